What follows belongs to an exercise in optimizing a design on an open flow for small area and a short achievable clock period; a production flow would make more cautious choices. Only simulation tests tie the RTL to the original design; equivalence was not proved. Runs are listed by start time; runs that overlapped did not see each other's results, and the first one shown may already differ from the original design. Not every run is shown, and edits may drop behaviour that the tests do not exercise.

**design/flow/config.mk**
```make
export PLATFORM = sky130hd
export DESIGN_NAME = datapath
export DESIGN_NICKNAME = datapath
export VERILOG_FILES = /design/flow/design.v
export SDC_FILE = /design/flow/constraint.sdc
export NUM_CORES = 4
export LEC_CHECK = 0
export CAP_MARGIN = 20
export CORE_MARGIN = 2
export CORE_UTILIZATION = 40
export SLEW_MARGIN = 20
```
**design/flow/constraint.sdc**
```tcl
create_clock -name core_clock -period 22.0 [get_ports {clk}]
set_input_delay 4.4000 -clock core_clock [delete_from_list [all_inputs] [get_ports {clk}]]
set_output_delay 4.4000 -clock core_clock [all_outputs]
set_load 0.01 [all_outputs]
```
**design/flow/design.v**
```verilog
module flipper (input logic a,
            output logic notA);
    assign notA = ~a;
endmodule  
module and3 (input logic a, b, c,
                output logic out);
        assign out = a & b & c;
endmodule  
module or4(input logic a, b, c, d,
            output logic out);
    assign out = a | b | c | d;
endmodule  
module mux2 #(parameter WIDTH = 8)
   (input  logic [WIDTH-1:0] d0, d1,
    input  logic             s,
    output logic [WIDTH-1:0] y);
   assign y = s ? d1 : d0;
endmodule
module mux4 (   input  logic        d0, d1, d2, d3,
                input  logic [1:0]  S,
                output logic        Y);
    flipper i1 (S[0], Sbar0);
    flipper i2 (S[1], Sbar1);
    and3 a1 (d0, Sbar0, Sbar1, w1);
    and3 a2 (d1, S[0], Sbar1, w2);
    and3 a3 (d2, Sbar0, S[1], w3);
    and3 a4 (d3, S[0], S[1], w4);
    or4 o1 (w1, w2, w3, w4, Y);
endmodule  
module mux4by19(input  logic [18:0]     d0, d1, d2, d3,
                input  logic [1:0]      S,
                output logic [18:0]     Y);
    mux4 m0 (d0[0], d1[0], d2[0], d3[0], S, Y[0]);
    mux4 m1 (d0[1], d1[1], d2[1], d3[1], S, Y[1]);
    mux4 m2 (d0[2], d1[2], d2[2], d3[2], S, Y[2]);
    mux4 m3 (d0[3], d1[3], d2[3], d3[3], S, Y[3]);
    mux4 m4 (d0[4], d1[4], d2[4], d3[4], S, Y[4]);
    mux4 m5 (d0[5], d1[5], d2[5], d3[5], S, Y[5]);
    mux4 m6 (d0[6], d1[6], d2[6], d3[6], S, Y[6]);
    mux4 m7 (d0[7], d1[7], d2[7], d3[7], S, Y[7]);
    mux4 m8 (d0[8], d1[8], d2[8], d3[8], S, Y[8]);
    mux4 m9 (d0[9], d1[9], d2[9], d3[9], S, Y[9]);
    mux4 m10 (d0[10], d1[10], d2[10], d3[10], S, Y[10]);
    mux4 m11 (d0[11], d1[11], d2[11], d3[11], S, Y[11]);
    mux4 m12 (d0[12], d1[12], d2[12], d3[12], S, Y[12]);
    mux4 m13 (d0[13], d1[13], d2[13], d3[13], S, Y[13]);
    mux4 m14 (d0[14], d1[14], d2[14], d3[14], S, Y[14]);
    mux4 m15 (d0[15], d1[15], d2[15], d3[15], S, Y[15]);
    mux4 m16 (d0[16], d1[16], d2[16], d3[16], S, Y[16]);
    mux4 m17 (d0[17], d1[17], d2[17], d3[17], S, Y[17]);
    mux4 m18 (d0[18], d1[18], d2[18], d3[18], S, Y[18]);
endmodule  
module oneC #(parameter WIDTH = 8)
    (   input [WIDTH-1:0] num,
        output [WIDTH-1:0] answer);
    assign answer = ~num;
endmodule
module half_adder(output logic Cout, S, input logic A, B);
  wire n;
  assign Cout = A & B;
  assign n = A & B;
  assign S = (A | B) & ~n;
endmodule
module full_adder(output logic Cout, S, input logic A, B , Cin);
  wire toOr1, toOr2, aNext;
  half_adder first(toOr1, aNext, A, B);
  half_adder second(toOr2, S, aNext, Cin);
  assign Cout = toOr1 | toOr2;
endmodule
module halfAdderChain(  input logic [18:0] oneC,
                        output logic [18:0] toMux);
    logic carry[18:0];
    half_adder CPA0(carry[0], toMux[0], oneC[0], 1'b0);
    half_adder CPA1(carry[1], toMux[1], oneC[1], 1'b1);
    half_adder CPA2(carry[2], toMux[2], oneC[2], carry[1]);
    half_adder CPA3(carry[3], toMux[3], oneC[3], carry[2]);
    half_adder CPA4(carry[4], toMux[4], oneC[4], carry[3]);
    half_adder CPA5(carry[5], toMux[5], oneC[5], carry[4]);
    half_adder CPA6(carry[6], toMux[6], oneC[6], carry[5]);
    half_adder CPA7(carry[7], toMux[7], oneC[7], carry[6]);
    half_adder CPA8(carry[8], toMux[8], oneC[8], carry[7]);
    half_adder CPA9(carry[9], toMux[9], oneC[9], carry[8]);
    half_adder CPA10(carry[10], toMux[10], oneC[10], carry[9]);
    half_adder CPA11(carry[11], toMux[11], oneC[11], carry[10]);
    half_adder CPA12(carry[12], toMux[12], oneC[12], carry[11]);
    half_adder CPA13(carry[13], toMux[13], oneC[13], carry[12]);
    half_adder CPA14(carry[14], toMux[14], oneC[14], carry[13]);
    half_adder CPA15(carry[15], toMux[15], oneC[15], carry[14]);
    half_adder CPA16(carry[16], toMux[16], oneC[16], carry[15]);
    half_adder CPA17(carry[17], toMux[17], oneC[17], carry[16]);
    half_adder CPA18(carry[18], toMux[18], oneC[18], carry[17]);
endmodule
module kGenerator(  input logic[18:0] previousK,
                    input logic[18:0] IA,
                    input logic kSelect,
                    output logic[18:0] k);
    logic [18:0] sum;
    logic [18:0] between;
    oneC #(19) negate(previousK, between);
    halfAdderChain adder(between, sum);
    mux2 #(19) selecter(sum, IA, kSelect, k);
endmodule
module partialProduct(output logic P, input logic A, B);
  assign P = A & B;
endmodule
module CSAM(Z, X, Y);
        input logic [18:0] Y;
        input logic [18:0] X;
        output logic [37:0] Z;
        logic [18:0] P0;
        logic [18:0] carry1;
        logic [18:0] sum1;
        logic [18:0] P1;
        logic [18:0] carry2;
        logic [18:0] sum2;
        logic [18:0] P2;
        logic [18:0] carry3;
        logic [18:0] sum3;
        logic [18:0] P3;
        logic [18:0] carry4;
        logic [18:0] sum4;
        logic [18:0] P4;
        logic [18:0] carry5;
        logic [18:0] sum5;
        logic [18:0] P5;
        logic [18:0] carry6;
        logic [18:0] sum6;
        logic [18:0] P6;
        logic [18:0] carry7;
        logic [18:0] sum7;
        logic [18:0] P7;
        logic [18:0] carry8;
        logic [18:0] sum8;
        logic [18:0] P8;
        logic [18:0] carry9;
        logic [18:0] sum9;
        logic [18:0] P9;
        logic [18:0] carry10;
        logic [18:0] sum10;
        logic [18:0] P10;
        logic [18:0] carry11;
        logic [18:0] sum11;
        logic [18:0] P11;
        logic [18:0] carry12;
        logic [18:0] sum12;
        logic [18:0] P12;
        logic [18:0] carry13;
        logic [18:0] sum13;
        logic [18:0] P13;
        logic [18:0] carry14;
        logic [18:0] sum14;
        logic [18:0] P14;
        logic [18:0] carry15;
        logic [18:0] sum15;
        logic [18:0] P15;
        logic [18:0] carry16;
        logic [18:0] sum16;
        logic [18:0] P16;
        logic [18:0] carry17;
        logic [18:0] sum17;
        logic [18:0] P17;
        logic [18:0] carry18;
        logic [18:0] sum18;
        logic [18:0] P18;
        logic [18:0] carry19;
        logic [18:0] sum19;
        logic [36:0] carry20;
        partialProduct pp1(P0[18], X[18], Y[0]);
        partialProduct pp2(P0[17], X[17], Y[0]);
        partialProduct pp3(P0[16], X[16], Y[0]);
        partialProduct pp4(P0[15], X[15], Y[0]);
        partialProduct pp5(P0[14], X[14], Y[0]);
        partialProduct pp6(P0[13], X[13], Y[0]);
        partialProduct pp7(P0[12], X[12], Y[0]);
        partialProduct pp8(P0[11], X[11], Y[0]);
        partialProduct pp9(P0[10], X[10], Y[0]);
        partialProduct pp10(P0[9], X[9], Y[0]);
        partialProduct pp11(P0[8], X[8], Y[0]);
        partialProduct pp12(P0[7], X[7], Y[0]);
        partialProduct pp13(P0[6], X[6], Y[0]);
        partialProduct pp14(P0[5], X[5], Y[0]);
        partialProduct pp15(P0[4], X[4], Y[0]);
        partialProduct pp16(P0[3], X[3], Y[0]);
        partialProduct pp17(P0[2], X[2], Y[0]);
        partialProduct pp18(P0[1], X[1], Y[0]);
        partialProduct pp19(P0[0], X[0], Y[0]);
        partialProduct pp20(sum1[18], X[18], Y[1]);
        partialProduct pp21(P1[17], X[17], Y[1]);
        partialProduct pp22(P1[16], X[16], Y[1]);
        partialProduct pp23(P1[15], X[15], Y[1]);
        partialProduct pp24(P1[14], X[14], Y[1]);
        partialProduct pp25(P1[13], X[13], Y[1]);
        partialProduct pp26(P1[12], X[12], Y[1]);
        partialProduct pp27(P1[11], X[11], Y[1]);
        partialProduct pp28(P1[10], X[10], Y[1]);
        partialProduct pp29(P1[9], X[9], Y[1]);
        partialProduct pp30(P1[8], X[8], Y[1]);
        partialProduct pp31(P1[7], X[7], Y[1]);
        partialProduct pp32(P1[6], X[6], Y[1]);
        partialProduct pp33(P1[5], X[5], Y[1]);
        partialProduct pp34(P1[4], X[4], Y[1]);
        partialProduct pp35(P1[3], X[3], Y[1]);
        partialProduct pp36(P1[2], X[2], Y[1]);
        partialProduct pp37(P1[1], X[1], Y[1]);
        partialProduct pp38(P1[0], X[0], Y[1]);
        partialProduct pp39(sum2[18], X[18], Y[2]);
        partialProduct pp40(P2[17], X[17], Y[2]);
        partialProduct pp41(P2[16], X[16], Y[2]);
        partialProduct pp42(P2[15], X[15], Y[2]);
        partialProduct pp43(P2[14], X[14], Y[2]);
        partialProduct pp44(P2[13], X[13], Y[2]);
        partialProduct pp45(P2[12], X[12], Y[2]);
        partialProduct pp46(P2[11], X[11], Y[2]);
        partialProduct pp47(P2[10], X[10], Y[2]);
        partialProduct pp48(P2[9], X[9], Y[2]);
        partialProduct pp49(P2[8], X[8], Y[2]);
        partialProduct pp50(P2[7], X[7], Y[2]);
        partialProduct pp51(P2[6], X[6], Y[2]);
        partialProduct pp52(P2[5], X[5], Y[2]);
        partialProduct pp53(P2[4], X[4], Y[2]);
        partialProduct pp54(P2[3], X[3], Y[2]);
        partialProduct pp55(P2[2], X[2], Y[2]);
        partialProduct pp56(P2[1], X[1], Y[2]);
        partialProduct pp57(P2[0], X[0], Y[2]);
        partialProduct pp58(sum3[18], X[18], Y[3]);
        partialProduct pp59(P3[17], X[17], Y[3]);
        partialProduct pp60(P3[16], X[16], Y[3]);
        partialProduct pp61(P3[15], X[15], Y[3]);
        partialProduct pp62(P3[14], X[14], Y[3]);
        partialProduct pp63(P3[13], X[13], Y[3]);
        partialProduct pp64(P3[12], X[12], Y[3]);
        partialProduct pp65(P3[11], X[11], Y[3]);
        partialProduct pp66(P3[10], X[10], Y[3]);
        partialProduct pp67(P3[9], X[9], Y[3]);
        partialProduct pp68(P3[8], X[8], Y[3]);
        partialProduct pp69(P3[7], X[7], Y[3]);
        partialProduct pp70(P3[6], X[6], Y[3]);
        partialProduct pp71(P3[5], X[5], Y[3]);
        partialProduct pp72(P3[4], X[4], Y[3]);
        partialProduct pp73(P3[3], X[3], Y[3]);
        partialProduct pp74(P3[2], X[2], Y[3]);
        partialProduct pp75(P3[1], X[1], Y[3]);
        partialProduct pp76(P3[0], X[0], Y[3]);
        partialProduct pp77(sum4[18], X[18], Y[4]);
        partialProduct pp78(P4[17], X[17], Y[4]);
        partialProduct pp79(P4[16], X[16], Y[4]);
        partialProduct pp80(P4[15], X[15], Y[4]);
        partialProduct pp81(P4[14], X[14], Y[4]);
        partialProduct pp82(P4[13], X[13], Y[4]);
        partialProduct pp83(P4[12], X[12], Y[4]);
        partialProduct pp84(P4[11], X[11], Y[4]);
        partialProduct pp85(P4[10], X[10], Y[4]);
        partialProduct pp86(P4[9], X[9], Y[4]);
        partialProduct pp87(P4[8], X[8], Y[4]);
        partialProduct pp88(P4[7], X[7], Y[4]);
        partialProduct pp89(P4[6], X[6], Y[4]);
        partialProduct pp90(P4[5], X[5], Y[4]);
        partialProduct pp91(P4[4], X[4], Y[4]);
        partialProduct pp92(P4[3], X[3], Y[4]);
        partialProduct pp93(P4[2], X[2], Y[4]);
        partialProduct pp94(P4[1], X[1], Y[4]);
        partialProduct pp95(P4[0], X[0], Y[4]);
        partialProduct pp96(sum5[18], X[18], Y[5]);
        partialProduct pp97(P5[17], X[17], Y[5]);
        partialProduct pp98(P5[16], X[16], Y[5]);
        partialProduct pp99(P5[15], X[15], Y[5]);
        partialProduct pp100(P5[14], X[14], Y[5]);
        partialProduct pp101(P5[13], X[13], Y[5]);
        partialProduct pp102(P5[12], X[12], Y[5]);
        partialProduct pp103(P5[11], X[11], Y[5]);
        partialProduct pp104(P5[10], X[10], Y[5]);
        partialProduct pp105(P5[9], X[9], Y[5]);
        partialProduct pp106(P5[8], X[8], Y[5]);
        partialProduct pp107(P5[7], X[7], Y[5]);
        partialProduct pp108(P5[6], X[6], Y[5]);
        partialProduct pp109(P5[5], X[5], Y[5]);
        partialProduct pp110(P5[4], X[4], Y[5]);
        partialProduct pp111(P5[3], X[3], Y[5]);
        partialProduct pp112(P5[2], X[2], Y[5]);
        partialProduct pp113(P5[1], X[1], Y[5]);
        partialProduct pp114(P5[0], X[0], Y[5]);
        partialProduct pp115(sum6[18], X[18], Y[6]);
        partialProduct pp116(P6[17], X[17], Y[6]);
        partialProduct pp117(P6[16], X[16], Y[6]);
        partialProduct pp118(P6[15], X[15], Y[6]);
        partialProduct pp119(P6[14], X[14], Y[6]);
        partialProduct pp120(P6[13], X[13], Y[6]);
        partialProduct pp121(P6[12], X[12], Y[6]);
        partialProduct pp122(P6[11], X[11], Y[6]);
        partialProduct pp123(P6[10], X[10], Y[6]);
        partialProduct pp124(P6[9], X[9], Y[6]);
        partialProduct pp125(P6[8], X[8], Y[6]);
        partialProduct pp126(P6[7], X[7], Y[6]);
        partialProduct pp127(P6[6], X[6], Y[6]);
        partialProduct pp128(P6[5], X[5], Y[6]);
        partialProduct pp129(P6[4], X[4], Y[6]);
        partialProduct pp130(P6[3], X[3], Y[6]);
        partialProduct pp131(P6[2], X[2], Y[6]);
        partialProduct pp132(P6[1], X[1], Y[6]);
        partialProduct pp133(P6[0], X[0], Y[6]);
        partialProduct pp134(sum7[18], X[18], Y[7]);
        partialProduct pp135(P7[17], X[17], Y[7]);
        partialProduct pp136(P7[16], X[16], Y[7]);
        partialProduct pp137(P7[15], X[15], Y[7]);
        partialProduct pp138(P7[14], X[14], Y[7]);
        partialProduct pp139(P7[13], X[13], Y[7]);
        partialProduct pp140(P7[12], X[12], Y[7]);
        partialProduct pp141(P7[11], X[11], Y[7]);
        partialProduct pp142(P7[10], X[10], Y[7]);
        partialProduct pp143(P7[9], X[9], Y[7]);
        partialProduct pp144(P7[8], X[8], Y[7]);
        partialProduct pp145(P7[7], X[7], Y[7]);
        partialProduct pp146(P7[6], X[6], Y[7]);
        partialProduct pp147(P7[5], X[5], Y[7]);
        partialProduct pp148(P7[4], X[4], Y[7]);
        partialProduct pp149(P7[3], X[3], Y[7]);
        partialProduct pp150(P7[2], X[2], Y[7]);
        partialProduct pp151(P7[1], X[1], Y[7]);
        partialProduct pp152(P7[0], X[0], Y[7]);
        partialProduct pp153(sum8[18], X[18], Y[8]);
        partialProduct pp154(P8[17], X[17], Y[8]);
        partialProduct pp155(P8[16], X[16], Y[8]);
        partialProduct pp156(P8[15], X[15], Y[8]);
        partialProduct pp157(P8[14], X[14], Y[8]);
        partialProduct pp158(P8[13], X[13], Y[8]);
        partialProduct pp159(P8[12], X[12], Y[8]);
        partialProduct pp160(P8[11], X[11], Y[8]);
        partialProduct pp161(P8[10], X[10], Y[8]);
        partialProduct pp162(P8[9], X[9], Y[8]);
        partialProduct pp163(P8[8], X[8], Y[8]);
        partialProduct pp164(P8[7], X[7], Y[8]);
        partialProduct pp165(P8[6], X[6], Y[8]);
        partialProduct pp166(P8[5], X[5], Y[8]);
        partialProduct pp167(P8[4], X[4], Y[8]);
        partialProduct pp168(P8[3], X[3], Y[8]);
        partialProduct pp169(P8[2], X[2], Y[8]);
        partialProduct pp170(P8[1], X[1], Y[8]);
        partialProduct pp171(P8[0], X[0], Y[8]);
        partialProduct pp172(sum9[18], X[18], Y[9]);
        partialProduct pp173(P9[17], X[17], Y[9]);
        partialProduct pp174(P9[16], X[16], Y[9]);
        partialProduct pp175(P9[15], X[15], Y[9]);
        partialProduct pp176(P9[14], X[14], Y[9]);
        partialProduct pp177(P9[13], X[13], Y[9]);
        partialProduct pp178(P9[12], X[12], Y[9]);
        partialProduct pp179(P9[11], X[11], Y[9]);
        partialProduct pp180(P9[10], X[10], Y[9]);
        partialProduct pp181(P9[9], X[9], Y[9]);
        partialProduct pp182(P9[8], X[8], Y[9]);
        partialProduct pp183(P9[7], X[7], Y[9]);
        partialProduct pp184(P9[6], X[6], Y[9]);
        partialProduct pp185(P9[5], X[5], Y[9]);
        partialProduct pp186(P9[4], X[4], Y[9]);
        partialProduct pp187(P9[3], X[3], Y[9]);
        partialProduct pp188(P9[2], X[2], Y[9]);
        partialProduct pp189(P9[1], X[1], Y[9]);
        partialProduct pp190(P9[0], X[0], Y[9]);
        partialProduct pp191(sum10[18], X[18], Y[10]);
        partialProduct pp192(P10[17], X[17], Y[10]);
        partialProduct pp193(P10[16], X[16], Y[10]);
        partialProduct pp194(P10[15], X[15], Y[10]);
        partialProduct pp195(P10[14], X[14], Y[10]);
        partialProduct pp196(P10[13], X[13], Y[10]);
        partialProduct pp197(P10[12], X[12], Y[10]);
        partialProduct pp198(P10[11], X[11], Y[10]);
        partialProduct pp199(P10[10], X[10], Y[10]);
        partialProduct pp200(P10[9], X[9], Y[10]);
        partialProduct pp201(P10[8], X[8], Y[10]);
        partialProduct pp202(P10[7], X[7], Y[10]);
        partialProduct pp203(P10[6], X[6], Y[10]);
        partialProduct pp204(P10[5], X[5], Y[10]);
        partialProduct pp205(P10[4], X[4], Y[10]);
        partialProduct pp206(P10[3], X[3], Y[10]);
        partialProduct pp207(P10[2], X[2], Y[10]);
        partialProduct pp208(P10[1], X[1], Y[10]);
        partialProduct pp209(P10[0], X[0], Y[10]);
        partialProduct pp210(sum11[18], X[18], Y[11]);
        partialProduct pp211(P11[17], X[17], Y[11]);
        partialProduct pp212(P11[16], X[16], Y[11]);
        partialProduct pp213(P11[15], X[15], Y[11]);
        partialProduct pp214(P11[14], X[14], Y[11]);
        partialProduct pp215(P11[13], X[13], Y[11]);
        partialProduct pp216(P11[12], X[12], Y[11]);
        partialProduct pp217(P11[11], X[11], Y[11]);
        partialProduct pp218(P11[10], X[10], Y[11]);
        partialProduct pp219(P11[9], X[9], Y[11]);
        partialProduct pp220(P11[8], X[8], Y[11]);
        partialProduct pp221(P11[7], X[7], Y[11]);
        partialProduct pp222(P11[6], X[6], Y[11]);
        partialProduct pp223(P11[5], X[5], Y[11]);
        partialProduct pp224(P11[4], X[4], Y[11]);
        partialProduct pp225(P11[3], X[3], Y[11]);
        partialProduct pp226(P11[2], X[2], Y[11]);
        partialProduct pp227(P11[1], X[1], Y[11]);
        partialProduct pp228(P11[0], X[0], Y[11]);
        partialProduct pp229(sum12[18], X[18], Y[12]);
        partialProduct pp230(P12[17], X[17], Y[12]);
        partialProduct pp231(P12[16], X[16], Y[12]);
        partialProduct pp232(P12[15], X[15], Y[12]);
        partialProduct pp233(P12[14], X[14], Y[12]);
        partialProduct pp234(P12[13], X[13], Y[12]);
        partialProduct pp235(P12[12], X[12], Y[12]);
        partialProduct pp236(P12[11], X[11], Y[12]);
        partialProduct pp237(P12[10], X[10], Y[12]);
        partialProduct pp238(P12[9], X[9], Y[12]);
        partialProduct pp239(P12[8], X[8], Y[12]);
        partialProduct pp240(P12[7], X[7], Y[12]);
        partialProduct pp241(P12[6], X[6], Y[12]);
        partialProduct pp242(P12[5], X[5], Y[12]);
        partialProduct pp243(P12[4], X[4], Y[12]);
        partialProduct pp244(P12[3], X[3], Y[12]);
        partialProduct pp245(P12[2], X[2], Y[12]);
        partialProduct pp246(P12[1], X[1], Y[12]);
        partialProduct pp247(P12[0], X[0], Y[12]);
        partialProduct pp248(sum13[18], X[18], Y[13]);
        partialProduct pp249(P13[17], X[17], Y[13]);
        partialProduct pp250(P13[16], X[16], Y[13]);
        partialProduct pp251(P13[15], X[15], Y[13]);
        partialProduct pp252(P13[14], X[14], Y[13]);
        partialProduct pp253(P13[13], X[13], Y[13]);
        partialProduct pp254(P13[12], X[12], Y[13]);
        partialProduct pp255(P13[11], X[11], Y[13]);
        partialProduct pp256(P13[10], X[10], Y[13]);
        partialProduct pp257(P13[9], X[9], Y[13]);
        partialProduct pp258(P13[8], X[8], Y[13]);
        partialProduct pp259(P13[7], X[7], Y[13]);
        partialProduct pp260(P13[6], X[6], Y[13]);
        partialProduct pp261(P13[5], X[5], Y[13]);
        partialProduct pp262(P13[4], X[4], Y[13]);
        partialProduct pp263(P13[3], X[3], Y[13]);
        partialProduct pp264(P13[2], X[2], Y[13]);
        partialProduct pp265(P13[1], X[1], Y[13]);
        partialProduct pp266(P13[0], X[0], Y[13]);
        partialProduct pp267(sum14[18], X[18], Y[14]);
        partialProduct pp268(P14[17], X[17], Y[14]);
        partialProduct pp269(P14[16], X[16], Y[14]);
        partialProduct pp270(P14[15], X[15], Y[14]);
        partialProduct pp271(P14[14], X[14], Y[14]);
        partialProduct pp272(P14[13], X[13], Y[14]);
        partialProduct pp273(P14[12], X[12], Y[14]);
        partialProduct pp274(P14[11], X[11], Y[14]);
        partialProduct pp275(P14[10], X[10], Y[14]);
        partialProduct pp276(P14[9], X[9], Y[14]);
        partialProduct pp277(P14[8], X[8], Y[14]);
        partialProduct pp278(P14[7], X[7], Y[14]);
        partialProduct pp279(P14[6], X[6], Y[14]);
        partialProduct pp280(P14[5], X[5], Y[14]);
        partialProduct pp281(P14[4], X[4], Y[14]);
        partialProduct pp282(P14[3], X[3], Y[14]);
        partialProduct pp283(P14[2], X[2], Y[14]);
        partialProduct pp284(P14[1], X[1], Y[14]);
        partialProduct pp285(P14[0], X[0], Y[14]);
        partialProduct pp286(sum15[18], X[18], Y[15]);
        partialProduct pp287(P15[17], X[17], Y[15]);
        partialProduct pp288(P15[16], X[16], Y[15]);
        partialProduct pp289(P15[15], X[15], Y[15]);
        partialProduct pp290(P15[14], X[14], Y[15]);
        partialProduct pp291(P15[13], X[13], Y[15]);
        partialProduct pp292(P15[12], X[12], Y[15]);
        partialProduct pp293(P15[11], X[11], Y[15]);
        partialProduct pp294(P15[10], X[10], Y[15]);
        partialProduct pp295(P15[9], X[9], Y[15]);
        partialProduct pp296(P15[8], X[8], Y[15]);
        partialProduct pp297(P15[7], X[7], Y[15]);
        partialProduct pp298(P15[6], X[6], Y[15]);
        partialProduct pp299(P15[5], X[5], Y[15]);
        partialProduct pp300(P15[4], X[4], Y[15]);
        partialProduct pp301(P15[3], X[3], Y[15]);
        partialProduct pp302(P15[2], X[2], Y[15]);
        partialProduct pp303(P15[1], X[1], Y[15]);
        partialProduct pp304(P15[0], X[0], Y[15]);
        partialProduct pp305(sum16[18], X[18], Y[16]);
        partialProduct pp306(P16[17], X[17], Y[16]);
        partialProduct pp307(P16[16], X[16], Y[16]);
        partialProduct pp308(P16[15], X[15], Y[16]);
        partialProduct pp309(P16[14], X[14], Y[16]);
        partialProduct pp310(P16[13], X[13], Y[16]);
        partialProduct pp311(P16[12], X[12], Y[16]);
        partialProduct pp312(P16[11], X[11], Y[16]);
        partialProduct pp313(P16[10], X[10], Y[16]);
        partialProduct pp314(P16[9], X[9], Y[16]);
        partialProduct pp315(P16[8], X[8], Y[16]);
        partialProduct pp316(P16[7], X[7], Y[16]);
        partialProduct pp317(P16[6], X[6], Y[16]);
        partialProduct pp318(P16[5], X[5], Y[16]);
        partialProduct pp319(P16[4], X[4], Y[16]);
        partialProduct pp320(P16[3], X[3], Y[16]);
        partialProduct pp321(P16[2], X[2], Y[16]);
        partialProduct pp322(P16[1], X[1], Y[16]);
        partialProduct pp323(P16[0], X[0], Y[16]);
        partialProduct pp324(sum17[18], X[18], Y[17]);
        partialProduct pp325(P17[17], X[17], Y[17]);
        partialProduct pp326(P17[16], X[16], Y[17]);
        partialProduct pp327(P17[15], X[15], Y[17]);
        partialProduct pp328(P17[14], X[14], Y[17]);
        partialProduct pp329(P17[13], X[13], Y[17]);
        partialProduct pp330(P17[12], X[12], Y[17]);
        partialProduct pp331(P17[11], X[11], Y[17]);
        partialProduct pp332(P17[10], X[10], Y[17]);
        partialProduct pp333(P17[9], X[9], Y[17]);
        partialProduct pp334(P17[8], X[8], Y[17]);
        partialProduct pp335(P17[7], X[7], Y[17]);
        partialProduct pp336(P17[6], X[6], Y[17]);
        partialProduct pp337(P17[5], X[5], Y[17]);
        partialProduct pp338(P17[4], X[4], Y[17]);
        partialProduct pp339(P17[3], X[3], Y[17]);
        partialProduct pp340(P17[2], X[2], Y[17]);
        partialProduct pp341(P17[1], X[1], Y[17]);
        partialProduct pp342(P17[0], X[0], Y[17]);
        partialProduct pp343(sum18[18], X[18], Y[18]);
        partialProduct pp344(P18[17], X[17], Y[18]);
        partialProduct pp345(P18[16], X[16], Y[18]);
        partialProduct pp346(P18[15], X[15], Y[18]);
        partialProduct pp347(P18[14], X[14], Y[18]);
        partialProduct pp348(P18[13], X[13], Y[18]);
        partialProduct pp349(P18[12], X[12], Y[18]);
        partialProduct pp350(P18[11], X[11], Y[18]);
        partialProduct pp351(P18[10], X[10], Y[18]);
        partialProduct pp352(P18[9], X[9], Y[18]);
        partialProduct pp353(P18[8], X[8], Y[18]);
        partialProduct pp354(P18[7], X[7], Y[18]);
        partialProduct pp355(P18[6], X[6], Y[18]);
        partialProduct pp356(P18[5], X[5], Y[18]);
        partialProduct pp357(P18[4], X[4], Y[18]);
        partialProduct pp358(P18[3], X[3], Y[18]);
        partialProduct pp359(P18[2], X[2], Y[18]);
        partialProduct pp360(P18[1], X[1], Y[18]);
        partialProduct pp361(P18[0], X[0], Y[18]);
        half_adder  HA1(carry1[17],sum1[17],P1[17],P0[18]);
        half_adder  HA2(carry1[16],sum1[16],P1[16],P0[17]);
        half_adder  HA3(carry1[15],sum1[15],P1[15],P0[16]);
        half_adder  HA4(carry1[14],sum1[14],P1[14],P0[15]);
        half_adder  HA5(carry1[13],sum1[13],P1[13],P0[14]);
        half_adder  HA6(carry1[12],sum1[12],P1[12],P0[13]);
        half_adder  HA7(carry1[11],sum1[11],P1[11],P0[12]);
        half_adder  HA8(carry1[10],sum1[10],P1[10],P0[11]);
        half_adder  HA9(carry1[9],sum1[9],P1[9],P0[10]);
        half_adder  HA10(carry1[8],sum1[8],P1[8],P0[9]);
        half_adder  HA11(carry1[7],sum1[7],P1[7],P0[8]);
        half_adder  HA12(carry1[6],sum1[6],P1[6],P0[7]);
        half_adder  HA13(carry1[5],sum1[5],P1[5],P0[6]);
        half_adder  HA14(carry1[4],sum1[4],P1[4],P0[5]);
        half_adder  HA15(carry1[3],sum1[3],P1[3],P0[4]);
        half_adder  HA16(carry1[2],sum1[2],P1[2],P0[3]);
        half_adder  HA17(carry1[1],sum1[1],P1[1],P0[2]);
        half_adder  HA18(carry1[0],sum1[0],P1[0],P0[1]);
        full_adder  FA1(carry2[17],sum2[17],P2[17],sum1[18],carry1[17]);
        full_adder  FA2(carry2[16],sum2[16],P2[16],sum1[17],carry1[16]);
        full_adder  FA3(carry2[15],sum2[15],P2[15],sum1[16],carry1[15]);
        full_adder  FA4(carry2[14],sum2[14],P2[14],sum1[15],carry1[14]);
        full_adder  FA5(carry2[13],sum2[13],P2[13],sum1[14],carry1[13]);
        full_adder  FA6(carry2[12],sum2[12],P2[12],sum1[13],carry1[12]);
        full_adder  FA7(carry2[11],sum2[11],P2[11],sum1[12],carry1[11]);
        full_adder  FA8(carry2[10],sum2[10],P2[10],sum1[11],carry1[10]);
        full_adder  FA9(carry2[9],sum2[9],P2[9],sum1[10],carry1[9]);
        full_adder  FA10(carry2[8],sum2[8],P2[8],sum1[9],carry1[8]);
        full_adder  FA11(carry2[7],sum2[7],P2[7],sum1[8],carry1[7]);
        full_adder  FA12(carry2[6],sum2[6],P2[6],sum1[7],carry1[6]);
        full_adder  FA13(carry2[5],sum2[5],P2[5],sum1[6],carry1[5]);
        full_adder  FA14(carry2[4],sum2[4],P2[4],sum1[5],carry1[4]);
        full_adder  FA15(carry2[3],sum2[3],P2[3],sum1[4],carry1[3]);
        full_adder  FA16(carry2[2],sum2[2],P2[2],sum1[3],carry1[2]);
        full_adder  FA17(carry2[1],sum2[1],P2[1],sum1[2],carry1[1]);
        full_adder  FA18(carry2[0],sum2[0],P2[0],sum1[1],carry1[0]);
        full_adder  FA19(carry3[17],sum3[17],P3[17],sum2[18],carry2[17]);
        full_adder  FA20(carry3[16],sum3[16],P3[16],sum2[17],carry2[16]);
        full_adder  FA21(carry3[15],sum3[15],P3[15],sum2[16],carry2[15]);
        full_adder  FA22(carry3[14],sum3[14],P3[14],sum2[15],carry2[14]);
        full_adder  FA23(carry3[13],sum3[13],P3[13],sum2[14],carry2[13]);
        full_adder  FA24(carry3[12],sum3[12],P3[12],sum2[13],carry2[12]);
        full_adder  FA25(carry3[11],sum3[11],P3[11],sum2[12],carry2[11]);
        full_adder  FA26(carry3[10],sum3[10],P3[10],sum2[11],carry2[10]);
        full_adder  FA27(carry3[9],sum3[9],P3[9],sum2[10],carry2[9]);
        full_adder  FA28(carry3[8],sum3[8],P3[8],sum2[9],carry2[8]);
        full_adder  FA29(carry3[7],sum3[7],P3[7],sum2[8],carry2[7]);
        full_adder  FA30(carry3[6],sum3[6],P3[6],sum2[7],carry2[6]);
        full_adder  FA31(carry3[5],sum3[5],P3[5],sum2[6],carry2[5]);
        full_adder  FA32(carry3[4],sum3[4],P3[4],sum2[5],carry2[4]);
        full_adder  FA33(carry3[3],sum3[3],P3[3],sum2[4],carry2[3]);
        full_adder  FA34(carry3[2],sum3[2],P3[2],sum2[3],carry2[2]);
        full_adder  FA35(carry3[1],sum3[1],P3[1],sum2[2],carry2[1]);
        full_adder  FA36(carry3[0],sum3[0],P3[0],sum2[1],carry2[0]);
        full_adder  FA37(carry4[17],sum4[17],P4[17],sum3[18],carry3[17]);
        full_adder  FA38(carry4[16],sum4[16],P4[16],sum3[17],carry3[16]);
        full_adder  FA39(carry4[15],sum4[15],P4[15],sum3[16],carry3[15]);
        full_adder  FA40(carry4[14],sum4[14],P4[14],sum3[15],carry3[14]);
        full_adder  FA41(carry4[13],sum4[13],P4[13],sum3[14],carry3[13]);
        full_adder  FA42(carry4[12],sum4[12],P4[12],sum3[13],carry3[12]);
        full_adder  FA43(carry4[11],sum4[11],P4[11],sum3[12],carry3[11]);
        full_adder  FA44(carry4[10],sum4[10],P4[10],sum3[11],carry3[10]);
        full_adder  FA45(carry4[9],sum4[9],P4[9],sum3[10],carry3[9]);
        full_adder  FA46(carry4[8],sum4[8],P4[8],sum3[9],carry3[8]);
        full_adder  FA47(carry4[7],sum4[7],P4[7],sum3[8],carry3[7]);
        full_adder  FA48(carry4[6],sum4[6],P4[6],sum3[7],carry3[6]);
        full_adder  FA49(carry4[5],sum4[5],P4[5],sum3[6],carry3[5]);
        full_adder  FA50(carry4[4],sum4[4],P4[4],sum3[5],carry3[4]);
        full_adder  FA51(carry4[3],sum4[3],P4[3],sum3[4],carry3[3]);
        full_adder  FA52(carry4[2],sum4[2],P4[2],sum3[3],carry3[2]);
        full_adder  FA53(carry4[1],sum4[1],P4[1],sum3[2],carry3[1]);
        full_adder  FA54(carry4[0],sum4[0],P4[0],sum3[1],carry3[0]);
        full_adder  FA55(carry5[17],sum5[17],P5[17],sum4[18],carry4[17]);
        full_adder  FA56(carry5[16],sum5[16],P5[16],sum4[17],carry4[16]);
        full_adder  FA57(carry5[15],sum5[15],P5[15],sum4[16],carry4[15]);
        full_adder  FA58(carry5[14],sum5[14],P5[14],sum4[15],carry4[14]);
        full_adder  FA59(carry5[13],sum5[13],P5[13],sum4[14],carry4[13]);
        full_adder  FA60(carry5[12],sum5[12],P5[12],sum4[13],carry4[12]);
        full_adder  FA61(carry5[11],sum5[11],P5[11],sum4[12],carry4[11]);
        full_adder  FA62(carry5[10],sum5[10],P5[10],sum4[11],carry4[10]);
        full_adder  FA63(carry5[9],sum5[9],P5[9],sum4[10],carry4[9]);
        full_adder  FA64(carry5[8],sum5[8],P5[8],sum4[9],carry4[8]);
        full_adder  FA65(carry5[7],sum5[7],P5[7],sum4[8],carry4[7]);
        full_adder  FA66(carry5[6],sum5[6],P5[6],sum4[7],carry4[6]);
        full_adder  FA67(carry5[5],sum5[5],P5[5],sum4[6],carry4[5]);
        full_adder  FA68(carry5[4],sum5[4],P5[4],sum4[5],carry4[4]);
        full_adder  FA69(carry5[3],sum5[3],P5[3],sum4[4],carry4[3]);
        full_adder  FA70(carry5[2],sum5[2],P5[2],sum4[3],carry4[2]);
        full_adder  FA71(carry5[1],sum5[1],P5[1],sum4[2],carry4[1]);
        full_adder  FA72(carry5[0],sum5[0],P5[0],sum4[1],carry4[0]);
        full_adder  FA73(carry6[17],sum6[17],P6[17],sum5[18],carry5[17]);
        full_adder  FA74(carry6[16],sum6[16],P6[16],sum5[17],carry5[16]);
        full_adder  FA75(carry6[15],sum6[15],P6[15],sum5[16],carry5[15]);
        full_adder  FA76(carry6[14],sum6[14],P6[14],sum5[15],carry5[14]);
        full_adder  FA77(carry6[13],sum6[13],P6[13],sum5[14],carry5[13]);
        full_adder  FA78(carry6[12],sum6[12],P6[12],sum5[13],carry5[12]);
        full_adder  FA79(carry6[11],sum6[11],P6[11],sum5[12],carry5[11]);
        full_adder  FA80(carry6[10],sum6[10],P6[10],sum5[11],carry5[10]);
        full_adder  FA81(carry6[9],sum6[9],P6[9],sum5[10],carry5[9]);
        full_adder  FA82(carry6[8],sum6[8],P6[8],sum5[9],carry5[8]);
        full_adder  FA83(carry6[7],sum6[7],P6[7],sum5[8],carry5[7]);
        full_adder  FA84(carry6[6],sum6[6],P6[6],sum5[7],carry5[6]);
        full_adder  FA85(carry6[5],sum6[5],P6[5],sum5[6],carry5[5]);
        full_adder  FA86(carry6[4],sum6[4],P6[4],sum5[5],carry5[4]);
        full_adder  FA87(carry6[3],sum6[3],P6[3],sum5[4],carry5[3]);
        full_adder  FA88(carry6[2],sum6[2],P6[2],sum5[3],carry5[2]);
        full_adder  FA89(carry6[1],sum6[1],P6[1],sum5[2],carry5[1]);
        full_adder  FA90(carry6[0],sum6[0],P6[0],sum5[1],carry5[0]);
        full_adder  FA91(carry7[17],sum7[17],P7[17],sum6[18],carry6[17]);
        full_adder  FA92(carry7[16],sum7[16],P7[16],sum6[17],carry6[16]);
        full_adder  FA93(carry7[15],sum7[15],P7[15],sum6[16],carry6[15]);
        full_adder  FA94(carry7[14],sum7[14],P7[14],sum6[15],carry6[14]);
        full_adder  FA95(carry7[13],sum7[13],P7[13],sum6[14],carry6[13]);
        full_adder  FA96(carry7[12],sum7[12],P7[12],sum6[13],carry6[12]);
        full_adder  FA97(carry7[11],sum7[11],P7[11],sum6[12],carry6[11]);
        full_adder  FA98(carry7[10],sum7[10],P7[10],sum6[11],carry6[10]);
        full_adder  FA99(carry7[9],sum7[9],P7[9],sum6[10],carry6[9]);
        full_adder  FA100(carry7[8],sum7[8],P7[8],sum6[9],carry6[8]);
        full_adder  FA101(carry7[7],sum7[7],P7[7],sum6[8],carry6[7]);
        full_adder  FA102(carry7[6],sum7[6],P7[6],sum6[7],carry6[6]);
        full_adder  FA103(carry7[5],sum7[5],P7[5],sum6[6],carry6[5]);
        full_adder  FA104(carry7[4],sum7[4],P7[4],sum6[5],carry6[4]);
        full_adder  FA105(carry7[3],sum7[3],P7[3],sum6[4],carry6[3]);
        full_adder  FA106(carry7[2],sum7[2],P7[2],sum6[3],carry6[2]);
        full_adder  FA107(carry7[1],sum7[1],P7[1],sum6[2],carry6[1]);
        full_adder  FA108(carry7[0],sum7[0],P7[0],sum6[1],carry6[0]);
        full_adder  FA109(carry8[17],sum8[17],P8[17],sum7[18],carry7[17]);
        full_adder  FA110(carry8[16],sum8[16],P8[16],sum7[17],carry7[16]);
        full_adder  FA111(carry8[15],sum8[15],P8[15],sum7[16],carry7[15]);
        full_adder  FA112(carry8[14],sum8[14],P8[14],sum7[15],carry7[14]);
        full_adder  FA113(carry8[13],sum8[13],P8[13],sum7[14],carry7[13]);
        full_adder  FA114(carry8[12],sum8[12],P8[12],sum7[13],carry7[12]);
        full_adder  FA115(carry8[11],sum8[11],P8[11],sum7[12],carry7[11]);
        full_adder  FA116(carry8[10],sum8[10],P8[10],sum7[11],carry7[10]);
        full_adder  FA117(carry8[9],sum8[9],P8[9],sum7[10],carry7[9]);
        full_adder  FA118(carry8[8],sum8[8],P8[8],sum7[9],carry7[8]);
        full_adder  FA119(carry8[7],sum8[7],P8[7],sum7[8],carry7[7]);
        full_adder  FA120(carry8[6],sum8[6],P8[6],sum7[7],carry7[6]);
        full_adder  FA121(carry8[5],sum8[5],P8[5],sum7[6],carry7[5]);
        full_adder  FA122(carry8[4],sum8[4],P8[4],sum7[5],carry7[4]);
        full_adder  FA123(carry8[3],sum8[3],P8[3],sum7[4],carry7[3]);
        full_adder  FA124(carry8[2],sum8[2],P8[2],sum7[3],carry7[2]);
        full_adder  FA125(carry8[1],sum8[1],P8[1],sum7[2],carry7[1]);
        full_adder  FA126(carry8[0],sum8[0],P8[0],sum7[1],carry7[0]);
        full_adder  FA127(carry9[17],sum9[17],P9[17],sum8[18],carry8[17]);
        full_adder  FA128(carry9[16],sum9[16],P9[16],sum8[17],carry8[16]);
        full_adder  FA129(carry9[15],sum9[15],P9[15],sum8[16],carry8[15]);
        full_adder  FA130(carry9[14],sum9[14],P9[14],sum8[15],carry8[14]);
        full_adder  FA131(carry9[13],sum9[13],P9[13],sum8[14],carry8[13]);
        full_adder  FA132(carry9[12],sum9[12],P9[12],sum8[13],carry8[12]);
        full_adder  FA133(carry9[11],sum9[11],P9[11],sum8[12],carry8[11]);
        full_adder  FA134(carry9[10],sum9[10],P9[10],sum8[11],carry8[10]);
        full_adder  FA135(carry9[9],sum9[9],P9[9],sum8[10],carry8[9]);
        full_adder  FA136(carry9[8],sum9[8],P9[8],sum8[9],carry8[8]);
        full_adder  FA137(carry9[7],sum9[7],P9[7],sum8[8],carry8[7]);
        full_adder  FA138(carry9[6],sum9[6],P9[6],sum8[7],carry8[6]);
        full_adder  FA139(carry9[5],sum9[5],P9[5],sum8[6],carry8[5]);
        full_adder  FA140(carry9[4],sum9[4],P9[4],sum8[5],carry8[4]);
        full_adder  FA141(carry9[3],sum9[3],P9[3],sum8[4],carry8[3]);
        full_adder  FA142(carry9[2],sum9[2],P9[2],sum8[3],carry8[2]);
        full_adder  FA143(carry9[1],sum9[1],P9[1],sum8[2],carry8[1]);
        full_adder  FA144(carry9[0],sum9[0],P9[0],sum8[1],carry8[0]);
        full_adder  FA145(carry10[17],sum10[17],P10[17],sum9[18],carry9[17]);
        full_adder  FA146(carry10[16],sum10[16],P10[16],sum9[17],carry9[16]);
        full_adder  FA147(carry10[15],sum10[15],P10[15],sum9[16],carry9[15]);
        full_adder  FA148(carry10[14],sum10[14],P10[14],sum9[15],carry9[14]);
        full_adder  FA149(carry10[13],sum10[13],P10[13],sum9[14],carry9[13]);
        full_adder  FA150(carry10[12],sum10[12],P10[12],sum9[13],carry9[12]);
        full_adder  FA151(carry10[11],sum10[11],P10[11],sum9[12],carry9[11]);
        full_adder  FA152(carry10[10],sum10[10],P10[10],sum9[11],carry9[10]);
        full_adder  FA153(carry10[9],sum10[9],P10[9],sum9[10],carry9[9]);
        full_adder  FA154(carry10[8],sum10[8],P10[8],sum9[9],carry9[8]);
        full_adder  FA155(carry10[7],sum10[7],P10[7],sum9[8],carry9[7]);
        full_adder  FA156(carry10[6],sum10[6],P10[6],sum9[7],carry9[6]);
        full_adder  FA157(carry10[5],sum10[5],P10[5],sum9[6],carry9[5]);
        full_adder  FA158(carry10[4],sum10[4],P10[4],sum9[5],carry9[4]);
        full_adder  FA159(carry10[3],sum10[3],P10[3],sum9[4],carry9[3]);
        full_adder  FA160(carry10[2],sum10[2],P10[2],sum9[3],carry9[2]);
        full_adder  FA161(carry10[1],sum10[1],P10[1],sum9[2],carry9[1]);
        full_adder  FA162(carry10[0],sum10[0],P10[0],sum9[1],carry9[0]);
        full_adder  FA163(carry11[17],sum11[17],P11[17],sum10[18],carry10[17]);
        full_adder  FA164(carry11[16],sum11[16],P11[16],sum10[17],carry10[16]);
        full_adder  FA165(carry11[15],sum11[15],P11[15],sum10[16],carry10[15]);
        full_adder  FA166(carry11[14],sum11[14],P11[14],sum10[15],carry10[14]);
        full_adder  FA167(carry11[13],sum11[13],P11[13],sum10[14],carry10[13]);
        full_adder  FA168(carry11[12],sum11[12],P11[12],sum10[13],carry10[12]);
        full_adder  FA169(carry11[11],sum11[11],P11[11],sum10[12],carry10[11]);
        full_adder  FA170(carry11[10],sum11[10],P11[10],sum10[11],carry10[10]);
        full_adder  FA171(carry11[9],sum11[9],P11[9],sum10[10],carry10[9]);
        full_adder  FA172(carry11[8],sum11[8],P11[8],sum10[9],carry10[8]);
        full_adder  FA173(carry11[7],sum11[7],P11[7],sum10[8],carry10[7]);
        full_adder  FA174(carry11[6],sum11[6],P11[6],sum10[7],carry10[6]);
        full_adder  FA175(carry11[5],sum11[5],P11[5],sum10[6],carry10[5]);
        full_adder  FA176(carry11[4],sum11[4],P11[4],sum10[5],carry10[4]);
        full_adder  FA177(carry11[3],sum11[3],P11[3],sum10[4],carry10[3]);
        full_adder  FA178(carry11[2],sum11[2],P11[2],sum10[3],carry10[2]);
        full_adder  FA179(carry11[1],sum11[1],P11[1],sum10[2],carry10[1]);
        full_adder  FA180(carry11[0],sum11[0],P11[0],sum10[1],carry10[0]);
        full_adder  FA181(carry12[17],sum12[17],P12[17],sum11[18],carry11[17]);
        full_adder  FA182(carry12[16],sum12[16],P12[16],sum11[17],carry11[16]);
        full_adder  FA183(carry12[15],sum12[15],P12[15],sum11[16],carry11[15]);
        full_adder  FA184(carry12[14],sum12[14],P12[14],sum11[15],carry11[14]);
        full_adder  FA185(carry12[13],sum12[13],P12[13],sum11[14],carry11[13]);
        full_adder  FA186(carry12[12],sum12[12],P12[12],sum11[13],carry11[12]);
        full_adder  FA187(carry12[11],sum12[11],P12[11],sum11[12],carry11[11]);
        full_adder  FA188(carry12[10],sum12[10],P12[10],sum11[11],carry11[10]);
        full_adder  FA189(carry12[9],sum12[9],P12[9],sum11[10],carry11[9]);
        full_adder  FA190(carry12[8],sum12[8],P12[8],sum11[9],carry11[8]);
        full_adder  FA191(carry12[7],sum12[7],P12[7],sum11[8],carry11[7]);
        full_adder  FA192(carry12[6],sum12[6],P12[6],sum11[7],carry11[6]);
        full_adder  FA193(carry12[5],sum12[5],P12[5],sum11[6],carry11[5]);
        full_adder  FA194(carry12[4],sum12[4],P12[4],sum11[5],carry11[4]);
        full_adder  FA195(carry12[3],sum12[3],P12[3],sum11[4],carry11[3]);
        full_adder  FA196(carry12[2],sum12[2],P12[2],sum11[3],carry11[2]);
        full_adder  FA197(carry12[1],sum12[1],P12[1],sum11[2],carry11[1]);
        full_adder  FA198(carry12[0],sum12[0],P12[0],sum11[1],carry11[0]);
        full_adder  FA199(carry13[17],sum13[17],P13[17],sum12[18],carry12[17]);
        full_adder  FA200(carry13[16],sum13[16],P13[16],sum12[17],carry12[16]);
        full_adder  FA201(carry13[15],sum13[15],P13[15],sum12[16],carry12[15]);
        full_adder  FA202(carry13[14],sum13[14],P13[14],sum12[15],carry12[14]);
        full_adder  FA203(carry13[13],sum13[13],P13[13],sum12[14],carry12[13]);
        full_adder  FA204(carry13[12],sum13[12],P13[12],sum12[13],carry12[12]);
        full_adder  FA205(carry13[11],sum13[11],P13[11],sum12[12],carry12[11]);
        full_adder  FA206(carry13[10],sum13[10],P13[10],sum12[11],carry12[10]);
        full_adder  FA207(carry13[9],sum13[9],P13[9],sum12[10],carry12[9]);
        full_adder  FA208(carry13[8],sum13[8],P13[8],sum12[9],carry12[8]);
        full_adder  FA209(carry13[7],sum13[7],P13[7],sum12[8],carry12[7]);
        full_adder  FA210(carry13[6],sum13[6],P13[6],sum12[7],carry12[6]);
        full_adder  FA211(carry13[5],sum13[5],P13[5],sum12[6],carry12[5]);
        full_adder  FA212(carry13[4],sum13[4],P13[4],sum12[5],carry12[4]);
        full_adder  FA213(carry13[3],sum13[3],P13[3],sum12[4],carry12[3]);
        full_adder  FA214(carry13[2],sum13[2],P13[2],sum12[3],carry12[2]);
        full_adder  FA215(carry13[1],sum13[1],P13[1],sum12[2],carry12[1]);
        full_adder  FA216(carry13[0],sum13[0],P13[0],sum12[1],carry12[0]);
        full_adder  FA217(carry14[17],sum14[17],P14[17],sum13[18],carry13[17]);
        full_adder  FA218(carry14[16],sum14[16],P14[16],sum13[17],carry13[16]);
        full_adder  FA219(carry14[15],sum14[15],P14[15],sum13[16],carry13[15]);
        full_adder  FA220(carry14[14],sum14[14],P14[14],sum13[15],carry13[14]);
        full_adder  FA221(carry14[13],sum14[13],P14[13],sum13[14],carry13[13]);
        full_adder  FA222(carry14[12],sum14[12],P14[12],sum13[13],carry13[12]);
        full_adder  FA223(carry14[11],sum14[11],P14[11],sum13[12],carry13[11]);
        full_adder  FA224(carry14[10],sum14[10],P14[10],sum13[11],carry13[10]);
        full_adder  FA225(carry14[9],sum14[9],P14[9],sum13[10],carry13[9]);
        full_adder  FA226(carry14[8],sum14[8],P14[8],sum13[9],carry13[8]);
        full_adder  FA227(carry14[7],sum14[7],P14[7],sum13[8],carry13[7]);
        full_adder  FA228(carry14[6],sum14[6],P14[6],sum13[7],carry13[6]);
        full_adder  FA229(carry14[5],sum14[5],P14[5],sum13[6],carry13[5]);
        full_adder  FA230(carry14[4],sum14[4],P14[4],sum13[5],carry13[4]);
        full_adder  FA231(carry14[3],sum14[3],P14[3],sum13[4],carry13[3]);
        full_adder  FA232(carry14[2],sum14[2],P14[2],sum13[3],carry13[2]);
        full_adder  FA233(carry14[1],sum14[1],P14[1],sum13[2],carry13[1]);
        full_adder  FA234(carry14[0],sum14[0],P14[0],sum13[1],carry13[0]);
        full_adder  FA235(carry15[17],sum15[17],P15[17],sum14[18],carry14[17]);
        full_adder  FA236(carry15[16],sum15[16],P15[16],sum14[17],carry14[16]);
        full_adder  FA237(carry15[15],sum15[15],P15[15],sum14[16],carry14[15]);
        full_adder  FA238(carry15[14],sum15[14],P15[14],sum14[15],carry14[14]);
        full_adder  FA239(carry15[13],sum15[13],P15[13],sum14[14],carry14[13]);
        full_adder  FA240(carry15[12],sum15[12],P15[12],sum14[13],carry14[12]);
        full_adder  FA241(carry15[11],sum15[11],P15[11],sum14[12],carry14[11]);
        full_adder  FA242(carry15[10],sum15[10],P15[10],sum14[11],carry14[10]);
        full_adder  FA243(carry15[9],sum15[9],P15[9],sum14[10],carry14[9]);
        full_adder  FA244(carry15[8],sum15[8],P15[8],sum14[9],carry14[8]);
        full_adder  FA245(carry15[7],sum15[7],P15[7],sum14[8],carry14[7]);
        full_adder  FA246(carry15[6],sum15[6],P15[6],sum14[7],carry14[6]);
        full_adder  FA247(carry15[5],sum15[5],P15[5],sum14[6],carry14[5]);
        full_adder  FA248(carry15[4],sum15[4],P15[4],sum14[5],carry14[4]);
        full_adder  FA249(carry15[3],sum15[3],P15[3],sum14[4],carry14[3]);
        full_adder  FA250(carry15[2],sum15[2],P15[2],sum14[3],carry14[2]);
        full_adder  FA251(carry15[1],sum15[1],P15[1],sum14[2],carry14[1]);
        full_adder  FA252(carry15[0],sum15[0],P15[0],sum14[1],carry14[0]);
        full_adder  FA253(carry16[17],sum16[17],P16[17],sum15[18],carry15[17]);
        full_adder  FA254(carry16[16],sum16[16],P16[16],sum15[17],carry15[16]);
        full_adder  FA255(carry16[15],sum16[15],P16[15],sum15[16],carry15[15]);
        full_adder  FA256(carry16[14],sum16[14],P16[14],sum15[15],carry15[14]);
        full_adder  FA257(carry16[13],sum16[13],P16[13],sum15[14],carry15[13]);
        full_adder  FA258(carry16[12],sum16[12],P16[12],sum15[13],carry15[12]);
        full_adder  FA259(carry16[11],sum16[11],P16[11],sum15[12],carry15[11]);
        full_adder  FA260(carry16[10],sum16[10],P16[10],sum15[11],carry15[10]);
        full_adder  FA261(carry16[9],sum16[9],P16[9],sum15[10],carry15[9]);
        full_adder  FA262(carry16[8],sum16[8],P16[8],sum15[9],carry15[8]);
        full_adder  FA263(carry16[7],sum16[7],P16[7],sum15[8],carry15[7]);
        full_adder  FA264(carry16[6],sum16[6],P16[6],sum15[7],carry15[6]);
        full_adder  FA265(carry16[5],sum16[5],P16[5],sum15[6],carry15[5]);
        full_adder  FA266(carry16[4],sum16[4],P16[4],sum15[5],carry15[4]);
        full_adder  FA267(carry16[3],sum16[3],P16[3],sum15[4],carry15[3]);
        full_adder  FA268(carry16[2],sum16[2],P16[2],sum15[3],carry15[2]);
        full_adder  FA269(carry16[1],sum16[1],P16[1],sum15[2],carry15[1]);
        full_adder  FA270(carry16[0],sum16[0],P16[0],sum15[1],carry15[0]);
        full_adder  FA271(carry17[17],sum17[17],P17[17],sum16[18],carry16[17]);
        full_adder  FA272(carry17[16],sum17[16],P17[16],sum16[17],carry16[16]);
        full_adder  FA273(carry17[15],sum17[15],P17[15],sum16[16],carry16[15]);
        full_adder  FA274(carry17[14],sum17[14],P17[14],sum16[15],carry16[14]);
        full_adder  FA275(carry17[13],sum17[13],P17[13],sum16[14],carry16[13]);
        full_adder  FA276(carry17[12],sum17[12],P17[12],sum16[13],carry16[12]);
        full_adder  FA277(carry17[11],sum17[11],P17[11],sum16[12],carry16[11]);
        full_adder  FA278(carry17[10],sum17[10],P17[10],sum16[11],carry16[10]);
        full_adder  FA279(carry17[9],sum17[9],P17[9],sum16[10],carry16[9]);
        full_adder  FA280(carry17[8],sum17[8],P17[8],sum16[9],carry16[8]);
        full_adder  FA281(carry17[7],sum17[7],P17[7],sum16[8],carry16[7]);
        full_adder  FA282(carry17[6],sum17[6],P17[6],sum16[7],carry16[6]);
        full_adder  FA283(carry17[5],sum17[5],P17[5],sum16[6],carry16[5]);
        full_adder  FA284(carry17[4],sum17[4],P17[4],sum16[5],carry16[4]);
        full_adder  FA285(carry17[3],sum17[3],P17[3],sum16[4],carry16[3]);
        full_adder  FA286(carry17[2],sum17[2],P17[2],sum16[3],carry16[2]);
        full_adder  FA287(carry17[1],sum17[1],P17[1],sum16[2],carry16[1]);
        full_adder  FA288(carry17[0],sum17[0],P17[0],sum16[1],carry16[0]);
        full_adder  FA289(carry18[17],sum18[17],P18[17],sum17[18],carry17[17]);
        full_adder  FA290(carry18[16],sum18[16],P18[16],sum17[17],carry17[16]);
        full_adder  FA291(carry18[15],sum18[15],P18[15],sum17[16],carry17[15]);
        full_adder  FA292(carry18[14],sum18[14],P18[14],sum17[15],carry17[14]);
        full_adder  FA293(carry18[13],sum18[13],P18[13],sum17[14],carry17[13]);
        full_adder  FA294(carry18[12],sum18[12],P18[12],sum17[13],carry17[12]);
        full_adder  FA295(carry18[11],sum18[11],P18[11],sum17[12],carry17[11]);
        full_adder  FA296(carry18[10],sum18[10],P18[10],sum17[11],carry17[10]);
        full_adder  FA297(carry18[9],sum18[9],P18[9],sum17[10],carry17[9]);
        full_adder  FA298(carry18[8],sum18[8],P18[8],sum17[9],carry17[8]);
        full_adder  FA299(carry18[7],sum18[7],P18[7],sum17[8],carry17[7]);
        full_adder  FA300(carry18[6],sum18[6],P18[6],sum17[7],carry17[6]);
        full_adder  FA301(carry18[5],sum18[5],P18[5],sum17[6],carry17[5]);
        full_adder  FA302(carry18[4],sum18[4],P18[4],sum17[5],carry17[4]);
        full_adder  FA303(carry18[3],sum18[3],P18[3],sum17[4],carry17[3]);
        full_adder  FA304(carry18[2],sum18[2],P18[2],sum17[3],carry17[2]);
        full_adder  FA305(carry18[1],sum18[1],P18[1],sum17[2],carry17[1]);
        full_adder  FA306(carry18[0],sum18[0],P18[0],sum17[1],carry17[0]);
        buf b1(Z[0], P0[0]);
        assign Z[1] = sum1[0];
        assign Z[2] = sum2[0];
        assign Z[3] = sum3[0];
        assign Z[4] = sum4[0];
        assign Z[5] = sum5[0];
        assign Z[6] = sum6[0];
        assign Z[7] = sum7[0];
        assign Z[8] = sum8[0];
        assign Z[9] = sum9[0];
        assign Z[10] = sum10[0];
        assign Z[11] = sum11[0];
        assign Z[12] = sum12[0];
        assign Z[13] = sum13[0];
        assign Z[14] = sum14[0];
        assign Z[15] = sum15[0];
        assign Z[16] = sum16[0];
        assign Z[17] = sum17[0];
        assign Z[18] = sum18[0];
        half_adder CPA1(carry19[0],Z[19],carry18[0],sum18[1]);
        full_adder CPA2(carry19[1],Z[20],carry18[1],carry19[0],sum18[2]);
        full_adder CPA3(carry19[2],Z[21],carry18[2],carry19[1],sum18[3]);
        full_adder CPA4(carry19[3],Z[22],carry18[3],carry19[2],sum18[4]);
        full_adder CPA5(carry19[4],Z[23],carry18[4],carry19[3],sum18[5]);
        full_adder CPA6(carry19[5],Z[24],carry18[5],carry19[4],sum18[6]);
        full_adder CPA7(carry19[6],Z[25],carry18[6],carry19[5],sum18[7]);
        full_adder CPA8(carry19[7],Z[26],carry18[7],carry19[6],sum18[8]);
        full_adder CPA9(carry19[8],Z[27],carry18[8],carry19[7],sum18[9]);
        full_adder CPA10(carry19[9],Z[28],carry18[9],carry19[8],sum18[10]);
        full_adder CPA11(carry19[10],Z[29],carry18[10],carry19[9],sum18[11]);
        full_adder CPA12(carry19[11],Z[30],carry18[11],carry19[10],sum18[12]);
        full_adder CPA13(carry19[12],Z[31],carry18[12],carry19[11],sum18[13]);
        full_adder CPA14(carry19[13],Z[32],carry18[13],carry19[12],sum18[14]);
        full_adder CPA15(carry19[14],Z[33],carry18[14],carry19[13],sum18[15]);
        full_adder CPA16(carry19[15],Z[34],carry18[15],carry19[14],sum18[16]);
        full_adder CPA17(carry19[16],Z[35],carry18[16],carry19[15],sum18[17]);
        full_adder CPA18(Z[37],Z[36],carry18[17],carry19[16],sum18[18]);
endmodule
module RNE19(input logic[37:0] big,
            output logic [18:0] rounded);
    assign rounded[18:1] = big[37:19];
    assign rounded[0] = (big[18] & big[17]) | (big[17]&big[16]);
endmodule
module RNE16(input logic[18:0] big,
            output logic [15:0] rounded);
    assign rounded[15:1] = big[18:3];
    assign rounded[0] = (big[2] & big[1]) | (big[1]&big[0]);
endmodule
module flopenr #(parameter WIDTH = 8)
   (input  logic             clk,
    input logic              reset,
    input logic              en,
    input logic [WIDTH-1:0]  d,
    output logic [WIDTH-1:0] q);
  always_ff @(posedge clk, posedge reset)
    if      (reset) q <= 0;
    else if (en)    q <= d;
endmodule  
module datapath(input   logic              clk, reset, kSelect, nEnable, dEnable,
                input   logic       [1:0]  ndSelect,
                input   logic       [15:0] N, D, IA,
                output  logic       [15:0] result);
    wire [37:0] CSAM_RNE;
    wire [18:0] RNE_reg, K_CSAM, newD, newN, num_CSAM;
    wire [15:0] final_16;
    wire [18:0] N19, D19, IA19;
    assign N19[18:3] = N;
    assign N19[2:0] = 3'b000;
    assign D19[18:3] = D;
    assign D19[2:0] = 3'b000;
    assign IA19[18:3] = IA;
    assign IA19[2:0] = 3'b000;
    kGenerator kStuff(.previousK(newD),
                      .IA(IA19),
                      .kSelect(kSelect),
                      .k(K_CSAM));
    mux4by19   selecter(.d0(D19),
                        .d1(N19),
                        .d2(newD),
                        .d3(newN),
                        .S(ndSelect),
                        .Y(num_CSAM));
    CSAM multiplier(.Z(CSAM_RNE),
                    .X(K_CSAM),
                    .Y(num_CSAM));
    RNE19 rounder19(.big(CSAM_RNE),
                .rounded(RNE_reg));
    flopenr  #(19) CSAM_Reg_N(.clk(clk),
                        .reset(reset),
                        .en(nEnable),
                        .d(RNE_reg),
                        .q(newN));
    flopenr  #(19) CSAM_Reg_D(.clk(clk),
                            .reset(reset),
                            .en(dEnable),
                            .d(RNE_reg),
                            .q(newD));
    RNE16 rounder16(.big(newD),
                    .rounded(final_16));
    assign result = final_16;
endmodule
```
**design/flow/run.sh**
```bash
#!/bin/bash
# synth_recipe.tcl (not shown) runs the flow's synth.tcl, then flattens the netlist and writes it again
# the make line also repeats each setting of config.mk as NAME=value (left out here)
make -C /OpenROAD-flow-scripts/flow DESIGN_CONFIG=/design/flow/config.mk WORK_HOME=/design/flow/orfs CLKGATE_MAP_FILE= SYNTH_SCRIPT=/design/flow/synth_recipe.tcl finish
```
==> results of run 1 <==
## metrics by stage
step | setup TNS [ns] | cells
global placement | 0 | 1441
detailed placement | -0.0717 | 1441
global route | 0 | 1450
CTS | 0 | 1449
finish | 0 | 1450
floorplan | 0 | 1063
## what timing repair did
action                     4_1_cts  5_1_grt
setup buffers                    0        1
resized for setup                0       11
setup endpoints to repair        0        4
## critical path: cells and delay by family
kind / cells / cell delay [ns]
AND/OR/NAND/NOR: 3 / 0.23
adder cells (fa/ha/maj): 35 / 15.10
AO/OA/AOI/OAI: 1 / 0.09
buffers and inverters: 6 / 0.97
multiplexers: 1 / 0.26
XOR/XNOR: 2 / 0.31
## cell type report
cell class                      count  area, µm²  share of cell area
Clock buffer                        6        139              0.0114
Tap cell                          378        473              0.0388
Inverter                           72        270              0.0222
Sequential cell                    38        951              0.0779
Clock inverter                      2       60.1             0.00492
Multi-Input combinational cell    865       9470               0.776
Timing Repair Buffer               89        838              0.0687
## logic make-up (layout without fill, tap and decap cells)
logic type / Yosys count / in the layout / share of synthesized area
multiplexers: 56 / 56 / 0.0708
XOR/XNOR: 3 / 3 / 0.00236
adder cells (fa/ha/maj): 357 / 357 / 0.609
flip-flops: 38 / 38 / 0.0855
AO/OA/AOI/OAI: 49 / 49 / 0.0257
AND/OR/NAND/NOR: 400 / 400 / 0.141
buffers and inverters: 160 / 169 / 0.0659
## flip-flops by register name, indices dropped and copies added (netlist names)
| signal | count |
|---|---|
| CSAM_Reg_D.q | 19 |
| CSAM_Reg_N.q | 19 |
## worst max path at each step
stage	start	to	slack, ns	cells past startpoint
2_1_floorplan	kSelect	CSAM_Reg_D.q[18]	0.60	46
3_3_place_gp	ndSelect[0]	CSAM_Reg_N.q[18]	0.15	45
3_5_place_dp	ndSelect[0]	CSAM_Reg_D.q[18]	-0.04	51
4_1_cts	ndSelect[0]	CSAM_Reg_D.q[18]	0.23	51
5_1_grt	ndSelect[0]	CSAM_Reg_D.q[18]	0.04	52
6_report	ndSelect[0]	CSAM_Reg_D.q[18]	0.79	48
## cell usage after synthesis, drive strengths merged, types with 2 or more instances
cell     number  share of area
and2         16         0.0090
ha           49          0.055
a21oi        31          0.014
fa          308           0.55
o21a          3         0.0020
dfrtp        38          0.085
buf          56          0.031
nor2         78          0.026
xnor2         2         0.0016
nor3          2        0.00090
inv          72          0.024
a2111oi       2         0.0016
nand2b        3         0.0017
mux4         16          0.032
nor2b         2         0.0011
mux2i        18          0.016
a21o          3         0.0020
clkbuf       32          0.011
mux2         22          0.022
o211ai        3         0.0025
nand3         2        0.00090
nand2       295           0.10
o21ai         5         0.0022
## routing by layer
| layer | global-route usage | vias to the layer above |
|---|---|---|
| met4 | 0.0357 | 0 |
| met3 | 0.0204 | 30 |
| li1 | - | 3262 |
| met2 | 0.343 | 84 |
| met1 | 0.227 | 3955 |
| met5 | 0 | - |
==> results.ini, run 1 <==
[cells_and_area]
final_util=0.443
area_delta_synth_final_pct=9.64
mostFrequentLayoutCells=fa_1 (303), nand2_1 (292), nor2_1 (78)
stdcell_area_um2=12200
n_antenna_cell=0
layout-drive-gt1-share=0.0700
final_common_cell=fa_1
fillers=2698
nNetsFinal=1483

[timing]
slew_violations=0
fin_crit_sh=0.964
finalHoldViolCount=0
setup_ws_ns=0.786
rsz0062_at_grt=no
fin_crit_ns=21.21
max_slew_margin=0.363
worstMarginPinSlew_ns=0.951
finClkSkew_ns=0.00601
setup_violations=0
holdWs_ns=0.515
fmax_mhz=47.1

[clock_tree]
cts_root_buf=clkbuf_16
clkTransAtPathRegs_ns=0.06
clock_latency_ns=0.28
clock_sinks=38
cts_buffers=5
hold_buffers=0
cts.htree.levels=2
cts.path.max_buffers=2
cts_tree=done

[worst_hold_path]
min_to=CSAM_Reg_N.q[2]
hp-class=register to register
hold_depth=1
worstHoldStart=CSAM_Reg_N.q[2]

[synthesis]
ys_warn_count=9
syn-num-nets=1475
syn_area_um2=11100
yosys_most_used_dff=dfrtp_1
post_synth.cell_area_avg_um2=10.5
synthCells=1063
ys_seq_area_frac=0.0855
synth_cell_type_count=32
synth_edf_count=0
async_reset_ff_frac=1.00
ys_ff_latch=38

[worst_setup_path]
r2r-end=CSAM_Reg_D.q[18]
slowest_stage=fa_1
crit_type=input port to register
required_ns=22.17
crit_path_frequent_cell=fa_1
rr_worst_depth=62
cp-start-kind=input port
cpPeakStageDelay_ns=0.57
cp_max_fo=7
reg2reg_slack_ns=1.73
worstReg2RegStart=CSAM_Reg_D.q[1]
cp.arrival_ns=21.39
cp-end-kind=register

[route]
firstDrtPassIters=5
met2WireLength_um=13100
wl_met1_um=10100
route.detailed.drc=0
route.met3.wl_um=551
wl_per_cell_um=16.7
drt-total-wl_um=24300
drt-initial-drc-count=309
highest-signal-layer=met4
vias=7331
drtAntennaViolNets=0
vias_per_cell=5.06

[grt]
grt_pass1_wl_um=41800
grt_pass1_vias=8209
globalRouteOverflowTotal=0
grt_max_degree=39
grt.total_usage=0.182
antenna_found_initial=0

[floorplan]
std_cell_rows=61
core_um2=27600
dieWidth_um=171
dieArea_um2=29200
dieHeight_um=171
ios=71
start_util=0.404

[status]
status=complete, no violations

[place]
post_dp_cell_area_um2=12000
dpl_worst_slack_ns=-0.0387
place.gp.congestion=0.829
hpwl_um=20800
port_buffers=70

[run]
drv_cap=0

Power of run 1 is not shown: default switching activity piles up to over one toggle a cycle in this logic, so the estimate is an artifact.
==> inputs of run 2 (changes only) <==
==> design/flow/design.v (replaced) <==
module fa(input logic a, b, ci, output logic s, co);
    assign s  = a ^ b ^ ci;
    assign co = (a & b) | (a & ci) | (b & ci);
endmodule
module ha(input logic a, b, output logic s, co);
    assign s  = a ^ b;
    assign co = a & b;
endmodule
module datapath(input   logic              clk, reset, kSelect, nEnable, dEnable,
                input   logic       [1:0]  ndSelect,
                input   logic       [15:0] N, D, IA,
                output  logic       [15:0] result);
    logic [18:0] regN, regD, K, M, R;
    assign K = kSelect ? {IA, 3'b000} : (~regD + 19'd2);
    always_comb
        case (ndSelect)
            2'd0: M = {D, 3'b000};
            2'd1: M = {N, 3'b000};
            2'd2: M = regD;
            default: M = regN;
        endcase
    wire s1;
    wire c2;
    ha u2 (.a((K[0] & M[13])), .b((K[1] & M[12])), .s(s1), .co(c2));
    wire s3;
    wire c4;
    fa u4 (.a((K[0] & M[14])), .b((K[1] & M[13])), .ci((K[2] & M[12])), .s(s3), .co(c4));
    wire s5;
    wire c6;
    ha u6 (.a((K[3] & M[11])), .b((K[4] & M[10])), .s(s5), .co(c6));
    wire s7;
    wire c8;
    fa u8 (.a((K[0] & M[15])), .b((K[1] & M[14])), .ci((K[2] & M[13])), .s(s7), .co(c8));
    wire s9;
    wire c10;
    fa u10 (.a((K[3] & M[12])), .b((K[4] & M[11])), .ci((K[5] & M[10])), .s(s9), .co(c10));
    wire s11;
    wire c12;
    ha u12 (.a((K[6] & M[9])), .b((K[7] & M[8])), .s(s11), .co(c12));
    wire s13;
    wire c14;
    fa u14 (.a((K[0] & M[16])), .b((K[1] & M[15])), .ci((K[2] & M[14])), .s(s13), .co(c14));
    wire s15;
    wire c16;
    fa u16 (.a((K[3] & M[13])), .b((K[4] & M[12])), .ci((K[5] & M[11])), .s(s15), .co(c16));
    wire s17;
    wire c18;
    fa u18 (.a((K[6] & M[10])), .b((K[7] & M[9])), .ci((K[8] & M[8])), .s(s17), .co(c18));
    wire s19;
    wire c20;
    ha u20 (.a((K[9] & M[7])), .b((K[10] & M[6])), .s(s19), .co(c20));
    wire s21;
    wire c22;
    fa u22 (.a((K[0] & M[17])), .b((K[1] & M[16])), .ci((K[2] & M[15])), .s(s21), .co(c22));
    wire s23;
    wire c24;
    fa u24 (.a((K[3] & M[14])), .b((K[4] & M[13])), .ci((K[5] & M[12])), .s(s23), .co(c24));
    wire s25;
    wire c26;
    fa u26 (.a((K[6] & M[11])), .b((K[7] & M[10])), .ci((K[8] & M[9])), .s(s25), .co(c26));
    wire s27;
    wire c28;
    fa u28 (.a((K[9] & M[8])), .b((K[10] & M[7])), .ci((K[11] & M[6])), .s(s27), .co(c28));
    wire s29;
    wire c30;
    ha u30 (.a((K[12] & M[5])), .b((K[13] & M[4])), .s(s29), .co(c30));
    wire s31;
    wire c32;
    fa u32 (.a((K[0] & M[18])), .b((K[1] & M[17])), .ci((K[2] & M[16])), .s(s31), .co(c32));
    wire s33;
    wire c34;
    fa u34 (.a((K[3] & M[15])), .b((K[4] & M[14])), .ci((K[5] & M[13])), .s(s33), .co(c34));
    wire s35;
    wire c36;
    fa u36 (.a((K[6] & M[12])), .b((K[7] & M[11])), .ci((K[8] & M[10])), .s(s35), .co(c36));
    wire s37;
    wire c38;
    fa u38 (.a((K[9] & M[9])), .b((K[10] & M[8])), .ci((K[11] & M[7])), .s(s37), .co(c38));
    wire s39;
    wire c40;
    fa u40 (.a((K[12] & M[6])), .b((K[13] & M[5])), .ci((K[14] & M[4])), .s(s39), .co(c40));
    wire s41;
    wire c42;
    ha u42 (.a((K[15] & M[3])), .b((K[16] & M[2])), .s(s41), .co(c42));
    wire s43;
    wire c44;
    fa u44 (.a((K[1] & M[18])), .b((K[2] & M[17])), .ci((K[3] & M[16])), .s(s43), .co(c44));
    wire s45;
    wire c46;
    fa u46 (.a((K[4] & M[15])), .b((K[5] & M[14])), .ci((K[6] & M[13])), .s(s45), .co(c46));
    wire s47;
    wire c48;
    fa u48 (.a((K[7] & M[12])), .b((K[8] & M[11])), .ci((K[9] & M[10])), .s(s47), .co(c48));
    wire s49;
    wire c50;
    fa u50 (.a((K[10] & M[9])), .b((K[11] & M[8])), .ci((K[12] & M[7])), .s(s49), .co(c50));
    wire s51;
    wire c52;
    fa u52 (.a((K[13] & M[6])), .b((K[14] & M[5])), .ci((K[15] & M[4])), .s(s51), .co(c52));
    wire s53;
    wire c54;
    ha u54 (.a((K[16] & M[3])), .b((K[17] & M[2])), .s(s53), .co(c54));
    wire s55;
    wire c56;
    fa u56 (.a((K[2] & M[18])), .b((K[3] & M[17])), .ci((K[4] & M[16])), .s(s55), .co(c56));
    wire s57;
    wire c58;
    fa u58 (.a((K[5] & M[15])), .b((K[6] & M[14])), .ci((K[7] & M[13])), .s(s57), .co(c58));
    wire s59;
    wire c60;
    fa u60 (.a((K[8] & M[12])), .b((K[9] & M[11])), .ci((K[10] & M[10])), .s(s59), .co(c60));
    wire s61;
    wire c62;
    fa u62 (.a((K[11] & M[9])), .b((K[12] & M[8])), .ci((K[13] & M[7])), .s(s61), .co(c62));
    wire s63;
    wire c64;
    fa u64 (.a((K[14] & M[6])), .b((K[15] & M[5])), .ci((K[16] & M[4])), .s(s63), .co(c64));
    wire s65;
    wire c66;
    fa u66 (.a((K[3] & M[18])), .b((K[4] & M[17])), .ci((K[5] & M[16])), .s(s65), .co(c66));
    wire s67;
    wire c68;
    fa u68 (.a((K[6] & M[15])), .b((K[7] & M[14])), .ci((K[8] & M[13])), .s(s67), .co(c68));
    wire s69;
    wire c70;
    fa u70 (.a((K[9] & M[12])), .b((K[10] & M[11])), .ci((K[11] & M[10])), .s(s69), .co(c70));
    wire s71;
    wire c72;
    fa u72 (.a((K[12] & M[9])), .b((K[13] & M[8])), .ci((K[14] & M[7])), .s(s71), .co(c72));
    wire s73;
    wire c74;
    fa u74 (.a((K[4] & M[18])), .b((K[5] & M[17])), .ci((K[6] & M[16])), .s(s73), .co(c74));
    wire s75;
    wire c76;
    fa u76 (.a((K[7] & M[15])), .b((K[8] & M[14])), .ci((K[9] & M[13])), .s(s75), .co(c76));
    wire s77;
    wire c78;
    fa u78 (.a((K[10] & M[12])), .b((K[11] & M[11])), .ci((K[12] & M[10])), .s(s77), .co(c78));
    wire s79;
    wire c80;
    fa u80 (.a((K[5] & M[18])), .b((K[6] & M[17])), .ci((K[7] & M[16])), .s(s79), .co(c80));
    wire s81;
    wire c82;
    fa u82 (.a((K[8] & M[15])), .b((K[9] & M[14])), .ci((K[10] & M[13])), .s(s81), .co(c82));
    wire s83;
    wire c84;
    fa u84 (.a((K[6] & M[18])), .b((K[7] & M[17])), .ci((K[8] & M[16])), .s(s83), .co(c84));
    wire s85;
    wire c86;
    ha u86 (.a((K[0] & M[9])), .b((K[1] & M[8])), .s(s85), .co(c86));
    wire s87;
    wire c88;
    fa u88 (.a((K[0] & M[10])), .b((K[1] & M[9])), .ci((K[2] & M[8])), .s(s87), .co(c88));
    wire s89;
    wire c90;
    ha u90 (.a((K[3] & M[7])), .b((K[4] & M[6])), .s(s89), .co(c90));
    wire s91;
    wire c92;
    fa u92 (.a((K[0] & M[11])), .b((K[1] & M[10])), .ci((K[2] & M[9])), .s(s91), .co(c92));
    wire s93;
    wire c94;
    fa u94 (.a((K[3] & M[8])), .b((K[4] & M[7])), .ci((K[5] & M[6])), .s(s93), .co(c94));
    wire s95;
    wire c96;
    ha u96 (.a((K[6] & M[5])), .b((K[7] & M[4])), .s(s95), .co(c96));
    wire s97;
    wire c98;
    fa u98 (.a((K[0] & M[12])), .b((K[1] & M[11])), .ci((K[2] & M[10])), .s(s97), .co(c98));
    wire s99;
    wire c100;
    fa u100 (.a((K[3] & M[9])), .b((K[4] & M[8])), .ci((K[5] & M[7])), .s(s99), .co(c100));
    wire s101;
    wire c102;
    fa u102 (.a((K[6] & M[6])), .b((K[7] & M[5])), .ci((K[8] & M[4])), .s(s101), .co(c102));
    wire s103;
    wire c104;
    ha u104 (.a((K[9] & M[3])), .b((K[10] & M[2])), .s(s103), .co(c104));
    wire s105;
    wire c106;
    fa u106 (.a(s1), .b((K[2] & M[11])), .ci((K[3] & M[10])), .s(s105), .co(c106));
    wire s107;
    wire c108;
    fa u108 (.a((K[4] & M[9])), .b((K[5] & M[8])), .ci((K[6] & M[7])), .s(s107), .co(c108));
    wire s109;
    wire c110;
    fa u110 (.a((K[7] & M[6])), .b((K[8] & M[5])), .ci((K[9] & M[4])), .s(s109), .co(c110));
    wire s111;
    wire c112;
    fa u112 (.a((K[10] & M[3])), .b((K[11] & M[2])), .ci((K[12] & M[1])), .s(s111), .co(c112));
    wire s113;
    wire c114;
    fa u114 (.a(c2), .b(s3), .ci(s5), .s(s113), .co(c114));
    wire s115;
    wire c116;
    fa u116 (.a((K[5] & M[9])), .b((K[6] & M[8])), .ci((K[7] & M[7])), .s(s115), .co(c116));
    wire s117;
    wire c118;
    fa u118 (.a((K[8] & M[6])), .b((K[9] & M[5])), .ci((K[10] & M[4])), .s(s117), .co(c118));
    wire s119;
    wire c120;
    fa u120 (.a((K[11] & M[3])), .b((K[12] & M[2])), .ci((K[13] & M[1])), .s(s119), .co(c120));
    wire s121;
    wire c122;
    fa u122 (.a(c4), .b(c6), .ci(s7), .s(s121), .co(c122));
    wire s123;
    wire c124;
    fa u124 (.a(s9), .b(s11), .ci((K[8] & M[7])), .s(s123), .co(c124));
    wire s125;
    wire c126;
    fa u126 (.a((K[9] & M[6])), .b((K[10] & M[5])), .ci((K[11] & M[4])), .s(s125), .co(c126));
    wire s127;
    wire c128;
    fa u128 (.a((K[12] & M[3])), .b((K[13] & M[2])), .ci((K[14] & M[1])), .s(s127), .co(c128));
    wire s129;
    wire c130;
    fa u130 (.a(c8), .b(c10), .ci(c12), .s(s129), .co(c130));
    wire s131;
    wire c132;
    fa u132 (.a(s13), .b(s15), .ci(s17), .s(s131), .co(c132));
    wire s133;
    wire c134;
    fa u134 (.a(s19), .b((K[11] & M[5])), .ci((K[12] & M[4])), .s(s133), .co(c134));
    wire s135;
    wire c136;
    fa u136 (.a((K[13] & M[3])), .b((K[14] & M[2])), .ci((K[15] & M[1])), .s(s135), .co(c136));
    wire s137;
    wire c138;
    fa u138 (.a(c14), .b(c16), .ci(c18), .s(s137), .co(c138));
    wire s139;
    wire c140;
    fa u140 (.a(c20), .b(s21), .ci(s23), .s(s139), .co(c140));
    wire s141;
    wire c142;
    fa u142 (.a(s25), .b(s27), .ci(s29), .s(s141), .co(c142));
    wire s143;
    wire c144;
    fa u144 (.a((K[14] & M[3])), .b((K[15] & M[2])), .ci((K[16] & M[1])), .s(s143), .co(c144));
    wire s145;
    wire c146;
    fa u146 (.a(c22), .b(c24), .ci(c26), .s(s145), .co(c146));
    wire s147;
    wire c148;
    fa u148 (.a(c28), .b(c30), .ci(s31), .s(s147), .co(c148));
    wire s149;
    wire c150;
    fa u150 (.a(s33), .b(s35), .ci(s37), .s(s149), .co(c150));
    wire s151;
    wire c152;
    fa u152 (.a(s39), .b(s41), .ci((K[17] & M[1])), .s(s151), .co(c152));
    wire s153;
    wire c154;
    fa u154 (.a(c32), .b(c34), .ci(c36), .s(s153), .co(c154));
    wire s155;
    wire c156;
    fa u156 (.a(c38), .b(c40), .ci(c42), .s(s155), .co(c156));
    wire s157;
    wire c158;
    fa u158 (.a(s43), .b(s45), .ci(s47), .s(s157), .co(c158));
    wire s159;
    wire c160;
    fa u160 (.a(s49), .b(s51), .ci(s53), .s(s159), .co(c160));
    wire s161;
    wire c162;
    fa u162 (.a(c44), .b(c46), .ci(c48), .s(s161), .co(c162));
    wire s163;
    wire c164;
    fa u164 (.a(c50), .b(c52), .ci(c54), .s(s163), .co(c164));
    wire s165;
    wire c166;
    fa u166 (.a(s55), .b(s57), .ci(s59), .s(s165), .co(c166));
    wire s167;
    wire c168;
    fa u168 (.a(s61), .b(s63), .ci((K[17] & M[3])), .s(s167), .co(c168));
    wire s169;
    wire c170;
    fa u170 (.a(c56), .b(c58), .ci(c60), .s(s169), .co(c170));
    wire s171;
    wire c172;
    fa u172 (.a(c62), .b(c64), .ci(s65), .s(s171), .co(c172));
    wire s173;
    wire c174;
    fa u174 (.a(s67), .b(s69), .ci(s71), .s(s173), .co(c174));
    wire s175;
    wire c176;
    fa u176 (.a((K[15] & M[6])), .b((K[16] & M[5])), .ci((K[17] & M[4])), .s(s175), .co(c176));
    wire s177;
    wire c178;
    fa u178 (.a(c66), .b(c68), .ci(c70), .s(s177), .co(c178));
    wire s179;
    wire c180;
    fa u180 (.a(c72), .b(s73), .ci(s75), .s(s179), .co(c180));
    wire s181;
    wire c182;
    fa u182 (.a(s77), .b((K[13] & M[9])), .ci((K[14] & M[8])), .s(s181), .co(c182));
    wire s183;
    wire c184;
    fa u184 (.a((K[15] & M[7])), .b((K[16] & M[6])), .ci((K[17] & M[5])), .s(s183), .co(c184));
    wire s185;
    wire c186;
    fa u186 (.a(c74), .b(c76), .ci(c78), .s(s185), .co(c186));
    wire s187;
    wire c188;
    fa u188 (.a(s79), .b(s81), .ci((K[11] & M[12])), .s(s187), .co(c188));
    wire s189;
    wire c190;
    fa u190 (.a((K[12] & M[11])), .b((K[13] & M[10])), .ci((K[14] & M[9])), .s(s189), .co(c190));
    wire s191;
    wire c192;
    fa u192 (.a((K[15] & M[8])), .b((K[16] & M[7])), .ci((K[17] & M[6])), .s(s191), .co(c192));
    wire s193;
    wire c194;
    fa u194 (.a(c80), .b(c82), .ci(s83), .s(s193), .co(c194));
    wire s195;
    wire c196;
    fa u196 (.a((K[9] & M[15])), .b((K[10] & M[14])), .ci((K[11] & M[13])), .s(s195), .co(c196));
    wire s197;
    wire c198;
    fa u198 (.a((K[12] & M[12])), .b((K[13] & M[11])), .ci((K[14] & M[10])), .s(s197), .co(c198));
    wire s199;
    wire c200;
    fa u200 (.a((K[15] & M[9])), .b((K[16] & M[8])), .ci((K[17] & M[7])), .s(s199), .co(c200));
    wire s201;
    wire c202;
    fa u202 (.a(c84), .b((K[7] & M[18])), .ci((K[8] & M[17])), .s(s201), .co(c202));
    wire s203;
    wire c204;
    fa u204 (.a((K[9] & M[16])), .b((K[10] & M[15])), .ci((K[11] & M[14])), .s(s203), .co(c204));
    wire s205;
    wire c206;
    fa u206 (.a((K[12] & M[13])), .b((K[13] & M[12])), .ci((K[14] & M[11])), .s(s205), .co(c206));
    wire s207;
    wire c208;
    fa u208 (.a((K[15] & M[10])), .b((K[16] & M[9])), .ci((K[17] & M[8])), .s(s207), .co(c208));
    wire s209;
    wire c210;
    fa u210 (.a((K[8] & M[18])), .b((K[9] & M[17])), .ci((K[10] & M[16])), .s(s209), .co(c210));
    wire s211;
    wire c212;
    fa u212 (.a((K[11] & M[15])), .b((K[12] & M[14])), .ci((K[13] & M[13])), .s(s211), .co(c212));
    wire s213;
    wire c214;
    fa u214 (.a((K[14] & M[12])), .b((K[15] & M[11])), .ci((K[16] & M[10])), .s(s213), .co(c214));
    wire s215;
    wire c216;
    fa u216 (.a((K[9] & M[18])), .b((K[10] & M[17])), .ci((K[11] & M[16])), .s(s215), .co(c216));
    wire s217;
    wire c218;
    fa u218 (.a((K[12] & M[15])), .b((K[13] & M[14])), .ci((K[14] & M[13])), .s(s217), .co(c218));
    wire s219;
    wire c220;
    fa u220 (.a((K[10] & M[18])), .b((K[11] & M[17])), .ci((K[12] & M[16])), .s(s219), .co(c220));
    wire s221;
    wire c222;
    ha u222 (.a((K[0] & M[6])), .b((K[1] & M[5])), .s(s221), .co(c222));
    wire s223;
    wire c224;
    fa u224 (.a((K[0] & M[7])), .b((K[1] & M[6])), .ci((K[2] & M[5])), .s(s223), .co(c224));
    wire s225;
    wire c226;
    ha u226 (.a((K[3] & M[4])), .b((K[4] & M[3])), .s(s225), .co(c226));
    wire s227;
    wire c228;
    fa u228 (.a((K[0] & M[8])), .b((K[1] & M[7])), .ci((K[2] & M[6])), .s(s227), .co(c228));
    wire s229;
    wire c230;
    fa u230 (.a((K[3] & M[5])), .b((K[4] & M[4])), .ci((K[5] & M[3])), .s(s229), .co(c230));
    wire s231;
    wire c232;
    ha u232 (.a((K[6] & M[2])), .b((K[7] & M[1])), .s(s231), .co(c232));
    wire s233;
    wire c234;
    fa u234 (.a(s85), .b((K[2] & M[7])), .ci((K[3] & M[6])), .s(s233), .co(c234));
    wire s235;
    wire c236;
    fa u236 (.a((K[4] & M[5])), .b((K[5] & M[4])), .ci((K[6] & M[3])), .s(s235), .co(c236));
    wire s237;
    wire c238;
    fa u238 (.a((K[7] & M[2])), .b((K[8] & M[1])), .ci((K[9] & M[0])), .s(s237), .co(c238));
    wire s239;
    wire c240;
    fa u240 (.a(c86), .b(s87), .ci(s89), .s(s239), .co(c240));
    wire s241;
    wire c242;
    fa u242 (.a((K[5] & M[5])), .b((K[6] & M[4])), .ci((K[7] & M[3])), .s(s241), .co(c242));
    wire s243;
    wire c244;
    fa u244 (.a((K[8] & M[2])), .b((K[9] & M[1])), .ci((K[10] & M[0])), .s(s243), .co(c244));
    wire s245;
    wire c246;
    fa u246 (.a(c88), .b(c90), .ci(s91), .s(s245), .co(c246));
    wire s247;
    wire c248;
    fa u248 (.a(s93), .b(s95), .ci((K[8] & M[3])), .s(s247), .co(c248));
    wire s249;
    wire c250;
    fa u250 (.a((K[9] & M[2])), .b((K[10] & M[1])), .ci((K[11] & M[0])), .s(s249), .co(c250));
    wire s251;
    wire c252;
    fa u252 (.a(c92), .b(c94), .ci(c96), .s(s251), .co(c252));
    wire s253;
    wire c254;
    fa u254 (.a(s97), .b(s99), .ci(s101), .s(s253), .co(c254));
    wire s255;
    wire c256;
    fa u256 (.a(s103), .b((K[11] & M[1])), .ci((K[12] & M[0])), .s(s255), .co(c256));
    wire s257;
    wire c258;
    fa u258 (.a(c98), .b(c100), .ci(c102), .s(s257), .co(c258));
    wire s259;
    wire c260;
    fa u260 (.a(c104), .b(s105), .ci(s107), .s(s259), .co(c260));
    wire s261;
    wire c262;
    fa u262 (.a(s109), .b(s111), .ci((K[13] & M[0])), .s(s261), .co(c262));
    wire s263;
    wire c264;
    fa u264 (.a(c106), .b(c108), .ci(c110), .s(s263), .co(c264));
    wire s265;
    wire c266;
    fa u266 (.a(c112), .b(s113), .ci(s115), .s(s265), .co(c266));
    wire s267;
    wire c268;
    fa u268 (.a(s117), .b(s119), .ci((K[14] & M[0])), .s(s267), .co(c268));
    wire s269;
    wire c270;
    fa u270 (.a(c114), .b(c116), .ci(c118), .s(s269), .co(c270));
    wire s271;
    wire c272;
    fa u272 (.a(c120), .b(s121), .ci(s123), .s(s271), .co(c272));
    wire s273;
    wire c274;
    fa u274 (.a(s125), .b(s127), .ci((K[15] & M[0])), .s(s273), .co(c274));
    wire s275;
    wire c276;
    fa u276 (.a(c122), .b(c124), .ci(c126), .s(s275), .co(c276));
    wire s277;
    wire c278;
    fa u278 (.a(c128), .b(s129), .ci(s131), .s(s277), .co(c278));
    wire s279;
    wire c280;
    fa u280 (.a(s133), .b(s135), .ci((K[16] & M[0])), .s(s279), .co(c280));
    wire s281;
    wire c282;
    fa u282 (.a(c130), .b(c132), .ci(c134), .s(s281), .co(c282));
    wire s283;
    wire c284;
    fa u284 (.a(c136), .b(s137), .ci(s139), .s(s283), .co(c284));
    wire s285;
    wire c286;
    fa u286 (.a(s141), .b(s143), .ci((K[17] & M[0])), .s(s285), .co(c286));
    wire s287;
    wire c288;
    fa u288 (.a(c138), .b(c140), .ci(c142), .s(s287), .co(c288));
    wire s289;
    wire c290;
    fa u290 (.a(c144), .b(s145), .ci(s147), .s(s289), .co(c290));
    wire s291;
    wire c292;
    fa u292 (.a(s149), .b(s151), .ci((K[18] & M[0])), .s(s291), .co(c292));
    wire s293;
    wire c294;
    fa u294 (.a(c146), .b(c148), .ci(c150), .s(s293), .co(c294));
    wire s295;
    wire c296;
    fa u296 (.a(c152), .b(s153), .ci(s155), .s(s295), .co(c296));
    wire s297;
    wire c298;
    fa u298 (.a(s157), .b(s159), .ci((K[18] & M[1])), .s(s297), .co(c298));
    wire s299;
    wire c300;
    fa u300 (.a(c154), .b(c156), .ci(c158), .s(s299), .co(c300));
    wire s301;
    wire c302;
    fa u302 (.a(c160), .b(s161), .ci(s163), .s(s301), .co(c302));
    wire s303;
    wire c304;
    fa u304 (.a(s165), .b(s167), .ci((K[18] & M[2])), .s(s303), .co(c304));
    wire s305;
    wire c306;
    fa u306 (.a(c162), .b(c164), .ci(c166), .s(s305), .co(c306));
    wire s307;
    wire c308;
    fa u308 (.a(c168), .b(s169), .ci(s171), .s(s307), .co(c308));
    wire s309;
    wire c310;
    fa u310 (.a(s173), .b(s175), .ci((K[18] & M[3])), .s(s309), .co(c310));
    wire s311;
    wire c312;
    fa u312 (.a(c170), .b(c172), .ci(c174), .s(s311), .co(c312));
    wire s313;
    wire c314;
    fa u314 (.a(c176), .b(s177), .ci(s179), .s(s313), .co(c314));
    wire s315;
    wire c316;
    fa u316 (.a(s181), .b(s183), .ci((K[18] & M[4])), .s(s315), .co(c316));
    wire s317;
    wire c318;
    fa u318 (.a(c178), .b(c180), .ci(c182), .s(s317), .co(c318));
    wire s319;
    wire c320;
    fa u320 (.a(c184), .b(s185), .ci(s187), .s(s319), .co(c320));
    wire s321;
    wire c322;
    fa u322 (.a(s189), .b(s191), .ci((K[18] & M[5])), .s(s321), .co(c322));
    wire s323;
    wire c324;
    fa u324 (.a(c186), .b(c188), .ci(c190), .s(s323), .co(c324));
    wire s325;
    wire c326;
    fa u326 (.a(c192), .b(s193), .ci(s195), .s(s325), .co(c326));
    wire s327;
    wire c328;
    fa u328 (.a(s197), .b(s199), .ci((K[18] & M[6])), .s(s327), .co(c328));
    wire s329;
    wire c330;
    fa u330 (.a(c194), .b(c196), .ci(c198), .s(s329), .co(c330));
    wire s331;
    wire c332;
    fa u332 (.a(c200), .b(s201), .ci(s203), .s(s331), .co(c332));
    wire s333;
    wire c334;
    fa u334 (.a(s205), .b(s207), .ci((K[18] & M[7])), .s(s333), .co(c334));
    wire s335;
    wire c336;
    fa u336 (.a(c202), .b(c204), .ci(c206), .s(s335), .co(c336));
    wire s337;
    wire c338;
    fa u338 (.a(c208), .b(s209), .ci(s211), .s(s337), .co(c338));
    wire s339;
    wire c340;
    fa u340 (.a(s213), .b((K[17] & M[9])), .ci((K[18] & M[8])), .s(s339), .co(c340));
    wire s341;
    wire c342;
    fa u342 (.a(c210), .b(c212), .ci(c214), .s(s341), .co(c342));
    wire s343;
    wire c344;
    fa u344 (.a(s215), .b(s217), .ci((K[15] & M[12])), .s(s343), .co(c344));
    wire s345;
    wire c346;
    fa u346 (.a((K[16] & M[11])), .b((K[17] & M[10])), .ci((K[18] & M[9])), .s(s345), .co(c346));
    wire s347;
    wire c348;
    fa u348 (.a(c216), .b(c218), .ci(s219), .s(s347), .co(c348));
    wire s349;
    wire c350;
    fa u350 (.a((K[13] & M[15])), .b((K[14] & M[14])), .ci((K[15] & M[13])), .s(s349), .co(c350));
    wire s351;
    wire c352;
    fa u352 (.a((K[16] & M[12])), .b((K[17] & M[11])), .ci((K[18] & M[10])), .s(s351), .co(c352));
    wire s353;
    wire c354;
    fa u354 (.a(c220), .b((K[11] & M[18])), .ci((K[12] & M[17])), .s(s353), .co(c354));
    wire s355;
    wire c356;
    fa u356 (.a((K[13] & M[16])), .b((K[14] & M[15])), .ci((K[15] & M[14])), .s(s355), .co(c356));
    wire s357;
    wire c358;
    fa u358 (.a((K[16] & M[13])), .b((K[17] & M[12])), .ci((K[18] & M[11])), .s(s357), .co(c358));
    wire s359;
    wire c360;
    fa u360 (.a((K[12] & M[18])), .b((K[13] & M[17])), .ci((K[14] & M[16])), .s(s359), .co(c360));
    wire s361;
    wire c362;
    fa u362 (.a((K[15] & M[15])), .b((K[16] & M[14])), .ci((K[17] & M[13])), .s(s361), .co(c362));
    wire s363;
    wire c364;
    fa u364 (.a((K[13] & M[18])), .b((K[14] & M[17])), .ci((K[15] & M[16])), .s(s363), .co(c364));
    wire s365;
    wire c366;
    ha u366 (.a((K[0] & M[4])), .b((K[1] & M[3])), .s(s365), .co(c366));
    wire s367;
    wire c368;
    fa u368 (.a((K[0] & M[5])), .b((K[1] & M[4])), .ci((K[2] & M[3])), .s(s367), .co(c368));
    wire s369;
    wire c370;
    ha u370 (.a((K[3] & M[2])), .b((K[4] & M[1])), .s(s369), .co(c370));
    wire s371;
    wire c372;
    fa u372 (.a(s221), .b((K[2] & M[4])), .ci((K[3] & M[3])), .s(s371), .co(c372));
    wire s373;
    wire c374;
    fa u374 (.a((K[4] & M[2])), .b((K[5] & M[1])), .ci((K[6] & M[0])), .s(s373), .co(c374));
    wire s375;
    wire c376;
    fa u376 (.a(c222), .b(s223), .ci(s225), .s(s375), .co(c376));
    wire s377;
    wire c378;
    fa u378 (.a((K[5] & M[2])), .b((K[6] & M[1])), .ci((K[7] & M[0])), .s(s377), .co(c378));
    wire s379;
    wire c380;
    fa u380 (.a(c224), .b(c226), .ci(s227), .s(s379), .co(c380));
    wire s381;
    wire c382;
    fa u382 (.a(s229), .b(s231), .ci((K[8] & M[0])), .s(s381), .co(c382));
    wire s383;
    wire c384;
    fa u384 (.a(c228), .b(c230), .ci(c232), .s(s383), .co(c384));
    wire s385;
    wire c386;
    fa u386 (.a(s233), .b(s235), .ci(s237), .s(s385), .co(c386));
    wire s387;
    wire c388;
    fa u388 (.a(c234), .b(c236), .ci(c238), .s(s387), .co(c388));
    wire s389;
    wire c390;
    fa u390 (.a(s239), .b(s241), .ci(s243), .s(s389), .co(c390));
    wire s391;
    wire c392;
    fa u392 (.a(c240), .b(c242), .ci(c244), .s(s391), .co(c392));
    wire s393;
    wire c394;
    fa u394 (.a(s245), .b(s247), .ci(s249), .s(s393), .co(c394));
    wire s395;
    wire c396;
    fa u396 (.a(c246), .b(c248), .ci(c250), .s(s395), .co(c396));
    wire s397;
    wire c398;
    fa u398 (.a(s251), .b(s253), .ci(s255), .s(s397), .co(c398));
    wire s399;
    wire c400;
    fa u400 (.a(c252), .b(c254), .ci(c256), .s(s399), .co(c400));
    wire s401;
    wire c402;
    fa u402 (.a(s257), .b(s259), .ci(s261), .s(s401), .co(c402));
    wire s403;
    wire c404;
    fa u404 (.a(c258), .b(c260), .ci(c262), .s(s403), .co(c404));
    wire s405;
    wire c406;
    fa u406 (.a(s263), .b(s265), .ci(s267), .s(s405), .co(c406));
    wire s407;
    wire c408;
    fa u408 (.a(c264), .b(c266), .ci(c268), .s(s407), .co(c408));
    wire s409;
    wire c410;
    fa u410 (.a(s269), .b(s271), .ci(s273), .s(s409), .co(c410));
    wire s411;
    wire c412;
    fa u412 (.a(c270), .b(c272), .ci(c274), .s(s411), .co(c412));
    wire s413;
    wire c414;
    fa u414 (.a(s275), .b(s277), .ci(s279), .s(s413), .co(c414));
    wire s415;
    wire c416;
    fa u416 (.a(c276), .b(c278), .ci(c280), .s(s415), .co(c416));
    wire s417;
    wire c418;
    fa u418 (.a(s281), .b(s283), .ci(s285), .s(s417), .co(c418));
    wire s419;
    wire c420;
    fa u420 (.a(c282), .b(c284), .ci(c286), .s(s419), .co(c420));
    wire s421;
    wire c422;
    fa u422 (.a(s287), .b(s289), .ci(s291), .s(s421), .co(c422));
    wire s423;
    wire c424;
    fa u424 (.a(c288), .b(c290), .ci(c292), .s(s423), .co(c424));
    wire s425;
    wire c426;
    fa u426 (.a(s293), .b(s295), .ci(s297), .s(s425), .co(c426));
    wire s427;
    wire c428;
    fa u428 (.a(c294), .b(c296), .ci(c298), .s(s427), .co(c428));
    wire s429;
    wire c430;
    fa u430 (.a(s299), .b(s301), .ci(s303), .s(s429), .co(c430));
    wire s431;
    wire c432;
    fa u432 (.a(c300), .b(c302), .ci(c304), .s(s431), .co(c432));
    wire s433;
    wire c434;
    fa u434 (.a(s305), .b(s307), .ci(s309), .s(s433), .co(c434));
    wire s435;
    wire c436;
    fa u436 (.a(c306), .b(c308), .ci(c310), .s(s435), .co(c436));
    wire s437;
    wire c438;
    fa u438 (.a(s311), .b(s313), .ci(s315), .s(s437), .co(c438));
    wire s439;
    wire c440;
    fa u440 (.a(c312), .b(c314), .ci(c316), .s(s439), .co(c440));
    wire s441;
    wire c442;
    fa u442 (.a(s317), .b(s319), .ci(s321), .s(s441), .co(c442));
    wire s443;
    wire c444;
    fa u444 (.a(c318), .b(c320), .ci(c322), .s(s443), .co(c444));
    wire s445;
    wire c446;
    fa u446 (.a(s323), .b(s325), .ci(s327), .s(s445), .co(c446));
    wire s447;
    wire c448;
    fa u448 (.a(c324), .b(c326), .ci(c328), .s(s447), .co(c448));
    wire s449;
    wire c450;
    fa u450 (.a(s329), .b(s331), .ci(s333), .s(s449), .co(c450));
    wire s451;
    wire c452;
    fa u452 (.a(c330), .b(c332), .ci(c334), .s(s451), .co(c452));
    wire s453;
    wire c454;
    fa u454 (.a(s335), .b(s337), .ci(s339), .s(s453), .co(c454));
    wire s455;
    wire c456;
    fa u456 (.a(c336), .b(c338), .ci(c340), .s(s455), .co(c456));
    wire s457;
    wire c458;
    fa u458 (.a(s341), .b(s343), .ci(s345), .s(s457), .co(c458));
    wire s459;
    wire c460;
    fa u460 (.a(c342), .b(c344), .ci(c346), .s(s459), .co(c460));
    wire s461;
    wire c462;
    fa u462 (.a(s347), .b(s349), .ci(s351), .s(s461), .co(c462));
    wire s463;
    wire c464;
    fa u464 (.a(c348), .b(c350), .ci(c352), .s(s463), .co(c464));
    wire s465;
    wire c466;
    fa u466 (.a(s353), .b(s355), .ci(s357), .s(s465), .co(c466));
    wire s467;
    wire c468;
    fa u468 (.a(c354), .b(c356), .ci(c358), .s(s467), .co(c468));
    wire s469;
    wire c470;
    fa u470 (.a(s359), .b(s361), .ci((K[18] & M[12])), .s(s469), .co(c470));
    wire s471;
    wire c472;
    fa u472 (.a(c360), .b(c362), .ci(s363), .s(s471), .co(c472));
    wire s473;
    wire c474;
    fa u474 (.a((K[16] & M[15])), .b((K[17] & M[14])), .ci((K[18] & M[13])), .s(s473), .co(c474));
    wire s475;
    wire c476;
    fa u476 (.a(c364), .b((K[14] & M[18])), .ci((K[15] & M[17])), .s(s475), .co(c476));
    wire s477;
    wire c478;
    fa u478 (.a((K[16] & M[16])), .b((K[17] & M[15])), .ci((K[18] & M[14])), .s(s477), .co(c478));
    wire s479;
    wire c480;
    fa u480 (.a((K[15] & M[18])), .b((K[16] & M[17])), .ci((K[17] & M[16])), .s(s479), .co(c480));
    wire s481;
    wire c482;
    ha u482 (.a((K[0] & M[3])), .b((K[1] & M[2])), .s(s481), .co(c482));
    wire s483;
    wire c484;
    fa u484 (.a(s365), .b((K[2] & M[2])), .ci((K[3] & M[1])), .s(s483), .co(c484));
    wire s485;
    wire c486;
    fa u486 (.a(c366), .b(s367), .ci(s369), .s(s485), .co(c486));
    wire s487;
    wire c488;
    fa u488 (.a(c368), .b(c370), .ci(s371), .s(s487), .co(c488));
    wire s489;
    wire c490;
    fa u490 (.a(c372), .b(c374), .ci(s375), .s(s489), .co(c490));
    wire s491;
    wire c492;
    fa u492 (.a(c376), .b(c378), .ci(s379), .s(s491), .co(c492));
    wire s493;
    wire c494;
    fa u494 (.a(c380), .b(c382), .ci(s383), .s(s493), .co(c494));
    wire s495;
    wire c496;
    fa u496 (.a(c384), .b(c386), .ci(s387), .s(s495), .co(c496));
    wire s497;
    wire c498;
    fa u498 (.a(c388), .b(c390), .ci(s391), .s(s497), .co(c498));
    wire s499;
    wire c500;
    fa u500 (.a(c392), .b(c394), .ci(s395), .s(s499), .co(c500));
    wire s501;
    wire c502;
    fa u502 (.a(c396), .b(c398), .ci(s399), .s(s501), .co(c502));
    wire s503;
    wire c504;
    fa u504 (.a(c400), .b(c402), .ci(s403), .s(s503), .co(c504));
    wire s505;
    wire c506;
    fa u506 (.a(c404), .b(c406), .ci(s407), .s(s505), .co(c506));
    wire s507;
    wire c508;
    fa u508 (.a(c408), .b(c410), .ci(s411), .s(s507), .co(c508));
    wire s509;
    wire c510;
    fa u510 (.a(c412), .b(c414), .ci(s415), .s(s509), .co(c510));
    wire s511;
    wire c512;
    fa u512 (.a(c416), .b(c418), .ci(s419), .s(s511), .co(c512));
    wire s513;
    wire c514;
    fa u514 (.a(c420), .b(c422), .ci(s423), .s(s513), .co(c514));
    wire s515;
    wire c516;
    fa u516 (.a(c424), .b(c426), .ci(s427), .s(s515), .co(c516));
    wire s517;
    wire c518;
    fa u518 (.a(c428), .b(c430), .ci(s431), .s(s517), .co(c518));
    wire s519;
    wire c520;
    fa u520 (.a(c432), .b(c434), .ci(s435), .s(s519), .co(c520));
    wire s521;
    wire c522;
    fa u522 (.a(c436), .b(c438), .ci(s439), .s(s521), .co(c522));
    wire s523;
    wire c524;
    fa u524 (.a(c440), .b(c442), .ci(s443), .s(s523), .co(c524));
    wire s525;
    wire c526;
    fa u526 (.a(c444), .b(c446), .ci(s447), .s(s525), .co(c526));
    wire s527;
    wire c528;
    fa u528 (.a(c448), .b(c450), .ci(s451), .s(s527), .co(c528));
    wire s529;
    wire c530;
    fa u530 (.a(c452), .b(c454), .ci(s455), .s(s529), .co(c530));
    wire s531;
    wire c532;
    fa u532 (.a(c456), .b(c458), .ci(s459), .s(s531), .co(c532));
    wire s533;
    wire c534;
    fa u534 (.a(c460), .b(c462), .ci(s463), .s(s533), .co(c534));
    wire s535;
    wire c536;
    fa u536 (.a(c464), .b(c466), .ci(s467), .s(s535), .co(c536));
    wire s537;
    wire c538;
    fa u538 (.a(c468), .b(c470), .ci(s471), .s(s537), .co(c538));
    wire s539;
    wire c540;
    fa u540 (.a(c472), .b(c474), .ci(s475), .s(s539), .co(c540));
    wire s541;
    wire c542;
    fa u542 (.a(c476), .b(c478), .ci(s479), .s(s541), .co(c542));
    wire s543;
    wire c544;
    fa u544 (.a(c480), .b((K[16] & M[18])), .ci((K[17] & M[17])), .s(s543), .co(c544));
    wire s545;
    wire c546;
    ha u546 (.a((K[0] & M[2])), .b((K[1] & M[1])), .s(s545), .co(c546));
    wire s547;
    wire c548;
    fa u548 (.a(s481), .b((K[2] & M[1])), .ci((K[3] & M[0])), .s(s547), .co(c548));
    wire s549;
    wire c550;
    fa u550 (.a(c482), .b(s483), .ci((K[4] & M[0])), .s(s549), .co(c550));
    wire s551;
    wire c552;
    fa u552 (.a(c484), .b(s485), .ci((K[5] & M[0])), .s(s551), .co(c552));
    wire s553;
    wire c554;
    fa u554 (.a(c486), .b(s487), .ci(s373), .s(s553), .co(c554));
    wire s555;
    wire c556;
    fa u556 (.a(c488), .b(s489), .ci(s377), .s(s555), .co(c556));
    wire s557;
    wire c558;
    fa u558 (.a(c490), .b(s491), .ci(s381), .s(s557), .co(c558));
    wire s559;
    wire c560;
    fa u560 (.a(c492), .b(s493), .ci(s385), .s(s559), .co(c560));
    wire s561;
    wire c562;
    fa u562 (.a(c494), .b(s495), .ci(s389), .s(s561), .co(c562));
    wire s563;
    wire c564;
    fa u564 (.a(c496), .b(s497), .ci(s393), .s(s563), .co(c564));
    wire s565;
    wire c566;
    fa u566 (.a(c498), .b(s499), .ci(s397), .s(s565), .co(c566));
    wire s567;
    wire c568;
    fa u568 (.a(c500), .b(s501), .ci(s401), .s(s567), .co(c568));
    wire s569;
    wire c570;
    fa u570 (.a(c502), .b(s503), .ci(s405), .s(s569), .co(c570));
    wire s571;
    wire c572;
    fa u572 (.a(c504), .b(s505), .ci(s409), .s(s571), .co(c572));
    wire s573;
    wire c574;
    fa u574 (.a(c506), .b(s507), .ci(s413), .s(s573), .co(c574));
    wire s575;
    wire c576;
    fa u576 (.a(c508), .b(s509), .ci(s417), .s(s575), .co(c576));
    wire s577;
    wire c578;
    fa u578 (.a(c510), .b(s511), .ci(s421), .s(s577), .co(c578));
    wire s579;
    wire c580;
    fa u580 (.a(c512), .b(s513), .ci(s425), .s(s579), .co(c580));
    wire s581;
    wire c582;
    fa u582 (.a(c514), .b(s515), .ci(s429), .s(s581), .co(c582));
    wire s583;
    wire c584;
    fa u584 (.a(c516), .b(s517), .ci(s433), .s(s583), .co(c584));
    wire s585;
    wire c586;
    fa u586 (.a(c518), .b(s519), .ci(s437), .s(s585), .co(c586));
    wire s587;
    wire c588;
    fa u588 (.a(c520), .b(s521), .ci(s441), .s(s587), .co(c588));
    wire s589;
    wire c590;
    fa u590 (.a(c522), .b(s523), .ci(s445), .s(s589), .co(c590));
    wire s591;
    wire c592;
    fa u592 (.a(c524), .b(s525), .ci(s449), .s(s591), .co(c592));
    wire s593;
    wire c594;
    fa u594 (.a(c526), .b(s527), .ci(s453), .s(s593), .co(c594));
    wire s595;
    wire c596;
    fa u596 (.a(c528), .b(s529), .ci(s457), .s(s595), .co(c596));
    wire s597;
    wire c598;
    fa u598 (.a(c530), .b(s531), .ci(s461), .s(s597), .co(c598));
    wire s599;
    wire c600;
    fa u600 (.a(c532), .b(s533), .ci(s465), .s(s599), .co(c600));
    wire s601;
    wire c602;
    fa u602 (.a(c534), .b(s535), .ci(s469), .s(s601), .co(c602));
    wire s603;
    wire c604;
    fa u604 (.a(c536), .b(s537), .ci(s473), .s(s603), .co(c604));
    wire s605;
    wire c606;
    fa u606 (.a(c538), .b(s539), .ci(s477), .s(s605), .co(c606));
    wire s607;
    wire c608;
    fa u608 (.a(c540), .b(s541), .ci((K[18] & M[15])), .s(s607), .co(c608));
    wire s609;
    wire c610;
    fa u610 (.a(c542), .b(s543), .ci((K[18] & M[16])), .s(s609), .co(c610));
    wire s611;
    wire c612;
    fa u612 (.a(c544), .b((K[17] & M[18])), .ci((K[18] & M[17])), .s(s611), .co(c612));
    wire [36:0] ra, rb, ps;
    assign ra[0] = (K[0] & M[0]);
    assign rb[0] = 1'b0;
    assign ra[1] = (K[0] & M[1]);
    assign rb[1] = (K[1] & M[0]);
    assign ra[2] = s545;
    assign rb[2] = (K[2] & M[0]);
    assign ra[3] = c546;
    assign rb[3] = s547;
    assign ra[4] = c548;
    assign rb[4] = s549;
    assign ra[5] = c550;
    assign rb[5] = s551;
    assign ra[6] = c552;
    assign rb[6] = s553;
    assign ra[7] = c554;
    assign rb[7] = s555;
    assign ra[8] = c556;
    assign rb[8] = s557;
    assign ra[9] = c558;
    assign rb[9] = s559;
    assign ra[10] = c560;
    assign rb[10] = s561;
    assign ra[11] = c562;
    assign rb[11] = s563;
    assign ra[12] = c564;
    assign rb[12] = s565;
    assign ra[13] = c566;
    assign rb[13] = s567;
    assign ra[14] = c568;
    assign rb[14] = s569;
    assign ra[15] = c570;
    assign rb[15] = s571;
    assign ra[16] = c572;
    assign rb[16] = s573;
    assign ra[17] = c574;
    assign rb[17] = s575;
    assign ra[18] = c576;
    assign rb[18] = s577;
    assign ra[19] = c578;
    assign rb[19] = s579;
    assign ra[20] = c580;
    assign rb[20] = s581;
    assign ra[21] = c582;
    assign rb[21] = s583;
    assign ra[22] = c584;
    assign rb[22] = s585;
    assign ra[23] = c586;
    assign rb[23] = s587;
    assign ra[24] = c588;
    assign rb[24] = s589;
    assign ra[25] = c590;
    assign rb[25] = s591;
    assign ra[26] = c592;
    assign rb[26] = s593;
    assign ra[27] = c594;
    assign rb[27] = s595;
    assign ra[28] = c596;
    assign rb[28] = s597;
    assign ra[29] = c598;
    assign rb[29] = s599;
    assign ra[30] = c600;
    assign rb[30] = s601;
    assign ra[31] = c602;
    assign rb[31] = s603;
    assign ra[32] = c604;
    assign rb[32] = s605;
    assign ra[33] = c606;
    assign rb[33] = s607;
    assign ra[34] = c608;
    assign rb[34] = s609;
    assign ra[35] = c610;
    assign rb[35] = s611;
    assign ra[36] = c612;
    assign rb[36] = (K[18] & M[18]);
    wire [36:0] g0 = ra & rb;
    wire [36:0] p0 = ra ^ rb;
    wire gg1 = g0[1] | (p0[1] & g0[0]);
    wire pp1 = p0[1] & p0[0];
    wire gg2 = g0[2] | (p0[2] & g0[1]);
    wire pp2 = p0[2] & p0[1];
    wire gg3 = g0[3] | (p0[3] & g0[2]);
    wire pp3 = p0[3] & p0[2];
    wire gg4 = g0[4] | (p0[4] & g0[3]);
    wire pp4 = p0[4] & p0[3];
    wire gg5 = g0[5] | (p0[5] & g0[4]);
    wire pp5 = p0[5] & p0[4];
    wire gg6 = g0[6] | (p0[6] & g0[5]);
    wire pp6 = p0[6] & p0[5];
    wire gg7 = g0[7] | (p0[7] & g0[6]);
    wire pp7 = p0[7] & p0[6];
    wire gg8 = g0[8] | (p0[8] & g0[7]);
    wire pp8 = p0[8] & p0[7];
    wire gg9 = g0[9] | (p0[9] & g0[8]);
    wire pp9 = p0[9] & p0[8];
    wire gg10 = g0[10] | (p0[10] & g0[9]);
    wire pp10 = p0[10] & p0[9];
    wire gg11 = g0[11] | (p0[11] & g0[10]);
    wire pp11 = p0[11] & p0[10];
    wire gg12 = g0[12] | (p0[12] & g0[11]);
    wire pp12 = p0[12] & p0[11];
    wire gg13 = g0[13] | (p0[13] & g0[12]);
    wire pp13 = p0[13] & p0[12];
    wire gg14 = g0[14] | (p0[14] & g0[13]);
    wire pp14 = p0[14] & p0[13];
    wire gg15 = g0[15] | (p0[15] & g0[14]);
    wire pp15 = p0[15] & p0[14];
    wire gg16 = g0[16] | (p0[16] & g0[15]);
    wire pp16 = p0[16] & p0[15];
    wire gg17 = g0[17] | (p0[17] & g0[16]);
    wire pp17 = p0[17] & p0[16];
    wire gg18 = g0[18] | (p0[18] & g0[17]);
    wire pp18 = p0[18] & p0[17];
    wire gg19 = g0[19] | (p0[19] & g0[18]);
    wire pp19 = p0[19] & p0[18];
    wire gg20 = g0[20] | (p0[20] & g0[19]);
    wire pp20 = p0[20] & p0[19];
    wire gg21 = g0[21] | (p0[21] & g0[20]);
    wire pp21 = p0[21] & p0[20];
    wire gg22 = g0[22] | (p0[22] & g0[21]);
    wire pp22 = p0[22] & p0[21];
    wire gg23 = g0[23] | (p0[23] & g0[22]);
    wire pp23 = p0[23] & p0[22];
    wire gg24 = g0[24] | (p0[24] & g0[23]);
    wire pp24 = p0[24] & p0[23];
    wire gg25 = g0[25] | (p0[25] & g0[24]);
    wire pp25 = p0[25] & p0[24];
    wire gg26 = g0[26] | (p0[26] & g0[25]);
    wire pp26 = p0[26] & p0[25];
    wire gg27 = g0[27] | (p0[27] & g0[26]);
    wire pp27 = p0[27] & p0[26];
    wire gg28 = g0[28] | (p0[28] & g0[27]);
    wire pp28 = p0[28] & p0[27];
    wire gg29 = g0[29] | (p0[29] & g0[28]);
    wire pp29 = p0[29] & p0[28];
    wire gg30 = g0[30] | (p0[30] & g0[29]);
    wire pp30 = p0[30] & p0[29];
    wire gg31 = g0[31] | (p0[31] & g0[30]);
    wire pp31 = p0[31] & p0[30];
    wire gg32 = g0[32] | (p0[32] & g0[31]);
    wire pp32 = p0[32] & p0[31];
    wire gg33 = g0[33] | (p0[33] & g0[32]);
    wire pp33 = p0[33] & p0[32];
    wire gg34 = g0[34] | (p0[34] & g0[33]);
    wire pp34 = p0[34] & p0[33];
    wire gg35 = g0[35] | (p0[35] & g0[34]);
    wire pp35 = p0[35] & p0[34];
    wire gg36 = g0[36] | (p0[36] & g0[35]);
    wire pp36 = p0[36] & p0[35];
    wire gg37 = gg2 | (pp2 & g0[0]);
    wire pp37 = pp2 & p0[0];
    wire gg38 = gg3 | (pp3 & gg1);
    wire pp38 = pp3 & pp1;
    wire gg39 = gg4 | (pp4 & gg2);
    wire pp39 = pp4 & pp2;
    wire gg40 = gg5 | (pp5 & gg3);
    wire pp40 = pp5 & pp3;
    wire gg41 = gg6 | (pp6 & gg4);
    wire pp41 = pp6 & pp4;
    wire gg42 = gg7 | (pp7 & gg5);
    wire pp42 = pp7 & pp5;
    wire gg43 = gg8 | (pp8 & gg6);
    wire pp43 = pp8 & pp6;
    wire gg44 = gg9 | (pp9 & gg7);
    wire pp44 = pp9 & pp7;
    wire gg45 = gg10 | (pp10 & gg8);
    wire pp45 = pp10 & pp8;
    wire gg46 = gg11 | (pp11 & gg9);
    wire pp46 = pp11 & pp9;
    wire gg47 = gg12 | (pp12 & gg10);
    wire pp47 = pp12 & pp10;
    wire gg48 = gg13 | (pp13 & gg11);
    wire pp48 = pp13 & pp11;
    wire gg49 = gg14 | (pp14 & gg12);
    wire pp49 = pp14 & pp12;
    wire gg50 = gg15 | (pp15 & gg13);
    wire pp50 = pp15 & pp13;
    wire gg51 = gg16 | (pp16 & gg14);
    wire pp51 = pp16 & pp14;
    wire gg52 = gg17 | (pp17 & gg15);
    wire pp52 = pp17 & pp15;
    wire gg53 = gg18 | (pp18 & gg16);
    wire pp53 = pp18 & pp16;
    wire gg54 = gg19 | (pp19 & gg17);
    wire pp54 = pp19 & pp17;
    wire gg55 = gg20 | (pp20 & gg18);
    wire pp55 = pp20 & pp18;
    wire gg56 = gg21 | (pp21 & gg19);
    wire pp56 = pp21 & pp19;
    wire gg57 = gg22 | (pp22 & gg20);
    wire pp57 = pp22 & pp20;
    wire gg58 = gg23 | (pp23 & gg21);
    wire pp58 = pp23 & pp21;
    wire gg59 = gg24 | (pp24 & gg22);
    wire pp59 = pp24 & pp22;
    wire gg60 = gg25 | (pp25 & gg23);
    wire pp60 = pp25 & pp23;
    wire gg61 = gg26 | (pp26 & gg24);
    wire pp61 = pp26 & pp24;
    wire gg62 = gg27 | (pp27 & gg25);
    wire pp62 = pp27 & pp25;
    wire gg63 = gg28 | (pp28 & gg26);
    wire pp63 = pp28 & pp26;
    wire gg64 = gg29 | (pp29 & gg27);
    wire pp64 = pp29 & pp27;
    wire gg65 = gg30 | (pp30 & gg28);
    wire pp65 = pp30 & pp28;
    wire gg66 = gg31 | (pp31 & gg29);
    wire pp66 = pp31 & pp29;
    wire gg67 = gg32 | (pp32 & gg30);
    wire pp67 = pp32 & pp30;
    wire gg68 = gg33 | (pp33 & gg31);
    wire pp68 = pp33 & pp31;
    wire gg69 = gg34 | (pp34 & gg32);
    wire pp69 = pp34 & pp32;
    wire gg70 = gg35 | (pp35 & gg33);
    wire pp70 = pp35 & pp33;
    wire gg71 = gg36 | (pp36 & gg34);
    wire pp71 = pp36 & pp34;
    wire gg72 = gg39 | (pp39 & g0[0]);
    wire pp72 = pp39 & p0[0];
    wire gg73 = gg40 | (pp40 & gg1);
    wire pp73 = pp40 & pp1;
    wire gg74 = gg41 | (pp41 & gg37);
    wire pp74 = pp41 & pp37;
    wire gg75 = gg42 | (pp42 & gg38);
    wire pp75 = pp42 & pp38;
    wire gg76 = gg43 | (pp43 & gg39);
    wire pp76 = pp43 & pp39;
    wire gg77 = gg44 | (pp44 & gg40);
    wire pp77 = pp44 & pp40;
    wire gg78 = gg45 | (pp45 & gg41);
    wire pp78 = pp45 & pp41;
    wire gg79 = gg46 | (pp46 & gg42);
    wire pp79 = pp46 & pp42;
    wire gg80 = gg47 | (pp47 & gg43);
    wire pp80 = pp47 & pp43;
    wire gg81 = gg48 | (pp48 & gg44);
    wire pp81 = pp48 & pp44;
    wire gg82 = gg49 | (pp49 & gg45);
    wire pp82 = pp49 & pp45;
    wire gg83 = gg50 | (pp50 & gg46);
    wire pp83 = pp50 & pp46;
    wire gg84 = gg51 | (pp51 & gg47);
    wire pp84 = pp51 & pp47;
    wire gg85 = gg52 | (pp52 & gg48);
    wire pp85 = pp52 & pp48;
    wire gg86 = gg53 | (pp53 & gg49);
    wire pp86 = pp53 & pp49;
    wire gg87 = gg54 | (pp54 & gg50);
    wire pp87 = pp54 & pp50;
    wire gg88 = gg55 | (pp55 & gg51);
    wire pp88 = pp55 & pp51;
    wire gg89 = gg56 | (pp56 & gg52);
    wire pp89 = pp56 & pp52;
    wire gg90 = gg57 | (pp57 & gg53);
    wire pp90 = pp57 & pp53;
    wire gg91 = gg58 | (pp58 & gg54);
    wire pp91 = pp58 & pp54;
    wire gg92 = gg59 | (pp59 & gg55);
    wire pp92 = pp59 & pp55;
    wire gg93 = gg60 | (pp60 & gg56);
    wire pp93 = pp60 & pp56;
    wire gg94 = gg61 | (pp61 & gg57);
    wire pp94 = pp61 & pp57;
    wire gg95 = gg62 | (pp62 & gg58);
    wire pp95 = pp62 & pp58;
    wire gg96 = gg63 | (pp63 & gg59);
    wire pp96 = pp63 & pp59;
    wire gg97 = gg64 | (pp64 & gg60);
    wire pp97 = pp64 & pp60;
    wire gg98 = gg65 | (pp65 & gg61);
    wire pp98 = pp65 & pp61;
    wire gg99 = gg66 | (pp66 & gg62);
    wire pp99 = pp66 & pp62;
    wire gg100 = gg67 | (pp67 & gg63);
    wire pp100 = pp67 & pp63;
    wire gg101 = gg68 | (pp68 & gg64);
    wire pp101 = pp68 & pp64;
    wire gg102 = gg69 | (pp69 & gg65);
    wire pp102 = pp69 & pp65;
    wire gg103 = gg70 | (pp70 & gg66);
    wire pp103 = pp70 & pp66;
    wire gg104 = gg71 | (pp71 & gg67);
    wire pp104 = pp71 & pp67;
    wire gg105 = gg76 | (pp76 & g0[0]);
    wire pp105 = pp76 & p0[0];
    wire gg106 = gg77 | (pp77 & gg1);
    wire pp106 = pp77 & pp1;
    wire gg107 = gg78 | (pp78 & gg37);
    wire pp107 = pp78 & pp37;
    wire gg108 = gg79 | (pp79 & gg38);
    wire pp108 = pp79 & pp38;
    wire gg109 = gg80 | (pp80 & gg72);
    wire pp109 = pp80 & pp72;
    wire gg110 = gg81 | (pp81 & gg73);
    wire pp110 = pp81 & pp73;
    wire gg111 = gg82 | (pp82 & gg74);
    wire pp111 = pp82 & pp74;
    wire gg112 = gg83 | (pp83 & gg75);
    wire pp112 = pp83 & pp75;
    wire gg113 = gg84 | (pp84 & gg76);
    wire pp113 = pp84 & pp76;
    wire gg114 = gg85 | (pp85 & gg77);
    wire pp114 = pp85 & pp77;
    wire gg115 = gg86 | (pp86 & gg78);
    wire pp115 = pp86 & pp78;
    wire gg116 = gg87 | (pp87 & gg79);
    wire pp116 = pp87 & pp79;
    wire gg117 = gg88 | (pp88 & gg80);
    wire pp117 = pp88 & pp80;
    wire gg118 = gg89 | (pp89 & gg81);
    wire pp118 = pp89 & pp81;
    wire gg119 = gg90 | (pp90 & gg82);
    wire pp119 = pp90 & pp82;
    wire gg120 = gg91 | (pp91 & gg83);
    wire pp120 = pp91 & pp83;
    wire gg121 = gg92 | (pp92 & gg84);
    wire pp121 = pp92 & pp84;
    wire gg122 = gg93 | (pp93 & gg85);
    wire pp122 = pp93 & pp85;
    wire gg123 = gg94 | (pp94 & gg86);
    wire pp123 = pp94 & pp86;
    wire gg124 = gg95 | (pp95 & gg87);
    wire pp124 = pp95 & pp87;
    wire gg125 = gg96 | (pp96 & gg88);
    wire pp125 = pp96 & pp88;
    wire gg126 = gg97 | (pp97 & gg89);
    wire pp126 = pp97 & pp89;
    wire gg127 = gg98 | (pp98 & gg90);
    wire pp127 = pp98 & pp90;
    wire gg128 = gg99 | (pp99 & gg91);
    wire pp128 = pp99 & pp91;
    wire gg129 = gg100 | (pp100 & gg92);
    wire pp129 = pp100 & pp92;
    wire gg130 = gg101 | (pp101 & gg93);
    wire pp130 = pp101 & pp93;
    wire gg131 = gg102 | (pp102 & gg94);
    wire pp131 = pp102 & pp94;
    wire gg132 = gg103 | (pp103 & gg95);
    wire pp132 = pp103 & pp95;
    wire gg133 = gg104 | (pp104 & gg96);
    wire pp133 = pp104 & pp96;
    wire gg134 = gg113 | (pp113 & g0[0]);
    wire pp134 = pp113 & p0[0];
    wire gg135 = gg114 | (pp114 & gg1);
    wire pp135 = pp114 & pp1;
    wire gg136 = gg115 | (pp115 & gg37);
    wire pp136 = pp115 & pp37;
    wire gg137 = gg116 | (pp116 & gg38);
    wire pp137 = pp116 & pp38;
    wire gg138 = gg117 | (pp117 & gg72);
    wire pp138 = pp117 & pp72;
    wire gg139 = gg118 | (pp118 & gg73);
    wire pp139 = pp118 & pp73;
    wire gg140 = gg119 | (pp119 & gg74);
    wire pp140 = pp119 & pp74;
    wire gg141 = gg120 | (pp120 & gg75);
    wire pp141 = pp120 & pp75;
    wire gg142 = gg121 | (pp121 & gg105);
    wire pp142 = pp121 & pp105;
    wire gg143 = gg122 | (pp122 & gg106);
    wire pp143 = pp122 & pp106;
    wire gg144 = gg123 | (pp123 & gg107);
    wire pp144 = pp123 & pp107;
    wire gg145 = gg124 | (pp124 & gg108);
    wire pp145 = pp124 & pp108;
    wire gg146 = gg125 | (pp125 & gg109);
    wire pp146 = pp125 & pp109;
    wire gg147 = gg126 | (pp126 & gg110);
    wire pp147 = pp126 & pp110;
    wire gg148 = gg127 | (pp127 & gg111);
    wire pp148 = pp127 & pp111;
    wire gg149 = gg128 | (pp128 & gg112);
    wire pp149 = pp128 & pp112;
    wire gg150 = gg129 | (pp129 & gg113);
    wire pp150 = pp129 & pp113;
    wire gg151 = gg130 | (pp130 & gg114);
    wire pp151 = pp130 & pp114;
    wire gg152 = gg131 | (pp131 & gg115);
    wire pp152 = pp131 & pp115;
    wire gg153 = gg132 | (pp132 & gg116);
    wire pp153 = pp132 & pp116;
    wire gg154 = gg133 | (pp133 & gg117);
    wire pp154 = pp133 & pp117;
    wire gg155 = gg150 | (pp150 & g0[0]);
    wire pp155 = pp150 & p0[0];
    wire gg156 = gg151 | (pp151 & gg1);
    wire pp156 = pp151 & pp1;
    wire gg157 = gg152 | (pp152 & gg37);
    wire pp157 = pp152 & pp37;
    wire gg158 = gg153 | (pp153 & gg38);
    wire pp158 = pp153 & pp38;
    wire gg159 = gg154 | (pp154 & gg72);
    wire pp159 = pp154 & pp72;
    assign ps[0] = p0[0];
    assign ps[1] = p0[1] ^ g0[0];
    assign ps[2] = p0[2] ^ gg1;
    assign ps[3] = p0[3] ^ gg37;
    assign ps[4] = p0[4] ^ gg38;
    assign ps[5] = p0[5] ^ gg72;
    assign ps[6] = p0[6] ^ gg73;
    assign ps[7] = p0[7] ^ gg74;
    assign ps[8] = p0[8] ^ gg75;
    assign ps[9] = p0[9] ^ gg105;
    assign ps[10] = p0[10] ^ gg106;
    assign ps[11] = p0[11] ^ gg107;
    assign ps[12] = p0[12] ^ gg108;
    assign ps[13] = p0[13] ^ gg109;
    assign ps[14] = p0[14] ^ gg110;
    assign ps[15] = p0[15] ^ gg111;
    assign ps[16] = p0[16] ^ gg112;
    assign ps[17] = p0[17] ^ gg134;
    assign ps[18] = p0[18] ^ gg135;
    assign ps[19] = p0[19] ^ gg136;
    assign ps[20] = p0[20] ^ gg137;
    assign ps[21] = p0[21] ^ gg138;
    assign ps[22] = p0[22] ^ gg139;
    assign ps[23] = p0[23] ^ gg140;
    assign ps[24] = p0[24] ^ gg141;
    assign ps[25] = p0[25] ^ gg142;
    assign ps[26] = p0[26] ^ gg143;
    assign ps[27] = p0[27] ^ gg144;
    assign ps[28] = p0[28] ^ gg145;
    assign ps[29] = p0[29] ^ gg146;
    assign ps[30] = p0[30] ^ gg147;
    assign ps[31] = p0[31] ^ gg148;
    assign ps[32] = p0[32] ^ gg149;
    assign ps[33] = p0[33] ^ gg155;
    assign ps[34] = p0[34] ^ gg156;
    assign ps[35] = p0[35] ^ gg157;
    assign ps[36] = p0[36] ^ gg158;
    assign R = {ps[36:19], ps[17] & (ps[18] | ps[16])};
    always_ff @(posedge clk, posedge reset)
        if (reset) begin
            regN <= 19'd0;
            regD <= 19'd0;
        end else begin
            if (nEnable) regN <= R;
            if (dEnable) regD <= R;
        end
    assign result = {regD[17:3], regD[1] & (regD[2] | regD[0])};
endmodule
==> run 2 against run 1 <==
  * Synthesized area grew 17%
  * Cell count grew 36%
  * First-iteration DRC count grew 120%
  * Die area grew 16%
  * Count of clock-buffer cells in the layout is the same
  * Non-clock buffer count grew 7
  * Register-to-register slack gained 12 ns
  * Worst setup slack gained 9.3 ns
  * Critical endpoint is now regN[18]
  * Core utilization grew 0.52 points
  * Highest routed layer is now met5
  * Still clean
  * Maximum frequency grew 77%
  * Sequential cell count is the same
==> results.ini, run 2 <==
[status]
status=complete, no violations

[route]
drt-total-wl_um=40100  ; +65%
vias_per_cell=5.23  ; +3.4%
route.detailed.drc=0  ; unchanged
firstDrtPassIters=6  ; +1
drt-initial-drc-count=677  ; +120%
drtAntennaViolNets=0  ; unchanged
wl_per_cell_um=20.4  ; +22%
vias=10300  ; +40%

[timing]
rsz0062_at_grt=no
setup_violations=0  ; unchanged
finalHoldViolCount=0  ; unchanged
fin_crit_sh=0.543  ; -0.421
worstMarginPinSlew_ns=1.15  ; +0.203 ns
max_slew_margin=0.231  ; -0.133
finClkSkew_ns=0.00432  ; -0.00169 ns
fin_crit_ns=11.95  ; -9.26 ns
setup_ws_ns=10.05  ; +9.26 ns
fmax_mhz=83.7  ; +77%
slew_violations=0  ; unchanged
fin_setup_tns_ns=0  ; unchanged

[clock_tree]
clock_latency_ns=0.29  ; about the same
cts_buffers=5  ; unchanged
cts.htree.levels=2  ; unchanged
hold_buffers=0  ; unchanged
postCtsSetupBuffers=0  ; unchanged
cts_root_buf=clkbuf_16
cts_tree=done
clock_sinks=38  ; unchanged
cts.path.max_buffers=2  ; unchanged
clkTransAtPathRegs_ns=0.06  ; about the same
cts_resized=0  ; unchanged

[worst_setup_path]
rr_worst_depth=29  ; -53%
crit_start=ndSelect[0]
cp.arrival_ns=12.11  ; -9.28 ns
worstReg2RegStart=regD[1]
cp-start-kind=input port
cp_max_fo=39  ; +32
required_ns=22.16  ; about the same
cp-end-kind=register
r2r-end=regN[18]
crit_type=input port to register
reg2reg_slack_ns=13.35  ; +11.62 ns

[grt]
grt.total_usage=0.251  ; +0.0687
grt_pass1_vias=11300  ; +37%
grt_max_degree=54  ; +38%
globalRouteOverflowTotal=0  ; unchanged
grt_pass1_wl_um=63600  ; +52%
antenna_found_initial=1  ; +1

[synthesis]
synthCells=1538  ; +45%
yosys_most_used_dff=dfrtp_1
syn_area_um2=13000  ; +17%
synth_most_common_cell=inv_1
synth.top_cell.area_share=0.444  ; -0.110
synth.largest_area_cell=fa_1
synth_edf_count=0  ; unchanged
async_reset_ff_frac=1.00  ; unchanged
ys_seq_area_frac=0.0733  ; -0.0122
ys_warn_count=1  ; -8
syn-num-nets=1934  ; +31%
post_synth.cell_area_avg_um2=8.44  ; -19%
synth.cells.most_frequent=inv_1 (351), fa_1 (288), nand2_1 (216), nor2_1 (212), ha_1 (53)
ys_ff_latch=38  ; unchanged
netlist_top_cells_area=fa_1 (44%), inv_1 (10%), dfrtp_1 (7.3%)
synth_cell_type_count=56  ; +75%

[cells_and_area]
mostFrequentLayoutCells=inv_1 (351), fa_1 (288), nand2_1 (216)
nNetsFinal=1960  ; +32%
reg.largest.list=regD: 19 flops, regN: 19 flops
area_delta_synth_final_pct=9.52
n_antenna_cell=0  ; unchanged
final_common_cell=inv_1
fillers=3142  ; +16%
layout-drive-gt1-share=0.0626  ; -0.00734

[floorplan]
ios=71  ; unchanged
std_cell_rows=65  ; +6.6%
dieHeight_um=184  ; +7.8%
core_um2=31700  ; +15%
dieWidth_um=184  ; +7.8%
start_util=0.409  ; +0.00519
dieArea_um2=33900  ; +16%

[place]
hpwl_um=33200  ; +60%
port_buffers=70  ; unchanged
dpl_worst_slack_ns=9.85  ; +9.89 ns
place.gp.congestion=0.919  ; +11%

[worst_hold_path]
min_to=regN[2]
hp-class=register to register
worstHoldStart=regN[2]
hold_depth=1  ; unchanged

[run]
drv_cap=0  ; unchanged

==> run 2: cell count changes after synthesis, moves of 21 or more <==
cell,before,now
nor2_1,78,212
inv_1,72,351
a21o_1,3,24
nand2_1,295,216
buf_2,31,2
==> run 2: critical path, stage by stage <==
cell       delay (ns)
buf_2            0.73
mux2_2           0.45
o21ai_1          0.66
nor2_1           0.16
fa_1             0.55
fa_1             0.52
inv_1            0.05
fa_1             0.38
fa_1             0.55
inv_1            0.06
fa_1             0.52
inv_1            0.05
fa_1             0.50
inv_1            0.04
ha_1             0.38
a211o_1          0.28
a31oi_1          0.13
o21ai_0          0.12
nand3b_1         0.29
a2bb2oi_1        0.32
a21oi_1          0.13
nor3_1           0.32
a21oi_1          0.14
xnor2_1          0.24
a21oi_1          0.10
==> run 2: cell families (layout without fill, tap and decap cells) <==
family	Yosys count	count (layout)	synth area share
AND/OR/NAND/NOR	506	506	0.163
XOR/XNOR	29	29	0.0202
adder cells (fa/ha/maj)	341	341	0.495
AO/OA/AOI/OAI	138	138	0.0689
buffers and inverters	428	455	0.129
flip-flops	38	38	0.0733
multiplexers	58	58	0.0507
==> run 2: layout make-up <==
type | instances | area, µm² | area share
multi-input cells | 1072 | 10400 | 0.729
inverters | 351 | 1320 | 0.0927
flip-flops and latches | 38 | 951 | 0.0669
repair buffers | 96 | 881 | 0.0620
well taps | 402 | 503 | 0.0354
clock buffers | 6 | 139 | 0.00977
clock inverters | 2 | 60.1 | 0.00423
==> run 2: metal layers <==
| layer | part of all wire | global-route usage | vias up | wire (µm) |
|---|---|---|---|---|
| met5 | 0.00032 | 0 | - | 13 |
| met4 | 0.042 | 0.0992 | 2 | 1690 |
| met3 | 0.077 | 0.0486 | 92 | 3080 |
| met2 | 0.49 | 0.438 | 372 | 19800 |
| met1 | 0.39 | 0.306 | 5211 | 15500 |
| li1 | - | - | 4603 | - |
==> run 2: how the worst max path moves through the flow <==
stage                     to  cells after the start  slack [ns]
floorplan           regD[17]                     30       10.63
global placement    regD[17]                     25        9.91
detailed placement  regN[18]                     25        9.85
CTS                 regN[18]                     25       10.14
global route        regD[18]                     25        9.68
finish              regN[18]                     25       10.05
==> run 2: stage by stage <==
stage | cell area, µm² | hold WS (ns) | instances | util
3_3_place_gp | 14000 | 0.486 | 1959 | 0.442
6_report | 14200 | 0.510 | 1967 | 0.448
5_1_grt | 14200 | 0.525 | 1967 | 0.448
2_1_floorplan | 13000 | 0.475 | 1538 | -
4_1_cts | 14200 | 0.507 | 1967 | 0.448
3_5_place_dp | 14000 | 0.494 | 1959 | 0.442
Power of run 2 is left out for the same reason.
==> inputs of run 3 (changes only) <==
==> design/flow/flow/run.sh (new file) <==
#!/bin/bash
# The standard layout, with Yosys's quick ABC pass inside `synth` turned off
# (-noabc) so that extract_fa sees the full adders as written in the RTL.
set -euo pipefail
bash standard.sh SYNTH_ARGS=-noabc finish > standard_flow.log 2>&1
==> design/flow/standard.sh (new file) <==
#!/bin/bash
# synth_recipe.tcl (not shown) runs the flow's synth.tcl, then flattens the netlist and writes it again
# the make line also repeats each setting of config.mk as NAME=value (left out here)
make -C /OpenROAD-flow-scripts/flow DESIGN_CONFIG=/design/flow/config.mk WORK_HOME=/design/flow/orfs CLKGATE_MAP_FILE= SYNTH_SCRIPT=/design/flow/synth_recipe.tcl "${@:-finish}"
removed: design/flow/run.sh
==> run 3 against run 2 <==
  * Still clean
  * Worst setup slack improved by 0.22 ns
  * Global-route usage down 0.33 points
  * Count of clock-buffer cells in the layout increased by 1
  * Largest cell class unchanged
==> results.ini, run 3 <==
[route]
vias_per_cell=5.77  ; +10%
vias=9469  ; -7.9%
wl_per_cell_um=22.3  ; +9.4%
route.detailed.drc=0  ; unchanged
drt-initial-drc-count=759  ; +12%
drt-total-wl_um=36600  ; -8.8%
drtAntennaViolNets=0  ; unchanged
firstDrtPassIters=7  ; +1

[synthesis]
async_reset_ff_frac=1.00  ; unchanged
synth_cell_type_count=66  ; +18%
synth.top_cell.area_share=0.490  ; +0.0460
synth.cells.most_frequent=nor2_1 (391), fa_1 (288), clkbuf_1 (58), ha_1 (57), nand2_1 (48)
synth_most_common_cell=nor2_1
yosys_most_used_dff=dfrtp_1
ys_seq_area_frac=0.0809  ; +0.00758
synth_edf_count=0  ; unchanged
netlist_top_cells_area=fa_1 (49%), nor2_1 (12%), dfrtp_1 (8.1%)
post_synth.cell_area_avg_um2=9.60  ; +14%
syn_area_um2=11800  ; -9.4%
syn-num-nets=1625  ; -16%
ys_warn_count=1  ; unchanged
synthCells=1225  ; -20%
ys_ff_latch=38  ; unchanged
synth.largest_area_cell=fa_1

[worst_setup_path]
cp.arrival_ns=11.90  ; -0.21 ns
crit_chain=clkdlybuf4s50_1 > inv_1 > ha_1 > a222oi_1 > nand2_1 > o21ai_1 > buf_4 > nor2_1 > fa_1 > fa_1 > fa_1 > fa_1 > fa_1 > fa_1 > ha_1 > nand2_1 > o21ai_0 > a41oi_1 > a31oi_1 > nand3_1 > a21boi_1 > o21ai_0 > a31o_2
reg2reg_slack_ns=13.92  ; +0.57 ns
crit_path_frequent_cell=fa_1
path_buf_inv=3  ; -2
cpPeakStageDelay_ns=0.53  ; -0.20 ns
crit_type=input port to register
slowest_stage=fa_1
cp-end-kind=register
required_ns=22.17  ; about the same
cp_max_fo=19  ; -51%
crit_family=adder cells
cp-start-kind=input port

[cells_and_area]
mostFrequentLayoutCells=nor2_1 (391), fa_1 (288), clkdlybuf4s50_1 (70)
final_util=0.451  ; +0.00317
reg.largest.list=regD: 19 flops, regN: 19 flops
area_delta_synth_final_pct=10.7
n_antenna_cell=0  ; unchanged
layout-drive-gt1-share=0.0748  ; +0.0122
nNetsFinal=1655  ; -16%
final_common_cell=nor2_1

[floorplan]
ios=71  ; unchanged
std_cell_rows=62  ; -4.6%
dieArea_um2=30800  ; -9.2%
dieHeight_um=175  ; -4.7%
dieWidth_um=175  ; -4.7%
start_util=0.407  ; -0.00160
core_um2=28900  ; -9.0%

[clock_tree]
hold_buffers=0  ; unchanged
clock_latency_ns=0.28  ; about the same
cts.htree.levels=2  ; unchanged
cts.path.max_buffers=2  ; unchanged
postCtsSetupBuffers=0  ; unchanged
clkTransAtPathRegs_ns=0.06  ; about the same
cts_resized=0  ; unchanged
cts_root_buf=clkbuf_16
cts_tree=done
cts_buffers=5  ; unchanged
clock_sinks=38  ; unchanged

[grt]
grt.total_usage=0.248  ; -0.00328
antenna_found_initial=0  ; -1
grt_max_degree=39  ; -28%
grt_pass1_wl_um=58600  ; -7.8%
globalRouteOverflowTotal=0  ; unchanged
grt_pass1_vias=10500  ; -7.3%

[place]
hpwl_um=26200  ; -21%
place.gp.congestion=0.872  ; -5.2%
port_buffers=70  ; unchanged

[timing]
worstMarginPinSlew_ns=0.966  ; -0.188 ns
fin_crit_sh=0.533  ; -0.0101
max_slew_margin=0.342  ; +0.111
fin_setup_tns_ns=0  ; unchanged
slew_violations=0  ; unchanged
fin_crit_ns=11.73  ; -0.223 ns
setup_violations=0  ; unchanged
finClkSkew_ns=0.00353  ; -0.000781 ns
fmax_mhz=85.2  ; +1.9%
rsz0062_at_grt=no
finalHoldViolCount=0  ; unchanged

[worst_hold_path]
hp-class=register to register

[status]
status=complete, no violations

[run]
drv_cap=0  ; unchanged

==> run 3: changes by cell type after synthesis, moves of 8 or more <==
cell | before | now
a21oi_2 | 0 | 8
inv_1 | 351 | 15
mux2_2 | 42 | 24
mux2i_1 | 14 | 3
a21o_1 | 24 | 14
nor2_1 | 212 | 391
clkbuf_1 | 50 | 58
o21a_1 | 17 | 3
a222oi_1 | 0 | 16
and2_1 | 20 | 2
nand2_1 | 216 | 48
o211ai_1 | 2 | 10
==> run 3: area by class of cell <==
class	instances	area, µm²
Inverter	16	60.1
Clock buffer	7	143
Clock inverter	1	5.00
Timing Repair Buffer	107	978
Sequential cell	38	951
Fill cell	2793	15800
Multi-Input combinational cell	1087	10400
Tap cell	384	480
==> run 3: per-stage QoR <==
| step | area (µm²) | hold WS, ns | std cells | setup WS, ns |
|---|---|---|---|---|
| floorplan | 11800 | 0.457 | 1225 | 11.01 |
| global placement | 12900 | 0.484 | 1632 | 10.22 |
| detailed placement | 12900 | 0.491 | 1632 | 10.12 |
| CTS | 13000 | 0.505 | 1640 | 10.37 |
| global route | 13000 | 0.526 | 1640 | 9.84 |
| finish | 13000 | 0.508 | 1640 | 10.27 |
==> run 3: cells by family after synthesis <==
group                    share of synthesized area
multiplexers                                0.0267
adder cells (fa/ha/maj)                      0.551
XOR/XNOR                                    0.0237
flip-flops                                  0.0809
AND/OR/NAND/NOR                              0.184
AO/OA/AOI/OAI                               0.0961
buffers and inverters                       0.0381
==> run 3: path summary, 6_finish.rpt <==
kind | from | endpoint | cells after the start
worst max-delay path | ndSelect[0] | regD[15] | 23
worst min-delay path | regN[17] | regN[17] | 2
worst max register to register | regD[3] | regD[15] | 22
worst min register to register | regN[17] | regN[17] | 2
max in group asynchronous | reset | regD[0] | 3
min in group asynchronous | reset | regN[18] | 3
==> run 3: routing by layer <==
layer	vias to the layer above	share of wire	track usage
met2	398	0.50	0.432
li1	4084	-	-
met5	-	0	0
met3	87	0.073	0.0407
met4	0	0.032	0.0634
met1	4900	0.39	0.323
==> run 3: worst register-to-register path: cells and delay by family (launching register included) <==
kind	cells	cell delay, ns
XOR/XNOR	1	0.15
AO/OA/AOI/OAI	7	2.15
flip-flops	1	0.47
AND/OR/NAND/NOR	7	1.87
adder cells (fa/ha/maj)	7	3.36
Power of run 3 is left out for the same reason.
==> inputs of run 4 (changes only) <==
==> design/flow/flow/run.sh (replaced) <==
#!/bin/bash
# The standard layout with three changes:
#  - Yosys's quick ABC pass inside `synth` is off (-noabc), so extract_fa
#    sees the full adders as written in the RTL (no inverters between them);
#  - ports are buffered with buf_1 instead of the resizer's default pick;
#  - repair_timing aims for 10.8 ns of setup slack, so that it sizes the
#    critical paths instead of stopping at the (easy) 22 ns clock.
set -euo pipefail
bash standard.sh SYNTH_ARGS=-noabc \
  "BUFFER_PORTS_ARGS=-buffer_cell sky130_fd_sc_hd__buf_1" \
  SETUP_SLACK_MARGIN=10.8 finish > standard_flow.log 2>&1
==> run 4 against run 3 <==
  * First-iteration DRC count is 1.2% higher
  * Count of clock-buffer cells in the layout decreased by 2
  * Critical path type unchanged
  * Still clean on timing, DRC and antenna
  * Die area unchanged
  * Largest cell class unchanged
  * Via count increased by 1.0%
  * Sequential cell count did not move
  * Non-clock buffer count up 6
  * Critical endpoint is now regN[14]
==> results.ini, run 4 <==
[worst_setup_path]
cp_max_fo=16  ; -3
cp-start-kind=input port
crit_chain=buf_1 > inv_1 > ha_2 > a222oi_1 > nand2_1 > o21ai_1 > buf_4 > nor2_1 > fa_1 > fa_1 > fa_1 > fa_1 > fa_1 > fa_1 > ha_2 > nand2_1 > o21ai_0 > inv_1 > a31oi_2 > nand3_1 > nand2_1 > xor2_1 > mux2_2
path_buf_inv=4  ; +1
rr_worst_depth=24  ; +9.1%
crit_end=regN[14]
reg2reg_slack_ns=14.31  ; +0.39 ns
crit_path_frequent_cell=fa_1
worstReg2RegStart=regD[1]
r2r-end=regN[14]
required_ns=22.23  ; +0.06 ns
crit_cells=23  ; unchanged
cp-end-kind=register
crit_start=ndSelect[0]
slowest_stage=fa_1
cp.arrival_ns=11.18  ; -0.72 ns
cpPeakStageDelay_ns=0.59  ; +0.06 ns
crit_family=adder cells
crit_type=input port to register

[clock_tree]
cts_tree=done
cts.htree.levels=2  ; unchanged
clock_sinks=38  ; unchanged
cts.path.max_buffers=2  ; unchanged
cts_buffers=5  ; unchanged
clkTransAtPathRegs_ns=0.06  ; about the same
clock_latency_ns=0.29  ; about the same
cts_root_buf=clkbuf_16

[synthesis]
yosys_most_used_dff=dfrtp_1
synth_cell_type_count=66  ; unchanged
ys_seq_area_frac=0.0809  ; unchanged
ys_warn_count=1  ; unchanged
netlist_top_cells_area=fa_1 (49%), nor2_1 (12%), dfrtp_1 (8.1%)
async_reset_ff_frac=1.00  ; unchanged
syn-num-nets=1625  ; unchanged
synth.largest_area_cell=fa_1
synthCells=1225  ; unchanged
ys_ff_latch=38  ; unchanged
post_synth.cell_area_avg_um2=9.60  ; unchanged
synth.cells.most_frequent=nor2_1 (391), fa_1 (288), clkbuf_1 (58), ha_1 (57), nand2_1 (48)
syn_area_um2=11800  ; unchanged
synth.top_cell.area_share=0.490  ; unchanged
synth_most_common_cell=nor2_1
synth_edf_count=0  ; unchanged

[grt]
grt.total_usage=0.244  ; -0.00386
antenna_found_initial=0  ; unchanged
grt_max_degree=39  ; unchanged
grt_pass1_wl_um=57900  ; -1.3%
globalRouteOverflowTotal=0  ; unchanged
grt_pass1_vias=10400  ; -0.47%

[cells_and_area]
final_util=0.439  ; -0.0123
final_common_cell=nor2_1
layout-drive-gt1-share=0.0880  ; +0.0132
nNetsFinal=1661  ; +0.36%
mostFrequentLayoutCells=nor2_1 (391), fa_1 (288), buf_1 (69)
reg.largest.list=regD: 19 flops, regN: 19 flops
area_delta_synth_final_pct=7.70
n_antenna_cell=0  ; unchanged

[timing]
max_slew_margin=0.416  ; +0.0742
slew_violations=0  ; unchanged
setup_violations=0  ; unchanged
finClkSkew_ns=0.00544  ; +0.00191 ns
fin_setup_tns_ns=0  ; unchanged
worstMarginPinSlew_ns=0.875  ; -0.0907 ns
fin_crit_sh=0.498  ; -0.0353
rsz0062_at_grt=no
fmax_mhz=91.3  ; +7.1%
finalHoldViolCount=0  ; unchanged
fin_crit_ns=10.95  ; -0.777 ns

[floorplan]
dieArea_um2=30800  ; unchanged
dieWidth_um=175  ; unchanged
ios=71  ; unchanged
core_um2=28900  ; unchanged
std_cell_rows=62  ; unchanged
start_util=0.407  ; unchanged
dieHeight_um=175  ; unchanged

[route]
firstDrtPassIters=8  ; +1
vias=9564  ; +1.0%
route.detailed.drc=0  ; unchanged
drtAntennaViolNets=0  ; unchanged
vias_per_cell=5.81  ; +0.70%
wl_per_cell_um=22.1  ; -1.0%
drt-initial-drc-count=768  ; +1.2%
drt-total-wl_um=36300  ; -0.74%

[run]
drv_cap=0  ; unchanged

[place]
place.gp.congestion=0.859  ; -1.4%
hpwl_um=26000  ; -0.90%
port_buffers=70  ; unchanged

[status]
status=complete, no violations

[worst_hold_path]
hp-class=register to register

[run 4: cell counts after synthesis]
Identical to the previous run, type by type.
[run 4: through the flow]
stage | worst slack (ns) | instances | instance area (µm²) | hold slack (ns)
after floorplan | 11.01 | 1225 | 11800 | 0.457
after global placement | 10.55 | 1634 | 12400 | 0.482
after detailed placement | 10.51 | 1634 | 12400 | 0.482
after CTS | 10.81 | 1641 | 12600 | 0.499
after global routing | 10.81 | 1645 | 12700 | 0.523
final | 11.05 | 1645 | 12700 | 0.501
[run 4: kinds of logic (layout without fill, tap and decap cells)]
| group | Yosys count | in the layout | synth area share |
|---|---|---|---|
| muxes | 28 | 28 | 0.0267 |
| AOI/OAI and AO/OA | 165 | 165 | 0.0961 |
| and+or+nand+nor | 518 | 518 | 0.184 |
| DFF | 38 | 38 | 0.0809 |
| xor gates and xnor gates | 31 | 31 | 0.0237 |
| buffers and inverters | 100 | 136 | 0.0381 |
| adders and majority gates | 345 | 345 | 0.551 |
[run 4: cell type report]
class                           instances  area [µm²]
Tap cell                              384         480
Inverter                               16        62.6
Clock buffer                            5         125
Multi-Input combinational cell       1087       10400
Sequential cell                        38         951
Timing Repair Buffer                  113         618
Fill cell                            2839       16200
Clock inverter                          2        10.0
[run 4: worst reg2reg max path: stages, from the launching register on]
cell	delay, ns
dfrtp_1	0.49
inv_1	0.17
ha_1	0.26
nand2_1	0.13
nor2_1	0.40
nand3b_1	0.16
xor2_1	0.18
mux2i_2	0.20
buf_4	0.37
nor2_1	0.13
fa_1	0.58
fa_1	0.45
fa_1	0.53
fa_1	0.40
fa_1	0.53
fa_1	0.42
ha_2	0.44
nand2_1	0.18
o21ai_0	0.26
inv_1	0.08
a31oi_2	0.37
nand3_1	0.25
nand2_1	0.14
xor2_1	0.30
mux2_2	0.22
[run 4: per-layer routing]
| layer | vias to the layer above | wire length, µm | track usage |
|---|---|---|---|
| li1 | 4095 | - | - |
| met1 | 4967 | 14600 | 0.328 |
| met2 | 431 | 18100 | 0.413 |
| met3 | 71 | 2670 | 0.0368 |
| met4 | 0 | 1020 | 0.0668 |
| met5 | - | 0 | 0 |
[run 4: worst min-delay path by stage]
stage | to | depth (start not counted) | start
2_1_floorplan | regN[17] | 2 | regN[17]
3_3_place_gp | regN[17] | 2 | regN[17]
3_5_place_dp | regN[17] | 2 | regN[17]
4_1_cts | regN[17] | 2 | regN[17]
5_1_grt | regN[1] | 1 | regN[1]
6_report | regN[17] | 2 | regN[17]
[run 4: what timing repair did]
item | in CTS | in global routing
gates resized for setup | 0 | 16
setup buffers | 0 | 4
hold buffers | 0 | 0
endpoints found under the setup margin | 0 | 31
Power of run 4 is left out for the same reason.
==> inputs of run 5 (changes only) <==
==> design/flow/flow/run.sh (replaced) <==
#!/bin/bash
# The standard layout (standard.sh) with these changes:
#  - Yosys's quick ABC pass inside `synth` is off (-noabc), so extract_fa
#    sees the full adders as written in the RTL (no inverters between them);
#  - ports are buffered with buf_1 instead of the resizer's default pick;
#  - repair_timing aims for 11.4 ns of setup slack, so that it sizes the
#    critical paths instead of stopping at the (easy) 22 ns clock; it only
#    resizes and swaps pins (no new buffers, no cloning);
#  - a denser core (70 %) and clkbuf_4 clock buffers.
# Each tool's full log stays in orfs/logs/; make's output is in standard_flow.log.
set -euo pipefail
bash standard.sh SYNTH_ARGS=-noabc \
  "BUFFER_PORTS_ARGS=-buffer_cell sky130_fd_sc_hd__buf_1" \
  SETUP_SLACK_MARGIN=11.4 SETUP_MOVE_SEQUENCE=unbuffer,sizeup,swap \
  finish > standard_flow.log 2>&1
--- a/design/flow/config.mk
+++ b/design/flow/config.mk
@@ -9,3 +9,4 @@
 export CORE_MARGIN = 2
-export CORE_UTILIZATION = 40
+export CORE_UTILIZATION = 70
+export CTS_BUF_LIST = sky130_fd_sc_hd__clkbuf_4
 export SLEW_MARGIN = 20
==> run 5 against run 4 <==
  * Critical endpoint is now regD[9]
  * Synthesized area is the same
  * Still clean
  * Die area shrank 42%
  * Count of clock-buffer cells in the layout grew 1
  * Final area grew 1.8%
  * Critical path depth shrank 1
  * Largest cell class unchanged
==> results.ini, run 5 <==
[timing]
fin_crit_sh=0.476  ; -0.0222
slew_violations=0  ; unchanged
setup_violations=0  ; unchanged
setup_ws_ns=11.53  ; +0.489 ns
max_slew_margin=0.417  ; +0.000714
holdWs_ns=0.528  ; +0.0266 ns
rsz0062_at_grt=no
worstMarginPinSlew_ns=0.874  ; -0.00107 ns
finalHoldViolCount=0  ; unchanged
fin_crit_ns=10.47  ; -0.489 ns
fmax_mhz=95.6  ; +4.7%
finClkSkew_ns=0.00843  ; +0.00298 ns
fin_setup_tns_ns=0  ; unchanged

[place]
dpl_worst_slack_ns=10.58  ; +0.0690 ns
port_buffers=70  ; unchanged
place.gp.congestion=0.920  ; +7.0%
hpwl_um=25100  ; -3.4%

[synthesis]
synth.top_cell.area_share=0.490  ; unchanged
ys_seq_area_frac=0.0809  ; unchanged
yosys_most_used_dff=dfrtp_1
synth_most_common_cell=nor2_1
synthCells=1225  ; unchanged
syn_area_um2=11800  ; unchanged
synth_cell_type_count=66  ; unchanged
synth.largest_area_cell=fa_1
post_synth.cell_area_avg_um2=9.60  ; unchanged
synth_edf_count=0  ; unchanged
synth.cells.most_frequent=nor2_1 (391), fa_1 (288), clkbuf_1 (58), ha_1 (57), nand2_1 (48)
async_reset_ff_frac=1.00  ; unchanged
netlist_top_cells_area=fa_1 (49%), nor2_1 (12%), dfrtp_1 (8.1%)
ys_ff_latch=38  ; unchanged
syn-num-nets=1625  ; unchanged
ys_warn_count=1  ; unchanged

[clock_tree]
hold_buffers=0  ; unchanged
cts_root_buf=clkbuf_4
clkTransAtPathRegs_ns=0.12  ; +0.06 ns
cts.path.max_buffers=2  ; unchanged
cts_tree=done
postCtsSetupBuffers=0  ; unchanged
cts_buffers=5  ; unchanged
clock_sinks=38  ; unchanged
cts.htree.levels=2  ; unchanged
clock_latency_ns=0.37  ; +0.08 ns

[cells_and_area]
reg.largest.list=regD: 19 flops, regN: 19 flops
mostFrequentLayoutCells=nor2_1 (382), fa_1 (270), buf_1 (67)
area_delta_synth_final_pct=9.68
nNetsFinal=1656  ; -0.30%
layout-drive-gt1-share=0.148  ; +0.0599
final_common_cell=nor2_1

[worst_setup_path]
cp_max_fo=19  ; +3
reg2reg_slack_ns=14.46  ; +0.15 ns
cp.arrival_ns=10.73  ; -0.45 ns
worstReg2RegStart=regD[3]
rr_worst_depth=23  ; -4.2%
required_ns=22.27  ; +0.04 ns
cp-start-kind=input port
crit_path_frequent_cell=fa_1
path_buf_inv=2  ; -2
crit_chain=buf_6 > inv_2 > ha_4 > a222oi_1 > nand2_1 > o21ai_4 > nor2_2 > fa_1 > fa_1 > fa_2 > fa_1 > fa_1 > fa_1 > ha_4 > a21oi_4 > o21bai_1 > a32o_2 > a31o_4 > a21o_1 > a21o_1 > xor2_2 > mux2_2
slowest_stage=fa_1
crit_type=input port to register
crit_family=adder cells
cp-end-kind=register
r2r-end=regD[9]
cpPeakStageDelay_ns=0.61  ; +0.02 ns

[route]
drtAntennaViolNets=0  ; unchanged
drt-initial-drc-count=800  ; +4.2%
vias_per_cell=6.79  ; +17%
drt-total-wl_um=36100  ; -0.75%
vias=10000  ; +4.9%
wl_per_cell_um=24.4  ; +10%
route.detailed.drc=0  ; unchanged
firstDrtPassIters=8  ; unchanged

[grt]
antenna_found_initial=0  ; unchanged
grt_pass1_vias=10600  ; +1.5%
grt_pass1_wl_um=55700  ; -3.7%
globalRouteOverflowTotal=0  ; unchanged
grt_max_degree=39  ; unchanged
grt.total_usage=0.413  ; +0.169

[floorplan]
core_um2=16500  ; -43%
std_cell_rows=47  ; -24%
ios=71  ; unchanged
dieHeight_um=134  ; -24%
start_util=0.712  ; +0.304
dieArea_um2=17900  ; -42%
dieWidth_um=134  ; -24%

[worst_hold_path]
hp-class=register to register
min_to=regN[17]
worstHoldStart=regN[17]
hold_depth=2  ; unchanged

[run]
drv_cap=0  ; unchanged

[status]
status=complete, no violations

[run 5: how the worst max path moves through the flow]
stage / startpoint / to / slack, ns / cells after the start
2_1_floorplan: ndSelect[0] / regD[7] / 11.40 / 23
3_3_place_gp: ndSelect[0] / regN[7] / 10.64 / 23
3_5_place_dp: ndSelect[0] / regN[7] / 10.58 / 23
4_1_cts: ndSelect[1] / regD[16] / 11.39 / 22
5_1_grt: ndSelect[0] / regN[9] / 11.36 / 23
6_report: ndSelect[0] / regD[9] / 11.53 / 22
[run 5: area by class of cell]
cell class	instances	area (µm²)
multi-input cells	1087	10900
clock buffers	6	45.0
clock inverters	2	8.76
inverters	16	67.6
repair buffers	108	672
well taps	220	275
fillers	1147	3630
diodes	1	2.50
flip-flops and latches	38	951
[run 5: kinds of logic after synthesis]
kind of cell               synth area share
DFF                                  0.0809
adders and majority gates             0.551
and+or+nand+nor                       0.184
AOI/OAI and AO/OA                    0.0961
muxes                                0.0267
xor gates and xnor gates             0.0237
buffers and inverters                0.0381
[run 5: metal layers]
layer | share of wire | GRT usage
met5 | 0 | 0
met1 | 0.36 | 0.514
met4 | 0.043 | 0.168
met3 | 0.094 | 0.102
met2 | 0.50 | 0.699
[run 5: stage by stage]
stage               cells  utilization  area (µm²)
floorplan            1225            -       11900
global placement     1469        0.743       12300
detailed placement   1469        0.743       12300
CTS                  1477        0.759       12500
global route         1477        0.780       12900
finish               1478        0.780       12900
[run 5: repair_timing]
item | 4_1_cts | 5_1_grt
gates resized for setup | 41 | 96
endpoints found under the setup margin | 37 | 38
pin swaps | 6 | 35
[run 5: worst reg2reg max path: cells and delay by family, from the launching register on]
family	cells	cell delay (ns)
fa+ha+maj	7	3.28
flops	1	0.49
xor+xnor	2	0.34
mux	2	0.44
simple gates	5	1.29
compound gates	6	1.23
buf+inv	1	0.36
Power of run 5 is left out for the same reason.
==> inputs of run 6 (changes only) <==
--- a/design/flow/design.v
+++ b/design/flow/design.v
@@ -1018,355 +1018,218 @@
     wire pp1 = p0[1] & p0[0];
-    wire gg2 = g0[2] | (p0[2] & g0[1]);
-    wire pp2 = p0[2] & p0[1];
-    wire gg3 = g0[3] | (p0[3] & g0[2]);
-    wire pp3 = p0[3] & p0[2];
-    wire gg4 = g0[4] | (p0[4] & g0[3]);
-    wire pp4 = p0[4] & p0[3];
-    wire gg5 = g0[5] | (p0[5] & g0[4]);
-    wire pp5 = p0[5] & p0[4];
-    wire gg6 = g0[6] | (p0[6] & g0[5]);
-    wire pp6 = p0[6] & p0[5];
-    wire gg7 = g0[7] | (p0[7] & g0[6]);
-    wire pp7 = p0[7] & p0[6];
-    wire gg8 = g0[8] | (p0[8] & g0[7]);
-    wire pp8 = p0[8] & p0[7];
-    wire gg9 = g0[9] | (p0[9] & g0[8]);
-    wire pp9 = p0[9] & p0[8];
-    wire gg10 = g0[10] | (p0[10] & g0[9]);
-    wire pp10 = p0[10] & p0[9];
-    wire gg11 = g0[11] | (p0[11] & g0[10]);
-    wire pp11 = p0[11] & p0[10];
-    wire gg12 = g0[12] | (p0[12] & g0[11]);
-    wire pp12 = p0[12] & p0[11];
-    wire gg13 = g0[13] | (p0[13] & g0[12]);
-    wire pp13 = p0[13] & p0[12];
-    wire gg14 = g0[14] | (p0[14] & g0[13]);
-    wire pp14 = p0[14] & p0[13];
-    wire gg15 = g0[15] | (p0[15] & g0[14]);
-    wire pp15 = p0[15] & p0[14];
-    wire gg16 = g0[16] | (p0[16] & g0[15]);
-    wire pp16 = p0[16] & p0[15];
-    wire gg17 = g0[17] | (p0[17] & g0[16]);
-    wire pp17 = p0[17] & p0[16];
-    wire gg18 = g0[18] | (p0[18] & g0[17]);
-    wire pp18 = p0[18] & p0[17];
-    wire gg19 = g0[19] | (p0[19] & g0[18]);
-    wire pp19 = p0[19] & p0[18];
-    wire gg20 = g0[20] | (p0[20] & g0[19]);
-    wire pp20 = p0[20] & p0[19];
-    wire gg21 = g0[21] | (p0[21] & g0[20]);
-    wire pp21 = p0[21] & p0[20];
-    wire gg22 = g0[22] | (p0[22] & g0[21]);
-    wire pp22 = p0[22] & p0[21];
-    wire gg23 = g0[23] | (p0[23] & g0[22]);
-    wire pp23 = p0[23] & p0[22];
-    wire gg24 = g0[24] | (p0[24] & g0[23]);
-    wire pp24 = p0[24] & p0[23];
-    wire gg25 = g0[25] | (p0[25] & g0[24]);
-    wire pp25 = p0[25] & p0[24];
-    wire gg26 = g0[26] | (p0[26] & g0[25]);
-    wire pp26 = p0[26] & p0[25];
-    wire gg27 = g0[27] | (p0[27] & g0[26]);
-    wire pp27 = p0[27] & p0[26];
-    wire gg28 = g0[28] | (p0[28] & g0[27]);
-    wire pp28 = p0[28] & p0[27];
-    wire gg29 = g0[29] | (p0[29] & g0[28]);
-    wire pp29 = p0[29] & p0[28];
-    wire gg30 = g0[30] | (p0[30] & g0[29]);
-    wire pp30 = p0[30] & p0[29];
-    wire gg31 = g0[31] | (p0[31] & g0[30]);
-    wire pp31 = p0[31] & p0[30];
-    wire gg32 = g0[32] | (p0[32] & g0[31]);
-    wire pp32 = p0[32] & p0[31];
-    wire gg33 = g0[33] | (p0[33] & g0[32]);
-    wire pp33 = p0[33] & p0[32];
-    wire gg34 = g0[34] | (p0[34] & g0[33]);
-    wire pp34 = p0[34] & p0[33];
-    wire gg35 = g0[35] | (p0[35] & g0[34]);
-    wire pp35 = p0[35] & p0[34];
-    wire gg36 = g0[36] | (p0[36] & g0[35]);
-    wire pp36 = p0[36] & p0[35];
-    wire gg37 = gg2 | (pp2 & g0[0]);
-    wire pp37 = pp2 & p0[0];
-    wire gg38 = gg3 | (pp3 & gg1);
-    wire pp38 = pp3 & pp1;
-    wire gg39 = gg4 | (pp4 & gg2);
-    wire pp39 = pp4 & pp2;
-    wire gg40 = gg5 | (pp5 & gg3);
-    wire pp40 = pp5 & pp3;
-    wire gg41 = gg6 | (pp6 & gg4);
-    wire pp41 = pp6 & pp4;
-    wire gg42 = gg7 | (pp7 & gg5);
-    wire pp42 = pp7 & pp5;
-    wire gg43 = gg8 | (pp8 & gg6);
-    wire pp43 = pp8 & pp6;
-    wire gg44 = gg9 | (pp9 & gg7);
-    wire pp44 = pp9 & pp7;
-    wire gg45 = gg10 | (pp10 & gg8);
-    wire pp45 = pp10 & pp8;
-    wire gg46 = gg11 | (pp11 & gg9);
-    wire pp46 = pp11 & pp9;
-    wire gg47 = gg12 | (pp12 & gg10);
-    wire pp47 = pp12 & pp10;
-    wire gg48 = gg13 | (pp13 & gg11);
-    wire pp48 = pp13 & pp11;
-    wire gg49 = gg14 | (pp14 & gg12);
-    wire pp49 = pp14 & pp12;
-    wire gg50 = gg15 | (pp15 & gg13);
-    wire pp50 = pp15 & pp13;
-    wire gg51 = gg16 | (pp16 & gg14);
-    wire pp51 = pp16 & pp14;
-    wire gg52 = gg17 | (pp17 & gg15);
-    wire pp52 = pp17 & pp15;
-    wire gg53 = gg18 | (pp18 & gg16);
-    wire pp53 = pp18 & pp16;
-    wire gg54 = gg19 | (pp19 & gg17);
-    wire pp54 = pp19 & pp17;
-    wire gg55 = gg20 | (pp20 & gg18);
-    wire pp55 = pp20 & pp18;
-    wire gg56 = gg21 | (pp21 & gg19);
-    wire pp56 = pp21 & pp19;
-    wire gg57 = gg22 | (pp22 & gg20);
-    wire pp57 = pp22 & pp20;
-    wire gg58 = gg23 | (pp23 & gg21);
-    wire pp58 = pp23 & pp21;
-    wire gg59 = gg24 | (pp24 & gg22);
-    wire pp59 = pp24 & pp22;
-    wire gg60 = gg25 | (pp25 & gg23);
-    wire pp60 = pp25 & pp23;
-    wire gg61 = gg26 | (pp26 & gg24);
-    wire pp61 = pp26 & pp24;
-    wire gg62 = gg27 | (pp27 & gg25);
-    wire pp62 = pp27 & pp25;
-    wire gg63 = gg28 | (pp28 & gg26);
-    wire pp63 = pp28 & pp26;
-    wire gg64 = gg29 | (pp29 & gg27);
-    wire pp64 = pp29 & pp27;
-    wire gg65 = gg30 | (pp30 & gg28);
-    wire pp65 = pp30 & pp28;
-    wire gg66 = gg31 | (pp31 & gg29);
-    wire pp66 = pp31 & pp29;
-    wire gg67 = gg32 | (pp32 & gg30);
-    wire pp67 = pp32 & pp30;
-    wire gg68 = gg33 | (pp33 & gg31);
-    wire pp68 = pp33 & pp31;
-    wire gg69 = gg34 | (pp34 & gg32);
-    wire pp69 = pp34 & pp32;
-    wire gg70 = gg35 | (pp35 & gg33);
-    wire pp70 = pp35 & pp33;
-    wire gg71 = gg36 | (pp36 & gg34);
-    wire pp71 = pp36 & pp34;
-    wire gg72 = gg39 | (pp39 & g0[0]);
-    wire pp72 = pp39 & p0[0];
-    wire gg73 = gg40 | (pp40 & gg1);
-    wire pp73 = pp40 & pp1;
-    wire gg74 = gg41 | (pp41 & gg37);
-    wire pp74 = pp41 & pp37;
-    wire gg75 = gg42 | (pp42 & gg38);
-    wire pp75 = pp42 & pp38;
-    wire gg76 = gg43 | (pp43 & gg39);
-    wire pp76 = pp43 & pp39;
-    wire gg77 = gg44 | (pp44 & gg40);
-    wire pp77 = pp44 & pp40;
-    wire gg78 = gg45 | (pp45 & gg41);
-    wire pp78 = pp45 & pp41;
-    wire gg79 = gg46 | (pp46 & gg42);
-    wire pp79 = pp46 & pp42;
-    wire gg80 = gg47 | (pp47 & gg43);
-    wire pp80 = pp47 & pp43;
-    wire gg81 = gg48 | (pp48 & gg44);
-    wire pp81 = pp48 & pp44;
-    wire gg82 = gg49 | (pp49 & gg45);
-    wire pp82 = pp49 & pp45;
-    wire gg83 = gg50 | (pp50 & gg46);
-    wire pp83 = pp50 & pp46;
-    wire gg84 = gg51 | (pp51 & gg47);
-    wire pp84 = pp51 & pp47;
-    wire gg85 = gg52 | (pp52 & gg48);
-    wire pp85 = pp52 & pp48;
-    wire gg86 = gg53 | (pp53 & gg49);
-    wire pp86 = pp53 & pp49;
-    wire gg87 = gg54 | (pp54 & gg50);
-    wire pp87 = pp54 & pp50;
-    wire gg88 = gg55 | (pp55 & gg51);
-    wire pp88 = pp55 & pp51;
-    wire gg89 = gg56 | (pp56 & gg52);
-    wire pp89 = pp56 & pp52;
-    wire gg90 = gg57 | (pp57 & gg53);
-    wire pp90 = pp57 & pp53;
-    wire gg91 = gg58 | (pp58 & gg54);
-    wire pp91 = pp58 & pp54;
-    wire gg92 = gg59 | (pp59 & gg55);
-    wire pp92 = pp59 & pp55;
-    wire gg93 = gg60 | (pp60 & gg56);
-    wire pp93 = pp60 & pp56;
-    wire gg94 = gg61 | (pp61 & gg57);
-    wire pp94 = pp61 & pp57;
-    wire gg95 = gg62 | (pp62 & gg58);
-    wire pp95 = pp62 & pp58;
-    wire gg96 = gg63 | (pp63 & gg59);
-    wire pp96 = pp63 & pp59;
-    wire gg97 = gg64 | (pp64 & gg60);
-    wire pp97 = pp64 & pp60;
-    wire gg98 = gg65 | (pp65 & gg61);
-    wire pp98 = pp65 & pp61;
-    wire gg99 = gg66 | (pp66 & gg62);
-    wire pp99 = pp66 & pp62;
-    wire gg100 = gg67 | (pp67 & gg63);
-    wire pp100 = pp67 & pp63;
-    wire gg101 = gg68 | (pp68 & gg64);
-    wire pp101 = pp68 & pp64;
-    wire gg102 = gg69 | (pp69 & gg65);
-    wire pp102 = pp69 & pp65;
-    wire gg103 = gg70 | (pp70 & gg66);
-    wire pp103 = pp70 & pp66;
-    wire gg104 = gg71 | (pp71 & gg67);
-    wire pp104 = pp71 & pp67;
-    wire gg105 = gg76 | (pp76 & g0[0]);
-    wire pp105 = pp76 & p0[0];
-    wire gg106 = gg77 | (pp77 & gg1);
-    wire pp106 = pp77 & pp1;
-    wire gg107 = gg78 | (pp78 & gg37);
-    wire pp107 = pp78 & pp37;
-    wire gg108 = gg79 | (pp79 & gg38);
-    wire pp108 = pp79 & pp38;
-    wire gg109 = gg80 | (pp80 & gg72);
-    wire pp109 = pp80 & pp72;
-    wire gg110 = gg81 | (pp81 & gg73);
-    wire pp110 = pp81 & pp73;
-    wire gg111 = gg82 | (pp82 & gg74);
-    wire pp111 = pp82 & pp74;
-    wire gg112 = gg83 | (pp83 & gg75);
-    wire pp112 = pp83 & pp75;
-    wire gg113 = gg84 | (pp84 & gg76);
-    wire pp113 = pp84 & pp76;
-    wire gg114 = gg85 | (pp85 & gg77);
-    wire pp114 = pp85 & pp77;
-    wire gg115 = gg86 | (pp86 & gg78);
-    wire pp115 = pp86 & pp78;
-    wire gg116 = gg87 | (pp87 & gg79);
-    wire pp116 = pp87 & pp79;
-    wire gg117 = gg88 | (pp88 & gg80);
-    wire pp117 = pp88 & pp80;
-    wire gg118 = gg89 | (pp89 & gg81);
-    wire pp118 = pp89 & pp81;
-    wire gg119 = gg90 | (pp90 & gg82);
-    wire pp119 = pp90 & pp82;
-    wire gg120 = gg91 | (pp91 & gg83);
-    wire pp120 = pp91 & pp83;
-    wire gg121 = gg92 | (pp92 & gg84);
-    wire pp121 = pp92 & pp84;
-    wire gg122 = gg93 | (pp93 & gg85);
-    wire pp122 = pp93 & pp85;
-    wire gg123 = gg94 | (pp94 & gg86);
-    wire pp123 = pp94 & pp86;
-    wire gg124 = gg95 | (pp95 & gg87);
-    wire pp124 = pp95 & pp87;
-    wire gg125 = gg96 | (pp96 & gg88);
-    wire pp125 = pp96 & pp88;
-    wire gg126 = gg97 | (pp97 & gg89);
-    wire pp126 = pp97 & pp89;
-    wire gg127 = gg98 | (pp98 & gg90);
-    wire pp127 = pp98 & pp90;
-    wire gg128 = gg99 | (pp99 & gg91);
-    wire pp128 = pp99 & pp91;
-    wire gg129 = gg100 | (pp100 & gg92);
-    wire pp129 = pp100 & pp92;
-    wire gg130 = gg101 | (pp101 & gg93);
-    wire pp130 = pp101 & pp93;
-    wire gg131 = gg102 | (pp102 & gg94);
-    wire pp131 = pp102 & pp94;
-    wire gg132 = gg103 | (pp103 & gg95);
-    wire pp132 = pp103 & pp95;
-    wire gg133 = gg104 | (pp104 & gg96);
-    wire pp133 = pp104 & pp96;
-    wire gg134 = gg113 | (pp113 & g0[0]);
-    wire pp134 = pp113 & p0[0];
-    wire gg135 = gg114 | (pp114 & gg1);
-    wire pp135 = pp114 & pp1;
-    wire gg136 = gg115 | (pp115 & gg37);
-    wire pp136 = pp115 & pp37;
-    wire gg137 = gg116 | (pp116 & gg38);
-    wire pp137 = pp116 & pp38;
-    wire gg138 = gg117 | (pp117 & gg72);
-    wire pp138 = pp117 & pp72;
-    wire gg139 = gg118 | (pp118 & gg73);
-    wire pp139 = pp118 & pp73;
-    wire gg140 = gg119 | (pp119 & gg74);
-    wire pp140 = pp119 & pp74;
-    wire gg141 = gg120 | (pp120 & gg75);
-    wire pp141 = pp120 & pp75;
-    wire gg142 = gg121 | (pp121 & gg105);
-    wire pp142 = pp121 & pp105;
-    wire gg143 = gg122 | (pp122 & gg106);
-    wire pp143 = pp122 & pp106;
-    wire gg144 = gg123 | (pp123 & gg107);
-    wire pp144 = pp123 & pp107;
-    wire gg145 = gg124 | (pp124 & gg108);
-    wire pp145 = pp124 & pp108;
-    wire gg146 = gg125 | (pp125 & gg109);
-    wire pp146 = pp125 & pp109;
-    wire gg147 = gg126 | (pp126 & gg110);
-    wire pp147 = pp126 & pp110;
-    wire gg148 = gg127 | (pp127 & gg111);
-    wire pp148 = pp127 & pp111;
-    wire gg149 = gg128 | (pp128 & gg112);
-    wire pp149 = pp128 & pp112;
-    wire gg150 = gg129 | (pp129 & gg113);
-    wire pp150 = pp129 & pp113;
-    wire gg151 = gg130 | (pp130 & gg114);
-    wire pp151 = pp130 & pp114;
-    wire gg152 = gg131 | (pp131 & gg115);
-    wire pp152 = pp131 & pp115;
-    wire gg153 = gg132 | (pp132 & gg116);
-    wire pp153 = pp132 & pp116;
-    wire gg154 = gg133 | (pp133 & gg117);
-    wire pp154 = pp133 & pp117;
-    wire gg155 = gg150 | (pp150 & g0[0]);
-    wire pp155 = pp150 & p0[0];
-    wire gg156 = gg151 | (pp151 & gg1);
-    wire pp156 = pp151 & pp1;
-    wire gg157 = gg152 | (pp152 & gg37);
-    wire pp157 = pp152 & pp37;
-    wire gg158 = gg153 | (pp153 & gg38);
-    wire pp158 = pp153 & pp38;
-    wire gg159 = gg154 | (pp154 & gg72);
-    wire pp159 = pp154 & pp72;
-    assign ps[0] = p0[0];
-    assign ps[1] = p0[1] ^ g0[0];
-    assign ps[2] = p0[2] ^ gg1;
-    assign ps[3] = p0[3] ^ gg37;
-    assign ps[4] = p0[4] ^ gg38;
-    assign ps[5] = p0[5] ^ gg72;
-    assign ps[6] = p0[6] ^ gg73;
-    assign ps[7] = p0[7] ^ gg74;
-    assign ps[8] = p0[8] ^ gg75;
-    assign ps[9] = p0[9] ^ gg105;
-    assign ps[10] = p0[10] ^ gg106;
-    assign ps[11] = p0[11] ^ gg107;
-    assign ps[12] = p0[12] ^ gg108;
-    assign ps[13] = p0[13] ^ gg109;
-    assign ps[14] = p0[14] ^ gg110;
-    assign ps[15] = p0[15] ^ gg111;
-    assign ps[16] = p0[16] ^ gg112;
-    assign ps[17] = p0[17] ^ gg134;
-    assign ps[18] = p0[18] ^ gg135;
-    assign ps[19] = p0[19] ^ gg136;
-    assign ps[20] = p0[20] ^ gg137;
-    assign ps[21] = p0[21] ^ gg138;
-    assign ps[22] = p0[22] ^ gg139;
-    assign ps[23] = p0[23] ^ gg140;
-    assign ps[24] = p0[24] ^ gg141;
-    assign ps[25] = p0[25] ^ gg142;
-    assign ps[26] = p0[26] ^ gg143;
-    assign ps[27] = p0[27] ^ gg144;
-    assign ps[28] = p0[28] ^ gg145;
-    assign ps[29] = p0[29] ^ gg146;
-    assign ps[30] = p0[30] ^ gg147;
-    assign ps[31] = p0[31] ^ gg148;
-    assign ps[32] = p0[32] ^ gg149;
-    assign ps[33] = p0[33] ^ gg155;
-    assign ps[34] = p0[34] ^ gg156;
-    assign ps[35] = p0[35] ^ gg157;
-    assign ps[36] = p0[36] ^ gg158;
+    wire gg2 = g0[3] | (p0[3] & g0[2]);
+    wire pp2 = p0[3] & p0[2];
+    wire gg3 = g0[5] | (p0[5] & g0[4]);
+    wire pp3 = p0[5] & p0[4];
+    wire gg4 = g0[7] | (p0[7] & g0[6]);
+    wire pp4 = p0[7] & p0[6];
+    wire gg5 = g0[9] | (p0[9] & g0[8]);
+    wire pp5 = p0[9] & p0[8];
+    wire gg6 = g0[11] | (p0[11] & g0[10]);
+    wire pp6 = p0[11] & p0[10];
+    wire gg7 = g0[13] | (p0[13] & g0[12]);
+    wire pp7 = p0[13] & p0[12];
+    wire gg8 = g0[15] | (p0[15] & g0[14]);
+    wire pp8 = p0[15] & p0[14];
+    wire gg9 = g0[17] | (p0[17] & g0[16]);
+    wire pp9 = p0[17] & p0[16];
+    wire gg10 = g0[19] | (p0[19] & g0[18]);
+    wire pp10 = p0[19] & p0[18];
+    wire gg11 = g0[21] | (p0[21] & g0[20]);
+    wire pp11 = p0[21] & p0[20];
+    wire gg12 = g0[23] | (p0[23] & g0[22]);
+    wire pp12 = p0[23] & p0[22];
+    wire gg13 = g0[25] | (p0[25] & g0[24]);
+    wire pp13 = p0[25] & p0[24];
+    wire gg14 = g0[27] | (p0[27] & g0[26]);
+    wire pp14 = p0[27] & p0[26];
+    wire gg15 = g0[29] | (p0[29] & g0[28]);
+    wire pp15 = p0[29] & p0[28];
+    wire gg16 = g0[31] | (p0[31] & g0[30]);
+    wire pp16 = p0[31] & p0[30];
+    wire gg17 = g0[33] | (p0[33] & g0[32]);
+    wire pp17 = p0[33] & p0[32];
+    wire gg18 = g0[35] | (p0[35] & g0[34]);
+    wire pp18 = p0[35] & p0[34];
+    wire gg19 = g0[2] | (p0[2] & gg1);
+    wire pp19 = p0[2] & pp1;
+    wire gg20 = gg2 | (pp2 & gg1);
+    wire pp20 = pp2 & pp1;
+    wire gg21 = g0[6] | (p0[6] & gg3);
+    wire pp21 = p0[6] & pp3;
+    wire gg22 = gg4 | (pp4 & gg3);
+    wire pp22 = pp4 & pp3;
+    wire gg23 = g0[10] | (p0[10] & gg5);
+    wire pp23 = p0[10] & pp5;
+    wire gg24 = gg6 | (pp6 & gg5);
+    wire pp24 = pp6 & pp5;
+    wire gg25 = g0[14] | (p0[14] & gg7);
+    wire pp25 = p0[14] & pp7;
+    wire gg26 = gg8 | (pp8 & gg7);
+    wire pp26 = pp8 & pp7;
+    wire gg27 = g0[18] | (p0[18] & gg9);
+    wire pp27 = p0[18] & pp9;
+    wire gg28 = gg10 | (pp10 & gg9);
+    wire pp28 = pp10 & pp9;
+    wire gg29 = g0[22] | (p0[22] & gg11);
+    wire pp29 = p0[22] & pp11;
+    wire gg30 = gg12 | (pp12 & gg11);
+    wire pp30 = pp12 & pp11;
+    wire gg31 = g0[26] | (p0[26] & gg13);
+    wire pp31 = p0[26] & pp13;
+    wire gg32 = gg14 | (pp14 & gg13);
+    wire pp32 = pp14 & pp13;
+    wire gg33 = g0[30] | (p0[30] & gg15);
+    wire pp33 = p0[30] & pp15;
+    wire gg34 = gg16 | (pp16 & gg15);
+    wire pp34 = pp16 & pp15;
+    wire gg35 = g0[34] | (p0[34] & gg17);
+    wire pp35 = p0[34] & pp17;
+    wire gg36 = gg18 | (pp18 & gg17);
+    wire pp36 = pp18 & pp17;
+    wire gg37 = g0[4] | (p0[4] & gg20);
+    wire pp37 = p0[4] & pp20;
+    wire gg38 = gg3 | (pp3 & gg20);
+    wire pp38 = pp3 & pp20;
+    wire gg39 = gg21 | (pp21 & gg20);
+    wire pp39 = pp21 & pp20;
+    wire gg40 = gg22 | (pp22 & gg20);
+    wire pp40 = pp22 & pp20;
+    wire gg41 = g0[12] | (p0[12] & gg24);
+    wire pp41 = p0[12] & pp24;
+    wire gg42 = gg7 | (pp7 & gg24);
+    wire pp42 = pp7 & pp24;
+    wire gg43 = gg25 | (pp25 & gg24);
+    wire pp43 = pp25 & pp24;
+    wire gg44 = gg26 | (pp26 & gg24);
+    wire pp44 = pp26 & pp24;
+    wire gg45 = g0[20] | (p0[20] & gg28);
+    wire pp45 = p0[20] & pp28;
+    wire gg46 = gg11 | (pp11 & gg28);
+    wire pp46 = pp11 & pp28;
+    wire gg47 = gg29 | (pp29 & gg28);
+    wire pp47 = pp29 & pp28;
+    wire gg48 = gg30 | (pp30 & gg28);
+    wire pp48 = pp30 & pp28;
+    wire gg49 = g0[28] | (p0[28] & gg32);
+    wire pp49 = p0[28] & pp32;
+    wire gg50 = gg15 | (pp15 & gg32);
+    wire pp50 = pp15 & pp32;
+    wire gg51 = gg33 | (pp33 & gg32);
+    wire pp51 = pp33 & pp32;
+    wire gg52 = gg34 | (pp34 & gg32);
+    wire pp52 = pp34 & pp32;
+    wire gg53 = g0[36] | (p0[36] & gg36);
+    wire pp53 = p0[36] & pp36;
+    wire gg54 = g0[8] | (p0[8] & gg40);
+    wire pp54 = p0[8] & pp40;
+    wire gg55 = gg5 | (pp5 & gg40);
+    wire pp55 = pp5 & pp40;
+    wire gg56 = gg23 | (pp23 & gg40);
+    wire pp56 = pp23 & pp40;
+    wire gg57 = gg24 | (pp24 & gg40);
+    wire pp57 = pp24 & pp40;
+    wire gg58 = gg41 | (pp41 & gg40);
+    wire pp58 = pp41 & pp40;
+    wire gg59 = gg42 | (pp42 & gg40);
+    wire pp59 = pp42 & pp40;
+    wire gg60 = gg43 | (pp43 & gg40);
+    wire pp60 = pp43 & pp40;
+    wire gg61 = gg44 | (pp44 & gg40);
+    wire pp61 = pp44 & pp40;
+    wire gg62 = g0[24] | (p0[24] & gg48);
+    wire pp62 = p0[24] & pp48;
+    wire gg63 = gg13 | (pp13 & gg48);
+    wire pp63 = pp13 & pp48;
+    wire gg64 = gg31 | (pp31 & gg48);
+    wire pp64 = pp31 & pp48;
+    wire gg65 = gg32 | (pp32 & gg48);
+    wire pp65 = pp32 & pp48;
+    wire gg66 = gg49 | (pp49 & gg48);
+    wire pp66 = pp49 & pp48;
+    wire gg67 = gg50 | (pp50 & gg48);
+    wire pp67 = pp50 & pp48;
+    wire gg68 = gg51 | (pp51 & gg48);
+    wire pp68 = pp51 & pp48;
+    wire gg69 = gg52 | (pp52 & gg48);
+    wire pp69 = pp52 & pp48;
+    wire gg70 = g0[16] | (p0[16] & gg61);
+    wire pp70 = p0[16] & pp61;
+    wire gg71 = gg9 | (pp9 & gg61);
+    wire pp71 = pp9 & pp61;
+    wire gg72 = gg27 | (pp27 & gg61);
+    wire pp72 = pp27 & pp61;
+    wire gg73 = gg28 | (pp28 & gg61);
+    wire pp73 = pp28 & pp61;
+    wire gg74 = gg45 | (pp45 & gg61);
+    wire pp74 = pp45 & pp61;
+    wire gg75 = gg46 | (pp46 & gg61);
+    wire pp75 = pp46 & pp61;
+    wire gg76 = gg47 | (pp47 & gg61);
+    wire pp76 = pp47 & pp61;
+    wire gg77 = gg48 | (pp48 & gg61);
+    wire pp77 = pp48 & pp61;
+    wire gg78 = gg62 | (pp62 & gg61);
+    wire pp78 = pp62 & pp61;
+    wire gg79 = gg63 | (pp63 & gg61);
+    wire pp79 = pp63 & pp61;
+    wire gg80 = gg64 | (pp64 & gg61);
+    wire pp80 = pp64 & pp61;
+    wire gg81 = gg65 | (pp65 & gg61);
+    wire pp81 = pp65 & pp61;
+    wire gg82 = gg66 | (pp66 & gg61);
+    wire pp82 = pp66 & pp61;
+    wire gg83 = gg67 | (pp67 & gg61);
+    wire pp83 = pp67 & pp61;
+    wire gg84 = gg68 | (pp68 & gg61);
+    wire pp84 = pp68 & pp61;
+    wire gg85 = gg69 | (pp69 & gg61);
+    wire pp85 = pp69 & pp61;
+    wire gg86 = g0[32] | (p0[32] & gg85);
+    wire pp86 = p0[32] & pp85;
+    wire gg87 = gg17 | (pp17 & gg85);
+    wire pp87 = pp17 & pp85;
+    wire gg88 = gg35 | (pp35 & gg85);
+    wire pp88 = pp35 & pp85;
+    wire gg89 = gg36 | (pp36 & gg85);
+    wire pp89 = pp36 & pp85;
+    wire gg90 = gg53 | (pp53 & gg85);
+    wire pp90 = pp53 & pp85;
+    wire [36:0] x0 = ra ^ rb;
+    assign ps[0] = x0[0];
+    assign ps[1] = x0[1] ^ g0[0];
+    assign ps[2] = x0[2] ^ gg1;
+    assign ps[3] = x0[3] ^ gg19;
+    assign ps[4] = x0[4] ^ gg20;
+    assign ps[5] = x0[5] ^ gg37;
+    assign ps[6] = x0[6] ^ gg38;
+    assign ps[7] = x0[7] ^ gg39;
+    assign ps[8] = x0[8] ^ gg40;
+    assign ps[9] = x0[9] ^ gg54;
+    assign ps[10] = x0[10] ^ gg55;
+    assign ps[11] = x0[11] ^ gg56;
+    assign ps[12] = x0[12] ^ gg57;
+    assign ps[13] = x0[13] ^ gg58;
+    assign ps[14] = x0[14] ^ gg59;
+    assign ps[15] = x0[15] ^ gg60;
+    assign ps[16] = x0[16] ^ gg61;
+    assign ps[17] = x0[17] ^ gg70;
+    assign ps[18] = x0[18] ^ gg71;
+    assign ps[19] = x0[19] ^ gg72;
+    assign ps[20] = x0[20] ^ gg73;
+    assign ps[21] = x0[21] ^ gg74;
+    assign ps[22] = x0[22] ^ gg75;
+    assign ps[23] = x0[23] ^ gg76;
+    assign ps[24] = x0[24] ^ gg77;
+    assign ps[25] = x0[25] ^ gg78;
+    assign ps[26] = x0[26] ^ gg79;
+    assign ps[27] = x0[27] ^ gg80;
+    assign ps[28] = x0[28] ^ gg81;
+    assign ps[29] = x0[29] ^ gg82;
+    assign ps[30] = x0[30] ^ gg83;
+    assign ps[31] = x0[31] ^ gg84;
+    assign ps[32] = x0[32] ^ gg85;
+    assign ps[33] = x0[33] ^ gg86;
+    assign ps[34] = x0[34] ^ gg87;
+    assign ps[35] = x0[35] ^ gg88;
+    assign ps[36] = x0[36] ^ gg89;
     assign R = {ps[36:19], ps[17] & (ps[18] | ps[16])};
--- a/design/flow/flow/run.sh
+++ b/design/flow/flow/run.sh
@@ -8,3 +8,3 @@
 #    resizes and swaps pins (no new buffers, no cloning);
-#  - a denser core (70 %) and clkbuf_4 clock buffers.
+#  - a denser core (70 %) and clkbuf_8 clock buffers.
 # Each tool's full log stays in orfs/logs/; make's output is in standard_flow.log.
--- a/design/flow/config.mk
+++ b/design/flow/config.mk
@@ -10,3 +10,3 @@
 export CORE_UTILIZATION = 70
-export CTS_BUF_LIST = sky130_fd_sc_hd__clkbuf_4
+export CTS_BUF_LIST = sky130_fd_sc_hd__clkbuf_8
 export SLEW_MARGIN = 20
==> run 6 against run 5 <==
  * Maximum frequency shrank 2.1%
  * Critical path depth fell by 2
  * Routed wire length down 6.0%
  * Worst setup slack worse by 0.23 ns
  * Count of clock-buffer cells in the layout stayed put
  * Register-to-register slack got worse by 0.26 ns
  * Synthesized cell count shrank 8.7%
  * Clock skew increased by 0.00069 ns
  * Cell count shrank 7.8%
  * First-iteration DRC count up 0.88%
  * Hold slack worse by 0.012 ns
  * Sequential cell count unchanged
==> results.ini, run 6 <==
[grt]
grt_busiest_layer=met2
grt_pass1_vias=9868  ; -6.7%
grt.total_usage=0.416  ; +0.00337
globalRouteOverflowTotal=0  ; unchanged
grt_max_degree=39  ; unchanged
grtUsageMet1=0.513  ; about the same
antenna_found_initial=0  ; unchanged
use_met2=0.695  ; -0.00358
grt_pass1_wl_um=52500  ; -5.7%
met3_usage=0.0932  ; -0.00836

[synthesis]
synthCells=1118  ; -8.7%
post_synth.cell_area_avg_um2=10.0  ; +4.5%
syn_area_um2=11200  ; -4.7%
yosys_most_used_dff=dfrtp_1
synthXorXnorAreaFrac=0.0250  ; +0.00127
syn-num-nets=1520  ; -6.5%
synth_fa_ha_area_frac=0.581  ; +0.0305
synthMuxAreaShare=0.0310  ; +0.00432
synth_simple_gate_area_frac=0.170  ; -0.0138
ys_seq_area_frac=0.0848  ; +0.00395
synth.cells.most_frequent=nor2_1 (387), fa_1 (290), ha_1 (57), clkbuf_1 (48), nand2_1 (43)
netlist_top_cells_area=fa_1 (52%), nor2_1 (13%), dfrtp_1 (8.5%)
ys_ff_latch=38  ; unchanged
synth_top_family_by_area=adder cells
synth.largest_area_cell=fa_1
synth_compound_area_frac=0.0729  ; -0.0232
synth_cell_type_count=63  ; -4.5%
ys_warn_count=1  ; unchanged
synth_edf_count=0  ; unchanged
synth.top_cell.area_share=0.518  ; +0.0275
async_reset_ff_frac=1.00  ; unchanged
synth_most_common_cell=nor2_1

[cells_and_area]
mostFrequentLayoutCells=nor2_1 (339), fa_1 (261), buf_1 (68)
area_delta_synth_final_pct=11.0
n_antenna_cell=0  ; -1
nNetsFinal=1547  ; -6.6%
finalNonFillerCells=1362  ; -7.8%
final_common_cell=nor2_1
layout-drive-gt1-share=0.182  ; +0.0344
reg.largest.list=regD: 19 flops, regN: 19 flops

[worst_hold_path]
hp-class=register to register
min_to=regN[1]
worstHoldStart=regN[1]
hold_depth=1  ; -1

[floorplan]
dieArea_um2=17000  ; -4.5%
core_um2=15800  ; -4.6%
ios=71  ; unchanged
dieHeight_um=131  ; -2.3%
start_util=0.711  ; about the same
dieWidth_um=131  ; -2.3%
std_cell_rows=46  ; -2.1%

[route]
route.detailed.drc=0  ; unchanged
vias_per_cell=6.70  ; -1.2%
wl_per_cell_um=24.9  ; +2.0%
firstDrtPassIters=6  ; -2
drt-initial-drc-count=807  ; +0.88%
drtAntennaViolNets=0  ; unchanged
vias=9130  ; -9.0%
drt-total-wl_um=33900  ; -6.0%

[worst_setup_path]
cp_max_fo=33  ; +14
cp.arrival_ns=10.90  ; +0.17 ns
cpPeakStageDelay_ns=0.69  ; +0.08 ns
crit_family=adder cells
cp-end-kind=register
crit_start=ndSelect[0]
crit_chain=buf_12 > ha_4 > clkinv_8 > o21ai_4 > nor2_1 > fa_1 > fa_1 > fa_2 > fa_2 > fa_1 > fa_2 > ha_4 > a21o_1 > a21o_1 > a221o_2 > nand2_2 > o21ai_4 > a211o_1 > a211o_1 > a31o_2
crit_type=input port to register
r2r-end=regD[12]
slowest_stage=o21ai_4
path_buf_inv=2  ; unchanged
reg2reg_slack_ns=14.20  ; -0.26 ns
worstReg2RegStart=regD[3]
cp-start-kind=input port
rr_worst_depth=24  ; +4.3%
required_ns=22.20  ; -0.07 ns

[clock_tree]
cts_buffers=5  ; unchanged
cts_root_buf=clkbuf_8
cts.htree.levels=2  ; unchanged
clock_sinks=38  ; unchanged
cts_tree=done
cts.path.max_buffers=2  ; unchanged
clkTransAtPathRegs_ns=0.09  ; -0.03 ns
clock_latency_ns=0.31  ; -0.06 ns
postCtsSetupBuffers=0  ; unchanged

[place]
placedCellCount=1354  ; -7.8%
port_buffers=70  ; unchanged
hpwl_um=23800  ; -5.1%
place.gp.congestion=0.917  ; -0.24%

[timing]
finalHoldViolCount=0  ; unchanged
holdWs_ns=0.516  ; -0.0117 ns
fin_crit_ns=10.69  ; +0.227 ns
rsz0062_at_grt=yes
max_slew_margin=0.330  ; -0.0869
fmax_mhz=93.5  ; -2.1%
setup_violations=0  ; unchanged
slew_violations=0  ; unchanged
finClkSkew_ns=0.00912  ; +0.000693 ns
fin_crit_sh=0.486  ; +0.0103
worstMarginPinSlew_ns=1.00  ; +0.130 ns
fin_setup_tns_ns=0  ; unchanged

[status]
status=complete, no violations

[run]
drv_cap=0  ; unchanged

-- run 6: cell count changes in the layout (fill, tap and decap cells not counted), sizes merged, moves of 7 or more --
cell    previous run  this run
buf              107        92
a21o              14         7
o211ai            10         1
a21oi             49        31
o21ai             33        25
nand3             15         2
-- run 6: cells by family after synthesis --
logic type / Yosys count
flops: 38
xor+xnor: 32
compound gates: 110
fa+ha+maj: 347
mux: 31
buf+inv: 84
simple gates: 476
-- run 6: final cells by class --
class | count | area [µm²]
multi-input cells | 996 | 10500
fillers | 1072 | 3330
flip-flops and latches | 38 | 951
repair buffers | 92 | 473
well taps | 216 | 270
clock buffers | 6 | 82.6
inverters | 12 | 70.1
clock inverters | 2 | 60.1
-- run 6: worst reg2reg max path: cells and delay by family (launching register included) --
kind / cells / cell delay [ns]
buf+inv: 1 / 0.36
flops: 1 / 0.46
xor+xnor: 1 / 0.20
fa+ha+maj: 7 / 3.29
compound gates: 6 / 1.44
simple gates: 9 / 1.94
-- run 6: metal layers --
layer  up-vias  part of all wire
met5         -                 0
met4         0             0.050
met3       163             0.096
met2       604              0.50
met1      4687              0.35
li1       3676                 -
-- run 6: timing repair --
item,in CTS,in global routing
gates resized for setup,102,38
pin swaps,63,44
hold buffers,0,0
endpoints found under the setup margin,38,26
-- run 6: worst max-delay path by stage --
stage | endpoint | slack (ns) | depth (start not counted)
final | regD[12] | 11.31 | 20
after global routing | regD[12] | 11.17 | 22
after CTS | regD[12] | 11.40 | 22
after detailed placement | regN[14] | 10.08 | 19
after global placement | regD[14] | 10.19 | 19
after floorplan | regD[14] | 11.40 | 23
-- run 6: metrics by stage --
step           area (µm²)  utilization  worst slack (ns)
3_5_place_dp        11800        0.749             10.08
5_1_grt             12400        0.789             11.17
2_1_floorplan       11600            -             11.40
3_3_place_gp        11800        0.749             10.19
6_report            12400        0.789             11.31
4_1_cts             12300        0.779             11.40
Power of run 6 is left out for the same reason.
==> inputs of run 7 (changes only) <==
--- a/design/flow/design.v
+++ b/design/flow/design.v
@@ -14,9 +14,6 @@
     assign K = kSelect ? {IA, 3'b000} : (~regD + 19'd2);
-    always_comb
-        case (ndSelect)
-            2'd0: M = {D, 3'b000};
-            2'd1: M = {N, 3'b000};
-            2'd2: M = regD;
-            default: M = regN;
-        endcase
+    logic [18:0] Mr, Mi;
+    assign Mr = ndSelect[0] ? regN : regD;
+    assign Mi = ndSelect[0] ? {N, 3'b000} : {D, 3'b000};
+    assign M = ndSelect[1] ? Mr : Mi;
     wire s1;
--- a/design/flow/flow/run.sh
+++ b/design/flow/flow/run.sh
@@ -5,3 +5,3 @@
 #  - ports are buffered with buf_1 instead of the resizer's default pick;
-#  - repair_timing aims for 11.4 ns of setup slack, so that it sizes the
+#  - repair_timing aims for 11.2 ns of setup slack, so that it sizes the
 #    critical paths instead of stopping at the (easy) 22 ns clock; it only
@@ -13,3 +13,3 @@
   "BUFFER_PORTS_ARGS=-buffer_cell sky130_fd_sc_hd__buf_1" \
-  SETUP_SLACK_MARGIN=11.4 SETUP_MOVE_SEQUENCE=unbuffer,sizeup,swap \
+  SETUP_SLACK_MARGIN=11.2 SETUP_MOVE_SEQUENCE=unbuffer,sizeup,swap \
   finish > standard_flow.log 2>&1
==> run 7 against run 6 <==
  * Highest routed layer unchanged
  * Maximum frequency is 0.38% higher
  * Core utilization is 2.2 points lower
  * Hold slack worse by 0.021 ns
  * Still clean on timing, DRC and antenna
  * Non-clock buffer count is 14 higher
==> results.ini, run 7 <==
[synthesis]
synth.top_cell.area_share=0.507  ; -0.0105
netlist_top_cells_area=fa_1 (51%), nor2_1 (12%), dfrtp_1 (8.3%)
synth.largest_area_cell=fa_1
ys_seq_area_frac=0.0831  ; -0.00172
post_synth.cell_area_avg_um2=9.86  ; -1.7%
synth.cells.most_frequent=nor2_1 (378), fa_1 (290), nand2_1 (62), ha_1 (53), clkbuf_1 (46)
ys_warn_count=1  ; unchanged
synth_cell_type_count=65  ; +3.2%
synth_edf_count=0  ; unchanged
yosys_most_used_dff=dfrtp_1
ys_ff_latch=38  ; unchanged
syn_area_um2=11400  ; +2.1%
syn-num-nets=1559  ; +2.6%
synth_most_common_cell=nor2_1
async_reset_ff_frac=1.00  ; unchanged
synthCells=1161  ; +3.8%

[floorplan]
std_cell_rows=46  ; unchanged
dieHeight_um=132  ; +1.0%
dieArea_um2=17400  ; +2.0%
start_util=0.718  ; +0.00690
dieWidth_um=132  ; +1.0%
core_um2=15900  ; +1.1%
ios=71  ; unchanged

[route]
route.detailed.drc=0  ; unchanged
vias=9326  ; +2.1%
wl_per_cell_um=23.9  ; -3.8%
drt-initial-drc-count=930  ; +15%
drt-total-wl_um=33900  ; about the same
drtAntennaViolNets=0  ; unchanged
firstDrtPassIters=5  ; -1
vias_per_cell=6.59  ; -1.7%

[status]
status=complete, no violations

[grt]
grt_pass1_wl_um=54100  ; +2.9%
grt_max_degree=41  ; +5.1%
antenna_found_initial=0  ; unchanged
grt_pass1_vias=10300  ; +4.9%
grt.total_usage=0.404  ; -0.0120
globalRouteOverflowTotal=0  ; unchanged

[timing]
fin_crit_ns=10.65  ; -0.0409 ns
worstMarginPinSlew_ns=0.878  ; -0.127 ns
max_slew_margin=0.415  ; +0.0846
finalHoldViolCount=0  ; unchanged
setup_violations=0  ; unchanged
fin_setup_tns_ns=0  ; unchanged
finClkSkew_ns=0.00832  ; -0.000798 ns
fmax_mhz=93.9  ; +0.38%
fin_crit_sh=0.484  ; -0.00186
holdWs_ns=0.495  ; -0.0215 ns
rsz0062_at_grt=no
slew_violations=0  ; unchanged

[clock_tree]
cts_buffers=5  ; unchanged
clock_sinks=38  ; unchanged
clock_latency_ns=0.32  ; about the same
clkTransAtPathRegs_ns=0.08  ; about the same
cts_tree=done
cts.htree.levels=2  ; unchanged
cts_root_buf=clkbuf_8
postCtsSetupBuffers=0  ; unchanged
cts.path.max_buffers=2  ; unchanged

[worst_setup_path]
crit_start=ndSelect[1]
r2r-end=regN[10]
worstReg2RegStart=regD[1]
cp-end-kind=register
reg2reg_slack_ns=14.49  ; +0.29 ns
rr_worst_depth=22  ; -8.3%
cp_max_fo=37  ; +12%
cp-start-kind=input port
crit_type=input port to register
cp.arrival_ns=10.86  ; -0.04 ns
required_ns=22.20  ; about the same

[cells_and_area]
n_antenna_cell=0  ; unchanged
mostFrequentLayoutCells=nor2_1 (370), fa_1 (285), buf_1 (67)
layout-drive-gt1-share=0.115  ; -0.0673
stdcell_area_um2=12200  ; -1.7%
area_delta_synth_final_pct=6.86
final_util=0.767  ; -0.0219
final_common_cell=nor2_1
nNetsFinal=1596  ; +3.2%
reg.largest.list=regD: 19 flops, regN: 19 flops

[place]
place.gp.congestion=0.903  ; -1.6%
post_dp_cell_area_um2=11900  ; +0.95%
port_buffers=70  ; unchanged
hpwl_um=24000  ; +0.75%

[worst_hold_path]
worstHoldStart=regN[17]
hp-class=register to register
hold_depth=2  ; +1
min_to=regN[17]

[run]
drv_cap=0  ; unchanged

[run 7: how the worst max path moves through the flow]
stage                          end  depth (start not counted)
final                     regN[10]                         19
after global routing      regN[14]                         20
after CTS                 regD[14]                         20
after detailed placement  regD[14]                         20
after global placement    regD[14]                         21
after floorplan           regD[14]                         23
[run 7: final cells by class]
type,instances,area [µm²]
Timing Repair Buffer,106,556
Inverter,10,37.5
Clock buffer,6,82.6
Multi-Input combinational cell,1037,10300
Clock inverter,2,12.5
Fill cell,1157,3710
Tap cell,216,270
Sequential cell,38,951
[run 7: critical path, stage by stage]
cell	delay, ns
clkbuf_2	0.11
buf_12	0.23
mux2_4	0.35
o21ai_4	0.64
nor2_2	0.11
fa_1	0.55
fa_1	0.45
fa_1	0.52
fa_1	0.42
fa_1	0.56
fa_1	0.49
ha_4	0.33
and3_2	0.24
nand3_1	0.15
or3_1	0.42
o21ai_4	0.27
a21oi_2	0.16
xnor2_1	0.16
mux2_2	0.27
[run 7: routing by layer]
layer | vias up | track usage | wire [µm]
li1 | 3839 | - | -
met1 | 4720 | 0.501 | 11900
met2 | 593 | 0.683 | 16600
met3 | 174 | 0.0919 | 3490
met4 | 0 | 0.183 | 1810
met5 | - | 0 | 0
[run 7: metrics by stage]
step / worst slack [ns] / cells
floorplan: 11.21 / 1161
global placement: 10.45 / 1407
detailed placement: 10.37 / 1407
CTS: 11.24 / 1415
global route: 11.19 / 1415
finish: 11.35 / 1415
[run 7: kinds of logic after synthesis]
kind of cell | count (synthesis) | synth area share
buf+inv | 86 | 0.0347
xor+xnor | 26 | 0.0199
fa+ha+maj | 343 | 0.565
flops | 38 | 0.0831
compound gates | 113 | 0.0669
simple gates | 500 | 0.178
mux | 55 | 0.0523
[run 7: repair_timing]
action                     4_1_cts  5_1_grt
hold buffers                     0        0
pin swaps                        2       15
gates resized for setup          8       37
setup endpoints to repair       38       26
Power of run 7 is left out for the same reason.

-- what the ideal ports hide --
No port has a modelled driver above. Below, the same layouts with a new extraction and two added sets of constraints. Step 1 sets driving cells, clkbuf_16 on the clock port and buf_2 on the other inputs (assumed; they add their load-dependent delay and slew). Step 2 moves the port delays by t, midway between the first and last clock arrival at a register: inputs arrive t later, outputs are due t later. That takes back most of the time a late clock gives input paths. Three values: ideal, step 1, step 2; two values: the first two.
run	shift t [ns]	slack for setup (ns)	worst setup path after step 2	worst data-port slew with drivers (ns)	pins driven straight from the clock port
run 1	0.316	0.786 / 0.783 / 0.467	input to register	0.04	1
run 2	0.319	10.046 / 10.056 / 9.737	input to register	0.05	1
run 3	0.312	10.269 / 10.282 / 9.969	input to register	0.05	1
run 4	0.320	11.045 / 11.058 / 10.739	input to register	0.04	1
run 5	0.394	11.535 / 11.515 / 11.122	input to register	0.05	1
run 6	0.342	11.308 / 11.265 / 10.923	input to register	0.07	1
run 7	0.344	11.349 / 11.358 / 11.014	input to register	0.04	1
After both steps setup and hold are still met in every run listed. For run 5, which loses most, drivers alone change the setup slack by -0.020 ns; drivers and shift together by -0.413 ns.
